Background: an optimization exercise with open tools, aiming at small area, a short achievable clock period and few clock cycles. Do not read the settings as production practice. RTL that was checked went through simulation tests only; none was proved equivalent to the original. Runs are listed by start time; runs that overlapped did not see each other's results, and the first one shown may already differ from the original design. Some runs may be left out. An edit can pass the tests and still lose a function that they never use. No functional check of the RTL was part of runs 2, 3, 9 and 12. Power and IR drop assume default switching activity.

### design/flow/design.v
module vh_bm (ra, rb, b1, b2, m);
  input  signed [7:0] ra, rb;
  input               b1, b2;
  output signed [9:0] m;
  wire signed [9:0] ta = b1 ? {{2{ra[7]}}, ra} : -{{2{ra[7]}}, ra};
  wire signed [9:0] tb = b2 ? {{2{rb[7]}}, rb} : -{{2{rb[7]}}, rb};
  assign m = ta + tb;
endmodule
module vh_acs (pa, ma, pb, mb, p, sel);
  input  signed [11:0] pa, pb;
  input  signed [9:0]  ma, mb;
  output signed [11:0] p;
  output               sel;
  wire signed [11:0] ca = pa + {{2{ma[9]}}, ma};
  wire signed [11:0] cb = pb + {{2{mb[9]}}, mb};
  assign sel = cb > ca;
  assign p   = sel ? cb : ca;
endmodule
module vh_section (p0, p1, p2, p3, ra, rb, q0, q1, q2, q3, d);
  input  signed [11:0] p0, p1, p2, p3;
  input  signed [7:0]  ra, rb;
  output signed [11:0] q0, q1, q2, q3;
  output [3:0]         d;
  wire signed [9:0] m00, m11, m01, m10;
  vh_bm bm00 (.ra(ra), .rb(rb), .b1(1'b0), .b2(1'b0), .m(m00));
  vh_bm bm11 (.ra(ra), .rb(rb), .b1(1'b1), .b2(1'b1), .m(m11));
  vh_bm bm01 (.ra(ra), .rb(rb), .b1(1'b0), .b2(1'b1), .m(m01));
  vh_bm bm10 (.ra(ra), .rb(rb), .b1(1'b1), .b2(1'b0), .m(m10));
  vh_acs a0 (.pa(p0), .ma(m00), .pb(p1), .mb(m11), .p(q0), .sel(d[0]));
  vh_acs a1 (.pa(p1), .ma(m00), .pb(p0), .mb(m11), .p(q1), .sel(d[1]));
  vh_acs a2 (.pa(p2), .ma(m01), .pb(p3), .mb(m10), .p(q2), .sel(d[2]));
  vh_acs a3 (.pa(p3), .ma(m01), .pb(p2), .mb(m10), .p(q3), .sel(d[3]));
endmodule
module vh_decode (r, cw, metric);
  input  [63:0] r;
  output [7:0]  cw;
  output [10:0] metric;
  wire signed [7:0] r1 = r[7:0],   r2 = r[15:8],  r3 = r[23:16], r4 = r[31:24];
  wire signed [7:0] r5 = r[39:32], r6 = r[47:40], r7 = r[55:48], r8 = r[63:56];
  wire signed [9:0] s1m0, s1m1, s1m2, s1m3;
  vh_bm b10 (.ra(r1), .rb(r2), .b1(1'b0), .b2(1'b0), .m(s1m0));
  vh_bm b11 (.ra(r1), .rb(r2), .b1(1'b1), .b2(1'b1), .m(s1m1));
  vh_bm b12 (.ra(r1), .rb(r2), .b1(1'b1), .b2(1'b0), .m(s1m2));
  vh_bm b13 (.ra(r1), .rb(r2), .b1(1'b0), .b2(1'b1), .m(s1m3));
  wire signed [11:0] p10 = {{2{s1m0[9]}}, s1m0};
  wire signed [11:0] p11 = {{2{s1m1[9]}}, s1m1};
  wire signed [11:0] p12 = {{2{s1m2[9]}}, s1m2};
  wire signed [11:0] p13 = {{2{s1m3[9]}}, s1m3};
  wire signed [11:0] p20, p21, p22, p23, p30, p31, p32, p33;
  wire [3:0] d2, d3;
  vh_section sec2 (.p0(p10), .p1(p11), .p2(p12), .p3(p13), .ra(r3), .rb(r5),
                   .q0(p20), .q1(p21), .q2(p22), .q3(p23), .d(d2));
  vh_section sec3 (.p0(p20), .p1(p21), .p2(p22), .p3(p23), .ra(r4), .rb(r6),
                   .q0(p30), .q1(p31), .q2(p32), .q3(p33), .d(d3));
  wire signed [9:0] s4m0, s4m1, s4m2, s4m3;
  vh_bm b40 (.ra(r7), .rb(r8), .b1(1'b0), .b2(1'b0), .m(s4m0));
  vh_bm b41 (.ra(r7), .rb(r8), .b1(1'b1), .b2(1'b1), .m(s4m1));
  vh_bm b42 (.ra(r7), .rb(r8), .b1(1'b1), .b2(1'b0), .m(s4m2));
  vh_bm b43 (.ra(r7), .rb(r8), .b1(1'b0), .b2(1'b1), .m(s4m3));
  wire signed [11:0] fA, fB, f;
  wire selA, selB, selF;
  vh_acs acs_a (.pa(p30), .ma(s4m0), .pb(p31), .mb(s4m1), .p(fA), .sel(selA));
  vh_acs acs_b (.pa(p32), .ma(s4m2), .pb(p33), .mb(s4m3), .p(fB), .sel(selB));
  assign selF = fB > fA;
  assign f    = selF ? fB : fA;
  wire [1:0] s3 = selF ? {1'b1, selB} : {1'b0, selA};
  wire [1:0] s2 = d3[s3] ? (s3 ^ 2'd1) : s3;
  wire [1:0] s1 = d2[s2] ? (s2 ^ 2'd1) : s2;
  function [1:0] end_label(input [1:0] s);
    case (s)
      2'd0: end_label = 2'b00;
      2'd1: end_label = 2'b11;
      2'd2: end_label = 2'b10;
      default: end_label = 2'b01;
    endcase
  endfunction
  function [1:0] mid_label(input [1:0] from, input [1:0] to);
    if (!to[1]) mid_label = (from == to) ? 2'b00 : 2'b11;
    else        mid_label = (from == to) ? 2'b01 : 2'b10;
  endfunction
  wire [1:0] l1 = end_label(s1);
  wire [1:0] l2 = mid_label(s1, s2);
  wire [1:0] l3 = mid_label(s2, s3);
  wire [1:0] l4 = end_label(s3);
  assign cw = {l4[0], l4[1], l3[0], l2[0], l3[1], l2[1], l1[0], l1[1]};
  assign metric = f[10:0];
endmodule
module viterbi_hamming (clk, reset, in_valid, r, out_valid, cw, metric);
  input         clk;
  input         reset;
  input         in_valid;
  input  [63:0] r;
  output reg        out_valid;
  output reg [7:0]  cw;
  output reg [10:0] metric;
  reg [63:0] r_q;
  reg        v_q;
  wire [7:0]  cw_d;
  wire [10:0] metric_d;
  vh_decode dec (.r(r_q), .cw(cw_d), .metric(metric_d));
  always @(posedge clk) begin
    if (reset) begin
      v_q <= 1'b0;
      out_valid <= 1'b0;
    end else begin
      v_q <= in_valid;
      out_valid <= v_q;
    end
    if (in_valid) r_q <= r;
    if (v_q) begin
      cw <= cw_d;
      metric <= metric_d;
    end
  end
endmodule
### design/flow/constraint.sdc
create_clock -name core_clock -period 15.0 [get_ports {clk}]
set_input_delay 3.0000 -clock core_clock [delete_from_list [all_inputs] [get_ports {clk}]]
set_output_delay 3.0000 -clock core_clock [all_outputs]
set_load 0.01 [all_outputs]
### design/flow/run.sh
#!/bin/bash
# synth_recipe.tcl (not shown) runs the flow's synth.tcl, then flattens the netlist and writes it again
# the make line also repeats each setting of config.mk as NAME=value (left out here)
make -C /OpenROAD-flow-scripts/flow DESIGN_CONFIG=/design/flow/config.mk WORK_HOME=/design/flow/orfs CLKGATE_MAP_FILE= SYNTH_SCRIPT=/design/flow/synth_recipe.tcl finish
### design/flow/config.mk
export PLATFORM = sky130hd
export DESIGN_NAME = viterbi_hamming
export DESIGN_NICKNAME = viterbi_hamming
export VERILOG_FILES = /design/flow/design.v
export SDC_FILE = /design/flow/constraint.sdc
export NUM_CORES = 4
export LEC_CHECK = 0
export CAP_MARGIN = 20
export CORE_MARGIN = 2
export CORE_UTILIZATION = 40
export SLEW_MARGIN = 20
==> summary.txt, run 1 <==
# TYPE chip_impl_metric gauge
chip_impl_metric{name="crit_required",unit="ns"} 15.14
chip_impl_info{name="critPathKind",value="reg -> reg"} 1
chip_impl_metric{name="antenna_found_initial",unit=""} 0
chip_impl_metric{name="synth.lib_cells_used.distinct",unit=""} 76
chip_impl_metric{name="place.detailed.hpwl",unit="mm"} 54.7
chip_impl_info{name="synth_top_cells_by_area",value="sky130_fd_sc_hd__ha_1, sky130_fd_sc_hd__edfxtp_1, sky130_fd_sc_hd__xnor2_1, sky130_fd_sc_hd__a21oi_1, sky130_fd_sc_hd__inv_1"} 1
chip_impl_metric{name="dr.pass1.iters",unit=""} 5
chip_impl_metric{name="ff_latch_area",unit="mm2"} 0.00253
chip_impl_metric{name="number_of_standard_cell_rows_in_the_floorplan",unit=""} 83
chip_impl_metric{name="min_period",unit="ns"} 14.34
chip_impl_metric{name="via_density_per_instance",unit=""} 5.60
chip_impl_metric{name="hold_viol_final",unit=""} 0
chip_impl_info{name="synthFlopType",value="sky130_fd_sc_hd__edfxtp_1"} 1
chip_impl_metric{name="layout-drive-gt1-share",unit="%"} 7.20
chip_impl_metric{name="globalplace.congestion",unit=""} 0.971
chip_impl_metric{name="num-fill-cells",unit=""} 5044
chip_impl_info{name="critical-path-top-cell-by-count",value="sky130_fd_sc_hd__a21oi_1"} 1
chip_impl_metric{name="multi_input_area",unit="mm2"} 0.0176
chip_impl_metric{name="synth_top_cell_area_share",unit="%"} 27.1
chip_impl_metric{name="layout_setup_ws",unit="ns"} 0.664
chip_impl_info{name="end_kind",value="register"} 1
chip_impl_metric{name="placement.setup.worst_slack",unit="ns"} 0.0246
chip_impl_info{name="startpoint_type",value="register"} 1
chip_impl_metric{name="count_of_buffering_cells_on_the_critical_path_with_inverters_included",unit=""} 7
chip_impl_info{name="hold_class",value="reg -> reg"} 1
chip_impl_metric{name="syn_avg_cell_area",unit="um2"} 8.29
chip_impl_metric{name="part_of_the_cycle_the_worst_path_needs",unit="%"} 95.6
chip_impl_info{name="synth_top_cells_by_count",value="sky130_fd_sc_hd__ha_1, sky130_fd_sc_hd__inv_1, sky130_fd_sc_hd__a21oi_1"} 1
chip_impl_metric{name="setup_viol",unit=""} 0
chip_impl_metric{name="fin_skew",unit="ns"} 0.0163
chip_impl_metric{name="chipWidth",unit="um"} 233
chip_impl_metric{name="grt_pass1_vias",unit=""} 18600
chip_impl_metric{name="cts_hold_repair.buffers",unit=""} 0
chip_impl_metric{name="netlist_instances",unit=""} 2521
chip_impl_info{name="cts_tree",value="built"} 1
chip_impl_metric{name="final-max-slew-violation-count",unit=""} 0
chip_impl_metric{name="first_iter_violations",unit=""} 1064
chip_impl_metric{name="max_freq",unit="MHz"} 69.8
chip_impl_metric{name="syn_area",unit="mm2"} 0.0209
chip_impl_metric{name="placed_cells",unit=""} 3321
chip_impl_metric{name="h-tree-depth",unit=""} 3
chip_impl_metric{name="clk_path_buf_depth",unit=""} 2
chip_impl_metric{name="synth-seq-area-share",unit="%"} 12.1
chip_impl_metric{name="synth.yosys.warnings",unit=""} 2
chip_impl_metric{name="fp.dieH",unit="um"} 233
chip_impl_info{name="clk_root_buffer_cell",value="sky130_fd_sc_hd__clkbuf_16"} 1
chip_impl_metric{name="synthToLayoutAreaGrowth",unit="%"} 13.7
chip_impl_metric{name="die_area",unit="mm2"} 0.0541
chip_impl_metric{name="antenna_diode_count",unit=""} 0
chip_impl_metric{name="vias",unit=""} 18800
chip_impl_metric{name="worst_path_largest_cell_delay",unit="ns"} 0.53
chip_impl_metric{name="finalWirelength",unit="mm"} 62.7
chip_impl_metric{name="grt_max_degree",unit=""} 66
chip_impl_metric{name="global_route_wire_length_before_repair",unit="mm"} 96.8
chip_impl_info{name="synth.most_common_cell",value="sky130_fd_sc_hd__ha_1"} 1
chip_impl_metric{name="post_drt_wl_per_cell",unit="um"} 18.7
chip_impl_metric{name="clock_sink_count",unit=""} 85
chip_impl_metric{name="critPathArrivalTime",unit="ns"} 14.48
chip_impl_metric{name="drcViolationCount",unit=""} 0
chip_impl_metric{name="io-pin-count",unit=""} 87
chip_impl_metric{name="clock_latency",unit="ns"} 0.40
chip_impl_metric{name="start_util",unit="%"} 40.6
chip_impl_metric{name="synth.net_count",unit=""} 3077
chip_impl_info{name="cell_type_with_the_largest_total_area_after_synthesis",value="sky130_fd_sc_hd__ha_1"} 1
chip_impl_metric{name="placeableCoreArea",unit="mm2"} 0.0515
chip_impl_info{name="status",value="finished clean"} 1
chip_impl_metric{name="postSynthRegisterBits",unit=""} 85
chip_impl_metric{name="worst_slew_margin_rel",unit="%"} 38.7
chip_impl_info{name="critPathTopFamily",value="compound AO/OA/AOI/OAI gates"} 1
chip_impl_metric{name="grt.overflow.total",unit=""} 0
chip_impl_metric{name="placement.io_buffers",unit=""} 86
chip_impl_metric{name="cts-buffers-inserted",unit=""} 9
chip_impl_metric{name="actual_slew_at_the_worst_max_slew_pin",unit="ns"} 0.920
chip_impl_metric{name="synth_async_sr_flop_share",unit="%"} 0
chip_impl_metric{name="antenna_violating_nets_post_route",unit=""} 0
chip_impl_metric{name="finish.cell_count_without_fillers",unit=""} 3361
chip_impl_metric{name="globalRouteTotalUtil",unit="%"} 22.8
chip_impl_metric{name="layout.nets",unit=""} 3232
chip_impl_info{name="highest_delay_cell_along_the_critical_path",value="sky130_fd_sc_hd__a2111oi_0"} 1
chip_impl_metric{name="cts.clk_slew.worst_paths",unit="ns"} 0.07
chip_impl_metric{name="synth-edff-count",unit=""} 83
chip_impl_metric{name="max-cap-violations",unit=""} 0
chip_impl_metric{name="critical_path.max_fanout",unit=""} 16
[placed cells by master (no fill, tap or decap), types with 6 or more instances in the layout]
cell,n
sky130_fd_sc_hd__clkdlybuf4s50_1,85
sky130_fd_sc_hd__a211oi_1,9
sky130_fd_sc_hd__o31a_1,6
sky130_fd_sc_hd__nor4b_1,14
sky130_fd_sc_hd__mux2_2,16
sky130_fd_sc_hd__nor2b_1,39
sky130_fd_sc_hd__inv_1,262
sky130_fd_sc_hd__o21ai_0,122
sky130_fd_sc_hd__a31oi_1,16
sky130_fd_sc_hd__xnor2_1,229
sky130_fd_sc_hd__buf_4,75
sky130_fd_sc_hd__ha_1,450
sky130_fd_sc_hd__a21oi_2,21
sky130_fd_sc_hd__nand2b_1,25
sky130_fd_sc_hd__nand2_1,115
sky130_fd_sc_hd__or3_1,10
sky130_fd_sc_hd__nand4_1,17
sky130_fd_sc_hd__nor3_1,52
sky130_fd_sc_hd__o211ai_1,16
sky130_fd_sc_hd__clkbuf_16,9
sky130_fd_sc_hd__a21oi_1,226
sky130_fd_sc_hd__xnor2_2,7
sky130_fd_sc_hd__xor2_1,92
sky130_fd_sc_hd__mux2i_1,41
sky130_fd_sc_hd__o21ai_1,11
sky130_fd_sc_hd__edfxtp_1,83
sky130_fd_sc_hd__fa_1,36
sky130_fd_sc_hd__nor2_1,163
sky130_fd_sc_hd__o21bai_1,91
sky130_fd_sc_hd__o31ai_1,6
sky130_fd_sc_hd__o21a_1,55
sky130_fd_sc_hd__nand3_1,28
sky130_fd_sc_hd__o41ai_1,7
sky130_fd_sc_hd__nor4_1,14
sky130_fd_sc_hd__a21o_1,88
[final timing paths]
| check | cells after the start | startpoint | slack [ns] | end |
|---|---|---|---|---|
| max | 66 | r_q[33] | 0.66 | cw[1] |
| min reg2reg | 0 | v_q | 0.91 | metric[6] |
| max reg2reg | 66 | r_q[33] | 0.66 | cw[1] |
| min | 0 | v_q | 0.91 | metric[6] |
[cell families (layout without fill, tap and decap cells)]
logic type,after synthesis,in the layout,share of synthesized area (%)
AO/OA/AOI/OAI,758,758,23.2
XOR/XNOR,332,332,14.0
multiplexers,62,62,3.07
flip-flops,85,85,12.1
adder cells (fa/ha/maj),489,489,30.6
AND/OR/NAND/NOR,513,513,11.9
buffers and inverters,282,442,5.11
[sequential cells by signal, indices dropped and copies added (netlist names)]
| signal | flops |
|---|---|
| cw | 8 |
| v_q | 1 |
| r_q | 64 |
| metric | 11 |
| out_valid | 1 |
[worst register-to-register path: cells and delay by family, from the launching register on]
family,cells,cell delay (ns)
AO/OA/AOI/OAI,32,5.96
XOR/XNOR,4,1.17
adder cells (fa/ha/maj),10,3.19
buffers and inverters,7,0.99
flip-flops,1,0.48
multiplexers,4,1.25
AND/OR/NAND/NOR,9,1.07
[per-layer routing]
| metal | vias up | GRT usage (%) | routed length, um |
|---|---|---|---|
| li1 | 9440 | - | - |
| met1 | 8844 | 28.1 | 27700 |
| met2 | 442 | 41.7 | 30700 |
| met3 | 81 | 2.22 | 2380 |
| met4 | 0 | 6.65 | 2030 |
| met5 | - | 0 | 0 |
[metrics by stage]
step	utilization (%)	setup TNS (ns)	hold slack (ns)	area (um2)
2_1_floorplan	-	0	0.736	20900
3_3_place_gp	44.6	0	0.890	22900
3_5_place_dp	44.6	0	0.885	22900
4_1_cts	45.1	0	0.900	23300
5_1_grt	46.1	-0.207	0.962	23800
6_report	46.1	0	0.905	23800
[repair_timing]
action	CTS	global route
pin swaps	0	13
setup buffers	0	24
setup endpoints to repair	2	18
gates resized for setup	1	84
[cell type report]
cell class | count | share of cell area [%]
clock inverter | 6 | 0.300
timing repair buffer | 163 | 6.07
sequential | 85 | 10.7
multi-input combinational | 2154 | 74.3
inverter | 263 | 4.16
clock buffer | 10 | 0.964
tap | 680 | 3.58
Testbench counts, summed over its fixed seeds: cycles 32,008.
Power of run 1 is not shown: default switching activity piles up to over one toggle a cycle in this logic, so the estimate is an artifact.
==> run 2: changes to the inputs <==
==> design/flow/design.v (replaced) <==
module viterbi_hamming (clk, reset, in_valid, r, out_valid, cw, metric);
  input         clk;
  input         reset;
  input         in_valid;
  input  [63:0] r;
  output reg        out_valid;
  output reg [7:0]  cw;
  output reg [10:0] metric;
  reg [63:0] r_q;
  reg        v_q;
  wire signed [7:0] x0 = r_q[7:0],   x1 = r_q[15:8],  x2 = r_q[23:16], x3 = r_q[39:32];
  wire signed [7:0] x4 = r_q[31:24], x5 = r_q[47:40], x6 = r_q[55:48], x7 = r_q[63:56];
  wire signed [8:0] a0 = x0 + x1, a1 = x0 - x1, a2 = x2 + x3, a3 = x2 - x3;
  wire signed [8:0] a4 = x4 + x5, a5 = x4 - x5, a6 = x6 + x7, a7 = x6 - x7;
  wire signed [9:0] b0 = a0 + a2, b1 = a1 + a3, b2 = a0 - a2, b3 = a1 - a3;
  wire signed [9:0] b4 = a4 + a6, b5 = a5 + a7, b6 = a4 - a6, b7 = a5 - a7;
  wire signed [10:0] h0 = b0 + b4, h1 = b1 + b5, h2 = b2 + b6, h3 = b3 + b7;
  wire signed [10:0] h4 = b0 - b4, h5 = b1 - b5, h6 = b2 - b6, h7 = b3 - b7;
  function [10:0] key(input [10:0] h);
    key = {h[9:0] ^ {10{h[10]}}, h[10]};
  endfunction
  wire [10:0] k0 = key(h0), k1 = key(h1), k2 = key(h2), k3 = key(h3);
  wire [10:0] k4 = key(h4), k5 = key(h5), k6 = key(h6), k7 = key(h7);
  wire g01 = k1 > k0, g23 = k3 > k2, g45 = k5 > k4, g67 = k7 > k6;
  wire [10:0] m01 = g01 ? k1 : k0, m23 = g23 ? k3 : k2;
  wire [10:0] m45 = g45 ? k5 : k4, m67 = g67 ? k7 : k6;
  wire g03 = m23 > m01, g47 = m67 > m45;
  wire [10:0] m03 = g03 ? m23 : m01, m47 = g47 ? m67 : m45;
  wire g07 = m47 > m03;
  wire [10:0] mk = g07 ? m47 : m03;
  wire [2:0] a;
  assign a[2] = g07;
  assign a[1] = g07 ? g47 : g03;
  assign a[0] = g07 ? (g47 ? g67 : g45) : (g03 ? g23 : g01);
  wire [10:0] mag = {1'b0, mk[10:1]} + {10'd0, mk[0]};
  wire        a0b = ~mk[0];   
  wire [7:0] c;
  assign c[0] = a0b;                          
  assign c[1] = a[0] ^ a0b;                   
  assign c[2] = a[1] ^ a0b;                   
  assign c[4] = a[0] ^ a[1] ^ a0b;            
  assign c[3] = a[2] ^ a0b;                   
  assign c[5] = a[2] ^ a[0] ^ a0b;            
  assign c[6] = a[2] ^ a[1] ^ a0b;            
  assign c[7] = a[2] ^ a[1] ^ a[0] ^ a0b;     
  always @(posedge clk) begin
    if (reset) begin
      v_q <= 1'b0;
      out_valid <= 1'b0;
    end else begin
      v_q <= in_valid;
      out_valid <= v_q;
    end
    r_q <= r;
    cw <= c;
    metric <= mag;
  end
endmodule
==> run 2 against run 1 <==
Compared with the run above:
- hold slack got worse by 0.45 ns
- via count is 29% lower
- sequential cell count stayed put
- critical path type unchanged
- first-iteration DRC count down 14%
- final cell count down 28%
- global-route usage fell by 0.92 points
- utilization decreased by 1.2 points
- critical path depth is 18 lower
==> summary.txt, run 2 <==
# TYPE chip_impl_metric gauge
chip_impl_metric{name="crit_required",unit="ns"} 15.26
chip_impl_metric{name="fin_skew",unit="ns"} 0.0155
chip_impl_metric{name="layout.nets",unit=""} 2348
chip_impl_metric{name="dr.pass1.iters",unit=""} 5
chip_impl_metric{name="quantity_of_gates_resized_following_cts",unit=""} 0
chip_impl_metric{name="multi_input_area",unit="mm2"} 0.0121
chip_impl_metric{name="setup_viol",unit=""} 0
chip_impl_info{name="synth_top_cells_by_count",value="sky130_fd_sc_hd__ha_1, sky130_fd_sc_hd__inv_1, sky130_fd_sc_hd__a21oi_1"} 1
chip_impl_metric{name="clock_sink_count",unit=""} 85
chip_impl_metric{name="netlist_instances",unit=""} 1925
chip_impl_metric{name="synth-edff-count",unit=""} 0
chip_impl_metric{name="postSynthRegisterBits",unit=""} 85
chip_impl_info{name="highest_delay_cell_along_the_critical_path",value="sky130_fd_sc_hd__a21bo_1"} 1
chip_impl_metric{name="syn_area",unit="mm2"} 0.0150
chip_impl_metric{name="globalplace.congestion",unit=""} 0.965
chip_impl_metric{name="largest_register_ffs",unit=""} 64
chip_impl_info{name="synthFlopType",value="sky130_fd_sc_hd__dfxtp_1"} 1
chip_impl_metric{name="dpl-instance-area",unit="mm2"} 0.0162
chip_impl_metric{name="finalWirelength",unit="mm"} 41.7
chip_impl_metric{name="cts_setup_buffers",unit=""} 0
chip_impl_metric{name="global_route_wire_length_before_repair",unit="mm"} 67.2
chip_impl_metric{name="clock_latency",unit="ns"} 0.39
chip_impl_metric{name="placement.io_buffers",unit=""} 86
chip_impl_metric{name="synth_top_cell_area_share",unit="%"} 24.6
chip_impl_info{name="cts_tree",value="built"} 1
chip_impl_metric{name="layout-drive-gt1-share",unit="%"} 3.61
chip_impl_metric{name="finish.cell_count_without_fillers",unit=""} 2435
chip_impl_metric{name="hold_viol_final",unit=""} 0
chip_impl_metric{name="globalRouteTotalUtil",unit="%"} 21.9
chip_impl_info{name="cell_type_with_the_largest_total_area_after_synthesis",value="sky130_fd_sc_hd__ha_1"} 1
chip_impl_metric{name="number_of_standard_cell_rows_in_the_floorplan",unit=""} 70
chip_impl_metric{name="place.detailed.hpwl",unit="mm"} 36.0
chip_impl_metric{name="layout.cell_area.non_filler",unit="mm2"} 0.0165
chip_impl_metric{name="synth.net_count",unit=""} 2311
chip_impl_metric{name="grt_max_degree",unit=""} 25
chip_impl_info{name="end_kind",value="register"} 1
chip_impl_info{name="critPathKind",value="reg -> reg"} 1
chip_impl_metric{name="setup-tns-final",unit="ns"} 0
chip_impl_metric{name="vias",unit=""} 13300
chip_impl_metric{name="grt.overflow.total",unit=""} 0
chip_impl_metric{name="fp.dieH",unit="um"} 198
chip_impl_metric{name="synthToLayoutAreaGrowth",unit="%"} 9.93
chip_impl_metric{name="first_iter_violations",unit=""} 920
chip_impl_metric{name="start_util",unit="%"} 40.9
chip_impl_info{name="startpoint_type",value="register"} 1
chip_impl_metric{name="part_of_the_cycle_the_worst_path_needs",unit="%"} 81.2
chip_impl_metric{name="max_freq",unit="MHz"} 82.1
chip_impl_metric{name="critical_path.max_fanout",unit=""} 24
chip_impl_metric{name="io-pin-count",unit=""} 87
chip_impl_metric{name="synth-seq-area-share",unit="%"} 11.3
chip_impl_metric{name="antenna_violating_nets_post_route",unit=""} 0
chip_impl_info{name="synth_top_cells_by_area",value="sky130_fd_sc_hd__ha_1, sky130_fd_sc_hd__dfxtp_1, sky130_fd_sc_hd__xnor2_1, sky130_fd_sc_hd__inv_1, sky130_fd_sc_hd__a21oi_1"} 1
chip_impl_metric{name="actual_slew_at_the_worst_max_slew_pin",unit="ns"} 1.12
chip_impl_metric{name="synth.yosys.warnings",unit=""} 1
chip_impl_metric{name="antenna_diode_count",unit=""} 0
chip_impl_metric{name="synth_async_sr_flop_share",unit="%"} 0
chip_impl_metric{name="clk_path_buf_depth",unit=""} 2
chip_impl_info{name="hold_class",value="reg -> reg"} 1
chip_impl_metric{name="synth.lib_cells_used.distinct",unit=""} 88
chip_impl_metric{name="cts.clk_slew.worst_paths",unit="ns"} 0.06
chip_impl_info{name="top_regs",value="r_q: 64 flops, metric: 11 flops, cw: 8 flops"} 1
chip_impl_metric{name="num-fill-cells",unit=""} 3786
chip_impl_metric{name="worst_slew_margin_rel",unit="%"} 24.5
chip_impl_metric{name="antenna_found_initial",unit=""} 0
chip_impl_metric{name="die_area",unit="mm2"} 0.0391
chip_impl_info{name="registers.top_by_ff_count",value="r_q"} 1
chip_impl_info{name="layout.cells.most_common",value="sky130_fd_sc_hd__ha_1"} 1
chip_impl_metric{name="ff_latch_area",unit="mm2"} 0.00170
chip_impl_info{name="layout_common_cells",value="sky130_fd_sc_hd__ha_1, sky130_fd_sc_hd__inv_1, sky130_fd_sc_hd__a21oi_1, sky130_fd_sc_hd__nor2_1, sky130_fd_sc_hd__xnor2_1"} 1
chip_impl_info{name="synth.most_common_cell",value="sky130_fd_sc_hd__ha_1"} 1
chip_impl_metric{name="grt_pass1_vias",unit=""} 12900
chip_impl_metric{name="placed_cells",unit=""} 2419
chip_impl_metric{name="worst_path_largest_cell_delay",unit="ns"} 0.61
chip_impl_metric{name="syn_avg_cell_area",unit="um2"} 7.81
chip_impl_metric{name="placeableCoreArea",unit="mm2"} 0.0368
chip_impl_info{name="grt_setup_unrepaired",value="no"} 1
chip_impl_metric{name="final-max-slew-violation-count",unit=""} 0
chip_impl_metric{name="post_drt_wl_per_cell",unit="um"} 17.1
chip_impl_metric{name="chipWidth",unit="um"} 198
chip_impl_metric{name="via_density_per_instance",unit=""} 5.45
chip_impl_metric{name="critPathArrivalTime",unit="ns"} 12.45
chip_impl_metric{name="max-cap-violations",unit=""} 0
chip_impl_metric{name="cts_hold_repair.buffers",unit=""} 0
chip_impl_metric{name="cts-buffers-inserted",unit=""} 9
chip_impl_metric{name="h-tree-depth",unit=""} 3
chip_impl_info{name="status",value="finished clean"} 1
chip_impl_info{name="clk_root_buffer_cell",value="sky130_fd_sc_hd__clkbuf_16"} 1
chip_impl_metric{name="min_period",unit="ns"} 12.19
chip_impl_metric{name="drcViolationCount",unit=""} 0
chip_impl_info{name="critical-path-top-cell-by-count",value="sky130_fd_sc_hd__ha_1"} 1
run 2: routing by layer:
layer | GRT usage (%) | vias to the layer above | part of all wire, %
met4 | 8.66 | 0 | 3.9
met3 | 2.66 | 80 | 4.6
met1 | 28.2 | 6127 | 47
met2 | 37.1 | 350 | 45
li1 | - | 6705 | -
met5 | 0 | - | 0
run 2: final cells by class:
class	count	area share, %
Clock inverter	7	0.477
Timing Repair Buffer	89	5.35
Tap cell	468	3.54
Multi-Input combinational cell	1514	73.0
Clock buffer	9	1.36
Inverter	263	5.98
Sequential cell	85	10.3
run 2: worst paths after layout:
path	start	to	slack (ns)	cells after the start
worst min register to register	v_q	out_valid	0.45	1
worst min-delay path	v_q	out_valid	0.45	1
worst max-delay path	r_q[10]	metric[8]	2.81	48
worst max register to register	r_q[10]	metric[8]	2.81	48
run 2: stage by stage:
| stage | hold slack (ns) | util [%] | setup WS [ns] |
|---|---|---|---|
| after floorplan | 0.414 | - | 4.78 |
| after global placement | 0.441 | 44.1 | 3.01 |
| after detailed placement | 0.436 | 44.1 | 2.90 |
| after CTS | 0.458 | 44.9 | 2.81 |
| after global routing | 0.473 | 44.9 | 1.92 |
| final | 0.452 | 44.9 | 2.81 |
run 2: cells by family (layout without fill, tap and decap cells):
| family | count (synthesis) | count (layout) | share of synthesized area (%) |
|---|---|---|---|
| muxes | 38 | 38 | 2.61 |
| xor gates and xnor gates | 228 | 228 | 13.4 |
| adders and majority gates | 319 | 319 | 27.8 |
| and+or+nand+nor | 426 | 426 | 13.9 |
| AOI/OAI and AO/OA | 503 | 503 | 22.5 |
| buffers and inverters | 326 | 368 | 8.46 |
| DFF | 85 | 85 | 11.3 |
run 2: worst max-delay path, delay by kind of cell (launching register included):
family	cells	cell delay, ns
fa+ha+maj	8	2.38
xor+xnor	5	1.46
buf+inv	5	0.44
flops	1	0.33
simple gates	10	1.49
compound gates	20	5.95
Power of run 2 is left out for the same reason.
==> run 3: changes to the inputs <==
==> design/flow/design.v (replaced) <==
module vh_addsub #(parameter W = 8, parameter SUB = 0) (a, b, s);
  input  [W-1:0] a, b;
  output [W:0]   s;
  wire [W:0] x = {a[W-1], a};
  wire [W:0] y = {b[W-1], b} ^ {(W+1){SUB[0]}};
  wire [W+1:0] c;
  assign c[0] = SUB[0];
  genvar i;
  generate
    for (i = 0; i <= W; i = i + 1) begin : bit_
      assign s[i]   = x[i] ^ y[i] ^ c[i];
      assign c[i+1] = (x[i] & y[i]) | (c[i] & (x[i] ^ y[i]));
    end
  endgenerate
endmodule
module vh_addu #(parameter W = 9) (a, b, ci, s);
  input  [W-1:0] a, b;
  input          ci;
  output [W:0]   s;
  wire [W:0] c;
  assign c[0] = ci;
  genvar i;
  generate
    for (i = 0; i < W; i = i + 1) begin : bit_
      assign s[i]   = a[i] ^ b[i] ^ c[i];
      assign c[i+1] = (a[i] & b[i]) | (c[i] & (a[i] ^ b[i]));
    end
  endgenerate
  assign s[W] = c[W];
endmodule
module vh_gt #(parameter W = 11) (a, b, gt);
  input  [W-1:0] a, b;
  output         gt;
  wire [W:0] c;
  assign c[0] = 1'b0;
  genvar i;
  generate
    for (i = 0; i < W; i = i + 1) begin : bit_
      assign c[i+1] = (a[i] & ~b[i]) | (c[i] & ~(a[i] ^ b[i]));
    end
  endgenerate
  assign gt = c[W];
endmodule
module vh_pair (x, y, key, hi, sx);
  input  [9:0]  x, y;
  output [10:0] key;
  output        hi, sx;
  assign sx = x[9];
  wire sy = y[9];
  wire [9:0] s;
  vh_addu #(9) add (.a(x[8:0] ^ {9{sx}}), .b(y[8:0] ^ {9{sy}}), .ci(sx), .s(s));
  assign key = {s, sy};
  assign hi  = sx ^ sy;
endmodule
module viterbi_hamming (clk, reset, in_valid, r, out_valid, cw, metric);
  input         clk;
  input         reset;
  input         in_valid;
  input  [63:0] r;
  output reg        out_valid;
  output reg [7:0]  cw;
  output reg [10:0] metric;
  reg [63:0] r_q;
  reg        v_q;
  wire [7:0] x0 = r_q[7:0],   x1 = r_q[15:8],  x2 = r_q[23:16], x3 = r_q[39:32];
  wire [7:0] x4 = r_q[31:24], x5 = r_q[47:40], x6 = r_q[55:48], x7 = r_q[63:56];
  wire [8:0] a0, a1, a2, a3, a4, a5, a6, a7;
  vh_addsub #(8, 0) s1_0 (.a(x0), .b(x1), .s(a0));
  vh_addsub #(8, 1) s1_1 (.a(x0), .b(x1), .s(a1));
  vh_addsub #(8, 0) s1_2 (.a(x2), .b(x3), .s(a2));
  vh_addsub #(8, 1) s1_3 (.a(x2), .b(x3), .s(a3));
  vh_addsub #(8, 0) s1_4 (.a(x4), .b(x5), .s(a4));
  vh_addsub #(8, 1) s1_5 (.a(x4), .b(x5), .s(a5));
  vh_addsub #(8, 0) s1_6 (.a(x6), .b(x7), .s(a6));
  vh_addsub #(8, 1) s1_7 (.a(x6), .b(x7), .s(a7));
  wire [9:0] b0, b1, b2, b3, b4, b5, b6, b7;
  vh_addsub #(9, 0) s2_0 (.a(a0), .b(a2), .s(b0));
  vh_addsub #(9, 0) s2_1 (.a(a1), .b(a3), .s(b1));
  vh_addsub #(9, 1) s2_2 (.a(a0), .b(a2), .s(b2));
  vh_addsub #(9, 1) s2_3 (.a(a1), .b(a3), .s(b3));
  vh_addsub #(9, 0) s2_4 (.a(a4), .b(a6), .s(b4));
  vh_addsub #(9, 0) s2_5 (.a(a5), .b(a7), .s(b5));
  vh_addsub #(9, 1) s2_6 (.a(a4), .b(a6), .s(b6));
  vh_addsub #(9, 1) s2_7 (.a(a5), .b(a7), .s(b7));
  wire [10:0] k0, k1, k2, k3;
  wire hi0, hi1, hi2, hi3, sg0, sg1, sg2, sg3;
  vh_pair p0 (.x(b0), .y(b4), .key(k0), .hi(hi0), .sx(sg0));
  vh_pair p1 (.x(b1), .y(b5), .key(k1), .hi(hi1), .sx(sg1));
  vh_pair p2 (.x(b2), .y(b6), .key(k2), .hi(hi2), .sx(sg2));
  vh_pair p3 (.x(b3), .y(b7), .key(k3), .hi(hi3), .sx(sg3));
  wire g01, g23, g;
  vh_gt #(11) c01 (.a(k1), .b(k0), .gt(g01));
  vh_gt #(11) c23 (.a(k3), .b(k2), .gt(g23));
  wire [10:0] m01 = g01 ? k1 : k0;
  wire [10:0] m23 = g23 ? k3 : k2;
  vh_gt #(11) c03 (.a(m23), .b(m01), .gt(g));
  wire [10:0] mk = g ? m23 : m01;
  wire [1:0]  j  = {g, g ? g23 : g01};
  wire        hi = g ? (g23 ? hi3 : hi2) : (g01 ? hi1 : hi0);
  wire        sg = g ? (g23 ? sg3 : sg2) : (g01 ? sg1 : sg0);
  wire [2:0]  a  = {hi, j};
  wire        a0b = ~sg;
  wire [10:0] mag = {1'b0, mk[10:1]} + {10'd0, mk[0]};
  wire [7:0] c;
  assign c[0] = a0b;                          
  assign c[1] = a[0] ^ a0b;                   
  assign c[2] = a[1] ^ a0b;                   
  assign c[4] = a[0] ^ a[1] ^ a0b;            
  assign c[3] = a[2] ^ a0b;                   
  assign c[5] = a[2] ^ a[0] ^ a0b;            
  assign c[6] = a[2] ^ a[1] ^ a0b;            
  assign c[7] = a[2] ^ a[1] ^ a[0] ^ a0b;     
  always @(posedge clk) begin
    if (reset) begin
      v_q <= 1'b0;
      out_valid <= 1'b0;
    end else begin
      v_q <= in_valid;
      out_valid <= v_q;
    end
    r_q <= r;
    cw <= c;
    metric <= mag;
  end
endmodule
==> run 3 against run 2 <==
Compared with the run above:
- still clean on timing, DRC and antenna
- setup slack lost 1.7 ns
- die area is 42% lower
- sequential share of layout area increased by 6.6 points
- global-route usage shrank 3.2 points
- synthesized area shrank 43%
- critical path depth grew 1
- clock-buffer cell count increased by 1
- register-to-register slack got worse by 1.7 ns
- largest cell class unchanged
- highest routed layer unchanged
==> summary.txt, run 3 <==
# TYPE chip_impl_metric gauge
chip_impl_info{name="status",value="finished clean"} 1
chip_impl_metric{name="met2_usage",unit="%"} 31.7
chip_impl_metric{name="globalplace.congestion",unit=""} 0.961
chip_impl_metric{name="synth.net_count",unit=""} 1152
chip_impl_metric{name="cts.clk_slew.worst_paths",unit="ns"} 0.07
chip_impl_metric{name="placeableCoreArea",unit="mm2"} 0.0211
chip_impl_metric{name="synthToLayoutAreaGrowth",unit="%"} 16.9
chip_impl_metric{name="dr.pass1.iters",unit=""} 5
chip_impl_info{name="startpoint_type",value="register"} 1
chip_impl_metric{name="antenna_diode_count",unit=""} 0
chip_impl_metric{name="synth_async_sr_flop_share",unit="%"} 0
chip_impl_metric{name="syn_area",unit="mm2"} 0.00860
chip_impl_metric{name="final-max-slew-violation-count",unit=""} 0
chip_impl_metric{name="drcViolationCount",unit=""} 0
chip_impl_info{name="hold_class",value="reg -> reg"} 1
chip_impl_metric{name="antenna_violating_nets_post_route",unit=""} 0
chip_impl_info{name="registers.top_by_ff_count",value="r_q"} 1
chip_impl_metric{name="globalRouteTotalUtil",unit="%"} 18.7
chip_impl_metric{name="first_iter_violations",unit=""} 236
chip_impl_metric{name="layout.nets",unit=""} 1236
chip_impl_metric{name="netlist_instances",unit=""} 862
chip_impl_metric{name="grt_max_degree",unit=""} 21
chip_impl_metric{name="cts-buffers-inserted",unit=""} 9
chip_impl_metric{name="setup_viol",unit=""} 0
chip_impl_info{name="synth.most_common_cell",value="sky130_fd_sc_hd__inv_1"} 1
chip_impl_info{name="top_regs",value="r_q: 64 flops, metric: 11 flops, cw: 8 flops"} 1
chip_impl_metric{name="finalWirelength",unit="mm"} 19.4
chip_impl_metric{name="quantity_of_gates_resized_following_cts",unit=""} 0
chip_impl_info{name="critical-path-top-cell-by-count",value="sky130_fd_sc_hd__fa_1"} 1
chip_impl_metric{name="fp.dieH",unit="um"} 151
chip_impl_metric{name="postSynthRegisterBits",unit=""} 85
chip_impl_metric{name="io-pin-count",unit=""} 87
chip_impl_metric{name="chipWidth",unit="um"} 151
chip_impl_info{name="cell_type_with_the_largest_total_area_after_synthesis",value="sky130_fd_sc_hd__fa_1"} 1
chip_impl_metric{name="worst_slew_margin_rel",unit="%"} 42.2
chip_impl_metric{name="start_util",unit="%"} 40.8
chip_impl_metric{name="via_density_per_instance",unit=""} 4.76
chip_impl_metric{name="post_drt_wl_per_cell",unit="um"} 15.8
chip_impl_info{name="synth_top_cells_by_count",value="sky130_fd_sc_hd__inv_1, sky130_fd_sc_hd__fa_1, sky130_fd_sc_hd__ha_1"} 1
chip_impl_metric{name="die_area",unit="mm2"} 0.0227
chip_impl_metric{name="vias",unit=""} 5836
chip_impl_metric{name="max-cap-violations",unit=""} 0
chip_impl_metric{name="synth.yosys.warnings",unit=""} 1
chip_impl_metric{name="met3_track_utilization_from_global_routing",unit="%"} 3.24
chip_impl_metric{name="placement.io_buffers",unit=""} 86
chip_impl_metric{name="cts_setup_buffers",unit=""} 0
chip_impl_metric{name="number_of_standard_cell_rows_in_the_floorplan",unit=""} 53
chip_impl_metric{name="layout-drive-gt1-share",unit="%"} 6.41
chip_impl_metric{name="hold_viol_final",unit=""} 0
chip_impl_metric{name="h-tree-depth",unit=""} 3
chip_impl_metric{name="layout.core_utilization",unit="%"} 47.7
chip_impl_metric{name="actual_slew_at_the_worst_max_slew_pin",unit="ns"} 0.863
chip_impl_metric{name="crit_required",unit="ns"} 15.25
chip_impl_info{name="layout_common_cells",value="sky130_fd_sc_hd__inv_1, sky130_fd_sc_hd__fa_1, sky130_fd_sc_hd__ha_1"} 1
chip_impl_metric{name="rrSetupSlack",unit="ns"} 1.14
chip_impl_metric{name="worst_path_largest_cell_delay",unit="ns"} 0.63
chip_impl_metric{name="synth-seq-area-share",unit="%"} 19.8
chip_impl_metric{name="critPathArrivalTime",unit="ns"} 14.10
chip_impl_info{name="end_kind",value="register"} 1
chip_impl_info{name="hold_start",value="v_q"} 1
chip_impl_info{name="critPathKind",value="reg -> reg"} 1
chip_impl_info{name="grt_setup_unrepaired",value="no"} 1
chip_impl_metric{name="place.detailed.hpwl",unit="mm"} 17.0
chip_impl_info{name="timing.rr.end",value="metric[9]"} 1
chip_impl_info{name="clk_root_buffer_cell",value="sky130_fd_sc_hd__clkbuf_16"} 1
chip_impl_metric{name="clock_sink_count",unit=""} 85
chip_impl_metric{name="critical_path.max_fanout",unit=""} 14
chip_impl_metric{name="num-fill-cells",unit=""} 2016
chip_impl_metric{name="synth.lib_cells_used.distinct",unit=""} 56
chip_impl_metric{name="timing.reg2reg.worst_path_depth",unit=""} 49
chip_impl_metric{name="synth-edff-count",unit=""} 0
chip_impl_info{name="synth_top_cells_by_area",value="sky130_fd_sc_hd__fa_1, sky130_fd_sc_hd__dfxtp_1, sky130_fd_sc_hd__ha_1, sky130_fd_sc_hd__inv_1, sky130_fd_sc_hd__xnor2_1"} 1
chip_impl_metric{name="part_of_the_cycle_the_worst_path_needs",unit="%"} 92.4
chip_impl_info{name="highest_delay_cell_along_the_critical_path",value="sky130_fd_sc_hd__fa_1"} 1
chip_impl_metric{name="max_freq",unit="MHz"} 72.2
chip_impl_info{name="cts_tree",value="built"} 1
chip_impl_info{name="hold_end",value="out_valid"} 1
chip_impl_metric{name="global_route_wire_length_before_repair",unit="mm"} 32.1
chip_impl_metric{name="cts_hold_repair.buffers",unit=""} 0
chip_impl_metric{name="grt.overflow.total",unit=""} 0
chip_impl_metric{name="grt_pass1_vias",unit=""} 6311
chip_impl_metric{name="synth_top_cell_area_share",unit="%"} 29.8
chip_impl_info{name="top_usage_layer",value="met2"} 1
chip_impl_metric{name="grt_use_met1",unit="%"} 24.1
chip_impl_metric{name="largest_register_ffs",unit=""} 64
chip_impl_metric{name="min_period",unit="ns"} 13.86
chip_impl_metric{name="min_delay_path_depth",unit=""} 1
chip_impl_metric{name="fin_skew",unit="ns"} 0.0107
chip_impl_info{name="layout.cells.most_common",value="sky130_fd_sc_hd__inv_1"} 1
chip_impl_info{name="regToRegStartpoint",value="r_q[0]"} 1
chip_impl_metric{name="clk_path_buf_depth",unit=""} 2
chip_impl_metric{name="antenna_found_initial",unit=""} 0
chip_impl_metric{name="syn_avg_cell_area",unit="um2"} 9.98
chip_impl_info{name="synthFlopType",value="sky130_fd_sc_hd__dfxtp_1"} 1
chip_impl_metric{name="setup-tns-final",unit="ns"} 0
chip_impl_metric{name="clock_latency",unit="ns"} 0.35
## run 3: cell types whose count changed in the layout (fill, tap and decap cells not counted), sizes merged, moves of 75 or more
cell / delta
nor2: -133
fa: +104
a21oi: -138
ha: -200
inv: -75
xnor2: -101
## run 3: critical path: cells and delay by family, from the launching register on
kind,cells,cell delay (ns)
adder cells (fa/ha/maj),22,7.78
AND/OR/NAND/NOR,11,2.88
AO/OA/AOI/OAI,7,1.59
buffers and inverters,7,0.70
flip-flops,1,0.31
XOR/XNOR,1,0.24
multiplexers,1,0.21
## run 3: per-layer routing
layer | share of wire (%) | wire (um) | vias up
li1 | - | - | 2885
met1 | 45 | 8810 | 2769
met2 | 48 | 9240 | 145
met3 | 4.2 | 815 | 37
met4 | 2.8 | 550 | 0
met5 | 0 | 0 | -
## run 3: stage by stage
| stage | hold WS, ns | worst slack [ns] | area [um2] | instances |
|---|---|---|---|---|
| finish | 0.447 | 1.14 | 10100 | 1226 |
| floorplan | 0.414 | 2.07 | 8600 | 862 |
| global placement | 0.435 | 1.39 | 9780 | 1210 |
| detailed placement | 0.438 | 1.28 | 9780 | 1210 |
| CTS | 0.454 | 1.22 | 10100 | 1226 |
| global route | 0.460 | 0.401 | 10100 | 1226 |
## run 3: cells by family (layout without fill, tap and decap cells)
logic type | count (synthesis) | count (layout) | share of synthesized area [%]
simple gates | 133 | 133 | 8.22
buf+inv | 209 | 298 | 9.28
xor+xnor | 84 | 84 | 8.56
flops | 85 | 85 | 19.8
compound gates | 112 | 112 | 8.66
fa+ha+maj | 223 | 223 | 43.6
mux | 16 | 16 | 1.88
## run 3: layout make-up
class | count | area (um2) | share of cell area [%]
Clock buffer | 10 | 229 | 2.28
Clock inverter | 6 | 47.5 | 0.473
Inverter | 187 | 702 | 6.98
Multi-Input combinational cell | 568 | 6100 | 60.7
Sequential cell | 85 | 1700 | 16.9
Tap cell | 275 | 344 | 3.42
Timing Repair Buffer | 95 | 928 | 9.24
## run 3: worst max path at each step
stage / start / to / slack [ns]
finish: r_q[0] / metric[9] / 1.14
global route: r_q[32] / metric[9] / 0.40
floorplan: r_q[24] / metric[9] / 2.07
detailed placement: r_q[0] / metric[9] / 1.28
global placement: r_q[0] / metric[9] / 1.39
CTS: r_q[0] / metric[9] / 1.22
Power of run 3 is left out for the same reason.
==> run 4: changes to the inputs <==
--- a/design/flow/design.v
+++ b/design/flow/design.v
@@ -57,9 +57,9 @@
   input         reset;
   input         in_valid;
   input  [63:0] r;
-  output reg        out_valid;
-  output reg [7:0]  cw;
-  output reg [10:0] metric;
+  output reg    out_valid;
+  output [7:0]  cw;
+  output [10:0] metric;
   reg [63:0] r_q;
   reg        v_q;
   wire [7:0] x0 = r_q[7:0],   x1 = r_q[15:8],  x2 = r_q[23:16], x3 = r_q[39:32];
@@ -88,28 +88,24 @@
   vh_pair p1 (.x(b1), .y(b5), .key(k1), .hi(hi1), .sx(sg1));
   vh_pair p2 (.x(b2), .y(b6), .key(k2), .hi(hi2), .sx(sg2));
   vh_pair p3 (.x(b3), .y(b7), .key(k3), .hi(hi3), .sx(sg3));
-  wire g01, g23, g;
-  vh_gt #(11) c01 (.a(k1), .b(k0), .gt(g01));
-  vh_gt #(11) c23 (.a(k3), .b(k2), .gt(g23));
-  wire [10:0] m01 = g01 ? k1 : k0;
-  wire [10:0] m23 = g23 ? k3 : k2;
-  vh_gt #(11) c03 (.a(m23), .b(m01), .gt(g));
-  wire [10:0] mk = g ? m23 : m01;
-  wire [1:0]  j  = {g, g ? g23 : g01};
-  wire        hi = g ? (g23 ? hi3 : hi2) : (g01 ? hi1 : hi0);
-  wire        sg = g ? (g23 ? sg3 : sg2) : (g01 ? sg1 : sg0);
-  wire [2:0]  a  = {hi, j};
-  wire        a0b = ~sg;
-  wire [10:0] mag = {1'b0, mk[10:1]} + {10'd0, mk[0]};
-  wire [7:0] c;
-  assign c[0] = a0b;                          
-  assign c[1] = a[0] ^ a0b;                   
-  assign c[2] = a[1] ^ a0b;                   
-  assign c[4] = a[0] ^ a[1] ^ a0b;            
-  assign c[3] = a[2] ^ a0b;                   
-  assign c[5] = a[2] ^ a[0] ^ a0b;            
-  assign c[6] = a[2] ^ a[1] ^ a0b;            
-  assign c[7] = a[2] ^ a[1] ^ a[0] ^ a0b;     
+  wire g10, g20, g30, g21, g31, g32;
+  vh_gt #(11) c10 (.a(k1), .b(k0), .gt(g10));
+  vh_gt #(11) c20 (.a(k2), .b(k0), .gt(g20));
+  vh_gt #(11) c30 (.a(k3), .b(k0), .gt(g30));
+  vh_gt #(11) c21 (.a(k2), .b(k1), .gt(g21));
+  vh_gt #(11) c31 (.a(k3), .b(k1), .gt(g31));
+  vh_gt #(11) c32 (.a(k3), .b(k2), .gt(g32));
+  wire w0 = ~g10 & ~g20 & ~g30;
+  wire w1 =  g10 & ~g21 & ~g31;
+  wire w2 =  g20 &  g21 & ~g32;
+  wire w3 =  g30 &  g31 &  g32;
+  wire [10:0] mk = ({11{w0}} & k0) | ({11{w1}} & k1) | ({11{w2}} & k2) | ({11{w3}} & k3);
+  wire hi = (w0 & hi0) | (w1 & hi1) | (w2 & hi2) | (w3 & hi3);
+  wire sg = (w0 & sg0) | (w1 & sg1) | (w2 & sg2) | (w3 & sg3);
+  wire [1:0] j = {w2 | w3, w1 | w3};
+  reg [10:0] mk_q;
+  reg [2:0]  a_q;
+  reg        sg_q;
   always @(posedge clk) begin
     if (reset) begin
       v_q <= 1'b0;
@@ -119,7 +115,18 @@
       out_valid <= v_q;
     end
     r_q <= r;
-    cw <= c;
-    metric <= mag;
+    mk_q <= mk;
+    a_q <= {hi, j};
+    sg_q <= sg;
   end
+  assign metric = {1'b0, mk_q[10:1]} + {10'd0, mk_q[0]};
+  wire a0b = ~sg_q;
+  assign cw[0] = a0b;                                
+  assign cw[1] = a_q[0] ^ a0b;                       
+  assign cw[2] = a_q[1] ^ a0b;                       
+  assign cw[4] = a_q[0] ^ a_q[1] ^ a0b;              
+  assign cw[3] = a_q[2] ^ a0b;                       
+  assign cw[5] = a_q[2] ^ a_q[0] ^ a0b;              
+  assign cw[6] = a_q[2] ^ a_q[1] ^ a0b;              
+  assign cw[7] = a_q[2] ^ a_q[1] ^ a_q[0] ^ a0b;     
 endmodule
==> design/flow/flow/run.sh (new file) <==
#!/bin/bash
# Layout flow: the standard flow, with Yosys's full/half-adder extraction off
# so that ABC maps the adders itself, and plain buffers on the ports.
set -e
echo "export ADDER_MAP_FILE =" >> config.mk
echo "export BUFFER_PORTS_ARGS = -buffer_cell sky130_fd_sc_hd__buf_1" >> config.mk
bash standard.sh > standard.log 2>&1
==> design/flow/standard.sh (new file) <==
#!/bin/bash
# synth_recipe.tcl (not shown) runs the flow's synth.tcl, then flattens the netlist and writes it again
# the make line also repeats each setting of config.mk as NAME=value (left out here)
make -C /OpenROAD-flow-scripts/flow DESIGN_CONFIG=/design/flow/config.mk WORK_HOME=/design/flow/orfs CLKGATE_MAP_FILE= SYNTH_SCRIPT=/design/flow/synth_recipe.tcl "${@:-finish}"
--- a/design/flow/config.mk
+++ b/design/flow/config.mk
@@ -5,7 +5,10 @@
 export SDC_FILE = /design/flow/constraint.sdc
 export NUM_CORES = 4
 export LEC_CHECK = 0
+export ABC_AREA = 1
 export CAP_MARGIN = 20
 export CORE_MARGIN = 2
 export CORE_UTILIZATION = 40
 export SLEW_MARGIN = 20
+export ADDER_MAP_FILE =
+export BUFFER_PORTS_ARGS = -buffer_cell sky130_fd_sc_hd__buf_1
removed: design/flow/run.sh
==> run 4 against run 3 <==
Compared with the run above:
- synthesized area increased by 21%
- final cell count is 85% higher
- sequential share of layout area down 2.6 points
- final area is 12% higher
- clock-buffer cell count grew 1
- global-route usage increased by 1.6 points
- utilization fell by 3.9 points
- wire length up 36%
- register-to-register slack better by 8.7 ns
- critical path type unchanged
- highest routed layer unchanged
==> summary.txt, run 4 <==
# TYPE chip_impl_metric gauge
chip_impl_metric{name="synthToLayoutAreaGrowth",unit="%"} 8.36
chip_impl_metric{name="grt_max_degree",unit=""} 15
chip_impl_metric{name="worst_hold_slack",unit="ns"} 0.410
chip_impl_metric{name="grt.overflow.total",unit=""} 0
chip_impl_metric{name="setup-tns-final",unit="ns"} 0
chip_impl_metric{name="synth_async_sr_flop_share",unit="%"} 0
chip_impl_metric{name="max_freq",unit="MHz"} 193
chip_impl_metric{name="place.detailed.hpwl",unit="mm"} 22.5
chip_impl_metric{name="start_util",unit="%"} 40.4
chip_impl_metric{name="cts_hold_repair.buffers",unit=""} 0
chip_impl_info{name="cell_type_with_the_largest_total_area_after_synthesis",value="sky130_fd_sc_hd__nand2_1"} 1
chip_impl_metric{name="chipWidth",unit="um"} 165
chip_impl_metric{name="postSynthRegisterBits",unit=""} 81
chip_impl_metric{name="cts_setup_buffers",unit=""} 0
chip_impl_metric{name="grt_pass1_vias",unit=""} 9511
chip_impl_info{name="layout.cells.most_common",value="sky130_fd_sc_hd__nand2_1"} 1
chip_impl_metric{name="placeableCoreArea",unit="mm2"} 0.0258
chip_impl_metric{name="critical_path.max_fanout",unit=""} 14
chip_impl_metric{name="clk_path_buf_depth",unit=""} 2
chip_impl_metric{name="vias",unit=""} 10400
chip_impl_metric{name="cts-buffers-inserted",unit=""} 9
chip_impl_info{name="top_regs",value="r_q: 64 flops, mk_q: 11 flops, a_q: 3 flops"} 1
chip_impl_info{name="startpoint_type",value="register"} 1
chip_impl_metric{name="hold_viol_final",unit=""} 0
chip_impl_metric{name="die_area",unit="mm2"} 0.0274
chip_impl_info{name="layout_common_cells",value="sky130_fd_sc_hd__nand2_1, sky130_fd_sc_hd__inv_1, sky130_fd_sc_hd__nand3_1"} 1
chip_impl_info{name="grt_setup_unrepaired",value="no"} 1
chip_impl_info{name="status",value="finished clean"} 1
chip_impl_info{name="synth_top_cells_by_count",value="sky130_fd_sc_hd__nand2_1, sky130_fd_sc_hd__inv_1, sky130_fd_sc_hd__nand3_1"} 1
chip_impl_metric{name="antenna_diode_count",unit=""} 0
chip_impl_metric{name="global_route_wire_length_before_repair",unit="mm"} 44.0
chip_impl_info{name="synth_top_cells_by_area",value="sky130_fd_sc_hd__nand2_1, sky130_fd_sc_hd__dfxtp_1, sky130_fd_sc_hd__nand3_1, sky130_fd_sc_hd__nand2_2, sky130_fd_sc_hd__inv_1"} 1
chip_impl_metric{name="h-tree-depth",unit=""} 3
chip_impl_info{name="highest_delay_cell_along_the_critical_path",value="sky130_fd_sc_hd__dfxtp_1"} 1
chip_impl_metric{name="placement.io_buffers",unit=""} 86
chip_impl_info{name="synthFlopType",value="sky130_fd_sc_hd__dfxtp_1"} 1
chip_impl_metric{name="post_drt_wl_per_cell",unit="um"} 11.6
chip_impl_metric{name="globalRouteTotalUtil",unit="%"} 20.2
chip_impl_metric{name="first_iter_violations",unit=""} 469
chip_impl_metric{name="finalWirelength",unit="mm"} 26.3
chip_impl_metric{name="synth.yosys.warnings",unit=""} 1
chip_impl_metric{name="io-pin-count",unit=""} 87
chip_impl_metric{name="synth-seq-area-share",unit="%"} 15.6
chip_impl_metric{name="actual_slew_at_the_worst_max_slew_pin",unit="ns"} 0.647
chip_impl_metric{name="netlist_instances",unit=""} 1842
chip_impl_metric{name="layout-drive-gt1-share",unit="%"} 16.5
chip_impl_metric{name="fp.dieH",unit="um"} 165
chip_impl_metric{name="syn_avg_cell_area",unit="um2"} 5.66
chip_impl_metric{name="via_density_per_instance",unit=""} 4.60
chip_impl_info{name="end_kind",value="register"} 1
chip_impl_metric{name="timing.reg2reg.worst_path_depth",unit=""} 51
chip_impl_info{name="registers.top_by_ff_count",value="r_q"} 1
chip_impl_metric{name="clock_sink_count",unit=""} 81
chip_impl_info{name="cts_tree",value="built"} 1
chip_impl_info{name="synth.most_common_cell",value="sky130_fd_sc_hd__nand2_1"} 1
chip_impl_metric{name="part_of_the_cycle_the_worst_path_needs",unit="%"} 34.5
chip_impl_metric{name="number_of_standard_cell_rows_in_the_floorplan",unit=""} 59
chip_impl_metric{name="fin_skew",unit="ns"} 0.0139
chip_impl_metric{name="antenna_violating_nets_post_route",unit=""} 0
chip_impl_metric{name="num-fill-cells",unit=""} 2831
chip_impl_metric{name="synth.net_count",unit=""} 1909
chip_impl_metric{name="max-cap-violations",unit=""} 0
chip_impl_metric{name="setup_viol",unit=""} 0
chip_impl_info{name="clk_root_buffer_cell",value="sky130_fd_sc_hd__clkbuf_16"} 1
chip_impl_metric{name="final-max-slew-violation-count",unit=""} 0
chip_impl_metric{name="critPathArrivalTime",unit="ns"} 5.41
chip_impl_metric{name="clock_latency",unit="ns"} 0.36
chip_impl_metric{name="layout.nets",unit=""} 1993
chip_impl_info{name="hold_class",value="reg -> reg"} 1
chip_impl_metric{name="largest_register_ffs",unit=""} 64
chip_impl_metric{name="antenna_found_initial",unit=""} 0
chip_impl_info{name="critPathKind",value="reg -> reg"} 1
chip_impl_metric{name="quantity_of_gates_resized_following_cts",unit=""} 0
chip_impl_metric{name="min_delay_path_depth",unit=""} 2
chip_impl_info{name="critical-path-top-cell-by-count",value="sky130_fd_sc_hd__nand2_1"} 1
chip_impl_metric{name="cts.clk_slew.worst_paths",unit="ns"} 0.07
chip_impl_metric{name="drcViolationCount",unit=""} 0
chip_impl_metric{name="synth_top_cell_area_share",unit="%"} 28.6
chip_impl_metric{name="min_period",unit="ns"} 5.18
chip_impl_metric{name="globalplace.congestion",unit=""} 0.873
chip_impl_metric{name="synth.lib_cells_used.distinct",unit=""} 41
chip_impl_metric{name="crit_required",unit="ns"} 15.24
chip_impl_metric{name="worst_slew_margin_rel",unit="%"} 56.4
chip_impl_metric{name="syn_area",unit="mm2"} 0.0104
chip_impl_metric{name="synth-edff-count",unit=""} 0
chip_impl_metric{name="dr.pass1.iters",unit=""} 5
chip_impl_metric{name="worst_path_largest_cell_delay",unit="ns"} 0.39
run 4: cell families (layout without fill, tap and decap cells):
| group | count (synthesis) | in the layout | share of synthesized area, % |
|---|---|---|---|
| and+or+nand+nor | 1316 | 1316 | 59.1 |
| buffers and inverters | 257 | 346 | 10.5 |
| xor gates and xnor gates | 133 | 133 | 11.6 |
| DFF | 81 | 81 | 15.6 |
| AOI/OAI and AO/OA | 53 | 53 | 3.06 |
| muxes | 2 | 2 | 0.204 |
run 4: layer usage:
metal  up-vias  global-route usage, %  part of all wire, %
met5         -                      0                    0
met2       183                   32.9                   43
met4         0                   7.88                  3.6
met3        38                   2.22                  3.7
met1      4458                   27.4                   50
li1       5742                      -                    -
run 4: cell type report:
type / count / area, um2 / share of cell area [%]
Clock buffer: 11 / 243 / 2.15
Clock inverter: 5 / 62.6 / 0.554
Inverter: 244 / 922 / 8.16
Multi-Input combinational cell: 1504 / 7710 / 68.2
Sequential cell: 81 / 1620 / 14.4
Tap cell: 335 / 419 / 3.71
Timing Repair Buffer: 86 / 323 / 2.86
run 4: worst max-delay path: cells and delay by family (launching register included):
kind                   cells  cell delay (ns)
AOI/OAI and AO/OA          1             0.11
DFF                        1             0.39
and+or+nand+nor           44             4.03
buffers and inverters      6             0.51
run 4: final timing paths:
| check | from | end | slack, ns |
|---|---|---|---|
| max | r_q[49] | sg_q | 9.82 |
| min | v_q | out_valid | 0.41 |
| max reg2reg | r_q[49] | sg_q | 9.82 |
| min reg2reg | v_q | out_valid | 0.41 |
run 4: per-stage QoR:
step,cell area [um2],instances,utilization (%),worst slack [ns]
after floorplan,10400,1842,-,10.49
after global placement,11000,2250,42.6,9.98
after detailed placement,11000,2250,42.6,9.89
after CTS,11300,2266,43.7,9.86
after global routing,11300,2266,43.7,9.26
final,11300,2266,43.7,9.82
Testbench counts for the RTL of run 4, summed over its fixed seeds: cycles 32,008.
Power of run 4 is not shown: the default activity estimate is doubtful for this run.
==> run 5: changes to the inputs <==
==> design/flow/design.v (replaced) <==
module vh_addsub #(parameter W = 8, parameter SUB = 0) (a, b, s);
  input  [W-1:0] a, b;
  output [W:0]   s;
  wire [W:0] x = {a[W-1], a};
  wire [W:0] y = {b[W-1], b} ^ {(W+1){SUB[0]}};
  wire [W+1:0] c;
  assign c[0] = SUB[0];
  genvar i;
  generate
    for (i = 0; i <= W; i = i + 1) begin : bit_
      assign s[i]   = x[i] ^ y[i] ^ c[i];
      assign c[i+1] = (x[i] & y[i]) | (c[i] & (x[i] ^ y[i]));
    end
  endgenerate
endmodule
module vh_addu #(parameter W = 9) (a, b, ci, s);
  input  [W-1:0] a, b;
  input          ci;
  output [W:0]   s;
  wire [W:0] c;
  assign c[0] = ci;
  genvar i;
  generate
    for (i = 0; i < W; i = i + 1) begin : bit_
      assign s[i]   = a[i] ^ b[i] ^ c[i];
      assign c[i+1] = (a[i] & b[i]) | (c[i] & (a[i] ^ b[i]));
    end
  endgenerate
  assign s[W] = c[W];
endmodule
module vh_gt #(parameter W = 11) (a, b, gt);
  input  [W-1:0] a, b;
  output         gt;
  wire [W:0] c;
  assign c[0] = 1'b0;
  genvar i;
  generate
    for (i = 0; i < W; i = i + 1) begin : bit_
      assign c[i+1] = (a[i] & ~b[i]) | (c[i] & ~(a[i] ^ b[i]));
    end
  endgenerate
  assign gt = c[W];
endmodule
module vh_pair (x, y, s, sx, sy);
  input  [9:0] x, y;
  output [9:0] s;
  output       sx, sy;
  assign sx = x[9];
  assign sy = y[9];
  vh_addu #(9) add (.a(x[8:0] ^ {9{sx}}), .b(y[8:0] ^ {9{sy}}), .ci(sx), .s(s));
endmodule
module viterbi_hamming (clk, reset, in_valid, r, out_valid, cw, metric);
  input         clk;
  input         reset;
  input         in_valid;
  input  [63:0] r;
  output reg        out_valid;
  output reg [7:0]  cw;
  output reg [10:0] metric;
  reg [63:0] r_q;
  reg        v_q, v2_q;
  wire [7:0] x0 = r_q[7:0],   x1 = r_q[15:8],  x2 = r_q[23:16], x3 = r_q[39:32];
  wire [7:0] x4 = r_q[31:24], x5 = r_q[47:40], x6 = r_q[55:48], x7 = r_q[63:56];
  wire [8:0] a0, a1, a2, a3, a4, a5, a6, a7;
  vh_addsub #(8, 0) s1_0 (.a(x0), .b(x1), .s(a0));
  vh_addsub #(8, 1) s1_1 (.a(x0), .b(x1), .s(a1));
  vh_addsub #(8, 0) s1_2 (.a(x2), .b(x3), .s(a2));
  vh_addsub #(8, 1) s1_3 (.a(x2), .b(x3), .s(a3));
  vh_addsub #(8, 0) s1_4 (.a(x4), .b(x5), .s(a4));
  vh_addsub #(8, 1) s1_5 (.a(x4), .b(x5), .s(a5));
  vh_addsub #(8, 0) s1_6 (.a(x6), .b(x7), .s(a6));
  vh_addsub #(8, 1) s1_7 (.a(x6), .b(x7), .s(a7));
  wire [9:0] b0, b1, b2, b3, b4, b5, b6, b7;
  vh_addsub #(9, 0) s2_0 (.a(a0), .b(a2), .s(b0));
  vh_addsub #(9, 0) s2_1 (.a(a1), .b(a3), .s(b1));
  vh_addsub #(9, 1) s2_2 (.a(a0), .b(a2), .s(b2));
  vh_addsub #(9, 1) s2_3 (.a(a1), .b(a3), .s(b3));
  vh_addsub #(9, 0) s2_4 (.a(a4), .b(a6), .s(b4));
  vh_addsub #(9, 0) s2_5 (.a(a5), .b(a7), .s(b5));
  vh_addsub #(9, 1) s2_6 (.a(a4), .b(a6), .s(b6));
  vh_addsub #(9, 1) s2_7 (.a(a5), .b(a7), .s(b7));
  wire [9:0] s0, s1, s2, s3;
  wire sx0, sx1, sx2, sx3, sy0, sy1, sy2, sy3;
  vh_pair p0 (.x(b0), .y(b4), .s(s0), .sx(sx0), .sy(sy0));
  vh_pair p1 (.x(b1), .y(b5), .s(s1), .sx(sx1), .sy(sy1));
  vh_pair p2 (.x(b2), .y(b6), .s(s2), .sx(sx2), .sy(sy2));
  vh_pair p3 (.x(b3), .y(b7), .s(s3), .sx(sx3), .sy(sy3));
  reg [9:0] s0_q, s1_q, s2_q, s3_q;
  reg [3:0] sx_q, sy_q;
  wire [10:0] k0 = {s0_q, sy_q[0]}, k1 = {s1_q, sy_q[1]};
  wire [10:0] k2 = {s2_q, sy_q[2]}, k3 = {s3_q, sy_q[3]};
  wire [3:0]  hiv = sx_q ^ sy_q;
  wire g10, g20, g30, g21, g31, g32;
  vh_gt #(11) c10 (.a(k1), .b(k0), .gt(g10));
  vh_gt #(11) c20 (.a(k2), .b(k0), .gt(g20));
  vh_gt #(11) c30 (.a(k3), .b(k0), .gt(g30));
  vh_gt #(11) c21 (.a(k2), .b(k1), .gt(g21));
  vh_gt #(11) c31 (.a(k3), .b(k1), .gt(g31));
  vh_gt #(11) c32 (.a(k3), .b(k2), .gt(g32));
  wire [3:0] w;
  assign w[0] = ~g10 & ~g20 & ~g30;
  assign w[1] =  g10 & ~g21 & ~g31;
  assign w[2] =  g20 &  g21 & ~g32;
  assign w[3] =  g30 &  g31 &  g32;
  wire [10:0] mk = ({11{w[0]}} & k0) | ({11{w[1]}} & k1) | ({11{w[2]}} & k2) | ({11{w[3]}} & k3);
  wire hi = |(w & hiv);
  wire sg = |(w & sx_q);
  wire [2:0] a = {hi, w[2] | w[3], w[1] | w[3]};
  wire [10:0] mag = {1'b0, mk[10:1]} + {10'd0, mk[0]};
  wire a0b = ~sg;
  wire [7:0] c;
  assign c[0] = a0b;                          
  assign c[1] = a[0] ^ a0b;                   
  assign c[2] = a[1] ^ a0b;                   
  assign c[4] = a[0] ^ a[1] ^ a0b;            
  assign c[3] = a[2] ^ a0b;                   
  assign c[5] = a[2] ^ a[0] ^ a0b;            
  assign c[6] = a[2] ^ a[1] ^ a0b;            
  assign c[7] = a[2] ^ a[1] ^ a[0] ^ a0b;     
  always @(posedge clk) begin
    if (reset) begin
      v_q <= 1'b0;
      v2_q <= 1'b0;
      out_valid <= 1'b0;
    end else begin
      v_q <= in_valid;
      v2_q <= v_q;
      out_valid <= v2_q;
    end
    r_q <= r;
    s0_q <= s0;
    s1_q <= s1;
    s2_q <= s2;
    s3_q <= s3;
    sx_q <= {sx3, sx2, sx1, sx0};
    sy_q <= {sy3, sy2, sy1, sy0};
    cw <= c;
    metric <= mag;
  end
endmodule
==> run 5 against run 4 <==
Compared with the run above:
- wire length fell by 4.7%
- global-route usage fell by 1.7 points
- register-to-register slack improved by 1.3 ns
- hold slack got worse by 0.0067 ns
- still clean
- sequential share of layout area rose by 8.3 points
==> summary.txt, run 5 <==
# TYPE chip_impl_metric gauge
chip_impl_info{name="status",value="finished clean"} 1
chip_impl_metric{name="synthToLayoutAreaGrowth",unit="%"} 12.2
chip_impl_metric{name="power.share.combinational",unit="%"} 62.2
chip_impl_metric{name="first_iter_violations",unit=""} 447
chip_impl_info{name="layout.cells.most_common",value="sky130_fd_sc_hd__nand2_1"} 1
chip_impl_info{name="layout_common_cells",value="sky130_fd_sc_hd__nand2_1, sky130_fd_sc_hd__inv_1, sky130_fd_sc_hd__dfxtp_1"} 1
chip_impl_metric{name="max_freq",unit="MHz"} 258
chip_impl_metric{name="chipWidth",unit="um"} 167
chip_impl_metric{name="min_period",unit="ns"} 3.87
chip_impl_info{name="synthFlopType",value="sky130_fd_sc_hd__dfxtp_1"} 1
chip_impl_metric{name="fin_skew",unit="ns"} 0.0137
chip_impl_metric{name="global_route_wire_length_before_repair",unit="mm"} 42.2
chip_impl_metric{name="cts_hold_repair.buffers",unit=""} 0
chip_impl_metric{name="p_int",unit="uW"} 1340
chip_impl_metric{name="placed_cells",unit=""} 2080
chip_impl_metric{name="globalplace.congestion",unit=""} 0.893
chip_impl_metric{name="synth.lib_cells_used.distinct",unit=""} 44
chip_impl_info{name="synth.most_common_cell",value="sky130_fd_sc_hd__nand2_1"} 1
chip_impl_metric{name="finalWirelength",unit="mm"} 25.1
chip_impl_metric{name="h-tree-depth",unit=""} 4
chip_impl_metric{name="synth_async_sr_flop_share",unit="%"} 0
chip_impl_metric{name="worst_hold_slack",unit="ns"} 0.403
chip_impl_metric{name="vias",unit=""} 9707
chip_impl_metric{name="grt.overflow.total",unit=""} 0
chip_impl_info{name="synth_top_cells_by_area",value="sky130_fd_sc_hd__dfxtp_1, sky130_fd_sc_hd__nand2_1, sky130_fd_sc_hd__xor2_1, sky130_fd_sc_hd__inv_1, sky130_fd_sc_hd__nand2_2"} 1
chip_impl_metric{name="antenna_diode_count",unit=""} 0
chip_impl_metric{name="synth_mux_area_share",unit="%"} 0
chip_impl_metric{name="syn_avg_cell_area",unit="um2"} 6.36
chip_impl_metric{name="ir_drop",unit="uV"} 122
chip_impl_metric{name="p_per_area",unit="mW/mm2"} 222
chip_impl_info{name="cell_type_with_the_largest_total_area_after_synthesis",value="sky130_fd_sc_hd__dfxtp_1"} 1
chip_impl_metric{name="synth_top_cell_area_share",unit="%"} 25.4
chip_impl_metric{name="dpl-instance-area",unit="mm2"} 0.0113
chip_impl_metric{name="netlist_instances",unit=""} 1663
chip_impl_metric{name="number_of_standard_cell_rows_in_the_floorplan",unit=""} 59
chip_impl_metric{name="worst_path_largest_cell_delay",unit="ns"} 0.30
chip_impl_metric{name="place.detailed.hpwl",unit="mm"} 21.3
chip_impl_metric{name="placement.io_buffers",unit=""} 86
chip_impl_metric{name="final-max-slew-violation-count",unit=""} 0
chip_impl_metric{name="synth.yosys.warnings",unit=""} 1
chip_impl_metric{name="clock_sink_count",unit=""} 134
chip_impl_info{name="grt_setup_unrepaired",value="no"} 1
chip_impl_info{name="top_regs",value="r_q: 64 flops, metric: 11 flops"} 1
chip_impl_metric{name="finish.cell_count_without_fillers",unit=""} 2110
chip_impl_info{name="critPathTopFamily",value="flip-flops"} 1
chip_impl_metric{name="antenna_found_initial",unit=""} 0
chip_impl_metric{name="layout.nets",unit=""} 1831
chip_impl_metric{name="grt_max_degree",unit=""} 17
chip_impl_metric{name="synthXorXnorAreaFrac",unit="%"} 14.0
chip_impl_metric{name="p_leak",unit="uW"} 0.00646
chip_impl_info{name="main_combinational_cell_family_by_area_after_synthesis",value="simple AND/OR/NAND/NOR gates"} 1
chip_impl_metric{name="power_dissipated_by_switching_net_loads",unit="uW"} 1290
chip_impl_info{name="end_kind",value="primary output"} 1
chip_impl_info{name="registers.top_by_ff_count",value="r_q"} 1
chip_impl_metric{name="layout-drive-gt1-share",unit="%"} 15.7
chip_impl_metric{name="io-pin-count",unit=""} 87
chip_impl_info{name="clk_root_buffer_cell",value="sky130_fd_sc_hd__clkbuf_16"} 1
chip_impl_metric{name="actual_slew_at_the_worst_max_slew_pin",unit="ns"} 0.715
chip_impl_metric{name="swShare",unit="%"} 49.0
chip_impl_metric{name="synth_simple_gate_area_share",unit="%"} 43.8
chip_impl_metric{name="grt_pass1_vias",unit=""} 9116
chip_impl_metric{name="syn_area",unit="mm2"} 0.0106
chip_impl_metric{name="clock_latency",unit="ns"} 0.43
chip_impl_metric{name="power.share.clock",unit="%"} 16.2
chip_impl_metric{name="antenna_violating_nets_post_route",unit=""} 0
chip_impl_metric{name="clk_path_buf_depth",unit=""} 2
chip_impl_metric{name="dr.pass1.iters",unit=""} 5
chip_impl_metric{name="cts.clk_slew.worst_paths",unit="ns"} 0.06
chip_impl_metric{name="synth_compound_gate_area_share",unit="%"} 7.37
chip_impl_metric{name="worst_slew_margin_rel",unit="%"} 51.8
chip_impl_metric{name="power.sequential.fraction",unit="%"} 21.6
chip_impl_metric{name="critPathArrivalTime",unit="ns"} 0.87
chip_impl_metric{name="part_of_the_cycle_the_worst_path_needs",unit="%"} 25.8
chip_impl_metric{name="setup_viol",unit=""} 0
chip_impl_metric{name="layout.cell_area.non_filler",unit="mm2"} 0.0119
chip_impl_metric{name="max-cap-violations",unit=""} 0
chip_impl_metric{name="setup-tns-final",unit="ns"} 0
chip_impl_metric{name="count_of_buffering_cells_on_the_critical_path_with_inverters_included",unit=""} 1
chip_impl_metric{name="crit_required",unit="ns"} 12.00
chip_impl_info{name="startpoint_type",value="register"} 1
chip_impl_info{name="highest_delay_cell_along_the_critical_path",value="sky130_fd_sc_hd__dfxtp_1"} 1
chip_impl_metric{name="post_drt_wl_per_cell",unit="um"} 11.9
chip_impl_info{name="hold_class",value="reg -> reg"} 1
chip_impl_metric{name="via_density_per_instance",unit=""} 4.60
chip_impl_metric{name="cts-buffers-inserted",unit=""} 17
chip_impl_metric{name="quantity_of_gates_resized_following_cts",unit=""} 0
chip_impl_metric{name="synth.net_count",unit=""} 1730
chip_impl_info{name="path_cells",value="buf_1"} 1
chip_impl_metric{name="fp.dieH",unit="um"} 167
chip_impl_metric{name="critical_path.max_fanout",unit=""} 1
chip_impl_metric{name="hold_viol_final",unit=""} 0
chip_impl_metric{name="placeableCoreArea",unit="mm2"} 0.0260
chip_impl_metric{name="post_synth_fa_ha_maj_area_fraction",unit="%"} 0.189
chip_impl_info{name="synth_top_cells_by_count",value="sky130_fd_sc_hd__nand2_1, sky130_fd_sc_hd__inv_1, sky130_fd_sc_hd__dfxtp_1"} 1
chip_impl_metric{name="cts_setup_buffers",unit=""} 0
chip_impl_metric{name="start_util",unit="%"} 40.7
chip_impl_info{name="critPathKind",value="reg -> out"} 1
chip_impl_info{name="cts_tree",value="built"} 1
chip_impl_metric{name="largest_register_ffs",unit=""} 64
chip_impl_metric{name="postSynthRegisterBits",unit=""} 134
chip_impl_metric{name="die_area",unit="mm2"} 0.0278
chip_impl_metric{name="synth-seq-area-share",unit="%"} 25.4
chip_impl_metric{name="globalRouteTotalUtil",unit="%"} 18.5
chip_impl_metric{name="drcViolationCount",unit=""} 0
chip_impl_metric{name="synth-edff-count",unit=""} 0
[run 5: changes by cell type after synthesis, sizes merged, moves of 10 or more]
cell and change:
o221ai +18, o21ai +17, dfxtp +53, buf -10, xor2 +29, o22ai +17, nand3 -70, nor2 -27
nand2 -235
[run 5: logic make-up (layout without fill, tap and decap cells)]
kind of cell	Yosys count	count (layout)
simple gates	994	994
flops	134	134
compound gates	117	117
fa+ha+maj	2	2
xor+xnor	163	163
buf+inv	253	365
[run 5: metal layers]
metal | routed length [um] | global-route usage [%] | vias to the layer above
li1 | - | - | 5317
met2 | 11000 | 30.4 | 169
met1 | 12400 | 25.0 | 4188
met5 | 0 | 0 | -
met3 | 876 | 2.47 | 33
met4 | 774 | 6.82 | 0
[run 5: power by group through the flow]
stage | clock, uW | sequential [uW] | combinational, uW
final | 428 | 569 | 1640
after CTS | 440 | 567 | 1650
after global placement | 0 | 575 | 1630
after global routing | 458 | 584 | 1860
after detailed placement | 0 | 575 | 1640
after floorplan | 0 | 557 | 1310
[run 5: metrics by stage]
step | total power [uW] | utilization [%] | worst slack, ns
final | 2640 | 45.7 | 11.13
after global routing | 2910 | 45.7 | 10.57
after CTS | 2660 | 45.7 | 11.10
after detailed placement | 2220 | 43.4 | 11.18
after global placement | 2200 | 43.4 | 11.26
after floorplan | 1860 | - | 11.67
[run 5: worst paths after layout]
path	from	end	cells after the start	slack, ns
setup / recovery	metric[5]	metric[5]	1	11.13
hold / removal	v_q	v2_q	2	0.40
setup reg to reg	r_q[33]	s2_q[9]	40	11.13
hold reg to reg	v_q	v2_q	2	0.40
[run 5: final cells by class]
cell class	count	area [um2]
fill	2701	14100
multi-input combinational	1276	6910
sequential	134	2680
inverter	248	931
clock buffer	18	439
tap	335	419
timing repair buffer	87	330
clock inverter	12	154
Testbench counts for the RTL of run 5, summed over its fixed seeds: cycles 32,016.
==> run 6: changes to the inputs <==
--- a/design/flow/config.mk
+++ b/design/flow/config.mk
@@ -8,7 +8,9 @@
 export ABC_AREA = 1
 export CAP_MARGIN = 20
 export CORE_MARGIN = 2
-export CORE_UTILIZATION = 40
+export CORE_UTILIZATION = 60
+export CTS_BUF_LIST = sky130_fd_sc_hd__clkbuf_8
+export CTS_CLUSTER_SIZE = 30
 export SLEW_MARGIN = 20
 export ADDER_MAP_FILE =
 export BUFFER_PORTS_ARGS = -buffer_cell sky130_fd_sc_hd__buf_1
==> run 6 against run 5 <==
Compared with the run above:
- die area decreased by 33%
- global-route usage is 8.9 points higher
- critical path type unchanged
- via count is 1.8% higher
- sequential power shrank 0.7%
- critical endpoint is now cw[4]
- synthesized area did not move
- fmax fell by 1.5%
==> summary.txt, run 6 <==
# TYPE chip_impl_metric gauge
chip_impl_metric{name="post_drt_wl_per_cell",unit="um"} 12.2
chip_impl_metric{name="largest_register_ffs",unit=""} 64
chip_impl_metric{name="quantity_of_gates_resized_following_cts",unit=""} 0
chip_impl_metric{name="min_delay_path_depth",unit=""} 2
chip_impl_metric{name="grt_max_degree",unit=""} 17
chip_impl_metric{name="place.detailed.hpwl",unit="mm"} 20.7
chip_impl_info{name="top_regs",value="r_q: 64 flops, metric: 11 flops"} 1
chip_impl_metric{name="cp.depth",unit=""} 1
chip_impl_metric{name="placeableCoreArea",unit="mm2"} 0.0172
chip_impl_metric{name="synth.lib_cells_used.distinct",unit=""} 44
chip_impl_metric{name="antenna_violating_nets_post_route",unit=""} 0
chip_impl_info{name="worst_setup_path_startpoint",value="cw[4]"} 1
chip_impl_metric{name="syn_area",unit="mm2"} 0.0106
chip_impl_metric{name="met3_track_utilization_from_global_routing",unit="%"} 3.96
chip_impl_metric{name="p_per_area",unit="mW/mm2"} 217
chip_impl_metric{name="setup_viol",unit=""} 0
chip_impl_info{name="synthFlopType",value="sky130_fd_sc_hd__dfxtp_1"} 1
chip_impl_metric{name="antenna_found_initial",unit=""} 0
chip_impl_metric{name="hold_viol_final",unit=""} 0
chip_impl_metric{name="final-max-slew-violation-count",unit=""} 0
chip_impl_metric{name="min_period",unit="ns"} 3.93
chip_impl_metric{name="first_iter_violations",unit=""} 496
chip_impl_metric{name="fp.dieH",unit="um"} 137
chip_impl_metric{name="ff_latch_area",unit="mm2"} 0.00268
chip_impl_metric{name="p_leak",unit="uW"} 0.00637
chip_impl_info{name="hold_class",value="reg -> reg"} 1
chip_impl_metric{name="synth-edff-count",unit=""} 0
chip_impl_metric{name="grt_pass1_vias",unit=""} 9046
chip_impl_metric{name="number_of_standard_cell_rows_in_the_floorplan",unit=""} 48
chip_impl_metric{name="antenna_diode_count",unit=""} 0
chip_impl_info{name="synth_top_cells_by_area",value="sky130_fd_sc_hd__dfxtp_1, sky130_fd_sc_hd__nand2_1, sky130_fd_sc_hd__xor2_1, sky130_fd_sc_hd__inv_1, sky130_fd_sc_hd__nand2_2"} 1
chip_impl_metric{name="fin_skew",unit="ns"} 0.0128
chip_impl_metric{name="globalRouteTotalUtil",unit="%"} 27.5
chip_impl_metric{name="h-tree-depth",unit=""} 4
chip_impl_metric{name="finalWirelength",unit="mm"} 24.5
chip_impl_metric{name="swShare",unit="%"} 51.7
chip_impl_metric{name="vias",unit=""} 9884
chip_impl_info{name="critPathKind",value="reg -> out"} 1
chip_impl_metric{name="timing.reg2reg.worst_path_depth",unit=""} 21
chip_impl_info{name="layout.cells.most_common",value="sky130_fd_sc_hd__nand2_1"} 1
chip_impl_metric{name="start_util",unit="%"} 61.4
chip_impl_metric{name="synth_top_cell_area_share",unit="%"} 25.4
chip_impl_info{name="hold_start",value="v_q"} 1
chip_impl_metric{name="synth.net_count",unit=""} 1730
chip_impl_metric{name="layout.nets",unit=""} 1831
chip_impl_metric{name="synth_async_sr_flop_share",unit="%"} 0
chip_impl_metric{name="grt.overflow.total",unit=""} 0
chip_impl_info{name="status",value="finished clean"} 1
chip_impl_metric{name="setup-tns-final",unit="ns"} 0
chip_impl_info{name="startpoint_type",value="register"} 1
chip_impl_info{name="layout_common_cells",value="sky130_fd_sc_hd__nand2_1, sky130_fd_sc_hd__inv_1, sky130_fd_sc_hd__dfxtp_1"} 1
chip_impl_metric{name="synthToLayoutAreaGrowth",unit="%"} 8.86
chip_impl_metric{name="cts_hold_repair.buffers",unit=""} 0
chip_impl_metric{name="power_dissipated_by_switching_net_loads",unit="uW"} 1290
chip_impl_metric{name="p_int",unit="uW"} 1210
chip_impl_info{name="highest_delay_cell_along_the_critical_path",value="sky130_fd_sc_hd__dfxtp_1"} 1
chip_impl_info{name="grt_setup_unrepaired",value="no"} 1
chip_impl_metric{name="clock_latency",unit="ns"} 0.46
chip_impl_info{name="synth.most_common_cell",value="sky130_fd_sc_hd__nand2_1"} 1
chip_impl_info{name="end_kind",value="primary output"} 1
chip_impl_metric{name="power.share.clock",unit="%"} 11.9
chip_impl_metric{name="io-pin-count",unit=""} 87
chip_impl_metric{name="cts.clk_slew.worst_paths",unit="ns"} 0.10
chip_impl_metric{name="critical_path.max_fanout",unit=""} 1
chip_impl_metric{name="worst_slew_margin_rel",unit="%"} 49.1
chip_impl_metric{name="dr.pass1.iters",unit=""} 5
chip_impl_metric{name="ir_drop",unit="uV"} 165
chip_impl_info{name="regToRegStartpoint",value="s2_q[0]"} 1
chip_impl_metric{name="cts_setup_buffers",unit=""} 0
chip_impl_metric{name="crit_required",unit="ns"} 12.00
chip_impl_metric{name="cts-buffers-inserted",unit=""} 17
chip_impl_metric{name="count_of_buffering_cells_on_the_critical_path_with_inverters_included",unit=""} 1
chip_impl_metric{name="die_area",unit="mm2"} 0.0187
chip_impl_metric{name="postSynthRegisterBits",unit=""} 134
chip_impl_metric{name="power.share.combinational",unit="%"} 65.5
chip_impl_metric{name="globalplace.congestion",unit=""} 0.905
chip_impl_info{name="clk_root_buffer_cell",value="sky130_fd_sc_hd__clkbuf_8"} 1
chip_impl_metric{name="layout-drive-gt1-share",unit="%"} 15.8
chip_impl_info{name="registers.top_by_ff_count",value="r_q"} 1
chip_impl_metric{name="clk_path_buf_depth",unit=""} 2
chip_impl_metric{name="multi_input_area",unit="mm2"} 0.00691
chip_impl_metric{name="drcViolationCount",unit=""} 0
chip_impl_metric{name="clock_sink_count",unit=""} 134
chip_impl_metric{name="synth.yosys.warnings",unit=""} 1
chip_impl_metric{name="netlist_instances",unit=""} 1663
chip_impl_info{name="cts_tree",value="built"} 1
chip_impl_info{name="critPathTopFamily",value="flip-flops"} 1
chip_impl_info{name="cell_type_with_the_largest_total_area_after_synthesis",value="sky130_fd_sc_hd__dfxtp_1"} 1
chip_impl_metric{name="part_of_the_cycle_the_worst_path_needs",unit="%"} 26.2
chip_impl_metric{name="met2_usage",unit="%"} 45.4
chip_impl_metric{name="actual_slew_at_the_worst_max_slew_pin",unit="ns"} 0.755
chip_impl_metric{name="synth-seq-area-share",unit="%"} 25.4
chip_impl_metric{name="syn_avg_cell_area",unit="um2"} 6.36
chip_impl_metric{name="global_route_wire_length_before_repair",unit="mm"} 40.5
chip_impl_metric{name="grt_use_met1",unit="%"} 35.9
chip_impl_metric{name="power.sequential.fraction",unit="%"} 22.7
chip_impl_metric{name="layout.core_utilization",unit="%"} 66.8
chip_impl_info{name="synth_top_cells_by_count",value="sky130_fd_sc_hd__nand2_1, sky130_fd_sc_hd__inv_1, sky130_fd_sc_hd__dfxtp_1"} 1
chip_impl_metric{name="max_freq",unit="MHz"} 254
chip_impl_info{name="path_cells",value="buf_1"} 1
chip_impl_metric{name="chipWidth",unit="um"} 137
chip_impl_metric{name="max-cap-violations",unit=""} 0
chip_impl_metric{name="num-fill-cells",unit=""} 1650
chip_impl_metric{name="critPathArrivalTime",unit="ns"} 0.93
chip_impl_metric{name="via_density_per_instance",unit=""} 4.94
chip_impl_info{name="top_usage_layer",value="met2"} 1
chip_impl_metric{name="worst_path_largest_cell_delay",unit="ns"} 0.32
chip_impl_metric{name="placement.io_buffers",unit=""} 86
==> run 6: layout make-up <==
cell class / instances / share of cell area [%]
flip-flops and latches: 134 / 23.3
clock buffers: 18 / 2.15
well taps: 225 / 2.45
inverters: 248 / 8.09
multi-input cells: 1276 / 60.0
clock inverters: 14 / 1.14
repair buffers: 87 / 2.87
==> run 6: worst paths after layout <==
path	endpoint	slack, ns
setup reg to reg	metric[8]	11.09
hold reg to reg	v2_q	0.41
hold / removal	v2_q	0.41
setup / recovery	cw[4]	11.07
==> run 6: power by group through the flow <==
stage          clock network [uW]  registers [uW]  logic (uW)
5_1_grt                       317             581        1840
6_report                      296             565        1630
3_3_place_gp                    0             572        1600
3_5_place_dp                    0             571        1630
4_1_cts                       304             563        1630
2_1_floorplan                   0             557        1310
==> run 6: metal layers <==
| metal | part of all wire [%] | wire (um) |
|---|---|---|
| met5 | 0 | 0 |
| met1 | 48 | 11800 |
| met2 | 45 | 11100 |
| met3 | 3.2 | 782 |
| met4 | 3.4 | 835 |
==> run 6: cell families after synthesis <==
group	count (synthesis)	share of synthesized area (%)
AND/OR/NAND/NOR	994	43.8
buffers and inverters	253	9.31
XOR/XNOR	163	14.0
flip-flops	134	25.4
AO/OA/AOI/OAI	117	7.37
adder cells (fa/ha/maj)	2	0.189
==> run 6: through the flow <==
stage	power, uW	hold WS, ns	setup WS (ns)	cell area (um2)	std cells
3_3_place_gp	2170	0.391	11.19	11100	1970
4_1_cts	2500	0.409	11.04	11500	2002
3_5_place_dp	2200	0.397	11.17	11100	1970
2_1_floorplan	1860	0.388	11.67	10600	1663
5_1_grt	2740	0.437	10.58	11500	2002
6_report	2500	0.409	11.07	11500	2002
==> run 7: changes to the inputs <==
--- a/design/flow/config.mk
+++ b/design/flow/config.mk
@@ -8,9 +8,11 @@
 export ABC_AREA = 1
 export CAP_MARGIN = 20
 export CORE_MARGIN = 2
-export CORE_UTILIZATION = 60
+export CORE_UTILIZATION = 40
 export CTS_BUF_LIST = sky130_fd_sc_hd__clkbuf_8
-export CTS_CLUSTER_SIZE = 30
+export CTS_CLUSTER_DIAMETER = 200
+export CTS_CLUSTER_SIZE = 50
+export PLACE_DENSITY = 0.75
 export SLEW_MARGIN = 20
 export ADDER_MAP_FILE =
 export BUFFER_PORTS_ARGS = -buffer_cell sky130_fd_sc_hd__buf_1
==> run 7 against run 6 <==
Compared with the run above:
- still clean on timing, DRC and antenna
- utilization down 22 points
- clock power up 16%
- synthesized area unchanged
- clock skew up 0.011 ns
- register-to-register slack worse by 0.095 ns
- first-iteration DRC count down 14%
- critical endpoint is now metric[7]
- largest power group unchanged
==> summary.txt, run 7 <==
# TYPE chip_impl_metric gauge
chip_impl_info{name="status",value="finished clean"} 1
chip_impl_metric{name="setup_viol",unit=""} 0
chip_impl_metric{name="max_freq",unit="MHz"} 250
chip_impl_metric{name="antenna_diode_count",unit=""} 0
chip_impl_info{name="highest_delay_cell_along_the_critical_path",value="sky130_fd_sc_hd__nor2_1"} 1
chip_impl_metric{name="power.share.clock",unit="%"} 13.5
chip_impl_metric{name="max-cap-violations",unit=""} 0
chip_impl_metric{name="min_period",unit="ns"} 4.01
chip_impl_metric{name="chipWidth",unit="um"} 167
chip_impl_metric{name="cts_setup_buffers",unit=""} 0
chip_impl_metric{name="hold_viol_final",unit=""} 0
chip_impl_metric{name="placeableCoreArea",unit="mm2"} 0.0260
chip_impl_info{name="hold_class",value="reg -> reg"} 1
chip_impl_metric{name="synth.yosys.warnings",unit=""} 1
chip_impl_metric{name="critical_path.max_fanout",unit=""} 13
chip_impl_info{name="synthFlopType",value="sky130_fd_sc_hd__dfxtp_1"} 1
chip_impl_metric{name="part_of_the_cycle_the_worst_path_needs",unit="%"} 26.7
chip_impl_metric{name="grt_pass1_vias",unit=""} 9239
chip_impl_metric{name="drcViolationCount",unit=""} 0
chip_impl_metric{name="cts.clk_slew.worst_paths",unit="ns"} 0.09
chip_impl_info{name="critPathKind",value="reg -> reg"} 1
chip_impl_metric{name="clock_latency",unit="ns"} 0.48
chip_impl_metric{name="wl_met2",unit="mm"} 11.3
chip_impl_metric{name="layout-drive-gt1-share",unit="%"} 15.7
chip_impl_info{name="top_regs",value="r_q: 64 flops, metric: 11 flops"} 1
chip_impl_metric{name="count_of_buffering_cells_on_the_critical_path_with_inverters_included",unit=""} 1
chip_impl_metric{name="power.share.combinational",unit="%"} 64.1
chip_impl_metric{name="power.sequential.fraction",unit="%"} 22.4
chip_impl_info{name="synth.most_common_cell",value="sky130_fd_sc_hd__nand2_1"} 1
chip_impl_metric{name="worst_path_largest_cell_delay",unit="ns"} 0.75
chip_impl_metric{name="first_iter_violations",unit=""} 426
chip_impl_info{name="synth_top_cells_by_area",value="sky130_fd_sc_hd__dfxtp_1, sky130_fd_sc_hd__nand2_1, sky130_fd_sc_hd__xor2_1, sky130_fd_sc_hd__inv_1, sky130_fd_sc_hd__nand2_2"} 1
chip_impl_metric{name="global_route_wire_length_before_repair",unit="mm"} 42.0
chip_impl_metric{name="globalplace.congestion",unit=""} 0.888
chip_impl_metric{name="netlist_instances",unit=""} 1663
chip_impl_metric{name="synth-seq-area-share",unit="%"} 25.4
chip_impl_metric{name="layout.nets",unit=""} 1830
chip_impl_metric{name="setup-tns-final",unit="ns"} 0
chip_impl_metric{name="number_of_standard_cell_rows_in_the_floorplan",unit=""} 59
chip_impl_metric{name="syn_area",unit="mm2"} 0.0106
chip_impl_metric{name="worst_slew_margin_rel",unit="%"} 33.9
chip_impl_info{name="synth_top_cells_by_count",value="sky130_fd_sc_hd__nand2_1, sky130_fd_sc_hd__inv_1, sky130_fd_sc_hd__dfxtp_1"} 1
chip_impl_metric{name="power_dissipated_by_switching_net_loads",unit="uW"} 1290
chip_impl_metric{name="synth_async_sr_flop_share",unit="%"} 0
chip_impl_metric{name="layout.cell_area.non_filler",unit="mm2"} 0.0117
chip_impl_metric{name="dr_wl_met3",unit="mm"} 1.07
chip_impl_metric{name="actual_slew_at_the_worst_max_slew_pin",unit="ns"} 0.988
chip_impl_metric{name="synth.lib_cells_used.distinct",unit=""} 44
chip_impl_metric{name="clk_path_buf_depth",unit=""} 2
chip_impl_metric{name="placement.io_buffers",unit=""} 86
chip_impl_metric{name="p_leak",unit="uW"} 0.00639
chip_impl_metric{name="grt.overflow.total",unit=""} 0
chip_impl_metric{name="vias",unit=""} 9856
chip_impl_metric{name="via_density_per_instance",unit=""} 4.67
chip_impl_info{name="layout_common_cells",value="sky130_fd_sc_hd__nand2_1, sky130_fd_sc_hd__inv_1, sky130_fd_sc_hd__dfxtp_1"} 1
chip_impl_info{name="critical-path-top-cell-by-count",value="sky130_fd_sc_hd__nand3_1"} 1
chip_impl_info{name="clk_root_buffer_cell",value="sky130_fd_sc_hd__clkbuf_8"} 1
chip_impl_metric{name="syn_avg_cell_area",unit="um2"} 6.36
chip_impl_metric{name="cts-buffers-inserted",unit=""} 17
chip_impl_metric{name="io-pin-count",unit=""} 87
chip_impl_info{name="registers.top_by_ff_count",value="r_q"} 1
chip_impl_info{name="top_routing_layer_in_use",value="met4"} 1
chip_impl_metric{name="place.detailed.hpwl",unit="mm"} 20.9
chip_impl_info{name="startpoint_type",value="register"} 1
chip_impl_info{name="layout.cells.most_common",value="sky130_fd_sc_hd__nand2_1"} 1
chip_impl_metric{name="synthToLayoutAreaGrowth",unit="%"} 10.6
chip_impl_info{name="critPathTopFamily",value="simple AND/OR/NAND/NOR gates"} 1
chip_impl_info{name="cell_type_with_the_largest_total_area_after_synthesis",value="sky130_fd_sc_hd__dfxtp_1"} 1
chip_impl_metric{name="die_area",unit="mm2"} 0.0278
chip_impl_metric{name="antenna_found_initial",unit=""} 0
chip_impl_info{name="end_kind",value="register"} 1
chip_impl_metric{name="dpl-instance-area",unit="mm2"} 0.0113
chip_impl_metric{name="start_util",unit="%"} 40.7
chip_impl_metric{name="fin_skew",unit="ns"} 0.0236
chip_impl_metric{name="final-max-slew-violation-count",unit=""} 0
chip_impl_metric{name="swShare",unit="%"} 50.6
chip_impl_metric{name="synth-edff-count",unit=""} 0
chip_impl_info{name="cts_tree",value="built"} 1
chip_impl_info{name="grt_setup_unrepaired",value="no"} 1
chip_impl_metric{name="postSynthRegisterBits",unit=""} 134
chip_impl_metric{name="finalWirelength",unit="mm"} 24.9
chip_impl_metric{name="power.total",unit="uW"} 2550
chip_impl_metric{name="p_int",unit="uW"} 1260
chip_impl_metric{name="grt_max_degree",unit=""} 17
chip_impl_metric{name="synth_top_cell_area_share",unit="%"} 25.4
chip_impl_metric{name="antenna_violating_nets_post_route",unit=""} 0
chip_impl_metric{name="largest_register_ffs",unit=""} 64
chip_impl_metric{name="ir_drop",unit="uV"} 132
chip_impl_metric{name="h-tree-depth",unit=""} 4
chip_impl_info{name="path_cells",value="inv_1, maj3_1, o21ai_0, o221ai_1, o221ai_1, nand3_1, o221ai_1, nand3_1, o221ai_1, nand3_1, nand2_1, nand3_1, nor2_1, nand2_1, o21ai_0, nor2_1, o21ai_0, nand2_1, nor2_1, nand3_1, xor2_1"} 1
chip_impl_metric{name="critPathArrivalTime",unit="ns"} 4.37
chip_impl_metric{name="clock_sink_count",unit=""} 134
chip_impl_metric{name="post_drt_wl_per_cell",unit="um"} 11.8
chip_impl_metric{name="dr.pass1.iters",unit=""} 5
chip_impl_metric{name="cts_hold_repair.buffers",unit=""} 0
chip_impl_metric{name="fp.dieH",unit="um"} 167
chip_impl_metric{name="crit_required",unit="ns"} 15.36
chip_impl_metric{name="synth.net_count",unit=""} 1730
chip_impl_metric{name="globalRouteTotalUtil",unit="%"} 18.4
chip_impl_metric{name="met1Wirelength",unit="mm"} 11.7
chip_impl_metric{name="p_per_area",unit="mW/mm2"} 218
chip_impl_metric{name="quantity_of_gates_resized_following_cts",unit=""} 0
run 7: cell types whose count changed in the layout (fill, tap and decap cells not counted):
cell and delta:
sky130_fd_sc_hd__bufinv_16 +4, sky130_fd_sc_hd__clkinv_4 +3, sky130_fd_sc_hd__inv_8 -3, sky130_fd_sc_hd__clkinvlp_4 -2
sky130_fd_sc_hd__inv_6 -2, sky130_fd_sc_hd__buf_4 -1, sky130_fd_sc_hd__clkbuf_8 -1, sky130_fd_sc_hd__clkinv_8 -1
sky130_fd_sc_hd__inv_1 +1
run 7: power groups by stage:
stage	Sequential [uW]	Combinational (uW)	Clock [uW]
final	571	1630	344
after global routing	584	1850	367
after global placement	575	1590	0
after floorplan	557	1310	0
after CTS	568	1630	351
after detailed placement	576	1620	0
run 7: area by class of cell:
cell class                 count  area [um2]
timing repair buffer          86         323
clock inverter                14         199
tap                          335         419
fill                        2708       14300
multi-input combinational   1276        6910
clock buffer                  17         234
sequential                   134        2680
inverter                     248         931
run 7: per-stage QoR:
stage	setup slack, ns	hold slack (ns)	cells	utilization (%)
global route	10.61	0.442	2110	45.0
CTS	11.03	0.413	2110	45.0
detailed placement	11.05	0.398	2079	43.4
global placement	11.04	0.392	2079	43.4
floorplan	11.67	0.388	1663	-
finish	10.99	0.407	2110	45.0
run 7: cells by family (layout without fill, tap and decap cells):
| family | Yosys count | after routing | share of synthesized area, % |
|---|---|---|---|
| AOI/OAI and AO/OA | 117 | 117 | 7.37 |
| xor gates and xnor gates | 163 | 163 | 14.0 |
| adders and majority gates | 2 | 2 | 0.189 |
| buffers and inverters | 253 | 365 | 9.31 |
| DFF | 134 | 134 | 25.4 |
| and+or+nand+nor | 994 | 994 | 43.8 |
run 7: worst paths after layout:
| kind | startpoint | to | slack [ns] | depth (start not counted) |
|---|---|---|---|---|
| worst max-delay path | s0_q[0] | metric[7] | 10.99 | 21 |
| worst min-delay path | v2_q | out_valid | 0.41 | 2 |
| worst max register to register | s0_q[0] | metric[7] | 10.99 | 21 |
| worst min register to register | v2_q | out_valid | 0.41 | 2 |
run 7: layer usage:
metal  up-vias  GRT usage (%)
met3        43           2.99
li1       5319              -
met4         0           7.01
met1      4281           23.7
met2       213           30.8
met5         -              0
run 7: worst min-delay path, cell delays in order, from the launching register on:
cell,delay (ns)
sky130_fd_sc_hd__dfxtp_1,0.31
sky130_fd_sc_hd__inv_1,0.04
sky130_fd_sc_hd__nor2_1,0.03
==> run 8: changes to the inputs <==
--- a/design/flow/config.mk
+++ b/design/flow/config.mk
@@ -10,9 +10,7 @@
 export CORE_MARGIN = 2
 export CORE_UTILIZATION = 40
 export CTS_BUF_LIST = sky130_fd_sc_hd__clkbuf_8
-export CTS_CLUSTER_DIAMETER = 200
-export CTS_CLUSTER_SIZE = 50
-export PLACE_DENSITY = 0.75
+export CTS_CLUSTER_SIZE = 30
 export SLEW_MARGIN = 20
 export ADDER_MAP_FILE =
 export BUFFER_PORTS_ARGS = -buffer_cell sky130_fd_sc_hd__buf_1
==> run 8 against run 7 <==
Compared with the run above:
- still clean on timing, DRC and antenna
- clock-buffer cell count is 1 higher
- final area fell by 0.20%
- sequential cell count stayed put
- clock skew decreased by 0.0035 ns
- synthesized area unchanged
- die area did not move
- clock power is 7.0% lower
- sequential share of layout area barely moved
- via count decreased by 1.5%
==> summary.txt, run 8 <==
# TYPE chip_impl_metric gauge
chip_impl_info{name="registers.top_by_ff_count",value="r_q"} 1
chip_impl_metric{name="timing.reg2reg.worst_path_depth",unit=""} 40
chip_impl_metric{name="max-cap-violations",unit=""} 0
chip_impl_metric{name="post_synth_fa_ha_maj_area_fraction",unit="%"} 0.189
chip_impl_info{name="clk_root_buffer_cell",value="sky130_fd_sc_hd__clkbuf_8"} 1
chip_impl_info{name="layout_common_cells",value="sky130_fd_sc_hd__nand2_1, sky130_fd_sc_hd__inv_1, sky130_fd_sc_hd__dfxtp_1"} 1
chip_impl_info{name="main_combinational_cell_family_by_area_after_synthesis",value="simple AND/OR/NAND/NOR gates"} 1
chip_impl_metric{name="synth-edff-count",unit=""} 0
chip_impl_metric{name="num-fill-cells",unit=""} 2718
chip_impl_metric{name="cts-buffers-inserted",unit=""} 17
chip_impl_metric{name="globalplace.congestion",unit=""} 0.893
chip_impl_metric{name="met2_usage",unit="%"} 30.2
chip_impl_metric{name="cts_setup_buffers",unit=""} 0
chip_impl_info{name="synth_top_cells_by_area",value="sky130_fd_sc_hd__dfxtp_1, sky130_fd_sc_hd__nand2_1, sky130_fd_sc_hd__xor2_1, sky130_fd_sc_hd__inv_1, sky130_fd_sc_hd__nand2_2"} 1
chip_impl_metric{name="min_period",unit="ns"} 3.91
chip_impl_metric{name="h-tree-depth",unit=""} 4
chip_impl_metric{name="min_delay_path_depth",unit=""} 2
chip_impl_metric{name="vias",unit=""} 9709
chip_impl_metric{name="part_of_the_cycle_the_worst_path_needs",unit="%"} 26.1
chip_impl_metric{name="antenna_diode_count",unit=""} 0
chip_impl_metric{name="power_dissipated_by_switching_net_loads",unit="uW"} 1280
chip_impl_metric{name="synthXorXnorAreaFrac",unit="%"} 14.0
chip_impl_metric{name="placement.io_buffers",unit=""} 86
chip_impl_info{name="grt_setup_unrepaired",value="no"} 1
chip_impl_metric{name="multi_input_area",unit="mm2"} 0.00691
chip_impl_metric{name="grt_use_met1",unit="%"} 25.0
chip_impl_metric{name="final-max-slew-violation-count",unit=""} 0
chip_impl_metric{name="die_area",unit="mm2"} 0.0278
chip_impl_metric{name="cp.depth",unit=""} 1
chip_impl_metric{name="power.share.combinational",unit="%"} 64.8
chip_impl_info{name="cts_tree",value="built"} 1
chip_impl_metric{name="p_leak",unit="uW"} 0.00637
chip_impl_info{name="critPathTopFamily",value="flip-flops"} 1
chip_impl_metric{name="count_of_buffering_cells_on_the_critical_path_with_inverters_included",unit=""} 1
chip_impl_metric{name="synth_async_sr_flop_share",unit="%"} 0
chip_impl_info{name="layout.cells.most_common",value="sky130_fd_sc_hd__nand2_1"} 1
chip_impl_metric{name="synth_simple_gate_area_share",unit="%"} 43.8
chip_impl_info{name="end_kind",value="primary output"} 1
chip_impl_metric{name="grt_max_degree",unit=""} 17
chip_impl_metric{name="layout-drive-gt1-share",unit="%"} 15.7
chip_impl_metric{name="cts_hold_repair.buffers",unit=""} 0
chip_impl_metric{name="quantity_of_gates_resized_following_cts",unit=""} 0
chip_impl_metric{name="actual_slew_at_the_worst_max_slew_pin",unit="ns"} 0.715
chip_impl_metric{name="number_of_standard_cell_rows_in_the_floorplan",unit=""} 59
chip_impl_metric{name="swShare",unit="%"} 50.6
chip_impl_metric{name="power.share.clock",unit="%"} 12.7
chip_impl_metric{name="synth_top_cell_area_share",unit="%"} 25.4
chip_impl_metric{name="critPathArrivalTime",unit="ns"} 0.91
chip_impl_metric{name="ir_drop",unit="uV"} 122
chip_impl_metric{name="drcViolationCount",unit=""} 0
chip_impl_info{name="synth.most_common_cell",value="sky130_fd_sc_hd__nand2_1"} 1
chip_impl_metric{name="fin_skew",unit="ns"} 0.0201
chip_impl_info{name="cell_type_with_the_largest_total_area_after_synthesis",value="sky130_fd_sc_hd__dfxtp_1"} 1
chip_impl_metric{name="grt.overflow.total",unit=""} 0
chip_impl_metric{name="synth.net_count",unit=""} 1730
chip_impl_metric{name="postSynthRegisterBits",unit=""} 134
chip_impl_metric{name="globalRouteTotalUtil",unit="%"} 18.6
chip_impl_metric{name="clock_latency",unit="ns"} 0.46
chip_impl_info{name="synth_top_cells_by_count",value="sky130_fd_sc_hd__nand2_1, sky130_fd_sc_hd__inv_1, sky130_fd_sc_hd__dfxtp_1"} 1
chip_impl_metric{name="syn_avg_cell_area",unit="um2"} 6.36
chip_impl_metric{name="worst_path_largest_cell_delay",unit="ns"} 0.32
chip_impl_metric{name="p_per_area",unit="mW/mm2"} 216
chip_impl_metric{name="p_int",unit="uW"} 1250
chip_impl_metric{name="max_freq",unit="MHz"} 255
chip_impl_metric{name="netlist_instances",unit=""} 1663
chip_impl_metric{name="ff_latch_area",unit="mm2"} 0.00268
chip_impl_info{name="highest_delay_cell_along_the_critical_path",value="sky130_fd_sc_hd__dfxtp_1"} 1
chip_impl_info{name="synthFlopType",value="sky130_fd_sc_hd__dfxtp_1"} 1
chip_impl_metric{name="synth.lib_cells_used.distinct",unit=""} 44
chip_impl_metric{name="cts.clk_slew.worst_paths",unit="ns"} 0.08
chip_impl_metric{name="clock_sink_count",unit=""} 134
chip_impl_metric{name="dr.pass1.iters",unit=""} 4
chip_impl_metric{name="grt_pass1_vias",unit=""} 9084
chip_impl_metric{name="synthToLayoutAreaGrowth",unit="%"} 10.4
chip_impl_info{name="top_usage_layer",value="met2"} 1
chip_impl_metric{name="synth_compound_gate_area_share",unit="%"} 7.37
chip_impl_metric{name="start_util",unit="%"} 40.7
chip_impl_info{name="status",value="finished clean"} 1
chip_impl_metric{name="via_density_per_instance",unit=""} 4.60
chip_impl_metric{name="setup-tns-final",unit="ns"} 0
chip_impl_metric{name="chipWidth",unit="um"} 167
chip_impl_metric{name="antenna_found_initial",unit=""} 0
chip_impl_metric{name="global_route_wire_length_before_repair",unit="mm"} 42.1
chip_impl_metric{name="critical_path.max_fanout",unit=""} 1
chip_impl_metric{name="post_drt_wl_per_cell",unit="um"} 11.9
chip_impl_metric{name="met3_track_utilization_from_global_routing",unit="%"} 3.11
chip_impl_metric{name="layout.nets",unit=""} 1831
chip_impl_metric{name="io-pin-count",unit=""} 87
chip_impl_metric{name="synth-seq-area-share",unit="%"} 25.4
chip_impl_metric{name="crit_required",unit="ns"} 12.00
chip_impl_metric{name="synth.yosys.warnings",unit=""} 1
chip_impl_metric{name="place.detailed.hpwl",unit="mm"} 21.3
chip_impl_info{name="startpoint_type",value="register"} 1
chip_impl_metric{name="clk_path_buf_depth",unit=""} 2
chip_impl_info{name="path_cells",value="buf_1"} 1
chip_impl_metric{name="largest_register_ffs",unit=""} 64
chip_impl_info{name="critPathKind",value="reg -> out"} 1
chip_impl_metric{name="first_iter_violations",unit=""} 431
chip_impl_metric{name="synth_mux_area_share",unit="%"} 0
chip_impl_metric{name="power.sequential.fraction",unit="%"} 22.5
chip_impl_metric{name="hold_viol_final",unit=""} 0
chip_impl_info{name="top_regs",value="r_q: 64 flops, metric: 11 flops"} 1
chip_impl_metric{name="worst_slew_margin_rel",unit="%"} 51.8
chip_impl_metric{name="worst_hold_slack",unit="ns"} 0.400
chip_impl_metric{name="syn_area",unit="mm2"} 0.0106
chip_impl_metric{name="finalWirelength",unit="mm"} 25.0
chip_impl_metric{name="antenna_violating_nets_post_route",unit=""} 0
chip_impl_info{name="hold_class",value="reg -> reg"} 1
chip_impl_metric{name="setup_viol",unit=""} 0
chip_impl_metric{name="placeableCoreArea",unit="mm2"} 0.0260
chip_impl_metric{name="fp.dieH",unit="um"} 167
[run 8: cell count changes in the layout (fill, tap and decap cells not counted), sizes merged]
cell	change
buf	+1
bufinv	-1
clkbuf	+1
clkinv	+1
clkinvlp	+3
inv	-5
[run 8: kinds of logic (layout without fill, tap and decap cells)]
family | Yosys count | count (layout)
AND/OR/NAND/NOR | 994 | 994
buffers and inverters | 253 | 365
adder cells (fa/ha/maj) | 2 | 2
AO/OA/AOI/OAI | 117 | 117
XOR/XNOR | 163 | 163
flip-flops | 134 | 134
[run 8: path summary, 6_finish.rpt]
check	from	end	slack, ns
setup / recovery	cw[0]	cw[0]	11.09
hold / removal	v_q	v2_q	0.40
setup reg to reg	r_q[33]	s2_q[9]	11.13
hold reg to reg	v_q	v2_q	0.40
[run 8: area by class of cell]
cell class / count / area share [%]
clock buffer: 18 / 2.12
clock inverter: 12 / 1.32
inverter: 248 / 7.97
multi-input combinational: 1276 / 59.2
sequential: 134 / 23.0
tap: 335 / 3.59
timing repair buffer: 87 / 2.83
[run 8: per-layer routing]
layer,part of all wire [%],wire (um),up-vias
met5,0,0,-
met1,50,12500,4202
met4,2.9,734,0
met3,3.3,827,28
met2,44,10900,158
li1,-,-,5321
[run 8: power by group through the flow]
stage	combinational [uW]	sequential, uW	clock [uW]
6_report	1640	569	320
5_1_grt	1860	584	349
4_1_cts	1650	567	330
3_5_place_dp	1640	575	0
3_3_place_gp	1630	575	0
2_1_floorplan	1310	557	0
[run 8: per-stage QoR]
step / setup WS (ns) / cells / util, % / instance area [um2] / total power (uW)
detailed placement: 11.18 / 2080 / 43.4 / 11300 / 2220
global route: 10.56 / 2110 / 44.9 / 11700 / 2790
finish: 11.09 / 2110 / 44.9 / 11700 / 2530
floorplan: 11.67 / 1663 / - / 10600 / 1860
CTS: 11.04 / 2110 / 44.9 / 11700 / 2540
global placement: 11.26 / 2080 / 43.4 / 11300 / 2200
==> run 9: changes to the inputs <==
--- a/design/flow/design.v
+++ b/design/flow/design.v
@@ -90,22 +90,17 @@
   wire [10:0] k0 = {s0_q, sy_q[0]}, k1 = {s1_q, sy_q[1]};
   wire [10:0] k2 = {s2_q, sy_q[2]}, k3 = {s3_q, sy_q[3]};
   wire [3:0]  hiv = sx_q ^ sy_q;
-  wire g10, g20, g30, g21, g31, g32;
+  wire g10, g32, g;
   vh_gt #(11) c10 (.a(k1), .b(k0), .gt(g10));
-  vh_gt #(11) c20 (.a(k2), .b(k0), .gt(g20));
-  vh_gt #(11) c30 (.a(k3), .b(k0), .gt(g30));
-  vh_gt #(11) c21 (.a(k2), .b(k1), .gt(g21));
-  vh_gt #(11) c31 (.a(k3), .b(k1), .gt(g31));
   vh_gt #(11) c32 (.a(k3), .b(k2), .gt(g32));
-  wire [3:0] w;
-  assign w[0] = ~g10 & ~g20 & ~g30;
-  assign w[1] =  g10 & ~g21 & ~g31;
-  assign w[2] =  g20 &  g21 & ~g32;
-  assign w[3] =  g30 &  g31 &  g32;
-  wire [10:0] mk = ({11{w[0]}} & k0) | ({11{w[1]}} & k1) | ({11{w[2]}} & k2) | ({11{w[3]}} & k3);
-  wire hi = |(w & hiv);
-  wire sg = |(w & sx_q);
-  wire [2:0] a = {hi, w[2] | w[3], w[1] | w[3]};
+  wire [10:0] m01 = g10 ? k1 : k0;
+  wire [10:0] m23 = g32 ? k3 : k2;
+  vh_gt #(11) cf (.a(m23), .b(m01), .gt(g));
+  wire [10:0] mk = g ? m23 : m01;
+  wire [1:0] j = {g, g ? g32 : g10};
+  wire hi = hiv[j];
+  wire sg = sx_q[j];
+  wire [2:0] a = {hi, j};
   wire [10:0] mag = {1'b0, mk[10:1]} + {10'd0, mk[0]};
   wire a0b = ~sg;
   wire [7:0] c;
==> run 9 against run 8 <==
Compared with the run above:
- still clean
- wire length fell by 8.5%
- fmax is 3.4% lower
- sequential share of layout area up 0.60 points
- register-to-register slack lost 0.18 ns
- synthesized cell count is 2.6% lower
- synthesized area down 2.5%
- final area fell by 2.5%
- first-iteration DRC count fell by 13%
- utilization grew 0.13 points
- non-clock buffer count is 1 lower
- critical endpoint is now cw[7]
==> summary.txt, run 9 <==
# TYPE chip_impl_metric gauge
chip_impl_metric{name="post_synth_fa_ha_maj_area_fraction",unit="%"} 0
chip_impl_metric{name="grt_max_degree",unit=""} 25
chip_impl_metric{name="part_of_the_cycle_the_worst_path_needs",unit="%"} 27.0
chip_impl_metric{name="rrSetupSlack",unit="ns"} 10.95
chip_impl_info{name="regToRegStartpoint",value="sy_q[2]"} 1
chip_impl_metric{name="post_drt_wl_per_cell",unit="um"} 11.1
chip_impl_metric{name="max-cap-violations",unit=""} 0
chip_impl_metric{name="synth_mux_area_share",unit="%"} 0.109
chip_impl_metric{name="start_util",unit="%"} 40.8
chip_impl_info{name="startpoint_type",value="register"} 1
chip_impl_info{name="synth_top_cells_by_area",value="sky130_fd_sc_hd__dfxtp_1, sky130_fd_sc_hd__nand2_1, sky130_fd_sc_hd__nand2_2, sky130_fd_sc_hd__xor2_1, sky130_fd_sc_hd__inv_1"} 1
chip_impl_metric{name="synth-edff-count",unit=""} 0
chip_impl_metric{name="finalWirelength",unit="mm"} 22.9
chip_impl_metric{name="synth_async_sr_flop_share",unit="%"} 0
chip_impl_metric{name="antenna_diode_count",unit=""} 0
chip_impl_metric{name="largest_register_ffs",unit=""} 64
chip_impl_info{name="end_kind",value="register"} 1
chip_impl_metric{name="placement.io_buffers",unit=""} 86
chip_impl_metric{name="first_iter_violations",unit=""} 374
chip_impl_metric{name="grt_pass1_vias",unit=""} 8452
chip_impl_info{name="synth_top_cells_by_count",value="sky130_fd_sc_hd__nand2_1, sky130_fd_sc_hd__inv_1, sky130_fd_sc_hd__nand2_2"} 1
chip_impl_metric{name="antenna_violating_nets_post_route",unit=""} 0
chip_impl_metric{name="placeableCoreArea",unit="mm2"} 0.0253
chip_impl_info{name="status",value="finished clean"} 1
chip_impl_metric{name="synth.yosys.warnings",unit=""} 1
chip_impl_metric{name="cts.clk_slew.worst_paths",unit="ns"} 0.09
chip_impl_metric{name="global_route_wire_length_before_repair",unit="mm"} 38.3
chip_impl_info{name="critPathKind",value="reg -> reg"} 1
chip_impl_metric{name="placed_cells",unit=""} 2026
chip_impl_metric{name="worst_slew_margin_rel",unit="%"} 56.1
chip_impl_metric{name="layout.nets",unit=""} 1782
chip_impl_metric{name="clock_latency",unit="ns"} 0.46
chip_impl_metric{name="antenna_found_initial",unit=""} 0
chip_impl_metric{name="fp.dieH",unit="um"} 165
chip_impl_metric{name="worst_path_largest_cell_delay",unit="ns"} 0.49
chip_impl_info{name="synthFlopType",value="sky130_fd_sc_hd__dfxtp_1"} 1
chip_impl_metric{name="num-fill-cells",unit=""} 2722
chip_impl_metric{name="quantity_of_gates_resized_following_cts",unit=""} 0
chip_impl_metric{name="netlist_instances",unit=""} 1620
chip_impl_metric{name="critPathArrivalTime",unit="ns"} 4.42
chip_impl_metric{name="vias",unit=""} 9078
chip_impl_metric{name="globalplace.congestion",unit=""} 0.857
chip_impl_metric{name="syn_avg_cell_area",unit="um2"} 6.36
chip_impl_metric{name="synthToLayoutAreaGrowth",unit="%"} 10.3
chip_impl_metric{name="dr.pass1.iters",unit=""} 5
chip_impl_info{name="highest_delay_cell_along_the_critical_path",value="sky130_fd_sc_hd__o21ai_0"} 1
chip_impl_info{name="timing.rr.end",value="cw[7]"} 1
chip_impl_info{name="clk_root_buffer_cell",value="sky130_fd_sc_hd__clkbuf_8"} 1
chip_impl_metric{name="actual_slew_at_the_worst_max_slew_pin",unit="ns"} 0.652
chip_impl_metric{name="synth.lib_cells_used.distinct",unit=""} 37
chip_impl_metric{name="syn_area",unit="mm2"} 0.0103
chip_impl_metric{name="synth_compound_gate_area_share",unit="%"} 5.58
chip_impl_metric{name="io-pin-count",unit=""} 87
chip_impl_info{name="hold_class",value="reg -> reg"} 1
chip_impl_info{name="cell_type_with_the_largest_total_area_after_synthesis",value="sky130_fd_sc_hd__dfxtp_1"} 1
chip_impl_metric{name="cts_hold_repair.buffers",unit=""} 0
chip_impl_metric{name="crit_required",unit="ns"} 15.36
chip_impl_info{name="cts_tree",value="built"} 1
chip_impl_metric{name="hold_viol_final",unit=""} 0
chip_impl_metric{name="postSynthRegisterBits",unit=""} 134
chip_impl_info{name="top_regs",value="r_q: 64 flops, metric: 11 flops"} 1
chip_impl_metric{name="synth-seq-area-share",unit="%"} 26.0
chip_impl_info{name="registers.top_by_ff_count",value="r_q"} 1
chip_impl_info{name="layout_common_cells",value="sky130_fd_sc_hd__nand2_1, sky130_fd_sc_hd__inv_1, sky130_fd_sc_hd__nand2_2"} 1
chip_impl_info{name="hold_end",value="v2_q"} 1
chip_impl_info{name="layout.cells.most_common",value="sky130_fd_sc_hd__nand2_1"} 1
chip_impl_metric{name="setup_viol",unit=""} 0
chip_impl_metric{name="max_freq",unit="MHz"} 247
chip_impl_metric{name="setup-tns-final",unit="ns"} 0
chip_impl_metric{name="final-max-slew-violation-count",unit=""} 0
chip_impl_metric{name="timing.reg2reg.worst_path_depth",unit=""} 33
chip_impl_metric{name="synth.net_count",unit=""} 1687
chip_impl_metric{name="chipWidth",unit="um"} 165
chip_impl_metric{name="finish.cell_count_without_fillers",unit=""} 2058
chip_impl_metric{name="drcViolationCount",unit=""} 0
chip_impl_info{name="critical-path-top-cell-by-count",value="sky130_fd_sc_hd__nand2_1"} 1
chip_impl_metric{name="cts_setup_buffers",unit=""} 0
chip_impl_info{name="main_combinational_cell_family_by_area_after_synthesis",value="simple AND/OR/NAND/NOR gates"} 1
chip_impl_metric{name="die_area",unit="mm2"} 0.0271
chip_impl_metric{name="synth_top_cell_area_share",unit="%"} 26.0
chip_impl_metric{name="layout-drive-gt1-share",unit="%"} 17.4
chip_impl_metric{name="place.detailed.hpwl",unit="mm"} 19.5
chip_impl_metric{name="globalRouteTotalUtil",unit="%"} 18.0
chip_impl_metric{name="min_delay_path_depth",unit=""} 2
chip_impl_metric{name="min_period",unit="ns"} 4.05
chip_impl_info{name="hold_start",value="v_q"} 1
chip_impl_info{name="synth.most_common_cell",value="sky130_fd_sc_hd__nand2_1"} 1
chip_impl_metric{name="clk_path_buf_depth",unit=""} 2
chip_impl_metric{name="h-tree-depth",unit=""} 4
chip_impl_metric{name="critical_path.max_fanout",unit=""} 24
chip_impl_metric{name="via_density_per_instance",unit=""} 4.41
chip_impl_metric{name="cts-buffers-inserted",unit=""} 17
chip_impl_info{name="grt_setup_unrepaired",value="no"} 1
chip_impl_metric{name="fin_skew",unit="ns"} 0.0151
chip_impl_metric{name="grt.overflow.total",unit=""} 0
chip_impl_metric{name="synthXorXnorAreaFrac",unit="%"} 15.0
chip_impl_metric{name="synth_simple_gate_area_share",unit="%"} 43.2
chip_impl_metric{name="number_of_standard_cell_rows_in_the_floorplan",unit=""} 58
chip_impl_metric{name="clock_sink_count",unit=""} 134
[run 9: cell count changes after synthesis, sizes merged, moves of 6 or more]
cell,before,now
o221ai,18,0
a21oi,20,13
buf,3,10
o21ai,46,66
o22ai,17,11
xor2,97,110
nor2,76,55
nand2,753,746
nand3,129,122
inv,247,254
[run 9: final cells by class]
class | count | area, um2 | share of cell area [%]
clock inverter | 13 | 159 | 1.40
tap | 330 | 413 | 3.63
timing repair buffer | 86 | 323 | 2.84
clock buffer | 19 | 262 | 2.30
inverter | 255 | 957 | 8.41
sequential | 134 | 2680 | 23.6
multi-input combinational | 1221 | 6580 | 57.8
[run 9: per-stage QoR]
stage | hold WS, ns | utilization, % | area (um2) | setup WS, ns
CTS | 0.405 | 45.1 | 11400 | 10.92
global placement | 0.393 | 43.4 | 11000 | 11.09
global route | 0.429 | 45.1 | 11400 | 10.36
finish | 0.405 | 45.1 | 11400 | 10.95
floorplan | 0.388 | - | 10300 | 11.67
detailed placement | 0.392 | 43.4 | 11000 | 10.97
[run 9: logic make-up after synthesis]
logic type | after synthesis
xor+xnor | 173
buf+inv | 265
compound gates | 96
simple gates | 951
flops | 134
mux | 1
[run 9: metal layers]
| layer | share of wire, % | track usage, % | routed length, um | vias to the layer above |
|---|---|---|---|---|
| met5 | 0 | 0 | 0 | - |
| met2 | 46 | 31.5 | 10500 | 127 |
| met1 | 49 | 22.8 | 11300 | 3856 |
| li1 | - | - | - | 5070 |
| met3 | 2.6 | 2.36 | 606 | 25 |
| met4 | 2.2 | 5.65 | 497 | 0 |
[run 9: worst max path at each step]
stage            start         to
2_1_floorplan    cw[0]      cw[0]
3_3_place_gp   sy_q[2]  metric[8]
3_5_place_dp   sy_q[2]      cw[7]
4_1_cts        sy_q[2]      cw[7]
5_1_grt        sy_q[2]      cw[7]
6_report       sy_q[2]      cw[7]
[run 9: critical path: cells and delay by family, from the launching register on]
kind            cells  cell delay (ns)
buf+inv             2             0.11
simple gates       24             2.41
compound gates      7             1.06
flops               1             0.38
Power of run 9 is not shown: the default activity estimate is doubtful for this run.
==> run 10: changes to the inputs <==
--- a/design/flow/design.v
+++ b/design/flow/design.v
@@ -90,17 +90,22 @@
   wire [10:0] k0 = {s0_q, sy_q[0]}, k1 = {s1_q, sy_q[1]};
   wire [10:0] k2 = {s2_q, sy_q[2]}, k3 = {s3_q, sy_q[3]};
   wire [3:0]  hiv = sx_q ^ sy_q;
-  wire g10, g32, g;
+  wire g10, g20, g30, g21, g31, g32;
   vh_gt #(11) c10 (.a(k1), .b(k0), .gt(g10));
+  vh_gt #(11) c20 (.a(k2), .b(k0), .gt(g20));
+  vh_gt #(11) c30 (.a(k3), .b(k0), .gt(g30));
+  vh_gt #(11) c21 (.a(k2), .b(k1), .gt(g21));
+  vh_gt #(11) c31 (.a(k3), .b(k1), .gt(g31));
   vh_gt #(11) c32 (.a(k3), .b(k2), .gt(g32));
-  wire [10:0] m01 = g10 ? k1 : k0;
-  wire [10:0] m23 = g32 ? k3 : k2;
-  vh_gt #(11) cf (.a(m23), .b(m01), .gt(g));
-  wire [10:0] mk = g ? m23 : m01;
-  wire [1:0] j = {g, g ? g32 : g10};
-  wire hi = hiv[j];
-  wire sg = sx_q[j];
-  wire [2:0] a = {hi, j};
+  wire [3:0] w;
+  assign w[0] = ~g10 & ~g20 & ~g30;
+  assign w[1] =  g10 & ~g21 & ~g31;
+  assign w[2] =  g20 &  g21 & ~g32;
+  assign w[3] =  g30 &  g31 &  g32;
+  wire [10:0] mk = ({11{w[0]}} & k0) | ({11{w[1]}} & k1) | ({11{w[2]}} & k2) | ({11{w[3]}} & k3);
+  wire hi = |(w & hiv);
+  wire sg = |(w & sx_q);
+  wire [2:0] a = {hi, w[2] | w[3], w[1] | w[3]};
   wire [10:0] mag = {1'b0, mk[10:1]} + {10'd0, mk[0]};
   wire a0b = ~sg;
   wire [7:0] c;
--- a/design/flow/config.mk
+++ b/design/flow/config.mk
@@ -9,8 +9,9 @@
 export CAP_MARGIN = 20
 export CORE_MARGIN = 2
 export CORE_UTILIZATION = 40
-export CTS_BUF_LIST = sky130_fd_sc_hd__clkbuf_8
-export CTS_CLUSTER_SIZE = 30
+export CTS_BUF_LIST = sky130_fd_sc_hd__clkbuf_16
+export CTS_CLUSTER_DIAMETER = 200
+export CTS_CLUSTER_SIZE = 40
 export SLEW_MARGIN = 20
 export ADDER_MAP_FILE =
 export BUFFER_PORTS_ARGS = -buffer_cell sky130_fd_sc_hd__buf_1
==> run 10 against run 9 <==
Compared with the run above:
- still clean
- final area is 4.2% higher
- clock-buffer cell count is 2 lower
- wire length is 9.3% higher
==> summary.txt, run 10 <==
# TYPE chip_impl_metric gauge
chip_impl_info{name="layout_common_cells",value="sky130_fd_sc_hd__nand2_1, sky130_fd_sc_hd__inv_1, sky130_fd_sc_hd__dfxtp_1"} 1
chip_impl_info{name="synthFlopType",value="sky130_fd_sc_hd__dfxtp_1"} 1
chip_impl_metric{name="place.detailed.hpwl",unit="mm"} 21.3
chip_impl_metric{name="actual_slew_at_the_worst_max_slew_pin",unit="ns"} 0.720
chip_impl_metric{name="part_of_the_cycle_the_worst_path_needs",unit="%"} 25.8
chip_impl_metric{name="netlist_instances",unit=""} 1663
chip_impl_metric{name="worst_hold_slack",unit="ns"} 0.403
chip_impl_metric{name="drcViolationCount",unit=""} 0
chip_impl_metric{name="crit_required",unit="ns"} 12.00
chip_impl_metric{name="dr.pass1.iters",unit=""} 5
chip_impl_metric{name="critical_path.max_fanout",unit=""} 1
chip_impl_metric{name="grt_max_degree",unit=""} 17
chip_impl_metric{name="count_of_buffering_cells_on_the_critical_path_with_inverters_included",unit=""} 1
chip_impl_metric{name="ir_drop",unit="uV"} 122
chip_impl_metric{name="synth-seq-area-share",unit="%"} 25.4
chip_impl_metric{name="layout-drive-gt1-share",unit="%"} 15.7
chip_impl_info{name="critPathTopFamily",value="flip-flops"} 1
chip_impl_info{name="regToRegStartpoint",value="r_q[8]"} 1
chip_impl_info{name="grt_setup_unrepaired",value="no"} 1
chip_impl_metric{name="synthToLayoutAreaGrowth",unit="%"} 12.1
chip_impl_metric{name="met3_track_utilization_from_global_routing",unit="%"} 2.47
chip_impl_metric{name="grt_pass1_vias",unit=""} 9102
chip_impl_info{name="critPathKind",value="reg -> out"} 1
chip_impl_metric{name="critPathArrivalTime",unit="ns"} 0.87
chip_impl_metric{name="placeableCoreArea",unit="mm2"} 0.0260
chip_impl_metric{name="synth.lib_cells_used.distinct",unit=""} 44
chip_impl_metric{name="setup_viol",unit=""} 0
chip_impl_metric{name="fin_skew",unit="ns"} 0.0138
chip_impl_info{name="layout.cells.most_common",value="sky130_fd_sc_hd__nand2_1"} 1
chip_impl_metric{name="layout_setup_ws",unit="ns"} 11.13
chip_impl_metric{name="h-tree-depth",unit=""} 4
chip_impl_metric{name="max_freq",unit="MHz"} 258
chip_impl_metric{name="die_area",unit="mm2"} 0.0278
chip_impl_metric{name="globalRouteTotalUtil",unit="%"} 18.5
chip_impl_info{name="path_cells",value="buf_1"} 1
chip_impl_metric{name="cts_setup_buffers",unit=""} 0
chip_impl_metric{name="number_of_standard_cell_rows_in_the_floorplan",unit=""} 59
chip_impl_metric{name="io-pin-count",unit=""} 87
chip_impl_metric{name="synth-edff-count",unit=""} 0
chip_impl_metric{name="first_iter_violations",unit=""} 400
chip_impl_metric{name="clock_sink_count",unit=""} 134
chip_impl_metric{name="vias",unit=""} 9715
chip_impl_metric{name="max-cap-violations",unit=""} 0
chip_impl_metric{name="layout.nets",unit=""} 1831
chip_impl_metric{name="via_density_per_instance",unit=""} 4.60
chip_impl_metric{name="grt_use_met1",unit="%"} 25.0
chip_impl_info{name="clk_root_buffer_cell",value="sky130_fd_sc_hd__clkbuf_16"} 1
chip_impl_metric{name="cts-buffers-inserted",unit=""} 17
chip_impl_info{name="hold_class",value="reg -> reg"} 1
chip_impl_metric{name="cts.clk_slew.worst_paths",unit="ns"} 0.06
chip_impl_metric{name="setup-tns-final",unit="ns"} 0
chip_impl_info{name="top_usage_layer",value="met2"} 1
chip_impl_info{name="synth_top_cells_by_count",value="sky130_fd_sc_hd__nand2_1, sky130_fd_sc_hd__inv_1, sky130_fd_sc_hd__dfxtp_1"} 1
chip_impl_metric{name="worst_slew_margin_rel",unit="%"} 51.5
chip_impl_metric{name="grt.overflow.total",unit=""} 0
chip_impl_metric{name="syn_area",unit="mm2"} 0.0106
chip_impl_metric{name="antenna_found_initial",unit=""} 0
chip_impl_metric{name="global_route_wire_length_before_repair",unit="mm"} 42.1
chip_impl_info{name="synth.most_common_cell",value="sky130_fd_sc_hd__nand2_1"} 1
chip_impl_metric{name="synth_async_sr_flop_share",unit="%"} 0
chip_impl_metric{name="worst_path_largest_cell_delay",unit="ns"} 0.30
chip_impl_metric{name="synth.net_count",unit=""} 1730
chip_impl_info{name="end_kind",value="primary output"} 1
chip_impl_info{name="registers.top_by_ff_count",value="r_q"} 1
chip_impl_metric{name="min_period",unit="ns"} 3.87
chip_impl_metric{name="num-fill-cells",unit=""} 2701
chip_impl_metric{name="postSynthRegisterBits",unit=""} 134
chip_impl_info{name="hold_start",value="v_q"} 1
chip_impl_info{name="cts_tree",value="built"} 1
chip_impl_metric{name="antenna_diode_count",unit=""} 0
chip_impl_metric{name="antenna_violating_nets_post_route",unit=""} 0
chip_impl_info{name="status",value="finished clean"} 1
chip_impl_metric{name="placement.io_buffers",unit=""} 86
chip_impl_metric{name="synth_top_cell_area_share",unit="%"} 25.4
chip_impl_metric{name="p_per_area",unit="mW/mm2"} 222
chip_impl_metric{name="final-max-slew-violation-count",unit=""} 0
chip_impl_metric{name="hold_viol_final",unit=""} 0
chip_impl_metric{name="finalWirelength",unit="mm"} 25.0
chip_impl_metric{name="placement.setup.worst_slack",unit="ns"} 11.18
chip_impl_info{name="startpoint_type",value="register"} 1
chip_impl_metric{name="start_util",unit="%"} 40.7
chip_impl_metric{name="synth.yosys.warnings",unit=""} 1
chip_impl_metric{name="syn_avg_cell_area",unit="um2"} 6.36
chip_impl_info{name="highest_delay_cell_along_the_critical_path",value="sky130_fd_sc_hd__dfxtp_1"} 1
chip_impl_metric{name="quantity_of_gates_resized_following_cts",unit=""} 0
chip_impl_metric{name="globalplace.congestion",unit=""} 0.893
chip_impl_metric{name="layout.core_utilization",unit="%"} 45.6
chip_impl_metric{name="largest_register_ffs",unit=""} 64
chip_impl_metric{name="clock_latency",unit="ns"} 0.43
chip_impl_metric{name="p_leak",unit="uW"} 0.00645
chip_impl_info{name="synth_top_cells_by_area",value="sky130_fd_sc_hd__dfxtp_1, sky130_fd_sc_hd__nand2_1, sky130_fd_sc_hd__xor2_1, sky130_fd_sc_hd__inv_1, sky130_fd_sc_hd__nand2_2"} 1
chip_impl_info{name="cell_type_with_the_largest_total_area_after_synthesis",value="sky130_fd_sc_hd__dfxtp_1"} 1
chip_impl_metric{name="cts_hold_repair.buffers",unit=""} 0
chip_impl_info{name="worst_setup_path_startpoint",value="metric[5]"} 1
chip_impl_metric{name="chipWidth",unit="um"} 167
chip_impl_metric{name="post_drt_wl_per_cell",unit="um"} 11.9
chip_impl_info{name="top_regs",value="r_q: 64 flops, metric: 11 flops"} 1
chip_impl_metric{name="fp.dieH",unit="um"} 167
chip_impl_metric{name="clk_path_buf_depth",unit=""} 2
chip_impl_metric{name="met2_usage",unit="%"} 30.2
-- run 10: cell types whose count changed in the layout (fill, tap and decap cells not counted), sizes merged, moves of 6 or more --
cell and delta:
o221ai +18, inv -13, nand3 +7, a21oi +7, nor2 +21, xor2 -13, o22ai +6, o21ai -20
nand2 +7
-- run 10: metrics by stage --
stage	total power, uW	std cells	area [um2]
4_1_cts	2650	2110	11900
6_report	2630	2110	11900
5_1_grt	2900	2110	11900
3_5_place_dp	2220	2080	11300
2_1_floorplan	1860	1663	10600
3_3_place_gp	2200	2080	11300
-- run 10: cell families after synthesis --
group	after synthesis	synth area share (%)
simple gates	994	43.8
buf+inv	253	9.31
xor+xnor	163	14.0
flops	134	25.4
compound gates	117	7.37
fa+ha+maj	2	0.189
-- run 10: cell type report --
| type | instances | area, um2 | area share (%) |
|---|---|---|---|
| Sequential cell | 134 | 2680 | 22.6 |
| Timing Repair Buffer | 87 | 330 | 2.79 |
| Multi-Input combinational cell | 1276 | 6910 | 58.3 |
| Clock buffer | 17 | 425 | 3.59 |
| Clock inverter | 13 | 158 | 1.33 |
| Tap cell | 335 | 419 | 3.54 |
| Inverter | 248 | 931 | 7.85 |
-- run 10: final timing paths --
check / to / depth (start not counted) / slack, ns
setup / recovery: metric[5] / 1 / 11.13
hold / removal: v2_q / 2 / 0.40
setup reg to reg: s3_q[9] / 38 / 11.15
hold reg to reg: v2_q / 2 / 0.40
-- run 10: metal layers --
| metal | part of all wire [%] | wire length [um] | vias to the layer above |
|---|---|---|---|
| li1 | - | - | 5321 |
| met4 | 3.3 | 832 | 0 |
| met5 | 0 | 0 | - |
| met1 | 50 | 12500 | 4196 |
| met3 | 3.1 | 783 | 35 |
| met2 | 44 | 10900 | 163 |
-- run 10: power breakdown --
group          switching [uW]  total (uW)  internal (uW)
Sequential               92.5         570            477
Clock                     164         423            259
Combinational            1040        1640            604
Total                    1290        2630           1340
Testbench counts for the RTL of run 10, summed over its fixed seeds: cycles 32,016.
==> run 11: changes to the inputs <==
--- a/design/flow/config.mk
+++ b/design/flow/config.mk
@@ -9,9 +9,9 @@
 export CAP_MARGIN = 20
 export CORE_MARGIN = 2
 export CORE_UTILIZATION = 40
-export CTS_BUF_LIST = sky130_fd_sc_hd__clkbuf_16
+export CTS_BUF_LIST = sky130_fd_sc_hd__clkbuf_8
 export CTS_CLUSTER_DIAMETER = 200
-export CTS_CLUSTER_SIZE = 40
+export CTS_CLUSTER_SIZE = 50
 export SLEW_MARGIN = 20
 export ADDER_MAP_FILE =
 export BUFFER_PORTS_ARGS = -buffer_cell sky130_fd_sc_hd__buf_1
==> run 11 against run 10 <==
Compared with the run above:
- total power is 4.0% lower
- non-clock buffer count stayed put
- register-to-register slack worse by 0.02 ns
- clock skew is 0.0063 ns higher
- sequential power barely moved
- critical path type unchanged
- largest power group unchanged
==> summary.txt, run 11 <==
# TYPE chip_impl_metric gauge
chip_impl_metric{name="clk_path_buf_depth",unit=""} 2
chip_impl_metric{name="synth_simple_gate_area_share",unit="%"} 43.8
chip_impl_info{name="registers.top_by_ff_count",value="r_q"} 1
chip_impl_metric{name="antenna_found_initial",unit=""} 0
chip_impl_info{name="synthFlopType",value="sky130_fd_sc_hd__dfxtp_1"} 1
chip_impl_metric{name="synth.yosys.warnings",unit=""} 1
chip_impl_info{name="highest_delay_cell_along_the_critical_path",value="sky130_fd_sc_hd__dfxtp_1"} 1
chip_impl_metric{name="global_route_wire_length_before_repair",unit="mm"} 42.1
chip_impl_info{name="hold_class",value="reg -> reg"} 1
chip_impl_metric{name="setup-tns-final",unit="ns"} 0
chip_impl_metric{name="drcViolationCount",unit=""} 0
chip_impl_metric{name="dr.pass1.iters",unit=""} 4
chip_impl_metric{name="multi_input_area",unit="mm2"} 0.00691
chip_impl_metric{name="final-max-slew-violation-count",unit=""} 0
chip_impl_metric{name="quantity_of_gates_resized_following_cts",unit=""} 0
chip_impl_info{name="cell_type_with_the_largest_total_area_after_synthesis",value="sky130_fd_sc_hd__dfxtp_1"} 1
chip_impl_metric{name="synth_top_cell_area_share",unit="%"} 25.4
chip_impl_info{name="regToRegStartpoint",value="r_q[33]"} 1
chip_impl_info{name="end_kind",value="primary output"} 1
chip_impl_metric{name="grt_max_degree",unit=""} 17
chip_impl_metric{name="die_area",unit="mm2"} 0.0278
chip_impl_metric{name="largest_register_ffs",unit=""} 64
chip_impl_info{name="clk_root_buffer_cell",value="sky130_fd_sc_hd__clkbuf_8"} 1
chip_impl_metric{name="globalRouteTotalUtil",unit="%"} 18.6
chip_impl_metric{name="fp.dieH",unit="um"} 167
chip_impl_metric{name="placement.io_buffers",unit=""} 86
chip_impl_metric{name="max-cap-violations",unit=""} 0
chip_impl_info{name="layout_common_cells",value="sky130_fd_sc_hd__nand2_1, sky130_fd_sc_hd__inv_1, sky130_fd_sc_hd__dfxtp_1"} 1
chip_impl_metric{name="worst_hold_slack",unit="ns"} 0.400
chip_impl_metric{name="number_of_standard_cell_rows_in_the_floorplan",unit=""} 59
chip_impl_metric{name="start_util",unit="%"} 40.7
chip_impl_metric{name="met2_usage",unit="%"} 30.2
chip_impl_metric{name="synth_async_sr_flop_share",unit="%"} 0
chip_impl_metric{name="synth.net_count",unit=""} 1730
chip_impl_metric{name="synthXorXnorAreaFrac",unit="%"} 14.0
chip_impl_metric{name="count_of_buffering_cells_on_the_critical_path_with_inverters_included",unit=""} 1
chip_impl_metric{name="setup_viol",unit=""} 0
chip_impl_metric{name="first_iter_violations",unit=""} 431
chip_impl_metric{name="globalplace.congestion",unit=""} 0.893
chip_impl_info{name="synth.most_common_cell",value="sky130_fd_sc_hd__nand2_1"} 1
chip_impl_metric{name="placement.setup.worst_slack",unit="ns"} 11.18
chip_impl_metric{name="max_freq",unit="MHz"} 255
chip_impl_metric{name="met3_track_utilization_from_global_routing",unit="%"} 3.11
chip_impl_metric{name="vias",unit=""} 9709
chip_impl_info{name="top_regs",value="r_q: 64 flops, metric: 11 flops"} 1
chip_impl_metric{name="p_per_area",unit="mW/mm2"} 216
chip_impl_metric{name="p_leak",unit="uW"} 0.00637
chip_impl_metric{name="layout_setup_ws",unit="ns"} 11.09
chip_impl_metric{name="critPathArrivalTime",unit="ns"} 0.91
chip_impl_metric{name="timing.reg2reg.worst_path_depth",unit=""} 40
chip_impl_metric{name="grt_pass1_vias",unit=""} 9084
chip_impl_metric{name="layout.nets",unit=""} 1831
chip_impl_metric{name="placed_cells",unit=""} 2080
chip_impl_metric{name="power.total",unit="uW"} 2530
chip_impl_metric{name="placeableCoreArea",unit="mm2"} 0.0260
chip_impl_metric{name="grt_use_met1",unit="%"} 25.0
chip_impl_metric{name="actual_slew_at_the_worst_max_slew_pin",unit="ns"} 0.715
chip_impl_metric{name="synth_compound_gate_area_share",unit="%"} 7.37
chip_impl_metric{name="syn_area",unit="mm2"} 0.0106
chip_impl_metric{name="antenna_diode_count",unit=""} 0
chip_impl_metric{name="worst_path_largest_cell_delay",unit="ns"} 0.32
chip_impl_metric{name="cts.clk_slew.worst_paths",unit="ns"} 0.08
chip_impl_metric{name="synth-seq-area-share",unit="%"} 25.4
chip_impl_metric{name="ff_latch_area",unit="mm2"} 0.00268
chip_impl_info{name="synth_top_cells_by_area",value="sky130_fd_sc_hd__dfxtp_1, sky130_fd_sc_hd__nand2_1, sky130_fd_sc_hd__xor2_1, sky130_fd_sc_hd__inv_1, sky130_fd_sc_hd__nand2_2"} 1
chip_impl_metric{name="syn_avg_cell_area",unit="um2"} 6.36
chip_impl_metric{name="via_density_per_instance",unit=""} 4.60
chip_impl_metric{name="clock_sink_count",unit=""} 134
chip_impl_metric{name="antenna_violating_nets_post_route",unit=""} 0
chip_impl_metric{name="critical_path.max_fanout",unit=""} 1
chip_impl_metric{name="io-pin-count",unit=""} 87
chip_impl_metric{name="grt.overflow.total",unit=""} 0
chip_impl_metric{name="crit_required",unit="ns"} 12.00
chip_impl_info{name="top_usage_layer",value="met2"} 1
chip_impl_info{name="critPathKind",value="reg -> out"} 1
chip_impl_metric{name="min_delay_path_depth",unit=""} 2
chip_impl_metric{name="num-fill-cells",unit=""} 2718
chip_impl_metric{name="synth-edff-count",unit=""} 0
chip_impl_metric{name="finalWirelength",unit="mm"} 25.0
chip_impl_metric{name="chipWidth",unit="um"} 167
chip_impl_metric{name="part_of_the_cycle_the_worst_path_needs",unit="%"} 26.1
chip_impl_metric{name="place.detailed.hpwl",unit="mm"} 21.3
chip_impl_metric{name="clock_latency",unit="ns"} 0.46
chip_impl_metric{name="layout-drive-gt1-share",unit="%"} 15.7
chip_impl_metric{name="cts_setup_buffers",unit=""} 0
chip_impl_metric{name="synth_mux_area_share",unit="%"} 0
chip_impl_metric{name="ir_drop",unit="uV"} 122
chip_impl_info{name="grt_setup_unrepaired",value="no"} 1
chip_impl_metric{name="netlist_instances",unit=""} 1663
chip_impl_info{name="timing.rr.end",value="s2_q[9]"} 1
chip_impl_metric{name="cts-buffers-inserted",unit=""} 17
chip_impl_info{name="status",value="finished clean"} 1
chip_impl_info{name="layout.cells.most_common",value="sky130_fd_sc_hd__nand2_1"} 1
chip_impl_info{name="path_cells",value="buf_1"} 1
chip_impl_metric{name="min_period",unit="ns"} 3.91
chip_impl_metric{name="h-tree-depth",unit=""} 4
chip_impl_metric{name="fin_skew",unit="ns"} 0.0201
chip_impl_metric{name="postSynthRegisterBits",unit=""} 134
chip_impl_metric{name="worst_slew_margin_rel",unit="%"} 51.8
chip_impl_metric{name="finish.cell_count_without_fillers",unit=""} 2110
chip_impl_metric{name="synth.lib_cells_used.distinct",unit=""} 44
chip_impl_info{name="cts_tree",value="built"} 1
chip_impl_metric{name="synthToLayoutAreaGrowth",unit="%"} 10.4
chip_impl_info{name="critPathTopFamily",value="flip-flops"} 1
chip_impl_info{name="startpoint_type",value="register"} 1
chip_impl_metric{name="rrSetupSlack",unit="ns"} 11.13
chip_impl_metric{name="hold_viol_final",unit=""} 0
chip_impl_metric{name="post_synth_fa_ha_maj_area_fraction",unit="%"} 0.189
chip_impl_metric{name="post_drt_wl_per_cell",unit="um"} 11.9
chip_impl_info{name="hold_end",value="v2_q"} 1
chip_impl_info{name="main_combinational_cell_family_by_area_after_synthesis",value="simple AND/OR/NAND/NOR gates"} 1
chip_impl_info{name="hold_start",value="v_q"} 1
chip_impl_info{name="synth_top_cells_by_count",value="sky130_fd_sc_hd__nand2_1, sky130_fd_sc_hd__inv_1, sky130_fd_sc_hd__dfxtp_1"} 1
chip_impl_metric{name="cts_hold_repair.buffers",unit=""} 0
==> run 11: changes by cell type in the layout (fill, tap and decap cells not counted) <==
| cell | previous run | this run |
|---|---|---|
| sky130_fd_sc_hd__clkinv_1 | 2 | 1 |
| sky130_fd_sc_hd__clkbuf_8 | 0 | 18 |
| sky130_fd_sc_hd__clkbuf_16 | 17 | 0 |
==> run 11: per-stage QoR <==
stage,util (%),instance area [um2]
after global placement,43.4,11300
final,44.9,11700
after CTS,44.9,11700
after global routing,44.9,11700
after detailed placement,43.4,11300
after floorplan,-,10600
==> run 11: area by class of cell <==
class / count / area share [%]
Tap cell: 335 / 3.59
Clock buffer: 18 / 2.12
Sequential cell: 134 / 23.0
Timing Repair Buffer: 87 / 2.83
Clock inverter: 12 / 1.32
Multi-Input combinational cell: 1276 / 59.2
Inverter: 248 / 7.97
==> run 11: routing by layer <==
layer  wire [um]  up-vias
li1            -     5321
met1       12500     4202
met2       10900      158
met3         827       28
met4         734        0
met5           0        -
==> run 11: worst max path at each step <==
stage / from / endpoint / slack (ns) / cells after the start
after floorplan: cw[0] / cw[0] / 11.67 / 0
after global placement: r_q[49] / s3_q[9] / 11.26 / 36
after detailed placement: r_q[49] / s3_q[9] / 11.18 / 39
after CTS: metric[5] / metric[5] / 11.04 / 1
after global routing: r_q[8] / s1_q[9] / 10.56 / 39
final: cw[0] / cw[0] / 11.09 / 1
==> run 11: worst reg2reg max path, delay by kind of cell (launching register included) <==
kind	cells	cell delay, ns
simple gates	35	2.88
xor+xnor	1	0.28
buf+inv	4	0.26
flops	1	0.37
==> run 11: kinds of logic (layout without fill, tap and decap cells) <==
kind of cell,Yosys count,after routing
AND/OR/NAND/NOR,994,994
buffers and inverters,253,365
XOR/XNOR,163,163
flip-flops,134,134
AO/OA/AOI/OAI,117,117
adder cells (fa/ha/maj),2,2
==> run 11: power breakdown <==
part | switching [uW] | internal (uW) | total, uW
sequential | 92.4 | 476 | 569
clock | 153 | 167 | 320
combinational | 1030 | 604 | 1640
total | 1280 | 1250 | 2530
==> run 12: changes to the inputs <==
--- a/design/flow/design.v
+++ b/design/flow/design.v
@@ -85,28 +85,32 @@
   vh_pair p1 (.x(b1), .y(b5), .s(s1), .sx(sx1), .sy(sy1));
   vh_pair p2 (.x(b2), .y(b6), .s(s2), .sx(sx2), .sy(sy2));
   vh_pair p3 (.x(b3), .y(b7), .s(s3), .sx(sx3), .sy(sy3));
-  reg [9:0] s0_q, s1_q, s2_q, s3_q;
+  wire par = b0[0] ^ b4[0];
+  reg [8:0] s0_q, s1_q, s2_q, s3_q;
   reg [3:0] sx_q, sy_q;
-  wire [10:0] k0 = {s0_q, sy_q[0]}, k1 = {s1_q, sy_q[1]};
-  wire [10:0] k2 = {s2_q, sy_q[2]}, k3 = {s3_q, sy_q[3]};
+  reg       par_q;
+  wire [3:0]  t  = sy_q & {4{~par_q}};
+  wire [9:0] k0 = {s0_q, t[0]}, k1 = {s1_q, t[1]};
+  wire [9:0] k2 = {s2_q, t[2]}, k3 = {s3_q, t[3]};
   wire [3:0]  hiv = sx_q ^ sy_q;
   wire g10, g20, g30, g21, g31, g32;
-  vh_gt #(11) c10 (.a(k1), .b(k0), .gt(g10));
-  vh_gt #(11) c20 (.a(k2), .b(k0), .gt(g20));
-  vh_gt #(11) c30 (.a(k3), .b(k0), .gt(g30));
-  vh_gt #(11) c21 (.a(k2), .b(k1), .gt(g21));
-  vh_gt #(11) c31 (.a(k3), .b(k1), .gt(g31));
-  vh_gt #(11) c32 (.a(k3), .b(k2), .gt(g32));
+  vh_gt #(10) c10 (.a(k1), .b(k0), .gt(g10));
+  vh_gt #(10) c20 (.a(k2), .b(k0), .gt(g20));
+  vh_gt #(10) c30 (.a(k3), .b(k0), .gt(g30));
+  vh_gt #(10) c21 (.a(k2), .b(k1), .gt(g21));
+  vh_gt #(10) c31 (.a(k3), .b(k1), .gt(g31));
+  vh_gt #(10) c32 (.a(k3), .b(k2), .gt(g32));
   wire [3:0] w;
   assign w[0] = ~g10 & ~g20 & ~g30;
   assign w[1] =  g10 & ~g21 & ~g31;
   assign w[2] =  g20 &  g21 & ~g32;
   assign w[3] =  g30 &  g31 &  g32;
-  wire [10:0] mk = ({11{w[0]}} & k0) | ({11{w[1]}} & k1) | ({11{w[2]}} & k2) | ({11{w[3]}} & k3);
+  wire [9:0] mk = ({10{w[0]}} & k0) | ({10{w[1]}} & k1) | ({10{w[2]}} & k2) | ({10{w[3]}} & k3);
   wire hi = |(w & hiv);
   wire sg = |(w & sx_q);
   wire [2:0] a = {hi, w[2] | w[3], w[1] | w[3]};
-  wire [10:0] mag = {1'b0, mk[10:1]} + {10'd0, mk[0]};
+  wire [9:0] half = {1'b0, mk[9:1]} + {9'd0, mk[0]};
+  wire [10:0] mag = {half, par_q};
   wire a0b = ~sg;
   wire [7:0] c;
   assign c[0] = a0b;                          
@@ -128,10 +132,11 @@
       out_valid <= v2_q;
     end
     r_q <= r;
-    s0_q <= s0;
-    s1_q <= s1;
-    s2_q <= s2;
-    s3_q <= s3;
+    s0_q <= s0[9:1];
+    s1_q <= s1[9:1];
+    s2_q <= s2[9:1];
+    s3_q <= s3[9:1];
+    par_q <= par;
     sx_q <= {sx3, sx2, sx1, sx0};
     sy_q <= {sy3, sy2, sy1, sy0};
     cw <= c;
--- a/design/flow/config.mk
+++ b/design/flow/config.mk
@@ -10,8 +10,7 @@
 export CORE_MARGIN = 2
 export CORE_UTILIZATION = 40
 export CTS_BUF_LIST = sky130_fd_sc_hd__clkbuf_8
-export CTS_CLUSTER_DIAMETER = 200
-export CTS_CLUSTER_SIZE = 50
+export CTS_CLUSTER_SIZE = 30
 export SLEW_MARGIN = 20
 export ADDER_MAP_FILE =
 export BUFFER_PORTS_ARGS = -buffer_cell sky130_fd_sc_hd__buf_1
==> run 12 against run 11 <==
Compared with the run above:
- sequential share of layout area decreased by 0.45 points
- non-clock buffer count decreased by 1
- first-iteration DRC count decreased by 10%
- utilization about the same
- clock power decreased by 3%
- sequential cell count decreased by 3
- hold slack improved by 0.0085 ns
- largest cell class unchanged
==> summary.txt, run 12 <==
# TYPE chip_impl_metric gauge
chip_impl_info{name="status",value="finished clean"} 1
chip_impl_info{name="path_cells",value="buf_1"} 1
chip_impl_metric{name="timing.reg2reg.worst_path_depth",unit=""} 34
chip_impl_info{name="synth_top_cells_by_area",value="sky130_fd_sc_hd__dfxtp_1, sky130_fd_sc_hd__nand2_1, sky130_fd_sc_hd__xor2_1, sky130_fd_sc_hd__inv_1, sky130_fd_sc_hd__nand2_2"} 1
chip_impl_metric{name="synth-edff-count",unit=""} 0
chip_impl_info{name="highest_delay_cell_along_the_critical_path",value="sky130_fd_sc_hd__dfxtp_1"} 1
chip_impl_metric{name="grt_max_degree",unit=""} 17
chip_impl_info{name="synth.most_common_cell",value="sky130_fd_sc_hd__nand2_1"} 1
chip_impl_info{name="end_kind",value="primary output"} 1
chip_impl_metric{name="ir_drop",unit="uV"} 147
chip_impl_metric{name="synthToLayoutAreaGrowth",unit="%"} 10.6
chip_impl_metric{name="min_delay_path_depth",unit=""} 2
chip_impl_metric{name="ff_latch_area",unit="mm2"} 0.00262
chip_impl_metric{name="synth.net_count",unit=""} 1728
chip_impl_metric{name="clock_sink_count",unit=""} 131
chip_impl_metric{name="layout-drive-gt1-share",unit="%"} 13.2
chip_impl_info{name="grt_setup_unrepaired",value="no"} 1
chip_impl_metric{name="max_freq",unit="MHz"} 254
chip_impl_metric{name="drcViolationCount",unit=""} 0
chip_impl_info{name="cts_tree",value="built"} 1
chip_impl_info{name="startpoint_type",value="register"} 1
chip_impl_metric{name="placement.io_buffers",unit=""} 86
chip_impl_metric{name="count_of_buffering_cells_on_the_critical_path_with_inverters_included",unit=""} 1
chip_impl_metric{name="syn_area",unit="mm2"} 0.0105
chip_impl_info{name="registers.top_by_ff_count",value="r_q"} 1
chip_impl_metric{name="critPathArrivalTime",unit="ns"} 0.94
chip_impl_metric{name="worst_path_largest_cell_delay",unit="ns"} 0.32
chip_impl_info{name="critPathKind",value="reg -> out"} 1
chip_impl_metric{name="setup_viol",unit=""} 0
chip_impl_metric{name="placed_cells",unit=""} 2079
chip_impl_metric{name="synth.lib_cells_used.distinct",unit=""} 49
chip_impl_info{name="layout_common_cells",value="sky130_fd_sc_hd__nand2_1, sky130_fd_sc_hd__inv_1, sky130_fd_sc_hd__dfxtp_1"} 1
chip_impl_metric{name="part_of_the_cycle_the_worst_path_needs",unit="%"} 26.2
chip_impl_metric{name="netlist_instances",unit=""} 1661
chip_impl_metric{name="first_iter_violations",unit=""} 387
chip_impl_metric{name="cts.clk_slew.worst_paths",unit="ns"} 0.09
chip_impl_metric{name="clock_latency",unit="ns"} 0.46
chip_impl_metric{name="crit_required",unit="ns"} 12.00
chip_impl_metric{name="antenna_found_initial",unit=""} 0
chip_impl_metric{name="multi_input_area",unit="mm2"} 0.00703
chip_impl_metric{name="antenna_violating_nets_post_route",unit=""} 0
chip_impl_metric{name="synth.yosys.warnings",unit=""} 1
chip_impl_metric{name="vias",unit=""} 9653
chip_impl_metric{name="synth-seq-area-share",unit="%"} 24.9
chip_impl_metric{name="globalplace.congestion",unit=""} 0.866
chip_impl_metric{name="cp.depth",unit=""} 1
chip_impl_info{name="synth_top_cells_by_count",value="sky130_fd_sc_hd__nand2_1, sky130_fd_sc_hd__inv_1, sky130_fd_sc_hd__dfxtp_1"} 1
chip_impl_metric{name="largest_register_ffs",unit=""} 64
chip_impl_info{name="layout.cells.most_common",value="sky130_fd_sc_hd__nand2_1"} 1
chip_impl_metric{name="postSynthRegisterBits",unit=""} 131
chip_impl_metric{name="final-max-slew-violation-count",unit=""} 0
chip_impl_metric{name="min_period",unit="ns"} 3.94
chip_impl_metric{name="dr.pass1.iters",unit=""} 5
chip_impl_metric{name="p_per_area",unit="mW/mm2"} 204
chip_impl_info{name="clk_root_buffer_cell",value="sky130_fd_sc_hd__clkbuf_8"} 1
chip_impl_metric{name="antenna_diode_count",unit=""} 0
chip_impl_info{name="critPathTopFamily",value="flip-flops"} 1
chip_impl_info{name="cell_type_with_the_largest_total_area_after_synthesis",value="sky130_fd_sc_hd__dfxtp_1"} 1
chip_impl_metric{name="post_drt_wl_per_cell",unit="um"} 11.8
chip_impl_metric{name="max-cap-violations",unit=""} 0
chip_impl_metric{name="place.detailed.hpwl",unit="mm"} 21.2
chip_impl_metric{name="finalWirelength",unit="mm"} 25.0
chip_impl_metric{name="global_route_wire_length_before_repair",unit="mm"} 42.1
chip_impl_metric{name="grt.overflow.total",unit=""} 0
chip_impl_metric{name="placeableCoreArea",unit="mm2"} 0.0259
chip_impl_metric{name="fp.dieH",unit="um"} 166
chip_impl_metric{name="num-fill-cells",unit=""} 2699
chip_impl_metric{name="p_leak",unit="uW"} 0.00645
chip_impl_metric{name="grt_pass1_vias",unit=""} 9026
chip_impl_info{name="top_regs",value="r_q: 64 flops, metric: 11 flops"} 1
chip_impl_metric{name="die_area",unit="mm2"} 0.0276
chip_impl_metric{name="hold_viol_final",unit=""} 0
chip_impl_metric{name="start_util",unit="%"} 40.6
chip_impl_metric{name="syn_avg_cell_area",unit="um2"} 6.34
chip_impl_metric{name="setup-tns-final",unit="ns"} 0
chip_impl_metric{name="cts_setup_buffers",unit=""} 0
chip_impl_metric{name="io-pin-count",unit=""} 87
chip_impl_metric{name="number_of_standard_cell_rows_in_the_floorplan",unit=""} 59
chip_impl_metric{name="quantity_of_gates_resized_following_cts",unit=""} 0
chip_impl_metric{name="cts_hold_repair.buffers",unit=""} 0
chip_impl_metric{name="placement.setup.worst_slack",unit="ns"} 11.10
chip_impl_metric{name="layout.nets",unit=""} 1830
chip_impl_metric{name="chipWidth",unit="um"} 166
chip_impl_metric{name="synth_top_cell_area_share",unit="%"} 24.9
chip_impl_metric{name="layout_setup_ws",unit="ns"} 11.06
chip_impl_info{name="synthFlopType",value="sky130_fd_sc_hd__dfxtp_1"} 1
chip_impl_metric{name="synth_async_sr_flop_share",unit="%"} 0
chip_impl_metric{name="finish.cell_count_without_fillers",unit=""} 2111
chip_impl_metric{name="h-tree-depth",unit=""} 4
chip_impl_metric{name="actual_slew_at_the_worst_max_slew_pin",unit="ns"} 0.924
chip_impl_metric{name="via_density_per_instance",unit=""} 4.57
chip_impl_metric{name="worst_slew_margin_rel",unit="%"} 37.8
chip_impl_info{name="hold_class",value="reg -> reg"} 1
chip_impl_metric{name="globalRouteTotalUtil",unit="%"} 18.6
chip_impl_metric{name="clk_path_buf_depth",unit=""} 2
chip_impl_metric{name="fin_skew",unit="ns"} 0.0136
chip_impl_metric{name="critical_path.max_fanout",unit=""} 1
chip_impl_metric{name="cts-buffers-inserted",unit=""} 17
## run 12: per-layer routing
metal	up-vias	wire length (um)	GRT usage, %	part of all wire, %
li1	5330	-	-	-
met1	4142	12500	24.9	50
met2	154	10900	30.7	44
met3	27	900	2.81	3.6
met4	0	648	6.60	2.6
met5	-	0	0	0
## run 12: report_power, final
| group | leakage (uW) | internal, uW | switching, uW |
|---|---|---|---|
| logic | 0.00514 | 564 | 956 |
| registers | 0.00110 | 462 | 79.7 |
| clock network | 0.000202 | 139 | 173 |
| total | 0.00645 | 1170 | 1210 |
## run 12: kinds of logic after synthesis
kind of cell    synth area share [%]
compound gates                  7.48
xor+xnor                        14.4
fa+ha+maj                     0.0951
buf+inv                         8.33
flops                           24.9
mux                           0.0951
simple gates                    44.7
## run 12: per-stage QoR
stage / util (%) / power [uW] / hold slack, ns / area, um2
finish: 44.9 / 2370 / 0.408 / 11600
global route: 44.9 / 2610 / 0.427 / 11600
floorplan: - / 1750 / 0.377 / 10500
CTS: 44.9 / 2390 / 0.412 / 11600
global placement: 43.4 / 2060 / 0.389 / 11200
detailed placement: 43.4 / 2070 / 0.395 / 11200
## run 12: final timing paths
kind,endpoint,start,slack (ns)
worst max-delay path,metric[0],metric[0],11.06
worst max register to register,s3_q[8],r_q[57],11.10
worst min-delay path,out_valid,v2_q,0.41
worst min register to register,out_valid,v2_q,0.41
## run 12: layout make-up
type,count,area share [%]
multi-input combinational,1302,60.4
clock buffer,17,2.01
sequential,131,22.5
clock inverter,15,1.38
tap,335,3.60
timing repair buffer,86,2.77
inverter,225,7.36
==> run 13: changes to the inputs <==
--- a/design/flow/design.v
+++ b/design/flow/design.v
@@ -10,6 +10,21 @@
     for (i = 0; i <= W; i = i + 1) begin : bit_
       assign s[i]   = x[i] ^ y[i] ^ c[i];
       assign c[i+1] = (x[i] & y[i]) | (c[i] & (x[i] ^ y[i]));
+    end
+  endgenerate
+endmodule
+module vh_bf1 #(parameter SUB = 0) (u, p, s);
+  input  [7:0] u, p;
+  output [8:0] s;
+  wire [8:0] x  = {u[7], u};
+  wire [8:0] pp = {p[7], p} ^ {9{SUB[0]}};
+  wire [9:0] c;
+  assign c[0] = SUB[0];
+  genvar i;
+  generate
+    for (i = 0; i <= 8; i = i + 1) begin : bit_
+      assign s[i]   = pp[i] ^ c[i];
+      assign c[i+1] = pp[i] ? c[i] : x[i];
     end
   endgenerate
 endmodule
@@ -57,19 +72,21 @@
   output reg        out_valid;
   output reg [7:0]  cw;
   output reg [10:0] metric;
-  reg [63:0] r_q;
+  wire [7:0] u0 = r[7:0],   v0 = r[15:8];     
+  wire [7:0] u1 = r[23:16], v1 = r[39:32];    
+  wire [7:0] u2 = r[31:24], v2 = r[47:40];    
+  wire [7:0] u3 = r[55:48], v3 = r[63:56];    
+  reg  [7:0] u0_q, u1_q, u2_q, u3_q, p0_q, p1_q, p2_q, p3_q;
   reg        v_q, v2_q;
-  wire [7:0] x0 = r_q[7:0],   x1 = r_q[15:8],  x2 = r_q[23:16], x3 = r_q[39:32];
-  wire [7:0] x4 = r_q[31:24], x5 = r_q[47:40], x6 = r_q[55:48], x7 = r_q[63:56];
   wire [8:0] a0, a1, a2, a3, a4, a5, a6, a7;
-  vh_addsub #(8, 0) s1_0 (.a(x0), .b(x1), .s(a0));
-  vh_addsub #(8, 1) s1_1 (.a(x0), .b(x1), .s(a1));
-  vh_addsub #(8, 0) s1_2 (.a(x2), .b(x3), .s(a2));
-  vh_addsub #(8, 1) s1_3 (.a(x2), .b(x3), .s(a3));
-  vh_addsub #(8, 0) s1_4 (.a(x4), .b(x5), .s(a4));
-  vh_addsub #(8, 1) s1_5 (.a(x4), .b(x5), .s(a5));
-  vh_addsub #(8, 0) s1_6 (.a(x6), .b(x7), .s(a6));
-  vh_addsub #(8, 1) s1_7 (.a(x6), .b(x7), .s(a7));
+  vh_bf1 #(0) s1_0 (.u(u0_q), .p(p0_q), .s(a0));
+  vh_bf1 #(1) s1_1 (.u(u0_q), .p(p0_q), .s(a1));
+  vh_bf1 #(0) s1_2 (.u(u1_q), .p(p1_q), .s(a2));
+  vh_bf1 #(1) s1_3 (.u(u1_q), .p(p1_q), .s(a3));
+  vh_bf1 #(0) s1_4 (.u(u2_q), .p(p2_q), .s(a4));
+  vh_bf1 #(1) s1_5 (.u(u2_q), .p(p2_q), .s(a5));
+  vh_bf1 #(0) s1_6 (.u(u3_q), .p(p3_q), .s(a6));
+  vh_bf1 #(1) s1_7 (.u(u3_q), .p(p3_q), .s(a7));
   wire [9:0] b0, b1, b2, b3, b4, b5, b6, b7;
   vh_addsub #(9, 0) s2_0 (.a(a0), .b(a2), .s(b0));
   vh_addsub #(9, 0) s2_1 (.a(a1), .b(a3), .s(b1));
@@ -131,7 +148,8 @@
       v2_q <= v_q;
       out_valid <= v2_q;
     end
-    r_q <= r;
+    {u0_q, u1_q, u2_q, u3_q} <= {u0, u1, u2, u3};
+    {p0_q, p1_q, p2_q, p3_q} <= {u0 ^ v0, u1 ^ v1, u2 ^ v2, u3 ^ v3};
     s0_q <= s0[9:1];
     s1_q <= s1[9:1];
     s2_q <= s2[9:1];
==> run 13 against run 12 <==
Compared with the run above:
- synthesized cell count down 6.7%
- via count down 1.4%
- global-route usage up 0.77 points
- first-iteration DRC count up 28%
- non-clock buffer count unchanged
- sequential share of layout area up 0.19 points
- hold slack worse by 0.0022 ns
- clock-buffer cell count unchanged
- total power up 15%
- sequential cell count unchanged
- clock skew up 0.0042 ns
==> summary.txt, run 13 <==
# TYPE chip_impl_metric gauge
chip_impl_metric{name="p_leak",unit="uW"} 0.00599
chip_impl_metric{name="cts_hold_repair.buffers",unit=""} 0
chip_impl_metric{name="critical_path.max_fanout",unit=""} 1
chip_impl_metric{name="hold_viol_final",unit=""} 0
chip_impl_metric{name="cts.clk_slew.worst_paths",unit="ns"} 0.09
chip_impl_metric{name="power.share.clock",unit="%"} 12.4
chip_impl_metric{name="global_route_wire_length_before_repair",unit="mm"} 41.8
chip_impl_metric{name="actual_slew_at_the_worst_max_slew_pin",unit="ns"} 0.802
chip_impl_metric{name="synth-edff-count",unit=""} 0
chip_impl_metric{name="p_per_area",unit="mW/mm2"} 237
chip_impl_metric{name="clock_latency",unit="ns"} 0.47
chip_impl_info{name="startpoint_type",value="register"} 1
chip_impl_metric{name="syn_avg_cell_area",unit="um2"} 6.70
chip_impl_metric{name="cts-buffers-inserted",unit=""} 17
chip_impl_metric{name="final-max-slew-violation-count",unit=""} 0
chip_impl_metric{name="synthToLayoutAreaGrowth",unit="%"} 11.1
chip_impl_metric{name="antenna_violating_nets_post_route",unit=""} 0
chip_impl_info{name="highest_delay_cell_along_the_critical_path",value="sky130_fd_sc_hd__dfxtp_1"} 1
chip_impl_info{name="cell_type_with_the_largest_total_area_after_synthesis",value="sky130_fd_sc_hd__dfxtp_1"} 1
chip_impl_metric{name="syn_area",unit="mm2"} 0.0104
chip_impl_metric{name="grt_max_degree",unit=""} 17
chip_impl_metric{name="layout-drive-gt1-share",unit="%"} 19.7
chip_impl_metric{name="start_util",unit="%"} 41.0
chip_impl_metric{name="vias",unit=""} 9518
chip_impl_metric{name="worst_hold_slack",unit="ns"} 0.406
chip_impl_metric{name="placeableCoreArea",unit="mm2"} 0.0253
chip_impl_info{name="end_kind",value="primary output"} 1
chip_impl_info{name="critPathTopFamily",value="flip-flops"} 1
chip_impl_metric{name="die_area",unit="mm2"} 0.0273
chip_impl_metric{name="largest_register_ffs",unit=""} 11
chip_impl_metric{name="worst_slew_margin_rel",unit="%"} 46.0
chip_impl_metric{name="power.sequential.fraction",unit="%"} 20.8
chip_impl_metric{name="power.total",unit="uW"} 2740
chip_impl_metric{name="antenna_diode_count",unit=""} 0
chip_impl_metric{name="io-pin-count",unit=""} 87
chip_impl_metric{name="power.share.combinational",unit="%"} 66.9
chip_impl_metric{name="p_int",unit="uW"} 1320
chip_impl_metric{name="clk_path_buf_depth",unit=""} 2
chip_impl_info{name="critPathKind",value="reg -> out"} 1
chip_impl_metric{name="synth.lib_cells_used.distinct",unit=""} 38
chip_impl_info{name="hold_class",value="reg -> reg"} 1
chip_impl_metric{name="finalWirelength",unit="mm"} 25.3
chip_impl_info{name="clk_root_buffer_cell",value="sky130_fd_sc_hd__clkbuf_8"} 1
chip_impl_metric{name="synth_top_cell_area_share",unit="%"} 25.2
chip_impl_info{name="path_cells",value="buf_1"} 1
chip_impl_info{name="synthFlopType",value="sky130_fd_sc_hd__dfxtp_1"} 1
chip_impl_metric{name="globalRouteTotalUtil",unit="%"} 19.4
chip_impl_metric{name="place.detailed.hpwl",unit="mm"} 21.3
chip_impl_metric{name="ir_drop",unit="uV"} 140
chip_impl_metric{name="max_freq",unit="MHz"} 255
chip_impl_metric{name="swShare",unit="%"} 51.8
chip_impl_metric{name="layout.nets",unit=""} 1720
chip_impl_info{name="cts_tree",value="built"} 1
chip_impl_metric{name="min_period",unit="ns"} 3.93
chip_impl_metric{name="met2_usage",unit="%"} 32.7
chip_impl_metric{name="setup-tns-final",unit="ns"} 0
chip_impl_info{name="synth_top_cells_by_area",value="sky130_fd_sc_hd__dfxtp_1, sky130_fd_sc_hd__nand2_1, sky130_fd_sc_hd__nand2_2, sky130_fd_sc_hd__xor2_1, sky130_fd_sc_hd__nand3_1"} 1
chip_impl_metric{name="fin_skew",unit="ns"} 0.0178
chip_impl_metric{name="max-cap-violations",unit=""} 0
chip_impl_info{name="layout_common_cells",value="sky130_fd_sc_hd__nand2_1, sky130_fd_sc_hd__nand2_2, sky130_fd_sc_hd__nand3_1"} 1
chip_impl_metric{name="quantity_of_gates_resized_following_cts",unit=""} 0
chip_impl_metric{name="via_density_per_instance",unit=""} 4.77
chip_impl_metric{name="critPathArrivalTime",unit="ns"} 0.93
chip_impl_info{name="top_usage_layer",value="met2"} 1
chip_impl_info{name="grt_setup_unrepaired",value="no"} 1
chip_impl_metric{name="crit_required",unit="ns"} 12.00
chip_impl_metric{name="placement.io_buffers",unit=""} 86
chip_impl_metric{name="cts_setup_buffers",unit=""} 0
chip_impl_metric{name="setup_viol",unit=""} 0
chip_impl_metric{name="grt.overflow.total",unit=""} 0
chip_impl_info{name="status",value="finished clean"} 1
chip_impl_metric{name="power_dissipated_by_switching_net_loads",unit="uW"} 1420
chip_impl_metric{name="drcViolationCount",unit=""} 0
chip_impl_metric{name="number_of_standard_cell_rows_in_the_floorplan",unit=""} 58
chip_impl_info{name="registers.top_by_ff_count",value="metric"} 1
chip_impl_metric{name="post_drt_wl_per_cell",unit="um"} 12.7
chip_impl_metric{name="antenna_found_initial",unit=""} 0
chip_impl_info{name="synth.most_common_cell",value="sky130_fd_sc_hd__nand2_1"} 1
chip_impl_metric{name="globalplace.congestion",unit=""} 0.883
chip_impl_metric{name="count_of_buffering_cells_on_the_critical_path_with_inverters_included",unit=""} 1
chip_impl_metric{name="postSynthRegisterBits",unit=""} 131
chip_impl_metric{name="met3_track_utilization_from_global_routing",unit="%"} 2.62
chip_impl_metric{name="synth.yosys.warnings",unit=""} 1
chip_impl_metric{name="chipWidth",unit="um"} 165
chip_impl_metric{name="synth-seq-area-share",unit="%"} 25.2
chip_impl_metric{name="first_iter_violations",unit=""} 497
chip_impl_metric{name="grt_pass1_vias",unit=""} 8812
chip_impl_metric{name="rrSetupSlack",unit="ns"} 11.20
chip_impl_metric{name="netlist_instances",unit=""} 1550
chip_impl_metric{name="fp.dieH",unit="um"} 165
chip_impl_metric{name="worst_path_largest_cell_delay",unit="ns"} 0.32
chip_impl_metric{name="synth_async_sr_flop_share",unit="%"} 0
chip_impl_metric{name="h-tree-depth",unit=""} 4
chip_impl_metric{name="grt_use_met1",unit="%"} 25.7
chip_impl_info{name="layout.cells.most_common",value="sky130_fd_sc_hd__nand2_1"} 1
chip_impl_metric{name="dr.pass1.iters",unit=""} 5
chip_impl_metric{name="part_of_the_cycle_the_worst_path_needs",unit="%"} 26.2
chip_impl_metric{name="synth.net_count",unit=""} 1617
chip_impl_info{name="synth_top_cells_by_count",value="sky130_fd_sc_hd__nand2_1, sky130_fd_sc_hd__nand2_2, sky130_fd_sc_hd__nand3_1"} 1
chip_impl_metric{name="clock_sink_count",unit=""} 131
[run 13: cell count changes in the layout (fill, tap and decap cells not counted), moves of 13 or more]
cell                      before  now
sky130_fd_sc_hd__inv_1       208  155
sky130_fd_sc_hd__inv_2        15   31
sky130_fd_sc_hd__nand2_1     627  465
sky130_fd_sc_hd__nand2_2     101  162
sky130_fd_sc_hd__nand3_1     116  157
sky130_fd_sc_hd__nand3_2       5   27
sky130_fd_sc_hd__nand4_1       0   13
sky130_fd_sc_hd__nor2_1       83   67
sky130_fd_sc_hd__xnor2_1      68   53
[run 13: layout make-up]
class | instances | area [um2]
clock buffers | 17 | 234
clock inverters | 15 | 198
fillers | 2623 | 13800
inverters | 186 | 698
multi-input cells | 1231 | 7060
flip-flops and latches | 131 | 2620
well taps | 330 | 413
repair buffers | 86 | 323
[run 13: worst reg2reg max path, delay by kind of cell, from the launching register on]
family,cells,cell delay [ns]
compound gates,3,0.54
buf+inv,1,0.07
flops,1,0.43
simple gates,28,2.67
[run 13: power groups by stage]
stage,combinational (uW),sequential (uW),clock (uW)
2_1_floorplan,1460,555,0
3_3_place_gp,1800,575,0
3_5_place_dp,1830,575,0
4_1_cts,1840,566,347
5_1_grt,2070,583,361
6_report,1830,568,338
[run 13: per-stage QoR]
stage	std cells	setup WS, ns	cell area [um2]	util (%)
global placement	1964	11.37	11100	43.9
finish	1996	11.07	11500	45.6
floorplan	1550	11.67	10400	-
CTS	1996	11.04	11500	45.6
global route	1996	10.87	11500	45.6
detailed placement	1964	11.32	11100	43.9
[run 13: cells by family (layout without fill, tap and decap cells)]
kind of cell | Yosys count | count (layout) | share of synthesized area [%]
compound gates | 114 | 114 | 7.08
flops | 131 | 131 | 25.2
simple gates | 958 | 958 | 46.7
buf+inv | 188 | 304 | 6.86
xor+xnor | 159 | 159 | 14.1
[run 13: metal layers]
metal  share of wire, %  up-vias
li1                   -     5126
met1                 49     4178
met2                 45      184
met3                3.8       30
met4                2.2        0
met5                  0        -
[run 13: path summary, 6_finish.rpt]
path                            depth (start not counted)     from         to
worst max-delay path                                    1    cw[7]      cw[7]
worst min-delay path                                    2     v2_q  out_valid
worst max register to register                         32  p3_q[1]    s3_q[7]
worst min register to register                          2     v2_q  out_valid
Testbench counts for the RTL of run 13, summed over its fixed seeds: cycles 32,016.
==> run 14: changes to the inputs <==
--- a/design/flow/config.mk
+++ b/design/flow/config.mk
@@ -8,7 +8,7 @@
 export ABC_AREA = 1
 export CAP_MARGIN = 20
 export CORE_MARGIN = 2
-export CORE_UTILIZATION = 40
+export CORE_UTILIZATION = 55
 export CTS_BUF_LIST = sky130_fd_sc_hd__clkbuf_8
 export CTS_CLUSTER_SIZE = 30
 export SLEW_MARGIN = 20
==> run 14 against run 13 <==
Compared with the run above:
- non-clock buffer count unchanged
- synthesized cell count unchanged
- combinational power about the same
- total power decreased by 1.0%
- wire length decreased by 5.0%
- fmax about the same
- clock power decreased by 1%
- via count decreased by 0.23%
==> summary.txt, run 14 <==
# TYPE chip_impl_metric gauge
chip_impl_metric{name="layout.core_utilization",unit="%"} 61.2
chip_impl_metric{name="cts-buffers-inserted",unit=""} 17
chip_impl_metric{name="worst_path_largest_cell_delay",unit="ns"} 0.32
chip_impl_info{name="registers.top_by_ff_count",value="metric"} 1
chip_impl_metric{name="synthToLayoutAreaGrowth",unit="%"} 9.89
chip_impl_info{name="highest_delay_cell_along_the_critical_path",value="sky130_fd_sc_hd__dfxtp_1"} 1
chip_impl_metric{name="io-pin-count",unit=""} 87
chip_impl_metric{name="num-fill-cells",unit=""} 1841
chip_impl_info{name="synth_top_cells_by_area",value="sky130_fd_sc_hd__dfxtp_1, sky130_fd_sc_hd__nand2_1, sky130_fd_sc_hd__nand2_2, sky130_fd_sc_hd__xor2_1, sky130_fd_sc_hd__nand3_1"} 1
chip_impl_metric{name="grt_max_degree",unit=""} 17
chip_impl_info{name="path_cells",value="buf_1"} 1
chip_impl_info{name="cell_type_with_the_largest_total_area_after_synthesis",value="sky130_fd_sc_hd__dfxtp_1"} 1
chip_impl_metric{name="quantity_of_gates_resized_following_cts",unit=""} 0
chip_impl_metric{name="rrSetupSlack",unit="ns"} 11.26
chip_impl_info{name="startpoint_type",value="register"} 1
chip_impl_metric{name="globalplace.congestion",unit=""} 0.875
chip_impl_info{name="cts_tree",value="built"} 1
chip_impl_metric{name="hold_viol_final",unit=""} 0
chip_impl_metric{name="layout_setup_ws",unit="ns"} 11.07
chip_impl_metric{name="synth-edff-count",unit=""} 0
chip_impl_info{name="clk_root_buffer_cell",value="sky130_fd_sc_hd__clkbuf_8"} 1
chip_impl_info{name="critPathKind",value="reg -> out"} 1
chip_impl_info{name="synthFlopType",value="sky130_fd_sc_hd__dfxtp_1"} 1
chip_impl_info{name="status",value="finished clean"} 1
chip_impl_metric{name="max-cap-violations",unit=""} 0
chip_impl_metric{name="ir_drop",unit="uV"} 90.5
chip_impl_metric{name="cts_setup_buffers",unit=""} 0
chip_impl_info{name="layout.cells.most_common",value="sky130_fd_sc_hd__nand2_1"} 1
chip_impl_metric{name="global_route_wire_length_before_repair",unit="mm"} 40.6
chip_impl_info{name="timing.rr.end",value="s3_q[8]"} 1
chip_impl_metric{name="layout.nets",unit=""} 1720
chip_impl_info{name="grt_setup_unrepaired",value="no"} 1
chip_impl_metric{name="synth_async_sr_flop_share",unit="%"} 0
chip_impl_metric{name="clock_latency",unit="ns"} 0.47
chip_impl_metric{name="cts_hold_repair.buffers",unit=""} 0
chip_impl_metric{name="clock_sink_count",unit=""} 131
chip_impl_metric{name="actual_slew_at_the_worst_max_slew_pin",unit="ns"} 0.747
chip_impl_metric{name="synth_top_cell_area_share",unit="%"} 25.2
chip_impl_metric{name="critPathArrivalTime",unit="ns"} 0.93
chip_impl_metric{name="cts.clk_slew.worst_paths",unit="ns"} 0.09
chip_impl_metric{name="layout-drive-gt1-share",unit="%"} 19.6
chip_impl_metric{name="placeableCoreArea",unit="mm2"} 0.0186
chip_impl_metric{name="synth.yosys.warnings",unit=""} 1
chip_impl_metric{name="placement.io_buffers",unit=""} 86
chip_impl_metric{name="place.detailed.hpwl",unit="mm"} 20.3
chip_impl_metric{name="synth.net_count",unit=""} 1617
chip_impl_info{name="critPathTopFamily",value="flip-flops"} 1
chip_impl_metric{name="grt_pass1_vias",unit=""} 8622
chip_impl_metric{name="worst_slew_margin_rel",unit="%"} 49.7
chip_impl_metric{name="start_util",unit="%"} 55.7
chip_impl_metric{name="synth.lib_cells_used.distinct",unit=""} 38
chip_impl_metric{name="die_area",unit="mm2"} 0.0200
chip_impl_metric{name="final-max-slew-violation-count",unit=""} 0
chip_impl_metric{name="vias",unit=""} 9496
chip_impl_metric{name="critical_path.max_fanout",unit=""} 1
chip_impl_metric{name="syn_avg_cell_area",unit="um2"} 6.70
chip_impl_metric{name="timing.reg2reg.worst_path_depth",unit=""} 32
chip_impl_metric{name="grt.overflow.total",unit=""} 0
chip_impl_metric{name="postSynthRegisterBits",unit=""} 131
chip_impl_metric{name="finalWirelength",unit="mm"} 24.0
chip_impl_metric{name="syn_area",unit="mm2"} 0.0104
chip_impl_info{name="hold_class",value="reg -> reg"} 1
chip_impl_metric{name="post_drt_wl_per_cell",unit="um"} 12.6
chip_impl_metric{name="fp.dieH",unit="um"} 141
chip_impl_metric{name="crit_required",unit="ns"} 12.00
chip_impl_metric{name="via_density_per_instance",unit=""} 5.00
chip_impl_metric{name="largest_register_ffs",unit=""} 11
chip_impl_metric{name="h-tree-depth",unit=""} 4
chip_impl_info{name="synth_top_cells_by_count",value="sky130_fd_sc_hd__nand2_1, sky130_fd_sc_hd__nand2_2, sky130_fd_sc_hd__nand3_1"} 1
chip_impl_metric{name="chipWidth",unit="um"} 141
chip_impl_info{name="regToRegStartpoint",value="p3_q[1]"} 1
chip_impl_metric{name="p_leak",unit="uW"} 0.00600
chip_impl_metric{name="number_of_standard_cell_rows_in_the_floorplan",unit=""} 50
chip_impl_metric{name="netlist_instances",unit=""} 1550
chip_impl_info{name="layout_common_cells",value="sky130_fd_sc_hd__nand2_1, sky130_fd_sc_hd__nand2_2, sky130_fd_sc_hd__nand3_1"} 1
chip_impl_info{name="hold_start",value="v2_q"} 1
chip_impl_info{name="end_kind",value="primary output"} 1
chip_impl_metric{name="min_delay_path_depth",unit=""} 2
chip_impl_metric{name="first_iter_violations",unit=""} 361
chip_impl_metric{name="drcViolationCount",unit=""} 0
chip_impl_metric{name="antenna_diode_count",unit=""} 0
chip_impl_metric{name="part_of_the_cycle_the_worst_path_needs",unit="%"} 26.2
chip_impl_info{name="hold_end",value="out_valid"} 1
chip_impl_metric{name="setup_viol",unit=""} 0
chip_impl_metric{name="p_per_area",unit="mW/mm2"} 237
chip_impl_metric{name="max_freq",unit="MHz"} 254
chip_impl_metric{name="antenna_violating_nets_post_route",unit=""} 0
chip_impl_metric{name="dr.pass1.iters",unit=""} 5
chip_impl_metric{name="placement.setup.worst_slack",unit="ns"} 11.33
chip_impl_metric{name="globalRouteTotalUtil",unit="%"} 25.2
chip_impl_metric{name="antenna_found_initial",unit=""} 0
chip_impl_metric{name="fin_skew",unit="ns"} 0.0159
chip_impl_metric{name="min_period",unit="ns"} 3.93
chip_impl_metric{name="setup-tns-final",unit="ns"} 0
chip_impl_metric{name="count_of_buffering_cells_on_the_critical_path_with_inverters_included",unit=""} 1
chip_impl_metric{name="synth-seq-area-share",unit="%"} 25.2
chip_impl_metric{name="clk_path_buf_depth",unit=""} 2
chip_impl_info{name="synth.most_common_cell",value="sky130_fd_sc_hd__nand2_1"} 1
[run 14: cell counts after synthesis]
Identical to the previous run, type by type.
[run 14: cell type report]
type / count / area (um2) / share of cell area, %
inverters: 186 / 698 / 6.11
well taps: 234 / 293 / 2.56
clock buffers: 17 / 234 / 2.05
flip-flops and latches: 131 / 2620 / 23.0
clock inverters: 15 / 193 / 1.69
repair buffers: 86 / 323 / 2.83
multi-input cells: 1231 / 7060 / 61.8
[run 14: how the worst max path moves through the flow]
| stage | startpoint | end | slack (ns) | cells past startpoint |
|---|---|---|---|---|
| floorplan | cw[0] | cw[0] | 11.67 | 0 |
| global placement | p3_q[1] | s3_q[8] | 11.39 | 32 |
| detailed placement | p3_q[1] | s3_q[8] | 11.33 | 32 |
| CTS | out_valid | out_valid | 11.04 | 1 |
| finish | out_valid | out_valid | 11.07 | 1 |
| global route | p3_q[1] | s3_q[8] | 10.83 | 32 |
[run 14: power breakdown]
part / internal [uW] / total, uW / switching (uW)
Clock: 169 / 334 / 165
Sequential: 475 / 565 / 89.4
Combinational: 675 / 1810 / 1140
Total: 1320 / 2710 / 1390
[run 14: metal layers]
metal / part of all wire (%) / vias up / GRT usage (%)
li1: - / 5150 / -
met1: 49 / 4133 / 33.9
met2: 45 / 185 / 42.1
met3: 3.3 / 28 / 3.54
met4: 2.1 / 0 / 7.63
met5: 0 / - / 0
[run 14: stage by stage]
stage               std cells  hold WS, ns  total power [uW]  area, um2
floorplan                1550        0.377              2020      10400
global placement         1868        0.391              2360      11000
detailed placement       1868        0.409              2380      11000
CTS                      1900        0.422              2720      11400
global route             1900        0.436              2980      11400
finish                   1900        0.415              2710      11400
[run 14: logic make-up after synthesis]
| kind of cell | share of synthesized area, % |
|---|---|
| XOR/XNOR | 14.1 |
| buffers and inverters | 6.86 |
| flip-flops | 25.2 |
| AO/OA/AOI/OAI | 7.08 |
| AND/OR/NAND/NOR | 46.7 |
==> run 15: changes to the inputs <==
--- a/design/flow/config.mk
+++ b/design/flow/config.mk
@@ -8,7 +8,7 @@
 export ABC_AREA = 1
 export CAP_MARGIN = 20
 export CORE_MARGIN = 2
-export CORE_UTILIZATION = 55
+export CORE_UTILIZATION = 30
 export CTS_BUF_LIST = sky130_fd_sc_hd__clkbuf_8
 export CTS_CLUSTER_SIZE = 30
 export SLEW_MARGIN = 20
==> run 15 against run 14 <==
Compared with the run above:
- fmax fell by 0.29%
- still clean
- synthesized area did not move
- clock-buffer cell count did not move
- largest cell class unchanged
- critical path type unchanged
- via count fell by 0.86%
- die area rose by 81%
- total power rose by 1.3%
- largest power group unchanged
- critical path depth did not move
- wire length rose by 7.5%
- sequential cell count did not move
==> summary.txt, run 15 <==
# TYPE chip_impl_metric gauge
chip_impl_info{name="grt_setup_unrepaired",value="no"} 1
chip_impl_metric{name="drcViolationCount",unit=""} 0
chip_impl_metric{name="fin_skew",unit="ns"} 0.0159
chip_impl_metric{name="part_of_the_cycle_the_worst_path_needs",unit="%"} 26.3
chip_impl_metric{name="synthToLayoutAreaGrowth",unit="%"} 12.7
chip_impl_metric{name="cts.clk_slew.worst_paths",unit="ns"} 0.08
chip_impl_metric{name="actual_slew_at_the_worst_max_slew_pin",unit="ns"} 0.801
chip_impl_metric{name="finalWirelength",unit="mm"} 25.8
chip_impl_metric{name="antenna_diode_count",unit=""} 0
chip_impl_metric{name="cts_setup_buffers",unit=""} 0
chip_impl_metric{name="synth_top_cell_area_share",unit="%"} 25.2
chip_impl_metric{name="via_density_per_instance",unit=""} 4.44
chip_impl_info{name="status",value="finished clean"} 1
chip_impl_info{name="path_cells",value="buf_1"} 1
chip_impl_metric{name="place.detailed.hpwl",unit="mm"} 22.0
chip_impl_metric{name="h-tree-depth",unit=""} 4
chip_impl_metric{name="clk_path_buf_depth",unit=""} 2
chip_impl_info{name="highest_delay_cell_along_the_critical_path",value="sky130_fd_sc_hd__dfxtp_1"} 1
chip_impl_info{name="synth_top_cells_by_count",value="sky130_fd_sc_hd__nand2_1, sky130_fd_sc_hd__nand2_2, sky130_fd_sc_hd__nand3_1"} 1
chip_impl_info{name="worst_setup_path_startpoint",value="metric[0]"} 1
chip_impl_metric{name="synth-edff-count",unit=""} 0
chip_impl_info{name="end_kind",value="primary output"} 1
chip_impl_metric{name="syn_area",unit="mm2"} 0.0104
chip_impl_metric{name="die_area",unit="mm2"} 0.0361
chip_impl_metric{name="synth.net_count",unit=""} 1617
chip_impl_metric{name="grt_pass1_vias",unit=""} 8867
chip_impl_metric{name="dr.pass1.iters",unit=""} 7
chip_impl_metric{name="globalRouteTotalUtil",unit="%"} 14.9
chip_impl_metric{name="layout.nets",unit=""} 1720
chip_impl_metric{name="cts-buffers-inserted",unit=""} 17
chip_impl_info{name="registers.top_by_ff_count",value="metric"} 1
chip_impl_metric{name="critical_path.max_fanout",unit=""} 1
chip_impl_metric{name="chipWidth",unit="um"} 190
chip_impl_metric{name="p_leak",unit="uW"} 0.00599
chip_impl_metric{name="grt_max_degree",unit=""} 17
chip_impl_metric{name="antenna_found_initial",unit=""} 0
chip_impl_metric{name="p_per_area",unit="mW/mm2"} 234
chip_impl_metric{name="layout.core_utilization",unit="%"} 34.1
chip_impl_metric{name="synth.yosys.warnings",unit=""} 1
chip_impl_metric{name="syn_avg_cell_area",unit="um2"} 6.70
chip_impl_info{name="critPathTopFamily",value="flip-flops"} 1
chip_impl_metric{name="largest_register_ffs",unit=""} 11
chip_impl_metric{name="synth_async_sr_flop_share",unit="%"} 0
chip_impl_metric{name="postSynthRegisterBits",unit=""} 131
chip_impl_metric{name="hold_viol_final",unit=""} 0
chip_impl_metric{name="crit_required",unit="ns"} 12.00
chip_impl_metric{name="io-pin-count",unit=""} 87
chip_impl_metric{name="placement.io_buffers",unit=""} 86
chip_impl_metric{name="layout-drive-gt1-share",unit="%"} 19.7
chip_impl_info{name="synth_top_cells_by_area",value="sky130_fd_sc_hd__dfxtp_1, sky130_fd_sc_hd__nand2_1, sky130_fd_sc_hd__nand2_2, sky130_fd_sc_hd__xor2_1, sky130_fd_sc_hd__nand3_1"} 1
chip_impl_info{name="synthFlopType",value="sky130_fd_sc_hd__dfxtp_1"} 1
chip_impl_metric{name="cts_hold_repair.buffers",unit=""} 0
chip_impl_metric{name="min_period",unit="ns"} 3.94
chip_impl_info{name="synth.most_common_cell",value="sky130_fd_sc_hd__nand2_1"} 1
chip_impl_metric{name="placeableCoreArea",unit="mm2"} 0.0343
chip_impl_metric{name="layout_setup_ws",unit="ns"} 11.06
chip_impl_metric{name="antenna_violating_nets_post_route",unit=""} 0
chip_impl_metric{name="post_drt_wl_per_cell",unit="um"} 12.2
chip_impl_metric{name="synth.lib_cells_used.distinct",unit=""} 38
chip_impl_info{name="layout_common_cells",value="sky130_fd_sc_hd__nand2_1, sky130_fd_sc_hd__nand2_2, sky130_fd_sc_hd__nand3_1"} 1
chip_impl_metric{name="final-max-slew-violation-count",unit=""} 0
chip_impl_info{name="layout.cells.most_common",value="sky130_fd_sc_hd__nand2_1"} 1
chip_impl_info{name="regToRegStartpoint",value="p3_q[1]"} 1
chip_impl_metric{name="placement.setup.worst_slack",unit="ns"} 11.23
chip_impl_metric{name="clock_latency",unit="ns"} 0.48
chip_impl_info{name="hold_class",value="reg -> reg"} 1
chip_impl_metric{name="setup-tns-final",unit="ns"} 0
chip_impl_info{name="critPathKind",value="reg -> out"} 1
chip_impl_info{name="cell_type_with_the_largest_total_area_after_synthesis",value="sky130_fd_sc_hd__dfxtp_1"} 1
chip_impl_metric{name="synth-seq-area-share",unit="%"} 25.2
chip_impl_metric{name="grt.overflow.total",unit=""} 0
chip_impl_metric{name="first_iter_violations",unit=""} 492
chip_impl_metric{name="critPathArrivalTime",unit="ns"} 0.94
chip_impl_metric{name="ir_drop",unit="uV"} 99.9
chip_impl_metric{name="clock_sink_count",unit=""} 131
chip_impl_metric{name="max_freq",unit="MHz"} 254
chip_impl_metric{name="count_of_buffering_cells_on_the_critical_path_with_inverters_included",unit=""} 1
chip_impl_metric{name="quantity_of_gates_resized_following_cts",unit=""} 0
chip_impl_metric{name="globalplace.congestion",unit=""} 0.873
chip_impl_metric{name="number_of_standard_cell_rows_in_the_floorplan",unit=""} 68
chip_impl_metric{name="netlist_instances",unit=""} 1550
chip_impl_metric{name="worst_path_largest_cell_delay",unit="ns"} 0.32
chip_impl_metric{name="global_route_wire_length_before_repair",unit="mm"} 42.9
chip_impl_metric{name="fp.dieH",unit="um"} 190
chip_impl_metric{name="max-cap-violations",unit=""} 0
chip_impl_info{name="cts_tree",value="built"} 1
chip_impl_metric{name="layout.cell_area.non_filler",unit="mm2"} 0.0117
chip_impl_metric{name="dpl-instance-area",unit="mm2"} 0.0113
chip_impl_metric{name="start_util",unit="%"} 30.3
chip_impl_info{name="startpoint_type",value="register"} 1
chip_impl_metric{name="vias",unit=""} 9414
chip_impl_metric{name="setup_viol",unit=""} 0
chip_impl_metric{name="placed_cells",unit=""} 2089
chip_impl_info{name="hold_start",value="v_q"} 1
chip_impl_info{name="clk_root_buffer_cell",value="sky130_fd_sc_hd__clkbuf_8"} 1
chip_impl_metric{name="finish.cell_count_without_fillers",unit=""} 2121
chip_impl_metric{name="worst_slew_margin_rel",unit="%"} 46.0
-- run 15: cell counts after synthesis --
No cell type changed its count.
-- run 15: final timing paths --
kind | end | slack (ns) | cells past startpoint
worst max-delay path | metric[0] | 11.06 | 1
worst min-delay path | v2_q | 0.40 | 2
worst max register to register | s3_q[7] | 11.19 | 32
worst min register to register | v2_q | 0.40 | 2
-- run 15: tightest hold or removal path, delay by kind of cell, from the launching register on --
kind / cells / cell delay (ns)
buffers and inverters: 1 / 0.04
DFF: 1 / 0.30
and+or+nand+nor: 1 / 0.03
-- run 15: final cells by class --
| class | count | area (um2) |
|---|---|---|
| clock buffers | 17 | 234 |
| clock inverters | 15 | 205 |
| fillers | 3708 | 22600 |
| inverters | 186 | 698 |
| multi-input cells | 1231 | 7060 |
| flip-flops and latches | 131 | 2620 |
| well taps | 455 | 569 |
| repair buffers | 86 | 323 |
-- run 15: power breakdown --
| group | switching, uW | internal [uW] | total, uW |
|---|---|---|---|
| combinational | 1160 | 675 | 1830 |
| clock | 159 | 182 | 341 |
| sequential | 93.5 | 475 | 569 |
| total | 1410 | 1330 | 2740 |
-- run 15: logic make-up (layout without fill, tap and decap cells) --
logic type,Yosys count,in the layout,share of synthesized area [%]
flops,131,131,25.2
compound gates,114,114,7.08
buf+inv,188,304,6.86
simple gates,958,958,46.7
xor+xnor,159,159,14.1
-- run 15: metal layers --
layer,vias up,routed length (um),track usage [%]
met2,156,11300,24.1
met1,4094,13000,19.9
li1,5130,-,-
met4,0,607,5.81
met3,34,908,2.32
met5,-,0,0
-- run 15: stage by stage --
stage,total power (uW),hold WS [ns]
after floorplan,2020,0.377
after global placement,2380,0.391
after detailed placement,2410,0.392
after CTS,2760,0.405
after global routing,3030,0.420
final,2740,0.404
==> run 16: changes to the inputs <==
--- a/design/flow/config.mk
+++ b/design/flow/config.mk
@@ -8,9 +8,9 @@
 export ABC_AREA = 1
 export CAP_MARGIN = 20
 export CORE_MARGIN = 2
-export CORE_UTILIZATION = 30
-export CTS_BUF_LIST = sky130_fd_sc_hd__clkbuf_8
-export CTS_CLUSTER_SIZE = 30
+export CORE_UTILIZATION = 40
+export CTS_BUF_LIST = sky130_fd_sc_hd__clkbuf_4 sky130_fd_sc_hd__clkbuf_8
+export CTS_CLUSTER_SIZE = 20
 export SLEW_MARGIN = 20
 export ADDER_MAP_FILE =
 export BUFFER_PORTS_ARGS = -buffer_cell sky130_fd_sc_hd__buf_1
==> run 16 against run 15 <==
Compared with the run above:
- wire length down 2.1%
- largest cell class unchanged
- largest power group unchanged
- sequential power about the same
- hold slack better by 0.0019 ns
- critical path type unchanged
- die area down 25%
- register-to-register slack about the same
- setup slack better by 0.013 ns
- sequential cell count unchanged
- still clean on timing, DRC and antenna
- sequential share of layout area up 0.32 points
==> summary.txt, run 16 <==
# TYPE chip_impl_metric gauge
chip_impl_metric{name="die_area",unit="mm2"} 0.0273
chip_impl_metric{name="syn_avg_cell_area",unit="um2"} 6.70
chip_impl_metric{name="placed_cells",unit=""} 1964
chip_impl_metric{name="clock_latency",unit="ns"} 0.47
chip_impl_metric{name="synth.lib_cells_used.distinct",unit=""} 38
chip_impl_metric{name="grt_pass1_vias",unit=""} 8812
chip_impl_metric{name="synth-edff-count",unit=""} 0
chip_impl_metric{name="synth_async_sr_flop_share",unit="%"} 0
chip_impl_info{name="path_cells",value="buf_1"} 1
chip_impl_metric{name="io-pin-count",unit=""} 87
chip_impl_metric{name="max_freq",unit="MHz"} 255
chip_impl_metric{name="layout.cell_area.non_filler",unit="mm2"} 0.0115
chip_impl_metric{name="finish.cell_count_without_fillers",unit=""} 1996
chip_impl_metric{name="layout_setup_ws",unit="ns"} 11.07
chip_impl_metric{name="ir_drop",unit="uV"} 140
chip_impl_metric{name="placement.setup.worst_slack",unit="ns"} 11.32
chip_impl_metric{name="via_density_per_instance",unit=""} 4.77
chip_impl_info{name="cell_type_with_the_largest_total_area_after_synthesis",value="sky130_fd_sc_hd__dfxtp_1"} 1
chip_impl_metric{name="finalWirelength",unit="mm"} 25.3
chip_impl_metric{name="global_route_wire_length_before_repair",unit="mm"} 41.8
chip_impl_metric{name="setup_viol",unit=""} 0
chip_impl_metric{name="synthToLayoutAreaGrowth",unit="%"} 11.1
chip_impl_metric{name="antenna_diode_count",unit=""} 0
chip_impl_metric{name="setup-tns-final",unit="ns"} 0
chip_impl_metric{name="min_period",unit="ns"} 3.93
chip_impl_metric{name="grt.overflow.total",unit=""} 0
chip_impl_metric{name="layout-drive-gt1-share",unit="%"} 19.7
chip_impl_metric{name="p_per_area",unit="mW/mm2"} 237
chip_impl_info{name="layout_common_cells",value="sky130_fd_sc_hd__nand2_1, sky130_fd_sc_hd__nand2_2, sky130_fd_sc_hd__nand3_1"} 1
chip_impl_info{name="hold_start",value="v2_q"} 1
chip_impl_info{name="top_usage_layer",value="met2"} 1
chip_impl_info{name="status",value="finished clean"} 1
chip_impl_info{name="synth_top_cells_by_area",value="sky130_fd_sc_hd__dfxtp_1, sky130_fd_sc_hd__nand2_1, sky130_fd_sc_hd__nand2_2, sky130_fd_sc_hd__xor2_1, sky130_fd_sc_hd__nand3_1"} 1
chip_impl_info{name="clk_root_buffer_cell",value="sky130_fd_sc_hd__clkbuf_8"} 1
chip_impl_metric{name="synth.net_count",unit=""} 1617
chip_impl_metric{name="start_util",unit="%"} 41.0
chip_impl_metric{name="globalplace.congestion",unit=""} 0.883
chip_impl_metric{name="cts.clk_slew.worst_paths",unit="ns"} 0.09
chip_impl_metric{name="rrSetupSlack",unit="ns"} 11.20
chip_impl_metric{name="antenna_violating_nets_post_route",unit=""} 0
chip_impl_metric{name="cts_hold_repair.buffers",unit=""} 0
chip_impl_metric{name="globalRouteTotalUtil",unit="%"} 19.4
chip_impl_metric{name="netlist_instances",unit=""} 1550
chip_impl_info{name="timing.rr.end",value="s3_q[7]"} 1
chip_impl_metric{name="final-max-slew-violation-count",unit=""} 0
chip_impl_metric{name="dr.pass1.iters",unit=""} 5
chip_impl_metric{name="clk_path_buf_depth",unit=""} 2
chip_impl_metric{name="actual_slew_at_the_worst_max_slew_pin",unit="ns"} 0.802
chip_impl_metric{name="num-fill-cells",unit=""} 2623
chip_impl_metric{name="hold_viol_final",unit=""} 0
chip_impl_metric{name="dpl-instance-area",unit="mm2"} 0.0111
chip_impl_metric{name="vias",unit=""} 9518
chip_impl_info{name="hold_end",value="out_valid"} 1
chip_impl_info{name="registers.top_by_ff_count",value="metric"} 1
chip_impl_metric{name="postSynthRegisterBits",unit=""} 131
chip_impl_metric{name="part_of_the_cycle_the_worst_path_needs",unit="%"} 26.2
chip_impl_info{name="synth.most_common_cell",value="sky130_fd_sc_hd__nand2_1"} 1
chip_impl_metric{name="critPathArrivalTime",unit="ns"} 0.93
chip_impl_metric{name="largest_register_ffs",unit=""} 11
chip_impl_metric{name="count_of_buffering_cells_on_the_critical_path_with_inverters_included",unit=""} 1
chip_impl_metric{name="fin_skew",unit="ns"} 0.0178
chip_impl_metric{name="synth-seq-area-share",unit="%"} 25.2
chip_impl_metric{name="quantity_of_gates_resized_following_cts",unit=""} 0
chip_impl_info{name="cts_tree",value="built"} 1
chip_impl_metric{name="p_leak",unit="uW"} 0.00599
chip_impl_metric{name="synth.yosys.warnings",unit=""} 1
chip_impl_metric{name="worst_path_largest_cell_delay",unit="ns"} 0.32
chip_impl_metric{name="syn_area",unit="mm2"} 0.0104
chip_impl_info{name="startpoint_type",value="register"} 1
chip_impl_info{name="critPathTopFamily",value="flip-flops"} 1
chip_impl_info{name="regToRegStartpoint",value="p3_q[1]"} 1
chip_impl_metric{name="drcViolationCount",unit=""} 0
chip_impl_metric{name="layout.nets",unit=""} 1720
chip_impl_metric{name="cts_setup_buffers",unit=""} 0
chip_impl_metric{name="place.detailed.hpwl",unit="mm"} 21.3
chip_impl_metric{name="critical_path.max_fanout",unit=""} 1
chip_impl_metric{name="placement.io_buffers",unit=""} 86
chip_impl_info{name="critPathKind",value="reg -> out"} 1
chip_impl_info{name="layout.cells.most_common",value="sky130_fd_sc_hd__nand2_1"} 1
chip_impl_metric{name="number_of_standard_cell_rows_in_the_floorplan",unit=""} 58
chip_impl_info{name="synthFlopType",value="sky130_fd_sc_hd__dfxtp_1"} 1
chip_impl_metric{name="first_iter_violations",unit=""} 497
chip_impl_info{name="synth_top_cells_by_count",value="sky130_fd_sc_hd__nand2_1, sky130_fd_sc_hd__nand2_2, sky130_fd_sc_hd__nand3_1"} 1
chip_impl_metric{name="placeableCoreArea",unit="mm2"} 0.0253
chip_impl_metric{name="chipWidth",unit="um"} 165
chip_impl_metric{name="post_drt_wl_per_cell",unit="um"} 12.7
chip_impl_metric{name="min_delay_path_depth",unit=""} 2
chip_impl_metric{name="worst_slew_margin_rel",unit="%"} 46.0
chip_impl_metric{name="clock_sink_count",unit=""} 131
chip_impl_info{name="grt_setup_unrepaired",value="no"} 1
chip_impl_metric{name="cts-buffers-inserted",unit=""} 17
chip_impl_metric{name="crit_required",unit="ns"} 12.00
chip_impl_metric{name="h-tree-depth",unit=""} 4
chip_impl_info{name="end_kind",value="primary output"} 1
chip_impl_metric{name="timing.reg2reg.worst_path_depth",unit=""} 32
chip_impl_metric{name="fp.dieH",unit="um"} 165
chip_impl_metric{name="grt_use_met1",unit="%"} 25.7
chip_impl_metric{name="met2_usage",unit="%"} 32.7
chip_impl_metric{name="grt_max_degree",unit=""} 17
chip_impl_info{name="highest_delay_cell_along_the_critical_path",value="sky130_fd_sc_hd__dfxtp_1"} 1
chip_impl_metric{name="max-cap-violations",unit=""} 0
chip_impl_metric{name="met3_track_utilization_from_global_routing",unit="%"} 2.62
chip_impl_info{name="hold_class",value="reg -> reg"} 1
chip_impl_metric{name="layout.core_utilization",unit="%"} 45.6
chip_impl_metric{name="synth_top_cell_area_share",unit="%"} 25.2
chip_impl_metric{name="antenna_found_initial",unit=""} 0
-- run 16: metal layers --
layer  part of all wire (%)  vias up  wire length [um]
met4                    2.2        0               554
li1                       -     5126                 -
met1                     49     4178             12500
met3                    3.8       30               948
met2                     45      184             11300
met5                      0        -                 0
-- run 16: area by class of cell --
cell class	instances	area, um2	share of cell area [%]
Clock inverter	15	198	1.71
Clock buffer	17	234	2.03
Sequential cell	131	2620	22.7
Inverter	186	698	6.05
Tap cell	330	413	3.58
Multi-Input combinational cell	1231	7060	61.1
Timing Repair Buffer	86	323	2.80
-- run 16: per-stage QoR --
step	power, uW	hold slack, ns
floorplan	2020	0.377
global placement	2370	0.391
detailed placement	2410	0.397
CTS	2750	0.410
global route	3010	0.432
finish	2740	0.406
-- run 16: worst max path at each step --
stage	startpoint	endpoint	cells past startpoint
2_1_floorplan	cw[0]	cw[0]	0
3_3_place_gp	p3_q[1]	s3_q[7]	32
5_1_grt	p1_q[0]	s0_q[7]	34
4_1_cts	cw[7]	cw[7]	1
6_report	cw[7]	cw[7]	1
3_5_place_dp	p3_q[1]	s3_q[7]	32
-- run 16: cells by family after synthesis --
logic type | after synthesis | share of synthesized area (%)
flops | 131 | 25.2
buf+inv | 188 | 6.86
xor+xnor | 159 | 14.1
simple gates | 958 | 46.7
compound gates | 114 | 7.08
-- run 16: worst reg2reg max path: cells and delay by family, from the launching register on --
kind	cells	cell delay, ns
compound gates	3	0.54
buf+inv	1	0.07
flops	1	0.43
simple gates	28	2.67
-- run 16: where the power goes --
part	internal [uW]	switching (uW)
combinational	675	1160
sequential	475	92.7
clock	170	168
total	1320	1420

==> separate check: timing with driven ports <==
How much do the figures lean on ideal ports? The routed layouts below were timed once more, with nothing changed but the port constraints. Step 1, drivers: a clkbuf_16 drives clk and a buf_2 each remaining input, both assumed. Step 2 adds t to the input delays and takes it off the output delays; t is the mean of the earliest and latest rising clock arrival at the registers after step 1. Input paths then give back, and output paths get back, about the clock's delay inside the block. Slacks: no drivers / after step 1 / after step 2; pairs: no drivers / after step 1.
run | t (ns) | slack for setup (ns) | latest minus earliest clock arrival (ns)
run 1 | 0.438 | 0.664 / 0.664 / 0.664 | 0.019 / 0.019
run 2 | 0.431 | 2.813 / 2.813 / 2.813 | 0.017 / 0.017
run 3 | 0.395 | 1.141 / 1.141 / 1.141 | 0.011 / 0.011
run 4 | 0.396 | 9.825 / 9.825 / 9.825 | 0.014 / 0.014
run 5 | 0.463 | 11.128 / 11.084 / 11.131 | 0.014 / 0.014
run 6 | 0.503 | 11.069 / 11.025 / 11.088 | 0.016 / 0.016
run 7 | 0.513 | 10.995 / 10.995 / 10.995 | 0.024 / 0.024
run 8 | 0.493 | 11.086 / 11.045 / 11.132 | 0.021 / 0.020
run 9 | 0.499 | 10.947 / 10.947 / 10.947 | 0.015 / 0.015
run 10 | 0.464 | 11.128 / 11.083 / 11.150 | 0.014 / 0.013
run 11 | 0.493 | 11.086 / 11.045 / 11.132 | 0.021 / 0.020
run 12 | 0.502 | 11.065 / 11.018 / 11.100 | 0.014 / 0.015
run 13 | 0.499 | 11.072 / 11.030 / 11.201 | 0.018 / 0.018
run 14 | 0.502 | 11.070 / 11.028 / 11.265 | 0.016 / 0.017
run 15 | 0.518 | 11.058 / 11.015 / 11.189 | 0.016 / 0.016
run 16 | 0.499 | 11.072 / 11.030 / 11.201 | 0.018 / 0.018
After both steps every run listed still meets setup and hold.
